What follows belongs to an exercise in optimizing a design on an open flow for small area and a short achievable clock period; a production flow would make more cautious choices.
RTL that was checked went through simulation tests only; none was proved equivalent to the original.
Runs are listed by start time; runs that overlapped did not see each other's results, and the first one shown may already differ from the original design.
The series may have gaps, and a smaller design here may also do less where the tests do not look.
Only the layout flow was run in runs 4 and 7 to 11; the RTL was not checked for function there.
No driver is modelled on the clock port, so clocking that relies on it looks cheaper here than on a real chip.
No activity file was given, so power comes from the tool's default toggle rates.

==> flow/design.v <==
module alu
  (
   input [2:0]       ctrl,
   input [31:0]      src_a, src_b,
   output reg [31:0] result);
   always @(*) begin
      case (ctrl)
        0: result = src_a & src_b;
        1: result = src_a | src_b;
        2: result = src_a + src_b;
        3: result = src_a * src_b;
        4: result = (src_b == 0) ? 32'hFFFFFFFF : src_a / src_b;
        6: result = src_a - src_b;
        7: result = src_a < src_b;
        default: result = src_a + src_b;
      endcase  
   end  
endmodule  
module dsp_alu
  (
   input             clk,
   input [2:0]       ctrl,
   input [31:0]      src_a, src_b,
   output reg [31:0] result);
   reg [2:0]         ctrl_q;
   reg [31:0]        src_a_q, src_b_q;
   wire [31:0]       alu_result;
   alu u_alu(.ctrl(ctrl_q), .src_a(src_a_q), .src_b(src_b_q), .result(alu_result));
   always @(posedge clk) begin
      ctrl_q  <= ctrl;
      src_a_q <= src_a;
      src_b_q <= src_b;
      result  <= alu_result;
   end
endmodule
==> flow/run.sh <==
#!/bin/bash
# synth_recipe.tcl (not shown) runs the flow's synth.tcl, then flattens the netlist and writes it again
# the make line also repeats each setting of config.mk as NAME=value (left out here)
make -C /OpenROAD-flow-scripts/flow DESIGN_CONFIG=/design/flow/config.mk WORK_HOME=/design/flow/orfs CLKGATE_MAP_FILE= SYNTH_SCRIPT=/design/flow/synth_recipe.tcl finish
==> flow/config.mk <==
export PLATFORM = sky130hd
export DESIGN_NAME = dsp_alu
export DESIGN_NICKNAME = dsp_alu
export VERILOG_FILES = /design/flow/design.v
export SDC_FILE = /design/flow/constraint.sdc
export NUM_CORES = 4
export LEC_CHECK = 0
export CAP_MARGIN = 20
export CORE_MARGIN = 2
export CORE_UTILIZATION = 40
export CTS_CLUSTER_DIAMETER = 60
export CTS_CLUSTER_SIZE = 12
export SLEW_MARGIN = 20
==> flow/constraint.sdc <==
create_clock -name core_clock -period 70.0 [get_ports {clk}]
set_input_delay 14.0000 -clock core_clock [delete_from_list [all_inputs] [get_ports {clk}]]
set_output_delay 14.0000 -clock core_clock [all_outputs]
set_load 0.01 [all_outputs]
==> metrics.md, run 1 <==
| Metric | Value |
|---|---|
| Footprint of the multi-input gates | `47100 µm²` |
| Fin Hold WS | `1.03 ns` |
| Share of cells above drive strength 1 | `11.6%` |
| Synth cell types | `108` |
| Status | `complete, no violations` |
| # Max-Cap Violations | `0` |
| Register area | `1990 µm²` |
| Cell Area, Synth | `51400 µm²` |
| Final core area utilization | `45.6%` |
| Total number of H-tree levels | `3` |
| Syn Nets | `8244` |
| Starting Density | `40.3%` |
| Initial antenna violation count | `18` |
| WP data arrival | `67.65 ns` |
| Die width | `363 µm` |
| Hold WC Path Type | `reg2reg` |
| FP Rows | `131` |
| First-pass GRT wire length | `354000 µm` |
| Port bufs | `99` |
| Wirelength per Cell | `27.5 µm` |
| TritonCTS sink count | `99` |
| Chip height | `363 µm` |
| Number of synthesized flops with an enable pin | `0` |
| Slew Viols, Final | `0` |
| Vias after detailed routing | `56.0k` |
| Synth area leaders | `ha_1 18%, fa_1 16%, nand2_1 6.5%` |
| CTS buffer count | `9` |
| LEAKAGE | `0.0275 µW` |
| Post-synthesis average cell area | `7.33 µm²` |
| CP Capture Type | `flop` |
| Root buffer cell | `clkbuf_16` |
| TritonRoute pass-1 iters | `6` |
| Clk_skew | `0.0451 ns` |
| Top-count cell post-synth | `nand2_1` |
| Dpl hpwl | `193000 µm` |
| Layout area overhead | `13.1%` |
| Crit path kind | `reg2reg` |
| Tot GR Track Use | `36.2%` |
| Final wirelength | `246000 µm` |
| Endpoints failing hold | `0` |
| Setup-failing EPs final | `0` |
| Worst path required time | `70.38 ns` |
| DRC Markers | `0` |
| PD cells | `44.6 nW/µm²` |
| CTS tree | `built` |
| IO Pins | `100` |
| Routed Antenna Nets | `0` |
| Synthesized flop and latch total | `99` |
| GRT overflow | `0` |
| Vias in the first global route | `53.4k` |
| Reg clk slew, reported paths | `0.13 ns` |
| Post-synth top area share | `18.2%` |
| GPL Wtd Cong | `1.07` |
| Max-slew headroom | `26.8%` |
| Worst Tran Pin Value | `1.10 ns` |
| Net count, final | `8483` |
| CP max stage cell | `or4_1` |
| Clock latency on the worst-skew pair | `0.49 ns` |
| CP max stage delay | `0.53 ns` |
| Post-synth ARST share | `0%` |
| Critical Path Source Type | `flop` |
| Bufs on Longest Clock Path | `2` |
| Hold Buf Count CTS | `0` |
| Largest net degree at the start of global routing | `40` |
| Synth area leader | `ha_1` |
| Top FF cell, synth | `dfxtp_1` |
| Number of fill cells | `13.1k` |
| Tcrit/Tclk final | `96.1%` |
| CP most frequent cell | `ha_1` |
| Cells after synthesis | `7016` |
| Die area | `131000 µm²` |
| Core footprint | `128000 µm²` |
| Tmin final | `67.27 ns` |
| VDD IR max | `0.168 mV` |
| Vias per inst | `6.28` |
| Max Clock Freq | `14.9 MHz` |
| Yosys warns | `2` |
| Commonest cells in the netlist | `885 x nand2_1, 750 x ha_1, 704 x inv_1, 700 x nor2_1, 494 x a21oi_1` |
| Critical path fanouts, max | `19` |
| Seq/Total Area, Yosys | `3.85%` |
| Initial DRC count | `6764` |
==> power breakdown <==
group	internal [µW]	total [µW]	leakage, µW	switching (µW)
sequential	68.0	79.3	0.000835	11.2
combinational	987	2450	0.0265	1470
clock	25.7	63.5	0.000148	37.7
total	1080	2600	0.0275	1520
==> through the flow <==
stage | TNS [ns] | power, µW | setup slack [ns] | area, µm² | cells
2_1_floorplan | 0 | 1750 | 0.905 | 51400 | 7016
3_3_place_gp | -1.93 | 2430 | -1.75 | 56200 | 8851
3_5_place_dp | -3.40 | 2440 | -2.51 | 56200 | 8851
4_1_cts | 0 | 2530 | 0.0143 | 56700 | 8872
5_1_grt | -0.524 | 2820 | -0.524 | 58200 | 8923
6_report | 0 | 2600 | 2.73 | 58200 | 8925
==> placed cells by master, fill, tap and decap left out, types with 42 or more instances in the layout <==
master / Yosys / layout
o21a_1: 123 / 121
a31oi_1: 86 / 77
xor2_1: 161 / 161
inv_1: 704 / 694
nor2_1: 700 / 686
nand4_1: 51 / 51
dfxtp_1: 99 / 94
nand2b_1: 54 / 53
or3_1: 46 / 44
o21ai_0: 339 / 305
and2_1: 43 / 42
a21oi_1: 494 / 446
clkdlybuf4s50_1: 0 / 99
nand2_1: 885 / 878
or2_2: 46 / 46
o211ai_1: 64 / 64
o21bai_1: 54 / 53
nand3_1: 133 / 128
buf_4: 2 / 383
xnor2_1: 272 / 272
mux2_2: 74 / 74
nor2b_1: 61 / 59
nor3_1: 152 / 139
a21o_1: 186 / 185
ha_1: 750 / 746
a21oi_2: 2 / 45
fa_1: 410 / 410
==> worst max-delay path, delay by kind of cell, from the launching register on <==
kind            cells  cell delay (ns)
compound gates    159            34.64
simple gates       82            15.81
buf+inv            31             5.80
mux                 1             0.39
flops               1             0.43
fa+ha+maj          31             9.91
==> flip-flops by register name, indices dropped and copies added (netlist names) <==
name	count
ctrl_q	3
result	32
src_b_q	32
src_a_q	32
==> per-layer routing <==
metal	vias up	wire, µm	track usage [%]
li1	25022	-	-
met5	-	188	0
met1	27111	102000	49.3
met4	22	14200	17.5
met3	719	26500	7.39
met2	3168	102000	54.3
==> path summary, 6_finish.rpt <==
check                                 start        end  slack, ns  cells after the start
worst max register to register  src_b_q[31]  result[0]       2.73                    304
worst min-delay path              ctrl_q[2]  result[7]       1.03                      2
worst min register to register    ctrl_q[2]  result[7]       1.03                      2
worst max-delay path            src_b_q[31]  result[0]       2.73                    304
==> cell families (layout without fill, tap and decap cells) <==
| family | count (synthesis) | count (layout) | share of synthesized area, % |
|---|---|---|---|
| AOI/OAI and AO/OA | 1904 | 1907 | 24.7 |
| xor gates and xnor gates | 433 | 433 | 7.37 |
| adders and majority gates | 1160 | 1160 | 34.2 |
| buffers and inverters | 983 | 1224 | 7.25 |
| DFF | 99 | 99 | 3.85 |
| muxes | 99 | 99 | 2.12 |
| other | 0 | 3 | 0 |
| and+or+nand+nor | 2338 | 2338 | 20.5 |
==> final cells by class <==
class                           instances  share of cell area, %
Timing Repair Buffer                  495                   6.95
Multi-Input combinational cell       5937                   80.9
Tap cell                             1662                   3.58
Clock buffer                            9                  0.387
Clock inverter                          7                  0.151
Inverter                              713                   4.60
Sequential cell                        99                   3.42
Antenna cell                            3                 0.0129
==> what timing repair did <==
action                     in CTS  in global routing
setup buffers                   5                 46
resized for setup              42                254
pin swaps                       3                 48
setup endpoints to repair       2                  3
gates cloned                    0                  4
==> run 2, diff against run 1 <==
==> flow/design.v (replaced) <==
module mdrow #(parameter W = 32)
  (
   input [W-1:0]  r,
   input [W-1:0]  x,
   input          ci,
   input          m,
   input          dv,
   output [W-1:0] ro,
   output         q);
   reg [W-1:0] g, p, c;
   reg         co;
   integer     l, i;
   always @(*) begin
      g = r & x;
      p = r ^ x;
      g[0] = g[0] | (p[0] & ci);
      for (l = 0; (1 << l) < W; l = l + 1)
        for (i = (2 << l) - 1; i < W; i = i + (2 << l)) begin
           g[i] = g[i] | (p[i] & g[i - (1 << l)]);
           p[i] = p[i] & p[i - (1 << l)];
        end
      for (l = 8; l >= 0; l = l - 1)
        if ((2 << l) < W)
          for (i = 3 * (1 << l) - 1; i < W; i = i + (2 << l)) begin
             g[i] = g[i] | (p[i] & g[i - (1 << l)]);
             p[i] = p[i] & p[i - (1 << l)];
          end
      c[0] = ci;
      for (i = 1; i < W; i = i + 1)
        c[i] = g[i-1];
      co = g[W-1];
   end
   wire sel = m & (co | ~dv);
   assign q  = co & m;
   assign ro = sel ? (r ^ x ^ c) : r;
endmodule
module dsp_alu
  (
   input             clk,
   input [2:0]       ctrl,
   input [31:0]      src_a, src_b,
   output [31:0]     result);
   localparam K1 = 20, K2 = 7;
   wire [31:0] a = src_a, b = src_b;
   wire op_and = ctrl == 3'd0;
   wire op_or  = ctrl == 3'd1;
   wire op_mul = ctrl == 3'd3;
   wire op_div = ctrl == 3'd4;
   wire op_sub = ctrl == 3'd6;
   wire op_slt = ctrl == 3'd7;
   wire op_add = ctrl == 3'd2 || ctrl == 3'd5;
   wire [31:0] x0 = op_mul ? a : op_add ? b : op_slt ? ~a : ~b;
   wire [31:0] r0 = (op_div | op_add | op_sub) ? a :
                    op_slt ? b : op_and ? (a & b) : op_or ? (a | b) : 32'd0;
   reg [31:0] m0;
   integer    k;
   always @(*) begin
      m0[0] = op_div | op_mul & b[0] | op_add | op_sub | op_slt;
      for (k = 1; k < 32; k = k + 1)
        m0[k] = op_div ? ~|(b >> (32 - k)) : op_mul & b[k];
   end
   wire [31:0] rv [0:32];
   wire [31:0] xv [0:32];
   wire [31:0] mq [0:32];
   wire        dv [0:32];
   wire        sb [0:32];
   wire        qs [0:32];
   assign rv[32] = r0;
   assign xv[32] = x0;
   assign mq[32] = m0;
   assign dv[32] = op_div;
   assign sb[32] = op_sub;
   assign qs[32] = op_div | op_slt;
   genvar j;
   generate
      for (j = 31; j >= 0; j = j - 1) begin : row
         wire [31:0] ri, xi, mi;
         wire        di, si, qi;
         if (j == K1 - 1 || j == K2 - 1) begin : cut
            reg [31:0] r_q, x_q, m_q;
            reg        d_q, s_q, qs_q;
            always @(posedge clk) begin
               r_q <= rv[j+1]; x_q <= xv[j+1]; m_q <= mq[j+1];
               d_q <= dv[j+1]; s_q <= sb[j+1]; qs_q <= qs[j+1];
            end
            assign ri = r_q; assign xi = x_q; assign mi = m_q;
            assign di = d_q; assign si = s_q; assign qi = qs_q;
         end else begin : nocut
            assign ri = rv[j+1]; assign xi = xv[j+1]; assign mi = mq[j+1];
            assign di = dv[j+1]; assign si = sb[j+1]; assign qi = qs[j+1];
         end
         wire [31-j:0] ro;
         wire          q;
         mdrow #(.W(32 - j)) u_row
           (.r(ri[31:j]), .x(xi[31-j:0]), .ci(di | (j == 0 ? si : 1'b0)),
            .m(mi[j]), .dv(di), .ro(ro), .q(q));
         if (j == 0) begin : lsb
            assign rv[j] = ro;
         end else begin : rest
            assign rv[j] = {ro, ri[j-1:0]};
         end
         assign mq[j] = (mi & ~(32'd1 << j)) | ({31'd0, q} << j);
         assign xv[j] = xi;
         assign dv[j] = di;
         assign sb[j] = si;
         assign qs[j] = qi;
      end
   endgenerate
   generate
      if (K2 == 0) begin : outreg
         reg [31:0] res_q;
         always @(posedge clk) res_q <= qs[0] ? mq[0] : rv[0];
         assign result = res_q;
      end else begin : outcomb
         assign result = qs[0] ? mq[0] : rv[0];
      end
   endgenerate
endmodule
==> run 2 against run 1 <==
  * Still clean on timing, DRC and antenna
  * Utilization down 1.8 points
  * Power down 47%
  * Hold slack worse by 0.70 ns
  * Via count down 42%
  * Register-to-register slack better by 20 ns
  * Maximum frequency up 43%
  * Global-route usage down 9.8 points
  * Setup slack better by 20 ns
  * Combinational power down 54%
==> metrics.md, run 2 <==
| Metric | Value |
|---|---|
| TritonRoute pass-1 iters | `6 (unchanged)` |
| CP max stage cell | `o21ai_0` |
| WP data arrival | `47.21 ns (-20.44 ns)` |
| IO Pins | `100 (unchanged)` |
| Die area | `90500 µm² (-31%)` |
| PD cells | `36.1 nW/µm² (-19%)` |
| Synth cell types | `83 (-23%)` |
| Root buffer cell | `clkbuf_16` |
| Seq/Total Area, Yosys | `11.2% (+7.4 points)` |
| Most frequent cells in the layout | `483 x nand2_1, 450 x ha_1, 337 x a21oi_1` |
| Post-synth top area share | `17.2% (-1.0 points)` |
| Fin Hold WS | `0.328 ns (-0.702 ns)` |
| CP most frequent cell | `a21o_1` |
| Worst path required time | `70.30 ns (-0.08 ns)` |
| Synthesized flop and latch total | `198 (+100%)` |
| Top Registers | `row.cut.m_q (64), row.cut.r_q (64), row.cut.x_q (64)` |
| Vias after detailed routing | `32.4k (-42%)` |
| Largest net degree at the start of global routing | `97 (+140%)` |
| Wirelength per Cell | `21.7 µm (-21%)` |
| Antenna cell count | `0 (-3)` |
| Net count, final | `5134 (-39%)` |
| Initial antenna violation count | `5 (-13)` |
| Chip height | `301 µm (-17%)` |
| Sw Ratio | `52.2% (-6.2 points)` |
| DRC Markers | `0 (unchanged)` |
| Tcrit/Tclk final | `67.0% (-29 points)` |
| Commonest cells in the netlist | `483 x nand2_1, 450 x ha_1, 339 x a21oi_1, 303 x fa_1, 296 x o21ai_0` |
| Slew Viols, Final | `0 (unchanged)` |
| Crit path kind | `reg2reg` |
| Cell Area, Synth | `35300 µm² (-31%)` |
| Seq pwr share | `11.0% (+7.9 points)` |
| CP max stage delay | `0.84 ns (+0.31 ns)` |
| GRT overflow | `0 (unchanged)` |
| CTS buffer count | `17 (+8)` |
| Syn Nets | `5140 (-38%)` |
| # Max-Cap Violations | `0 (unchanged)` |
| CTS resizes | `0 (-100%)` |
| CTS tree | `built` |
| Max-slew headroom | `9.37% (-17 points)` |
| Synth area leaders | `fa_1 17%, ha_1 16%, dfxtp_1 11%` |
| Initial DRC count | `2859 (-58%)` |
| Clock latency on the worst-skew pair | `0.48 ns (about the same)` |
| Synth area leader | `fa_1` |
| GPL Wtd Cong | `0.940 (-12%)` |
| Worst Tran Pin Value | `1.34 ns (+0.246 ns)` |
| Routed Antenna Nets | `0 (unchanged)` |
| Int Power | `658 µW (-39%)` |
| Max Clock Freq | `21.3 MHz (+43%)` |
| First-pass GRT wire length | `186000 µm (-48%)` |
| Clk_skew | `0.0199 ns (-0.0251 ns)` |
| Hold Buf Count CTS | `0 (unchanged)` |
| Cell count of the worst hold path | `0 (-2)` |
| TritonCTS sink count | `198 (+100%)` |
| Vias per inst | `5.90 (-6.0%)` |
| Most common cell after layout, fill and taps aside | `nand2_1` |
| Number of synthesized flops with an enable pin | `0 (unchanged)` |
| R2r worst-path depth | `172 (-43%)` |
| Post-synthesis average cell area | `8.16 µm² (+11%)` |
| Share of cells above drive strength 1 | `5.64% (-5.9 points)` |
| Final core area utilization | `43.8% (-1.8 points)` |
| Port bufs | `99 (unchanged)` |
| RSZ-0062 raised after global routing | `false` |
| Top-count cell post-synth | `nand2_1` |
| Yosys warns | `33 (+31)` |
| Top FF cell, synth | `dfxtp_1` |
| Setup-failing EPs final | `0 (unchanged)` |
| Bufs on Longest Clock Path | `2 (unchanged)` |
| LEAKAGE | `0.0174 µW (-37%)` |
| Status | `complete, no violations` |
| Final wirelength | `119000 µm (-51%)` |
| Vias in the first global route | `31.1k (-42%)` |
| CP Capture Type | `flop` |
| Comb pwr share | `81.7% (-13 points)` |
| Post-CTS setup buffer count | `0 (-5)` |
| Psw | `718 µW (-53%)` |
| Cells after synthesis | `4319 (-38%)` |
| FP Rows | `108 (-18%)` |
| Layout area overhead | `8.15%` |
| Clock Power Share | `7.3% (+4.9 points)` |
| Tot GR Track Use | `26.4% (-9.8 points)` |
| Critical path fanouts, max | `39 (+20)` |
| Reg clk slew, reported paths | `0.08 ns (-0.05 ns)` |
| Critical Path Source Type | `flop` |
| Total number of H-tree levels | `4 (+1)` |
| Endpoints failing hold | `0 (unchanged)` |
| Cells after DPL | `5449 (-38%)` |
| Core footprint | `87000 µm² (-32%)` |
| Starting Density | `40.5% (+0.18 points)` |
| Finished Layout Cells | `5481 (-39%)` |
| Die width | `301 µm (-17%)` |
| VDD IR max | `0.0177 mV (-89%)` |
| Post-synth ARST share | `0% (unchanged)` |
| Dpl hpwl | `95400 µm (-50%)` |
| Tmin final | `46.91 ns (-20.37 ns)` |
| Hold WC Path Type | `reg2reg` |
| TNS Setup | `0 ns (unchanged)` |
run 2: cell types whose count changed in the layout (fill, tap and decap cells not counted), moves of 42 or more:
cell     previous run  this run
inv_1             694       244
nor2_1            686       266
a21oi_1           446       337
fa_1              410       303
ha_1              746       450
nand2_1           878       483
a21oi_2            45         1
dfxtp_1            94       197
xnor2_1           272       130
nand3_1           128        44
o21a_1            121        79
buf_4             383        81
mux2i_1            18        66
run 2: cells by family (layout without fill, tap and decap cells):
| group | count (synthesis) | after routing | share of synthesized area (%) |
|---|---|---|---|
| DFF | 198 | 198 | 11.2 |
| xor gates and xnor gates | 253 | 253 | 6.29 |
| and+or+nand+nor | 1161 | 1161 | 14.9 |
| buffers and inverters | 449 | 456 | 4.83 |
| muxes | 145 | 145 | 4.41 |
| AOI/OAI and AO/OA | 1360 | 1360 | 25.1 |
| adders and majority gates | 753 | 753 | 33.2 |
run 2: layout make-up:
class                      count  area, µm²
clock inverter                13        143
sequential                   198       3970
inverter                     245        920
fill                        8797      48900
multi-input combinational   3672      29600
tap                         1155       1450
timing repair buffer         179       1580
clock buffer                  19        453
run 2: path summary, 6_finish.rpt:
check | from | end | slack, ns
worst max-delay path | row[19].cut.x_q[0] | row[6].cut.r_q[29] | 23.09
worst min-delay path | row[19].cut.x_q[31] | row[6].cut.x_q[31] | 0.33
worst max register to register | row[19].cut.x_q[0] | row[6].cut.r_q[29] | 23.09
worst min register to register | row[19].cut.x_q[31] | row[6].cut.x_q[31] | 0.33
run 2: stage by stage:
| stage | cell area [µm²] | total power [µW] | worst slack [ns] |
|---|---|---|---|
| final | 38100 | 1380 | 23.09 |
| after global routing | 38100 | 1530 | 19.12 |
| after CTS | 38100 | 1370 | 23.52 |
| after detailed placement | 37500 | 1260 | 23.69 |
| after global placement | 37500 | 1250 | 24.76 |
| after floorplan | 35300 | 966 | 30.16 |
run 2: critical path, delay by kind of cell, from the launching register on:
| kind | cells | cell delay, ns |
|---|---|---|
| compound gates | 103 | 26.52 |
| fa+ha+maj | 21 | 6.99 |
| buf+inv | 5 | 0.96 |
| flops | 1 | 0.30 |
| mux | 7 | 2.99 |
| simple gates | 36 | 8.91 |
run 2: routing by layer:
metal | track usage, % | part of all wire [%] | vias up
li1 | - | - | 15465
met3 | 4.08 | 7.3 | 189
met1 | 37.7 | 46 | 15601
met5 | 0 | 0.031 | -
met4 | 6.89 | 2.6 | 6
met2 | 41.5 | 44 | 1104
run 2: power groups by stage:
stage	Clock (µW)	Sequential, µW	Combinational, µW
2_1_floorplan	0	148	818
3_3_place_gp	0	154	1100
3_5_place_dp	0	154	1110
4_1_cts	103	151	1120
5_1_grt	107	152	1270
6_report	100	151	1120
==> run 3, diff against run 2 <==
--- a/flow/design.v
+++ b/flow/design.v
@@ -1,2 +1,2 @@
-module mdrow #(parameter W = 32)
+module mdrow #(parameter W = 32, parameter ARCH = 1)
   (
@@ -9,3 +9,3 @@
    output         q);
-   reg [W-1:0] g, p, c;
+   reg [W-1:0] g, t, c;
    reg         co;
@@ -14,15 +14,34 @@
       g = r & x;
-      p = r ^ x;
-      g[0] = g[0] | (p[0] & ci);
-      for (l = 0; (1 << l) < W; l = l + 1)
-        for (i = (2 << l) - 1; i < W; i = i + (2 << l)) begin
-           g[i] = g[i] | (p[i] & g[i - (1 << l)]);
-           p[i] = p[i] & p[i - (1 << l)];
-        end
-      for (l = 8; l >= 0; l = l - 1)
-        if ((2 << l) < W)
-          for (i = 3 * (1 << l) - 1; i < W; i = i + (2 << l)) begin
-             g[i] = g[i] | (p[i] & g[i - (1 << l)]);
-             p[i] = p[i] & p[i - (1 << l)];
-          end
+      t = r | x;
+      g[0] = g[0] | (t[0] & ci);
+      if (ARCH == 0) begin
+         for (i = 1; i < W; i = i + 1) begin
+            g[i] = g[i] | (t[i] & g[i-1]);
+         end
+      end else if (ARCH == 1) begin
+         for (l = 0; (1 << l) < W; l = l + 1)
+           for (i = (2 << l) - 1; i < W; i = i + (2 << l)) begin
+              g[i] = g[i] | (t[i] & g[i - (1 << l)]);
+              t[i] = t[i] & t[i - (1 << l)];
+           end
+         for (l = 8; l >= 0; l = l - 1)
+           if ((2 << l) < W)
+             for (i = 3 * (1 << l) - 1; i < W; i = i + (2 << l)) begin
+                g[i] = g[i] | (t[i] & g[i - (1 << l)]);
+                t[i] = t[i] & t[i - (1 << l)];
+             end
+      end else if (ARCH == 2) begin
+         for (l = 0; (1 << l) < W; l = l + 1)
+           for (i = W - 1; i >= 0; i = i - 1)
+             if ((i >> l) & 1) begin
+                g[i] = g[i] | (t[i] & g[((i >> l) << l) - 1]);
+                t[i] = t[i] & t[((i >> l) << l) - 1];
+             end
+      end else begin
+         for (l = 0; (1 << l) < W; l = l + 1)
+           for (i = W - 1; i >= (1 << l); i = i - 1) begin
+              g[i] = g[i] | (t[i] & g[i - (1 << l)]);
+              t[i] = t[i] & t[i - (1 << l)];
+           end
+      end
       c[0] = ci;
@@ -34,3 +53,3 @@
    assign q  = co & m;
-   assign ro = sel ? (r ^ x ^ c) : r;
+   assign ro = r ^ ({W{sel}} & (x ^ c));
 endmodule
@@ -42,3 +61,3 @@
    output [31:0]     result);
-   localparam K1 = 20, K2 = 7;
+   localparam K1 = 23, K2 = 6;
    wire [31:0] a = src_a, b = src_b;
--- a/flow/config.mk
+++ b/flow/config.mk
@@ -7,2 +7,3 @@
 export LEC_CHECK = 0
+export ABC_AREA = 1
 export CAP_MARGIN = 20
@@ -13 +14,2 @@
 export SLEW_MARGIN = 20
+export SYNTH_HIERARCHICAL = 1
==> run 3 against run 2 <==
  * Synthesized cell count rose by 58%
  * Sequential power grew 5%
  * Global-route usage shrank 2.4 points
  * Sequential share of layout area decreased by 0.80 points
  * Count of clock-buffer cells in the layout decreased by 2
  * Synthesized area up 11%
  * Critical endpoint is now result[5]
  * Still clean on timing, DRC and antenna
  * Design area rose by 9.0%
  * Setup slack gained 18 ns
  * Sequential cell count unchanged
  * Clock power about the same
  * Maximum frequency is 61% higher
  * Largest power group unchanged
  * Via count rose by 26%
==> metrics.md, run 3 <==
| Metric | Value |
|---|---|
| Power Total | `2270 µW (+65%)` |
| CTS buffer count | `17 (unchanged)` |
| Synth area leaders | `nand2_1 23%, dfxtp_1 10%, xor2_1 9.3%` |
| GPL Wtd Cong | `0.925 (-1.5%)` |
| Critical Path Source Type | `flop` |
| DRC Markers | `0 (unchanged)` |
| Final wirelength | `121000 µm (+1.9%)` |
| Bufs on Longest Clock Path | `2 (unchanged)` |
| CP Capture Type | `primary output` |
| Crit path kind | `reg2out` |
| Critical path's top delay family | `simple AND/OR/NAND/NOR gates` |
| Cell Area, Synth | `39000 µm² (+11%)` |
| Max-slew headroom | `21.5% (+12 points)` |
| TNS Setup | `0 ns (unchanged)` |
| Largest net degree at the start of global routing | `63 (-35%)` |
| Core footprint | `96600 µm² (+11%)` |
| Post-CTS setup buffer count | `0 (unchanged)` |
| Post-synthesis adder-cell area fraction | `0.494% (-33 points)` |
| Endpoints failing hold | `0 (unchanged)` |
| Seq/Total Area, Yosys | `10.2% (-1.1 points)` |
| Most frequent cells in the layout | `2363 x nand2_1, 903 x inv_1, 527 x nor2_1` |
| Root buffer cell | `clkbuf_16` |
| Syn Nets | `6883 (+34%)` |
| Most common cell after layout, fill and taps aside | `nand2_1` |
| IO Pins | `100 (unchanged)` |
| Routed Antenna Nets | `0 (unchanged)` |
| WP data arrival | `15.09 ns (-32.12 ns)` |
| Wirelength per Cell | `14.9 µm (-32%)` |
| Post-synthesis average cell area | `5.72 µm² (-30%)` |
| First-pass GRT wire length | `193000 µm (+3.9%)` |
| Yosys warns | `39 (+18%)` |
| Seq pwr share | `7.0% (-4.0 points)` |
| VDD IR max | `0.0299 mV (+69%)` |
| Final core area utilization | `43.0% (-0.78 points)` |
| Number of synthesized flops with an enable pin | `0 (unchanged)` |
| Die width | `316 µm (+5.1%)` |
| Sw Ratio | `60.2% (+8.1 points)` |
| Worst Tran Pin Value | `1.18 ns (-0.166 ns)` |
| Reg clk slew, reported paths | `0.08 ns (about the same)` |
| Pre-CTS setup slack | `41.44 ns (+17.75 ns)` |
| Compound-cell area share of the yosys netlist | `10.7% (-14 points)` |
| FP Rows | `114 (+5.6%)` |
| Synth area leader | `nand2_1` |
| Post-synth ARST share | `0% (unchanged)` |
| Layout area overhead | `6.62%` |
| Synthesized flop and latch total | `198 (unchanged)` |
| Synth Area in Simple Gates | `50.0% (+35 points)` |
| Vias after detailed routing | `40.7k (+26%)` |
| Tcrit/Tclk final | `41.6% (-25 points)` |
| Port bufs | `99 (unchanged)` |
| Multiplexer share of the synthesized area | `0.925% (-3.5 points)` |
| Buffers and inverters on the worst path | `5 (unchanged)` |
| # Max-Cap Violations | `0 (unchanged)` |
| Number of fill cells | `10.4k (+18%)` |
| Initial DRC count | `3019 (+5.6%)` |
| Comb pwr share | `88.6% (+6.9 points)` |
| Top-count cell post-synth | `nand2_1` |
| Xor/xnor share of the synthesized area | `15.6% (+9.3 points)` |
| Int Power | `904 µW (+37%)` |
| TritonRoute pass-1 iters | `6 (unchanged)` |
| Top FF cell, synth | `dfxtp_1` |
| Clk_skew | `0.0240 ns (+0.00405 ns)` |
| Post-synth top area share | `22.8% (+5.6 points)` |
| Footprint of the multi-input gates | `30300 µm² (+2.3%)` |
| RSZ-0062 raised after global routing | `false` |
| LEAKAGE | `0.0216 µW (+24%)` |
| Dpl hpwl | `95600 µm (+0.15%)` |
| Slew Viols, Final | `0 (unchanged)` |
| Status | `complete, no violations` |
| Cells after synthesis | `6815 (+58%)` |
| Tmin final | `29.09 ns (-17.82 ns)` |
| Register area | `3990 µm² (+0.60%)` |
| Synth cell types | `72 (-13%)` |
| Chip height | `316 µm (+5.1%)` |
| Setup-failing EPs final | `0 (unchanged)` |
| Initial antenna violation count | `4 (-1)` |
| Clock Power Share | `4.5% (-2.8 points)` |
| Worst path required time | `56.00 ns (-14.30 ns)` |
| Vias in the first global route | `36.4k (+17%)` |
| Net count, final | `6953 (+35%)` |
| Cells after DPL | `8142 (+49%)` |
| Vias per inst | `4.98 (-16%)` |
| CTS resizes | `0 (unchanged)` |
| Final Worst Setup Slack | `40.91 ns (+17.82 ns)` |
| PD cells | `54.7 nW/µm² (+52%)` |
| Finished Layout Cells | `8175 (+49%)` |
| Tot GR Track Use | `24.0% (-2.4 points)` |
| Max Clock Freq | `34.4 MHz (+61%)` |
| Commonest cells in the netlist | `2363 x nand2_1, 903 x inv_1, 527 x nor2_1, 444 x nand3_1, 412 x xor2_1` |
| Largest family of logic cells by synthesized area | `simple AND/OR/NAND/NOR gates` |
| CP most frequent cell | `nand2_4` |
| CP max stage cell | `dfxtp_1` |
| CTS tree | `built` |
| Psw | `1370 µW (+91%)` |
| Hold WC Path Type | `reg2reg` |
| TritonCTS sink count | `198 (unchanged)` |
| Total number of H-tree levels | `4 (unchanged)` |
| Top Registers | `row.cut.m_q (64), row.cut.r_q (64), row.cut.x_q (64)` |
| GRT overflow | `0 (unchanged)` |
| Clock latency on the worst-skew pair | `0.50 ns (+0.02 ns)` |
| Share of cells above drive strength 1 | `13.3% (+7.7 points)` |
| Die area | `100000 µm² (+10%)` |
| Critical path fanouts, max | `62 (+59%)` |
| CP max stage delay | `1.10 ns (+0.26 ns)` |
| Hold Buf Count CTS | `0 (unchanged)` |
| Starting Density | `40.4% (-0.15 points)` |
[run 3: cell types whose count changed in the layout (fill, tap and decap cells not counted), moves of 289 or more]
cell     before   now
nand3_1      44   444
inv_1       244   903
ha_1        450     0
xor2_1      123   412
fa_1        303     0
nand2_1     483  2363
[run 3: worst reg2reg max path, delay by kind of cell (launching register included)]
kind	cells	cell delay, ns
flops	1	0.33
compound gates	26	4.04
buf+inv	9	1.48
xor+xnor	11	3.19
simple gates	173	18.92
[run 3: area by class of cell]
cell class | instances | share of cell area (%)
multi-input cells | 5536 | 72.9
diodes | 1 | 0.00602
well taps | 1276 | 3.84
inverters | 978 | 8.84
clock buffers | 17 | 1.02
flip-flops and latches | 198 | 9.60
clock inverters | 15 | 0.416
repair buffers | 154 | 3.38
[run 3: worst paths after layout]
check / end / slack (ns) / cells after the start / startpoint
max: result[5] / 40.91 / 93 / row[5].cut.x_q[13]
min: row[5].cut.x_q[30] / 0.32 / 0 / row[22].cut.x_q[30]
max reg2reg: row[5].cut.r_q[22] / 42.01 / 219 / row[22].cut.x_q[4]
min reg2reg: row[5].cut.x_q[30] / 0.32 / 0 / row[22].cut.x_q[30]
[run 3: logic make-up (layout without fill, tap and decap cells)]
kind of cell	Yosys count	count (layout)
buffers and inverters	1081	1164
and+or+nand+nor	4136	4136
adders and majority gates	17	17
AOI/OAI and AO/OA	695	695
DFF	198	198
muxes	32	32
other	0	1
xor gates and xnor gates	656	656
[run 3: routing by layer]
layer	vias to the layer above	global-route usage, %	share of wire [%]
li1	21308	-	-
met1	18376	33.1	48
met2	929	40.0	45
met3	126	2.50	5.0
met4	4	5.61	2.0
met5	-	0	0.017
[run 3: power groups by stage]
stage                     Sequential (µW)  Clock, µW  Combinational (µW)
after CTS                             158        104                2010
after global routing                  161        108                2270
final                                 159        102                2010
after detailed placement              161          0                2000
after global placement                160          0                1980
after floorplan                       166          0                1570
[run 3: metrics by stage]
stage | instance area (µm²) | hold slack (ns)
floorplan | 39000 | 0.310
global placement | 41000 | 0.311
detailed placement | 41000 | 0.312
CTS | 41500 | 0.330
global route | 41600 | 0.333
finish | 41600 | 0.323
==> run 4, diff against run 3 <==
==> flow/design.v (replaced) <==
module mdrow #(parameter W = 32)
  (
   input [W-1:0]  r,
   input [W-1:0]  x,
   input          ci,
   input          en,
   input          dv,
   input          mul,
   output [W-1:0] ro,
   output         q);
   reg [W-1:0] ra, g, t, c;
   reg         co;
   integer     l, i;
   always @(*) begin
      ra = r;
      ra[0] = r[0] & ~mul;
      g = ra & x;
      t = ra | x;
      g[0] = g[0] | (t[0] & ci);
      for (l = 0; (1 << l) < W; l = l + 1)
        for (i = (2 << l) - 1; i < W; i = i + (2 << l)) begin
           g[i] = g[i] | (t[i] & g[i - (1 << l)]);
           t[i] = t[i] & t[i - (1 << l)];
        end
      for (l = 8; l >= 0; l = l - 1)
        if ((2 << l) < W)
          for (i = 3 * (1 << l) - 1; i < W; i = i + (2 << l)) begin
             g[i] = g[i] | (t[i] & g[i - (1 << l)]);
             t[i] = t[i] & t[i - (1 << l)];
          end
      c[0] = ci;
      for (i = 1; i < W; i = i + 1)
        c[i] = g[i-1];
      co = g[W-1];
   end
   wire sel = mul ? r[0] : en & (co | ~dv);
   assign q  = co & en;
   assign ro = ra ^ ({W{sel}} & (x ^ c));
endmodule
module dsp_alu
  (
   input             clk,
   input [2:0]       ctrl,
   input [31:0]      src_a, src_b,
   output [31:0]     result);
   localparam K1 = 23, K2 = 6;
   function [31:0] top_and(input [31:0] x);
      integer l, i;
      reg [31:0] p;
      begin
         for (i = 0; i < 32; i = i + 1)
           p[i] = x[31 - i];
         for (l = 0; l < 5; l = l + 1)
           for (i = 31; i >= 0; i = i - 1)
             if ((i >> l) & 1)
               p[i] = p[i] & p[((i >> l) << l) - 1];
         top_and = p;
      end
   endfunction
   wire [31:0] a = src_a, b = src_b;
   wire op_slt = ctrl == 3'd7;
   wire [31:0] r0 = op_slt ? b : ctrl == 3'd0 ? (a & b) : ctrl == 3'd1 ? (a | b) : a;
   wire [31:0] x0 = (op_slt ? a : b) ^ {32{ctrl == 3'd4 || ctrl == 3'd6 || op_slt}};
   wire [31:0] rv [0:32];
   wire [31:0] xv [0:32];
   wire [31:0] qv [0:32];
   wire [2:0]  cv [0:32];
   wire        dvv [0:32];
   wire        mlv [0:32];
   assign rv[32] = r0;
   assign xv[32] = x0;
   assign qv[32] = 32'd0;
   assign cv[32] = ctrl;
   assign dvv[32] = ctrl == 3'd4;
   assign mlv[32] = ctrl == 3'd3;
   genvar j;
   generate
      for (j = 31; j >= 0; j = j - 1) begin : row
         wire [31:0] ri, xi, qi;
         wire [2:0]  ci;
         wire        dv, mul;
         if (j == K1 - 1 || j == K2 - 1) begin : cut
            reg [31:0]  r_q, x_q;
            reg [31:j+1] q_q;
            reg [2:0]   c_q;
            reg         dv_q, mul_q;
            always @(posedge clk) begin
               dv_q <= dvv[j+1];
               mul_q <= mlv[j+1];
               r_q <= rv[j+1];
               x_q <= xv[j+1];
               q_q <= qv[j+1][31:j+1];
               c_q <= cv[j+1];
            end
            assign ri = r_q; assign xi = x_q; assign ci = c_q;
            assign dv = dv_q; assign mul = mul_q;
            assign qi = {q_q, {(j+1){1'b0}}};
         end else begin : nocut
            assign ri = rv[j+1]; assign xi = xv[j+1]; assign qi = qv[j+1];
            assign ci = cv[j+1];
            assign dv = dvv[j+1]; assign mul = mlv[j+1];
         end
         wire [31:0] ta = top_and(xi);
         wire en;
         if (j == 0) begin : r0en
            assign en = dv | ci == 3'd2 | ci == 3'd5 | ci == 3'd6 | ci == 3'd7;
         end else begin : rnen
            assign en = dv & ta[j-1];
         end
         wire [31-j:0] ro;
         wire          q;
         mdrow #(.W(32 - j)) u_row
           (.r(ri[31:j]), .x(xi[31-j:0]),
            .ci(j == 0 ? (dv | ci == 3'd6) : dv),
            .en(en), .dv(dv), .mul(mul), .ro(ro), .q(q));
         if (j == 0) begin : lsb
            assign rv[j] = ro;
         end else begin : rest
            assign rv[j] = {ro, ri[j-1:0]};
         end
         assign qv[j] = qi | ({31'd0, q} << j);
         assign xv[j] = xi;
         assign cv[j] = ci;
         assign dvv[j] = dv;
         assign mlv[j] = mul;
      end
   endgenerate
   wire [31:0] res = (cv[0] == 3'd4 || cv[0] == 3'd7) ? qv[0] : rv[0];
   generate
      if (K2 == 0) begin : outreg
         reg [31:0] res_q;
         always @(posedge clk) res_q <= res;
         assign result = res_q;
      end else begin : outcomb
         assign result = res;
      end
   endgenerate
endmodule
==> run 4 against run 3 <==
  * Utilization hardly changed
  * Synthesized area is 0.93% lower
  * Sequential cell count is 25 lower
  * Design area is 1.4% lower
  * Critical path type is now reg2reg
  * Clock skew is 0.010 ns lower
  * Power is 39% lower
==> metrics.md, run 4 <==
| Metric | Value |
|---|---|
| Status | `complete, no violations` |
| Post-synth ARST share | `0% (unchanged)` |
| Routed Antenna Nets | `0 (unchanged)` |
| Cells after synthesis | `7045 (+3.4%)` |
| Crit path kind | `reg2reg` |
| Critical Path Source Type | `flop` |
| WP data arrival | `31.03 ns (+15.94 ns)` |
| Core footprint | `95300 µm² (-1.3%)` |
| IO Pins | `100 (unchanged)` |
| Cell Area, Synth | `38600 µm² (-0.93%)` |
| TritonCTS sink count | `173 (-13%)` |
| Share of cells above drive strength 1 | `11.6% (-1.7 points)` |
| Synth area leaders | `nand2_1 23%, inv_1 12%, xor2_1 10%` |
| PD cells | `33.6 nW/µm² (-39%)` |
| Power Total | `1380 µW (-39%)` |
| Critical path's top delay family | `simple AND/OR/NAND/NOR gates` |
| TNS Setup | `0 ns (unchanged)` |
| Die width | `315 µm (-0.46%)` |
| Chip height | `315 µm (-0.46%)` |
| Seq/Total Area, Yosys | `8.97% (-1.2 points)` |
| Psw | `824 µW (-40%)` |
| Tcrit/Tclk final | `43.8% (+2.2 points)` |
| Root buffer cell | `clkbuf_16` |
| CP max stage delay | `0.80 ns (-0.30 ns)` |
| Post-synth top area share | `22.6% (-0.20 points)` |
| Sw Ratio | `59.8% (-0.38 points)` |
| Commonest cells in the netlist | `2320 x nand2_1, 1212 x inv_1, 547 x nor2_1, 486 x nand3_1, 454 x xor2_1` |
| Die area | `99000 µm² (-0.92%)` |
| Slew Viols, Final | `0 (unchanged)` |
| CP Capture Type | `flop` |
| # Max-Cap Violations | `0 (unchanged)` |
| CTS buffer count | `17 (unchanged)` |
| Net count, final | `7175 (+3.2%)` |
| Clock latency on the worst-skew pair | `0.48 ns (-0.02 ns)` |
| Top FF cell, synth | `dfxtp_1` |
| Number of synthesized flops with an enable pin | `0 (unchanged)` |
| Total number of H-tree levels | `4 (unchanged)` |
| Synth cell types | `61 (-15%)` |
| Post-synthesis average cell area | `5.48 µm² (-4.2%)` |
| Endpoints failing hold | `0 (unchanged)` |
| Comb pwr share | `82.8% (-5.8 points)` |
| Largest net degree at the start of global routing | `63 (unchanged)` |
| Top Registers | `row.cut.r_q (64), row.cut.x_q (64), row.cut.q_q (35)` |
| DP Area | `40400 µm² (-1.3%)` |
| CTS tree | `built` |
| Initial DRC count | `2838 (-6.0%)` |
| Tmin final | `30.63 ns (+1.54 ns)` |
| GPL Wtd Cong | `0.904 (-2.3%)` |
| Bufs on Longest Clock Path | `2 (unchanged)` |
| Max Clock Freq | `32.6 MHz (-5.0%)` |
| Setup-failing EPs final | `0 (unchanged)` |
| Clock Power Share | `7.0% (+2.5 points)` |
| Number of fill cells | `10.4k (+0.14%)` |
| Layout area overhead | `6.17%` |
| Design area | `41000 µm² (-1.4%)` |
| Port bufs | `99 (unchanged)` |
| Most common cell after layout, fill and taps aside | `nand2_1` |
| Max-slew headroom | `19.1% (-2.4 points)` |
| Tot GR Track Use | `22.7% (-1.3 points)` |
| CP max stage cell | `dfxtp_2` |
| Clk_skew | `0.0139 ns (-0.0101 ns)` |
| Critical path fanouts, max | `46 (-26%)` |
| Worst Tran Pin Value | `1.20 ns (+0.0255 ns)` |
| Synth area leader | `nand2_1` |
| Final wirelength | `114000 µm (-6.4%)` |
| Yosys warns | `39 (unchanged)` |
| Starting Density | `40.5% (+0.16 points)` |
| Dpl hpwl | `90100 µm (-5.8%)` |
| Vias after detailed routing | `40.9k (+0.28%)` |
| Reg clk slew, reported paths | `0.08 ns (about the same)` |
| Vias per inst | `4.87 (-2.3%)` |
| VDD IR max | `0.0264 mV (-12%)` |
| Worst path required time | `70.39 ns (+14.39 ns)` |
| Synthesized flop and latch total | `173 (-13%)` |
| Vias in the first global route | `35.5k (-2.4%)` |
| GRT overflow | `0 (unchanged)` |
| Seq pwr share | `10.2% (+3.2 points)` |
| Initial antenna violation count | `15 (+11)` |
| First-pass GRT wire length | `183000 µm (-5.4%)` |
| Post-CTS setup buffer count | `0 (unchanged)` |
| CTS resizes | `0 (unchanged)` |
| RSZ-0062 raised after global routing | `false` |
| Buffers and inverters on the worst path | `3 (-2)` |
| FP Rows | `113 (-0.88%)` |
| Most frequent cells in the layout | `2320 x nand2_1, 1212 x inv_1, 547 x nor2_1` |
| CP most frequent cell | `nand2_2` |
| DRC Markers | `0 (unchanged)` |
| Int Power | `553 µW (-39%)` |
| Hold WC Path Type | `reg2reg` |
| LEAKAGE | `0.0217 µW (+0.32%)` |
| Syn Nets | `7113 (+3.3%)` |
| Top-count cell post-synth | `nand2_1` |
| Wirelength per Cell | `13.6 µm (-8.8%)` |
| TritonRoute pass-1 iters | `5 (-1)` |
| Hold Buf Count CTS | `0 (unchanged)` |
| Fin Hold WS | `0.321 ns (-0.00255 ns)` |
-- run 4: changes by cell type in the layout (fill, tap and decap cells not counted), sizes merged, moves of 43 or more --
cell	before	now
inv	979	1240
xnor2	211	134
o21ai	217	148
a21oi	331	396
nand3b	88	25
a31oi	64	124
or2	131	73
nor2	582	629
nor3	11	54
-- run 4: per-stage QoR --
stage	instances	worst slack, ns	util [%]
global placement	8353	40.23	42.4
detailed placement	8353	39.66	42.4
global route	8385	35.64	43.0
finish	8387	39.37	43.0
floorplan	7045	43.23	-
CTS	8385	39.55	43.0
-- run 4: kinds of logic (layout without fill, tap and decap cells) --
group,count (synthesis),count (layout),share of synthesized area [%]
AOI/OAI and AO/OA,727,727,10.4
DFF,173,173,8.97
and+or+nand+nor,4164,4164,50.5
buffers and inverters,1338,1413,15.1
muxes,32,32,0.933
other,0,2,0
xor gates and xnor gates,595,595,13.7
adders and majority gates,16,16,0.415
-- run 4: final timing paths --
path | startpoint | endpoint | slack (ns) | depth (start not counted)
setup / recovery | row[22].cut.x_q[6] | row[5].cut.r_q[9] | 39.37 | 246
hold / removal | row[22].cut.r_q[3] | row[5].cut.r_q[3] | 0.32 | 0
setup reg to reg | row[22].cut.x_q[6] | row[5].cut.r_q[9] | 39.37 | 246
hold reg to reg | row[22].cut.r_q[3] | row[5].cut.r_q[3] | 0.32 | 0
-- run 4: cell type report --
cell class	count	area [µm²]	share of cell area [%]
inverters	1234	4630	11.3
repair buffers	147	1350	3.30
diodes	2	5.00	0.0122
clock inverters	13	124	0.302
clock buffers	19	443	1.08
multi-input cells	5534	29400	71.6
well taps	1265	1580	3.86
flip-flops and latches	173	3480	8.50
-- run 4: power groups by stage --
stage	sequential [µW]	combinational (µW)	clock, µW
finish	141	1140	96.0
CTS	140	1130	98.1
global route	143	1290	102
detailed placement	142	1130	0
floorplan	144	877	0
global placement	142	1120	0
-- run 4: metal layers --
metal	up-vias	track usage (%)	part of all wire, %
met1	18083	31.1	48
met2	829	37.1	44
li1	21818	-	-
met5	-	0	0.011
met3	124	3.15	5.3
met4	2	6.02	2.4
==> run 5, diff against run 4 <==
==> flow/design.v: back to that of run 3 <==
--- a/flow/config.mk
+++ b/flow/config.mk
@@ -10,3 +10,3 @@
 export CORE_MARGIN = 2
-export CORE_UTILIZATION = 40
+export CORE_UTILIZATION = 60
 export CTS_CLUSTER_DIAMETER = 60
==> run 5 against run 4 <==
  * Synthesized cell count down 3.3%
  * Clock power up 5%
  * Register-to-register slack gained 2.0 ns
  * Largest cell class unchanged
  * Routed wire length up 1.6%
  * Sequential cell count rose by 25
  * Hold slack better by 0.0086 ns
  * Power up 65%
  * Critical path type is now reg2out
  * Critical endpoint is now result[17]
  * Design area is essentially flat
  * Non-clock buffer count is 2 higher
==> metrics.md, run 5 <==
| Metric | Value |
|---|---|
| Status | `complete, no violations` |
| Layout area overhead | `5.19%` |
| Top FF cell, synth | `dfxtp_1` |
| Syn Nets | `6883 (-3.2%)` |
| Port bufs | `99 (unchanged)` |
| Register area | `3990 µm² (+14%)` |
| Synthesized flop and latch total | `198 (+14%)` |
| Die area | `67000 µm² (-32%)` |
| Setup crit end | `result[17]` |
| Share of cells above drive strength 1 | `13.2% (+1.6 points)` |
| Chip height | `259 µm (-18%)` |
| Root buffer cell | `clkbuf_16` |
| Number of synthesized flops with an enable pin | `0 (unchanged)` |
| Synth area leader | `nand2_1` |
| FP Rows | `93 (-18%)` |
| Hold WC Path Type | `reg2reg` |
| WP data arrival | `15.21 ns (-15.82 ns)` |
| Net count, final | `6948 (-3.2%)` |
| Largest net degree at the start of global routing | `71 (+13%)` |
| Vias per inst | `5.35 (+9.8%)` |
| GPL Wtd Cong | `0.963 (+6.5%)` |
| PD cells | `55.6 nW/µm² (+65%)` |
| Worst path depth | `99 (-60%)` |
| Worst path required time | `56.00 ns (-14.39 ns)` |
| R2r startpoint | `row[22].cut.d_q` |
| Cells after synthesis | `6815 (-3.3%)` |
| CTS buffer count | `17 (unchanged)` |
| First-pass GRT wire length | `186000 µm (+1.7%)` |
| CTS tree | `built` |
| Tcrit/Tclk final | `41.7% (-2.0 points)` |
| CTS resizes | `0 (unchanged)` |
| R2r worst-path depth | `223 (-9.3%)` |
| Post-synthesis average cell area | `5.72 µm² (+4.3%)` |
| Wirelength per Cell | `14.9 µm (+9.9%)` |
| Post-CTS setup buffer count | `0 (unchanged)` |
| Crit path kind | `reg2out` |
| Max Clock Freq | `34.2 MHz (+4.9%)` |
| Worst Tran Pin Value | `1.16 ns (-0.0397 ns)` |
| Slew Viols, Final | `0 (unchanged)` |
| Reg clk slew, reported paths | `0.08 ns (about the same)` |
| RR Endpoint | `row[5].cut.r_q[23]` |
| Endpoints failing hold | `0 (unchanged)` |
| Most common cell after layout, fill and taps aside | `nand2_1` |
| Total number of H-tree levels | `4 (unchanged)` |
| Final wirelength | `115000 µm (+1.6%)` |
| Dpl hpwl | `90400 µm (+0.39%)` |
| Synth cell types | `72 (+18%)` |
| IO Pins | `100 (unchanged)` |
| Synth area leaders | `nand2_1 23%, dfxtp_1 10%, xor2_1 9.3%` |
| Setup-failing EPs final | `0 (unchanged)` |
| Yosys warns | `39 (unchanged)` |
| Initial DRC count | `3552 (+25%)` |
| Bufs on Longest Clock Path | `2 (unchanged)` |
| Buffers and inverters on the worst path | `4 (+1)` |
| Worst reg-to-reg setup slack | `41.40 ns (+2.03 ns)` |
| Post-synth ARST share | `0% (unchanged)` |
| CP most frequent cell | `nand2_4` |
| Seq/Total Area, Yosys | `10.2% (+1.2 points)` |
| Commonest cells in the netlist | `2363 x nand2_1, 903 x inv_1, 527 x nor2_1, 444 x nand3_1, 412 x xor2_1` |
| Critical Path Start | `row[5].cut.x_q[14]` |
| Vias after detailed routing | `41.4k (+1.4%)` |
| Top Registers | `row.cut.m_q (64), row.cut.r_q (64), row.cut.x_q (64)` |
| Routed Antenna Nets | `0 (unchanged)` |
| Cells after DPL | `7716 (-7.6%)` |
| CP max stage cell | `dfxtp_1` |
| VDD IR max | `0.0281 mV (+6.4%)` |
| Most frequent cells in the layout | `2363 x nand2_1, 903 x inv_1, 527 x nor2_1` |
| Cell Area, Synth | `39000 µm² (+0.94%)` |
| Number of fill cells | `6465 (-38%)` |
| CP max stage delay | `1.09 ns (+0.29 ns)` |
| RSZ-0062 raised after global routing | `false` |
| Post-synth top area share | `22.8% (+0.20 points)` |
| Fin Hold WS | `0.329 ns (+0.00857 ns)` |
| TNS Setup | `0 ns (unchanged)` |
| DRC Markers | `0 (unchanged)` |
| Finished Layout Cells | `7749 (-7.6%)` |
| Clock latency on the worst-skew pair | `0.48 ns (about the same)` |
| Tmin final | `29.21 ns (-1.42 ns)` |
| CP Capture Type | `primary output` |
| Starting Density | `60.6% (+20 points)` |
| Hold Buf Count CTS | `0 (unchanged)` |
| Critical path fanouts, max | `62 (+35%)` |
| TritonRoute pass-1 iters | `6 (+1)` |
| Top-count cell post-synth | `nand2_1` |
| # Max-Cap Violations | `0 (unchanged)` |
| TritonCTS sink count | `198 (+14%)` |
| Max-slew headroom | `22.5% (+3.4 points)` |
| LEAKAGE | `0.0216 µW (-0.44%)` |
| Critical path's top delay family | `simple AND/OR/NAND/NOR gates` |
| Critical Path Source Type | `flop` |
| Footprint of the multi-input gates | `30300 µm² (+3.1%)` |
| Clk_skew | `0.0173 ns (+0.00344 ns)` |
| Tot GR Track Use | `34.0% (+11 points)` |
| Die width | `259 µm (-18%)` |
| GRT overflow | `0 (unchanged)` |
| Vias in the first global route | `36.6k (+3.1%)` |
| Core footprint | `64300 µm² (-32%)` |
| Initial antenna violation count | `8 (-7)` |
==> run 5: worst min-delay path by stage <==
stage | cells after the start | start | to | slack [ns]
detailed placement | 0 | row[22].cut.qs_q | row[5].cut.qs_q | 0.31
CTS | 0 | row[22].cut.qs_q | row[5].cut.qs_q | 0.33
finish | 0 | row[22].cut.x_q[29] | row[5].cut.x_q[29] | 0.33
floorplan | 0 | row[22].cut.m_q[0] | row[5].cut.m_q[0] | 0.31
global placement | 0 | row[22].cut.r_q[0] | row[5].cut.r_q[0] | 0.31
global route | 0 | row[22].cut.m_q[1] | row[5].cut.m_q[1] | 0.34
==> run 5: per-layer routing <==
metal | global-route usage [%] | up-vias | share of wire [%]
met5 | 0 | - | 0.034
met4 | 10.9 | 6 | 3.0
met1 | 46.0 | 18589 | 45
li1 | - | 21342 | -
met3 | 3.95 | 185 | 7.0
met2 | 56.1 | 1309 | 45
==> run 5: cells by family (layout without fill, tap and decap cells) <==
kind of cell,after synthesis,after routing,share of synthesized area (%)
AOI/OAI and AO/OA,695,695,10.7
muxes,32,32,0.925
buffers and inverters,1081,1159,12.1
other,0,1,0
xor gates and xnor gates,656,656,15.6
adders and majority gates,17,17,0.494
and+or+nand+nor,4136,4136,50.0
DFF,198,198,10.2
==> run 5: area by class of cell <==
type / instances / area share [%]
Multi-Input combinational cell: 5536 / 73.9
Sequential cell: 198 / 9.72
Inverter: 978 / 8.96
Timing Repair Buffer: 149 / 3.33
Tap cell: 855 / 2.61
Clock buffer: 18 / 1.05
Clock inverter: 14 / 0.433
Antenna cell: 1 / 0.00610
==> run 5: where the power goes <==
| group | switching (µW) | internal, µW | total [µW] |
|---|---|---|---|
| Combinational | 1300 | 721 | 2020 |
| Sequential | 26.1 | 132 | 159 |
| Clock | 52.8 | 48.6 | 101 |
==> run 5: stage by stage <==
step                power [µW]  worst slack [ns]  instance area [µm²]  util (%)
floorplan                 1740             45.08                39000         -
global placement          2130             41.75                40400      62.8
detailed placement        2150             41.57                40400      62.8
CTS                       2260             41.01                41000      63.7
global route              2530             38.39                41000      63.7
finish                    2280             40.79                41000      63.7
==> run 5: worst reg2reg max path, delay by kind of cell (launching register included) <==
kind            cells  cell delay (ns)
xor+xnor           11             3.50
buf+inv             7             1.31
flops               1             0.36
compound gates     20             2.99
simple gates      185            20.33
==> run 6, diff against run 5 <==
--- a/flow/design.v
+++ b/flow/design.v
@@ -61,3 +61,3 @@
    output [31:0]     result);
-   localparam K1 = 23, K2 = 6;
+   localparam K1 = 21, K2 = 5;
    wire [31:0] a = src_a, b = src_b;
--- a/flow/config.mk
+++ b/flow/config.mk
@@ -10,3 +10,3 @@
 export CORE_MARGIN = 2
-export CORE_UTILIZATION = 60
+export CORE_UTILIZATION = 40
 export CTS_CLUSTER_DIAMETER = 60
==> run 6 against run 5 <==
  * Still clean
  * Maximum frequency is 3.9% higher
  * Count of clock-buffer cells in the layout is 1 lower
  * Global-route usage is 10 points lower
  * Routed wire length is 3.1% higher
  * Sequential share of layout area is 0.12 points lower
  * Critical path depth is 13 lower
  * Highest routed layer unchanged
==> metrics.md, run 6 <==
| Metric | Value |
|---|---|
| Clk_skew | `0.0173 ns (-0.0000414 ns)` |
| Most common cell after layout, fill and taps aside | `nand2_1` |
| R2r worst-path depth | `216 (-3.1%)` |
| Initial DRC count | `3251 (-8.5%)` |
| Layout area overhead | `6.49%` |
| # Max-Cap Violations | `0 (unchanged)` |
| Core footprint | `96600 µm² (+50%)` |
| Die area | `100000 µm² (+49%)` |
| TNS Setup | `0 ns (unchanged)` |
| Crit path kind | `reg2out` |
| Critical path fanouts, max | `62 (unchanged)` |
| Initial antenna violation count | `6 (-2)` |
| Worst path required time | `56.00 ns (about the same)` |
| WP data arrival | `14.12 ns (-1.09 ns)` |
| Share of cells above drive strength 1 | `13.2% (about the same)` |
| Finished Layout Cells | `8170 (+5.4%)` |
| Vias per inst | `4.96 (-7.2%)` |
| Total number of H-tree levels | `4 (unchanged)` |
| Number of fill cells | `10.4k (+61%)` |
| LEAKAGE | `0.0216 µW (about the same)` |
| Cell Area, Synth | `39000 µm² (unchanged)` |
| Bufs on Longest Clock Path | `2 (unchanged)` |
| R2r startpoint | `row[20].cut.d_q` |
| CTS buffer count | `17 (unchanged)` |
| Net count, final | `6945 (-0.043%)` |
| GRT overflow | `0 (unchanged)` |
| Critical Path Source Type | `flop` |
| CTS tree | `built` |
| Die width | `316 µm (+22%)` |
| Syn Nets | `6883 (unchanged)` |
| Post-synth top area share | `22.8% (unchanged)` |
| Number of synthesized flops with an enable pin | `0 (unchanged)` |
| Setup-failing EPs final | `0 (unchanged)` |
| Reg clk slew, reported paths | `0.08 ns (about the same)` |
| Hold WC Path Type | `reg2reg` |
| Synth area leaders | `nand2_1 23%, dfxtp_1 10%, xor2_1 9.3%` |
| Top Registers | `row.cut.m_q (64), row.cut.r_q (64), row.cut.x_q (64)` |
| Synth area leader | `nand2_1` |
| Most frequent cells in the layout | `2363 x nand2_1, 902 x inv_1, 527 x nor2_1` |
| Seq/Total Area, Yosys | `10.2% (unchanged)` |
| Setup crit end | `result[13]` |
| Tot GR Track Use | `23.6% (-10 points)` |
| TritonRoute pass-1 iters | `6 (unchanged)` |
| GPL Wtd Cong | `0.926 (-3.8%)` |
| CP max stage delay | `0.73 ns (-0.36 ns)` |
| Synth cell types | `72 (unchanged)` |
| Dpl hpwl | `93500 µm (+3.4%)` |
| Final wirelength | `119000 µm (+3.1%)` |
| Chip height | `316 µm (+22%)` |
| Tmin final | `28.12 ns (-1.09 ns)` |
| Top-count cell post-synth | `nand2_1` |
| Top FF cell, synth | `dfxtp_1` |
| First-pass GRT wire length | `190000 µm (+2.4%)` |
| Post-synthesis average cell area | `5.72 µm² (unchanged)` |
| Footprint of the multi-input gates | `30300 µm² (unchanged)` |
| Root buffer cell | `clkbuf_16` |
| RR Endpoint | `row[4].cut.r_q[7]` |
| Max Clock Freq | `35.6 MHz (+3.9%)` |
| IO Pins | `100 (unchanged)` |
| Endpoints failing hold | `0 (unchanged)` |
| Wirelength per Cell | `14.6 µm (-2.2%)` |
| DP Area | `40900 µm² (+1.3%)` |
| Vias after detailed routing | `40.5k (-2.1%)` |
| Tcrit/Tclk final | `40.2% (-1.6 points)` |
| RSZ-0062 raised after global routing | `false` |
| Largest net degree at the start of global routing | `63 (-11%)` |
| Register area | `3990 µm² (unchanged)` |
| VDD IR max | `0.0293 mV (+4.4%)` |
| TritonCTS sink count | `198 (unchanged)` |
| Routed Antenna Nets | `0 (unchanged)` |
| Max-slew headroom | `26.5% (+4.0 points)` |
| Cells after synthesis | `6815 (unchanged)` |
| Worst Tran Pin Value | `1.10 ns (-0.0590 ns)` |
| Starting Density | `40.4% (-20 points)` |
| Clock latency on the worst-skew pair | `0.49 ns (about the same)` |
| Status | `complete, no violations` |
| Critical Path Start | `row[4].cut.x_q[2]` |
| DRC Markers | `0 (unchanged)` |
| CP max stage cell | `dfxtp_1` |
| Synthesized flop and latch total | `198 (unchanged)` |
| Slew Viols, Final | `0 (unchanged)` |
| PD cells | `56.2 nW/µm² (+1.1%)` |
| Port bufs | `99 (unchanged)` |
| Cells after DPL | `8134 (+5.4%)` |
| CP Capture Type | `primary output` |
| Post-CTS setup buffer count | `0 (unchanged)` |
| Vias in the first global route | `36.2k (-1.1%)` |
| FP Rows | `114 (+23%)` |
| Commonest cells in the netlist | `2363 x nand2_1, 903 x inv_1, 527 x nor2_1, 444 x nand3_1, 412 x xor2_1` |
| Worst reg-to-reg setup slack | `42.20 ns (+0.80 ns)` |
| CTS resizes | `0 (unchanged)` |
| Hold Buf Count CTS | `0 (unchanged)` |
| Design area | `41500 µm² (+1.2%)` |
| CP most frequent cell | `nand2_4` |
| Post-synth ARST share | `0% (unchanged)` |
| Yosys warns | `39 (unchanged)` |
| Fin Hold WS | `0.329 ns (-0.0000320 ns)` |
-- run 6: logic make-up (layout without fill, tap and decap cells) --
group / count (synthesis) / in the layout / synth area share [%]
AOI/OAI and AO/OA: 695 / 695 / 10.7
buffers and inverters: 1081 / 1156 / 12.1
xor gates and xnor gates: 656 / 656 / 15.6
muxes: 32 / 32 / 0.925
and+or+nand+nor: 4136 / 4136 / 50.0
DFF: 198 / 198 / 10.2
adders and majority gates: 17 / 17 / 0.494
other: 0 / 4 / 0
-- run 6: routing by layer --
layer  wire length (µm)  part of all wire [%]  vias up  global-route usage (%)
met5                 11                0.0092        -                       0
li1                   -                     -    21338                       -
met4               2800                   2.4        2                    6.01
met3               6190                   5.2      127                    2.20
met1              57100                    48    18126                    32.5
met2              52900                    44      956                    39.5
-- run 6: cell type report --
| type | instances | area share (%) |
|---|---|---|
| Antenna cell | 4 | 0.0241 |
| Clock buffer | 17 | 1.02 |
| Clock inverter | 15 | 0.428 |
| Inverter | 978 | 8.85 |
| Multi-Input combinational cell | 5536 | 73.0 |
| Sequential cell | 198 | 9.60 |
| Tap cell | 1276 | 3.85 |
| Timing Repair Buffer | 146 | 3.24 |
-- run 6: critical path: cells and delay by family (launching register included) --
family | cells | cell delay (ns)
simple gates | 71 | 8.32
xor+xnor | 3 | 1.52
buf+inv | 4 | 1.48
compound gates | 7 | 1.03
flops | 1 | 0.73
mux | 1 | 0.40
-- run 6: where the power goes --
group	leakage [µW]	internal, µW	total (µW)	switching (µW)
Sequential	0.00165	134	166	32.3
Clock	0.000293	51.1	103	52.4
Combinational	0.0196	729	2060	1330
Total	0.0216	914	2330	1420
-- run 6: how the worst min path moves through the flow --
stage	start	end	slack, ns	depth (start not counted)
after floorplan	row[20].cut.m_q[0]	row[4].cut.m_q[0]	0.31	0
after global placement	row[20].cut.m_q[0]	row[4].cut.m_q[0]	0.31	0
after detailed placement	row[20].cut.m_q[26]	row[4].cut.m_q[26]	0.31	0
after CTS	row[20].cut.x_q[27]	row[4].cut.x_q[27]	0.33	0
after global routing	row[20].cut.x_q[27]	row[4].cut.x_q[27]	0.33	0
final	row[20].cut.m_q[29]	row[4].cut.m_q[29]	0.33	0
-- run 6: through the flow --
stage	util (%)	setup WS [ns]	power, µW
4_1_cts	43.0	42.05	2330
5_1_grt	43.0	38.71	2600
3_3_place_gp	42.3	42.73	2190
3_5_place_dp	42.3	42.47	2220
2_1_floorplan	-	45.11	1780
6_report	43.0	41.88	2330
==> run 7, diff against run 6 <==
--- a/flow/design.v
+++ b/flow/design.v
@@ -61,3 +61,3 @@
    output [31:0]     result);
-   localparam K1 = 21, K2 = 5;
+   localparam K1 = 20, K2 = 5;
    wire [31:0] a = src_a, b = src_b;
==> run 7 against run 6 <==
  * Synthesized cell count unchanged
  * Routed wire length decreased by 6.0%
  * Sequential share of layout area about the same
  * First-iteration DRC count decreased by 23%
  * Clock skew increased by 0.0031 ns
  * Largest power group unchanged
==> metrics.md, run 7 <==
| Metric | Value |
|---|---|
| Power Total | `2250 µW (-3.5%)` |
| FP Rows | `114 (unchanged)` |
| GR Util met2 | `37.0% (-2.5 points)` |
| Top-count cell post-synth | `nand2_1` |
| Clock latency on the worst-skew pair | `0.50 ns (about the same)` |
| Cells after synthesis | `6815 (unchanged)` |
| IO Pins | `100 (unchanged)` |
| Critical Path Source Type | `input port` |
| VDD IR max | `0.0272 mV (-7.2%)` |
| Critical path's top delay family | `simple AND/OR/NAND/NOR gates` |
| Root buffer cell | `clkbuf_16` |
| Endpoints failing hold | `0 (unchanged)` |
| Core footprint | `96600 µm² (unchanged)` |
| CP max stage delay | `0.72 ns (about the same)` |
| Max Clock Freq | `36.0 MHz (+1.2%)` |
| Largest net degree at the start of global routing | `63 (unchanged)` |
| Synth area leaders | `nand2_1 23%, dfxtp_1 10%, xor2_1 9.3%` |
| Cell count of the worst hold path | `0 (unchanged)` |
| PD cells | `54.3 nW/µm² (-3.4%)` |
| Crit path kind | `in2reg` |
| R2r startpoint | `row[19].cut.x_q[5]` |
| TritonRoute pass-1 iters | `6 (unchanged)` |
| CP most frequent cell | `nand2_1` |
| Synthesized flop and latch total | `198 (unchanged)` |
| Max-slew headroom | `27.2% (+0.73 points)` |
| Initial DRC count | `2493 (-23%)` |
| Critical Path Start | `ctrl[1]` |
| Layout area overhead | `6.35%` |
| WP data arrival | `28.18 ns (+14.06 ns)` |
| Die width | `316 µm (unchanged)` |
| Bufs on Longest Clock Path | `2 (unchanged)` |
| Number of synthesized flops with an enable pin | `0 (unchanged)` |
| Tmin final | `27.79 ns (-0.329 ns)` |
| Starting Density | `40.4% (unchanged)` |
| Critical path fanouts, max | `37 (-40%)` |
| Initial antenna violation count | `2 (-4)` |
| Min-Delay Endpoint | `row[4].cut.qs_q` |
| Synth area leader | `nand2_1` |
| Post-synth ARST share | `0% (unchanged)` |
| # Max-Cap Violations | `0 (unchanged)` |
| Setup-failing EPs final | `0 (unchanged)` |
| Total number of H-tree levels | `4 (unchanged)` |
| Tcrit/Tclk final | `39.7% (-0.47 points)` |
| Die area | `100000 µm² (unchanged)` |
| Clk_skew | `0.0204 ns (+0.00306 ns)` |
| LEAKAGE | `0.0215 µW (-0.21%)` |
| Most frequent cells in the layout | `2363 x nand2_1, 902 x inv_1, 527 x nor2_1` |
| Hold Buf Count CTS | `0 (unchanged)` |
| Commonest cells in the netlist | `2363 x nand2_1, 903 x inv_1, 527 x nor2_1, 444 x nand3_1, 412 x xor2_1` |
| M1 GR Usage | `30.1% (-2.4 points)` |
| Post-synthesis average cell area | `5.72 µm² (unchanged)` |
| Chip height | `316 µm (unchanged)` |
| R2r worst-path depth | `201 (-6.9%)` |
| Most common cell after layout, fill and taps aside | `nand2_1` |
| CTS resizes | `0 (unchanged)` |
| Wirelength per Cell | `13.7 µm (-5.8%)` |
| TritonCTS sink count | `198 (unchanged)` |
| Cells after DPL | `8123 (-0.14%)` |
| Worst reg-to-reg setup slack | `42.54 ns (+0.34 ns)` |
| Tot GR Track Use | `22.2% (-1.4 points)` |
| Top Registers | `row.cut.m_q (64), row.cut.r_q (64), row.cut.x_q (64)` |
| Syn Nets | `6883 (unchanged)` |
| Dpl hpwl | `90100 µm (-3.7%)` |
| Worst path required time | `70.39 ns (+14.39 ns)` |
| First-pass GRT wire length | `181000 µm (-4.9%)` |
| Vias after detailed routing | `40.0k (-1.4%)` |
| Worst Tran Pin Value | `1.09 ns (-0.0110 ns)` |
| Buffers and inverters on the worst path | `5 (+1)` |
| RSZ-0062 raised after global routing | `false` |
| DRC Markers | `0 (unchanged)` |
| Top FF cell, synth | `dfxtp_1` |
| Routed Antenna Nets | `0 (unchanged)` |
| Net count, final | `6934 (-0.16%)` |
| Share of cells above drive strength 1 | `13.1% (-0.12 points)` |
| Reg clk slew, reported paths | `0.08 ns (about the same)` |
| Seq/Total Area, Yosys | `10.2% (unchanged)` |
| CTS tree | `built` |
| GPL Wtd Cong | `0.932 (+0.64%)` |
| Synth cell types | `72 (unchanged)` |
| Post-synth top area share | `22.8% (unchanged)` |
| Most Crowded Layer GR | `met2` |
| Cell Area, Synth | `39000 µm² (unchanged)` |
| GRT overflow | `0 (unchanged)` |
| Yosys warns | `39 (unchanged)` |
| CP max stage cell | `clkdlybuf4s50_1` |
| RR Endpoint | `row[4].cut.r_q[9]` |
| CTS buffer count | `17 (unchanged)` |
| Finished Layout Cells | `8158 (-0.15%)` |
| Final wirelength | `112000 µm (-6.0%)` |
| Hold WC Path Type | `reg2reg` |
| Vias per inst | `4.90 (-1.3%)` |
| Vias in the first global route | `35.4k (-2.1%)` |
| Status | `complete, no violations` |
| GRT met3 Usage | `3.02% (+0.82 points)` |
| HP Start | `row[19].cut.qs_q` |
| Slew Viols, Final | `0 (unchanged)` |
| Port bufs | `99 (unchanged)` |
| CP Capture Type | `flop` |
| TNS Setup | `0 ns (unchanged)` |
| Post-CTS setup buffer count | `0 (unchanged)` |
run 7: changes by cell type in the layout (fill, tap and decap cells not counted), moves of 2 or more:
| cell | before | now |
|---|---|---|
| clkinv_8 | 3 | 5 |
| inv_6 | 4 | 2 |
| dfxtp_2 | 18 | 16 |
| buf_4 | 47 | 36 |
| dfxtp_4 | 0 | 2 |
run 7: layer usage:
metal / routed length [µm] / vias to the layer above / part of all wire, %
met3: 5830 / 134 / 5.2
li1: - / 21297 / -
met2: 50200 / 761 / 45
met1: 53400 / 17775 / 48
met4: 2470 / 2 / 2.2
met5: 15 / - / 0.013
run 7: cell type report:
type,instances,area (µm²)
clock inverter,15,203
fill,10454,55100
clock buffer,17,425
antenna,3,7.51
timing repair buffer,135,1260
sequential,198,3990
inverter,978,3670
tap,1276,1600
multi-input combinational,5536,30300
run 7: kinds of logic (layout without fill, tap and decap cells):
group / after synthesis / after routing / share of synthesized area [%]
AND/OR/NAND/NOR: 4136 / 4136 / 50.0
buffers and inverters: 1081 / 1145 / 12.1
AO/OA/AOI/OAI: 695 / 695 / 10.7
XOR/XNOR: 656 / 656 / 15.6
flip-flops: 198 / 198 / 10.2
multiplexers: 32 / 32 / 0.925
adder cells (fa/ha/maj): 17 / 17 / 0.494
other: 0 / 3 / 0
run 7: worst max path at each step:
stage	endpoint	slack (ns)	cells after the start
floorplan	row[19].cut.r_q[31]	43.82	125
global placement	row[19].cut.r_q[23]	42.25	123
detailed placement	row[19].cut.r_q[25]	41.84	120
CTS	result[17]	42.26	84
global route	row[4].cut.r_q[9]	39.48	198
finish	row[19].cut.r_q[25]	42.21	120
run 7: report_power, final:
part	switching (µW)	leakage, µW	internal [µW]
logic	1260	0.0196	717
registers	34.2	0.00165	134
clock network	53.9	0.000297	51.9
run 7: metrics by stage:
step	util (%)	setup slack, ns	cell area (µm²)	hold WS (ns)
detailed placement	42.3	41.84	40800	0.312
global placement	42.3	42.25	40800	0.311
global route	42.9	39.48	41400	0.335
floorplan	-	43.82	39000	0.310
CTS	42.9	42.26	41400	0.328
finish	42.9	42.21	41400	0.328
run 7: worst reg2reg max path, delay by kind of cell (launching register included):
kind	cells	cell delay, ns
simple gates	158	18.18
compound gates	27	4.11
xor+xnor	11	3.42
buf+inv	5	1.07
flops	1	0.57
==> run 8, diff against run 7 <==
--- a/flow/design.v
+++ b/flow/design.v
@@ -1,2 +1,2 @@
-module mdrow #(parameter W = 32, parameter ARCH = 1)
+module mdrow #(parameter W = 32, parameter LAST = 0)
   (
@@ -16,32 +16,13 @@
       g[0] = g[0] | (t[0] & ci);
-      if (ARCH == 0) begin
-         for (i = 1; i < W; i = i + 1) begin
-            g[i] = g[i] | (t[i] & g[i-1]);
-         end
-      end else if (ARCH == 1) begin
-         for (l = 0; (1 << l) < W; l = l + 1)
-           for (i = (2 << l) - 1; i < W; i = i + (2 << l)) begin
-              g[i] = g[i] | (t[i] & g[i - (1 << l)]);
-              t[i] = t[i] & t[i - (1 << l)];
-           end
-         for (l = 8; l >= 0; l = l - 1)
-           if ((2 << l) < W)
-             for (i = 3 * (1 << l) - 1; i < W; i = i + (2 << l)) begin
-                g[i] = g[i] | (t[i] & g[i - (1 << l)]);
-                t[i] = t[i] & t[i - (1 << l)];
-             end
-      end else if (ARCH == 2) begin
-         for (l = 0; (1 << l) < W; l = l + 1)
-           for (i = W - 1; i >= 0; i = i - 1)
-             if ((i >> l) & 1) begin
-                g[i] = g[i] | (t[i] & g[((i >> l) << l) - 1]);
-                t[i] = t[i] & t[((i >> l) << l) - 1];
-             end
-      end else begin
-         for (l = 0; (1 << l) < W; l = l + 1)
-           for (i = W - 1; i >= (1 << l); i = i - 1) begin
-              g[i] = g[i] | (t[i] & g[i - (1 << l)]);
-              t[i] = t[i] & t[i - (1 << l)];
-           end
-      end
+      for (l = 0; (1 << l) < W; l = l + 1)
+        for (i = (2 << l) - 1; i < W; i = i + (2 << l)) begin
+           g[i] = g[i] | (t[i] & g[i - (1 << l)]);
+           t[i] = t[i] & t[i - (1 << l)];
+        end
+      for (l = 8; l >= 0; l = l - 1)
+        if ((2 << l) < W)
+          for (i = 3 * (1 << l) - 1; i < W; i = i + (2 << l)) begin
+             g[i] = g[i] | (t[i] & g[i - (1 << l)]);
+             t[i] = t[i] & t[i - (1 << l)];
+          end
       c[0] = ci;
@@ -51,3 +32,3 @@
    end
-   wire sel = m & (co | ~dv);
+   wire sel = LAST ? m : m & (co | ~dv);
    assign q  = co & m;
@@ -61,3 +42,3 @@
    output [31:0]     result);
-   localparam K1 = 20, K2 = 5;
+   localparam K1 = 21, K2 = 5;
    wire [31:0] a = src_a, b = src_b;
@@ -112,3 +93,3 @@
          wire          q;
-         mdrow #(.W(32 - j)) u_row
+         mdrow #(.W(32 - j), .LAST(j == 0)) u_row
            (.r(ri[31:j]), .x(xi[31-j:0]), .ci(di | (j == 0 ? si : 1'b0)),
==> flow/flow/run.sh (new file) <==
#!/bin/bash
# Standard layout, with the timing repair steps asked to leave a setup
# margin so that they also work on paths that already meet the clock.
set -euo pipefail
bash standard.sh finish SETUP_SLACK_MARGIN=44 > standard.log 2>&1
==> flow/standard.sh (new file) <==
#!/bin/bash
# synth_recipe.tcl (not shown) runs the flow's synth.tcl, then flattens the netlist and writes it again
# the make line also repeats each setting of config.mk as NAME=value (left out here)
make -C /OpenROAD-flow-scripts/flow DESIGN_CONFIG=/design/flow/config.mk WORK_HOME=/design/flow/orfs CLKGATE_MAP_FILE= SYNTH_SCRIPT=/design/flow/synth_recipe.tcl "${@:-finish}"
removed: flow/run.sh
==> run 8 against run 7 <==
  * First-iteration DRC count rose by 34%
  * Critical path depth fell by 37
  * Setup slack better by 2.5 ns
  * Sequential share of layout area down 0.74 points
  * Utilization grew 4.7 points
  * Hold slack lost 0.0092 ns
  * Die area is 0.33% lower
  * Routed wire length grew 14%
  * Clock skew rose by 0.011 ns
  * Largest cell class unchanged
  * Count of clock-buffer cells in the layout is the same
==> metrics.md, run 8 <==
| Metric | Value |
|---|---|
| Slew Viols, Final | `0 (unchanged)` |
| # Max-Cap Violations | `0 (unchanged)` |
| Xor/xnor share of the synthesized area | `15.4% (-0.19 points)` |
| Crit path kind | `reg2out` |
| Vias per inst | `5.07 (+3.5%)` |
| Synth area leader | `nand2_1` |
| Multiplexer share of the synthesized area | `0.928% (+0.0031 points)` |
| Largest family of logic cells by synthesized area | `simple AND/OR/NAND/NOR gates` |
| Worst Tran Pin Value | `1.09 ns (-0.00500 ns)` |
| Initial antenna violation count | `9 (+7)` |
| Top-count cell post-synth | `nand2_1` |
| CTS buffer count | `17 (unchanged)` |
| Top FF cell, synth | `dfxtp_1` |
| Worst path required time | `56.00 ns (-14.39 ns)` |
| Footprint of the multi-input gates | `33100 µm² (+9.1%)` |
| PD cells | `53.5 nW/µm² (-1.5%)` |
| Clk_skew | `0.0309 ns (+0.0105 ns)` |
| TritonCTS sink count | `198 (unchanged)` |
| Synth cell types | `69 (-4.2%)` |
| Endpoints failing hold | `0 (unchanged)` |
| Starting Density | `40.3% (-0.077 points)` |
| Critical Path Source Type | `flop` |
| CP max stage delay | `0.56 ns (-0.16 ns)` |
| Setup-failing EPs final | `0 (unchanged)` |
| Pre-CTS setup slack | `41.96 ns (+0.122 ns)` |
| Synthesized flop and latch total | `198 (unchanged)` |
| Post-synth top area share | `22.6% (-0.17 points)` |
| Final wirelength | `128000 µm (+14%)` |
| Cells after synthesis | `6778 (-0.54%)` |
| Synth area leaders | `nand2_1 23%, dfxtp_1 10%, xor2_1 9.3%` |
| Reg clk slew, reported paths | `0.08 ns (about the same)` |
| CTS tree | `built` |
| Syn Nets | `6846 (-0.54%)` |
| Post-synthesis adder-cell area fraction | `0.470% (-0.024 points)` |
| GRT overflow | `0 (unchanged)` |
| CP most frequent cell | `nand2_4` |
| VDD IR max | `0.0305 mV (+12%)` |
| Tot GR Track Use | `23.2% (+1.0 points)` |
| Core footprint | `96400 µm² (-0.15%)` |
| Status | `complete, no violations` |
| Net count, final | `7068 (+1.9%)` |
| First-pass GRT wire length | `188000 µm (+3.6%)` |
| Final core area utilization | `47.6% (+4.7 points)` |
| Routed Antenna Nets | `0 (unchanged)` |
| RSZ-0062 raised after global routing | `false` |
| CP Capture Type | `primary output` |
| Commonest cells in the netlist | `2337 x nand2_1, 882 x inv_1, 521 x nor2_1, 442 x nand3_1, 411 x xor2_1` |
| Tmin final | `25.25 ns (-2.54 ns)` |
| Port bufs | `99 (unchanged)` |
| R2r startpoint | `row[20].cut.x_q[11]` |
| Post-synthesis average cell area | `5.73 µm² (+0.21%)` |
| Layout area overhead | `18.1%` |
| Number of fill cells | `10.1k (-3.1%)` |
| IO Pins | `100 (unchanged)` |
| LEAKAGE | `0.0235 µW (+9.1%)` |
| Most frequent cells in the layout | `2275 x nand2_1, 878 x inv_1, 479 x nor2_1` |
| Synth Area in Simple Gates | `49.9% (-0.13 points)` |
| Register area | `4080 µm² (+2.2%)` |
| Cell Area, Synth | `38800 µm² (-0.34%)` |
| DP Area | `40800 µm² (about the same)` |
| Design area | `45900 µm² (+11%)` |
| Total number of H-tree levels | `4 (unchanged)` |
| Critical path fanouts, max | `31 (-16%)` |
| Critical Path Start | `row[4].cut.x_q[5]` |
| Final Worst Setup Slack | `44.75 ns (+2.54 ns)` |
| Number of synthesized flops with an enable pin | `0 (unchanged)` |
| TNS Setup | `0 ns (unchanged)` |
| Wirelength per Cell | `15.4 µm (+13%)` |
| Clock latency on the worst-skew pair | `0.51 ns (about the same)` |
| Chip height | `316 µm (-0.17%)` |
| CP max stage cell | `clkdlybuf4s50_1` |
| Yosys warns | `39 (unchanged)` |
| GPL Wtd Cong | `0.901 (-3.4%)` |
| TritonRoute pass-1 iters | `6 (unchanged)` |
| Share of cells above drive strength 1 | `20.0% (+6.9 points)` |
| Largest net degree at the start of global routing | `63 (unchanged)` |
| WP data arrival | `11.25 ns (-16.93 ns)` |
| Post-synth ARST share | `0% (unchanged)` |
| Seq/Total Area, Yosys | `10.2% (+0.034 points)` |
| FP Rows | `114 (unchanged)` |
| Max Clock Freq | `39.6 MHz (+10%)` |
| Die width | `316 µm (-0.17%)` |
| Most common cell after layout, fill and taps aside | `nand2_1` |
| Hold WC Path Type | `reg2reg` |
| Top Registers | `row.cut.m_q (64), row.cut.r_q (64), row.cut.x_q (64)` |
| Dpl hpwl | `92400 µm (+2.5%)` |
| Vias after detailed routing | `42.0k (+5.2%)` |
| Compound-cell area share of the yosys netlist | `11.2% (+0.52 points)` |
| Vias in the first global route | `35.8k (+0.95%)` |
| Initial DRC count | `3331 (+34%)` |
| Hold Buf Count CTS | `0 (unchanged)` |
| Tcrit/Tclk final | `36.1% (-3.6 points)` |
| Max-slew headroom | `27.4% (+0.16 points)` |
| Die area | `99600 µm² (-0.33%)` |
| Root buffer cell | `clkbuf_16` |
| DRC Markers | `0 (unchanged)` |
| HP Start | `row[20].cut.r_q[4]` |
| Bufs on Longest Clock Path | `2 (unchanged)` |
## run 8: power by group
part / total [µW] / switching, µW / leakage (µW) / internal, µW
Combinational: 2180 / 1390 / 0.0215 / 796
Sequential: 165 / 30.7 / 0.00165 / 134
Clock: 105 / 53.3 / 0.000295 / 51.2
## run 8: metal layers
metal	up-vias	share of wire [%]	GRT usage [%]
met4	2	2.2	4.85
met3	137	5.7	2.14
met5	-	0.010	0
met2	1115	46	39.3
li1	21593	-	-
met1	19187	46	32.0
## run 8: logic make-up (layout without fill, tap and decap cells)
| kind of cell | count (synthesis) | in the layout |
|---|---|---|
| DFF | 198 | 198 |
| and+or+nand+nor | 4094 | 4130 |
| muxes | 32 | 32 |
| AOI/OAI and AO/OA | 725 | 728 |
| other | 0 | 3 |
| xor gates and xnor gates | 648 | 648 |
| adders and majority gates | 16 | 16 |
| buffers and inverters | 1065 | 1261 |
## run 8: what timing repair did
item | in CTS | in global routing
gates cloned | 2 | 59
pin swaps | 2 | 77
buffers inserted | 4 | 98
endpoints found under the setup margin | 68 | 70
resized for setup | 67 | 508
## run 8: stage by stage
step | hold WS [ns] | instances | total power (µW)
3_5_place_dp | 0.312 | 8094 | 2150
3_3_place_gp | 0.311 | 8094 | 2130
2_1_floorplan | 0.310 | 6778 | 1740
4_1_cts | 0.322 | 8132 | 2270
5_1_grt | 0.325 | 8289 | 2710
6_report | 0.318 | 8292 | 2450
## run 8: critical path, delay by kind of cell (launching register included)
kind	cells	cell delay, ns
AO/OA/AOI/OAI	4	0.61
XOR/XNOR	2	0.58
buffers and inverters	3	0.82
flip-flops	1	0.52
multiplexers	1	0.26
AND/OR/NAND/NOR	73	7.93
## run 8: worst paths after layout
check | end | slack, ns | cells after the start
worst max-delay path | result[15] | 44.75 | 83
worst min-delay path | row[4].cut.r_q[4] | 0.32 | 0
worst max register to register | row[4].cut.r_q[15] | 45.52 | 214
worst min register to register | row[4].cut.r_q[4] | 0.32 | 0
## run 8: cell type report
type,instances,area share (%)
inverter,962,7.91
sequential,198,8.89
timing repair buffer,265,6.31
clock inverter,15,0.398
tap,1276,3.48
multi-input combinational,5554,72.0
antenna,3,0.0164
clock buffer,17,0.927
timing repair inverter,2,0.0382
==> run 9, diff against run 8 <==
==> flow/run.sh (new file) <==
#!/bin/bash
# synth_recipe.tcl (not shown) runs the flow's synth.tcl, then flattens the netlist and writes it again
# the make line also repeats each setting of config.mk as NAME=value (left out here)
make -C /OpenROAD-flow-scripts/flow DESIGN_CONFIG=/design/flow/config.mk WORK_HOME=/design/flow/orfs CLKGATE_MAP_FILE= SYNTH_SCRIPT=/design/flow/synth_recipe.tcl finish
removed: flow/flow/run.sh
removed: flow/standard.sh
==> run 9 against run 8 <==
  * Still clean
  * Clock skew increased by 0.0062 ns
  * Non-clock buffer count fell by 122
  * Register-to-register slack lost 3.8 ns
  * Die area unchanged
  * Critical endpoint is now row[4].cut.r_q[28]
  * Largest power group unchanged
  * Highest routed layer unchanged
==> metrics.md, run 9 <==
| Metric | Value |
|---|---|
| Root buffer cell | `clkbuf_16` |
| Hold WC Path Type | `reg2reg` |
| DP Area | `40800 µm² (unchanged)` |
| Cell Area, Synth | `38800 µm² (unchanged)` |
| Tmin final | `28.25 ns (+2.99 ns)` |
| Number of synthesized flops with an enable pin | `0 (unchanged)` |
| Vias in the first global route | `35.6k (-0.60%)` |
| Syn Nets | `6846 (unchanged)` |
| Endpoints failing hold | `0 (unchanged)` |
| Post-synthesis average cell area | `5.73 µm² (unchanged)` |
| Most common cell after layout, fill and taps aside | `nand2_1` |
| DRC Markers | `0 (unchanged)` |
| Layout area overhead | `6.55%` |
| Hold Buf Count CTS | `0 (unchanged)` |
| Commonest cells in the netlist | `2337 x nand2_1, 882 x inv_1, 521 x nor2_1, 442 x nand3_1, 411 x xor2_1` |
| Most frequent cells in the layout | `2337 x nand2_1, 881 x inv_1, 521 x nor2_1` |
| CP most frequent cell | `nand2_2` |
| Max Clock Freq | `35.4 MHz (-11%)` |
| Port bufs | `99 (unchanged)` |
| Pre-CTS setup slack | `41.96 ns (unchanged)` |
| LEAKAGE | `0.0214 µW (-8.9%)` |
| Vias per inst | `4.94 (-2.6%)` |
| CP max stage delay | `0.94 ns (+0.38 ns)` |
| # Max-Cap Violations | `0 (unchanged)` |
| Cells after synthesis | `6778 (unchanged)` |
| Chip height | `316 µm (unchanged)` |
| R2r startpoint | `row[20].cut.x_q[7]` |
| CTS resizes | `0 (-100%)` |
| Post-synth top area share | `22.6% (unchanged)` |
| Synthesized flop and latch total | `198 (unchanged)` |
| Dpl hpwl | `92400 µm (unchanged)` |
| Setup-failing EPs final | `0 (unchanged)` |
| Starting Density | `40.3% (unchanged)` |
| Core footprint | `96400 µm² (unchanged)` |
| CP Capture Type | `flop` |
| Tot GR Track Use | `23.0% (-0.22 points)` |
| Die area | `99600 µm² (unchanged)` |
| Die width | `316 µm (unchanged)` |
| Wirelength per Cell | `14.3 µm (-7.6%)` |
| Clk_skew | `0.0371 ns (+0.00620 ns)` |
| CTS buffer count | `17 (unchanged)` |
| CP max stage cell | `dfxtp_2` |
| TNS Setup | `0 ns (unchanged)` |
| Vias after detailed routing | `40.1k (-4.5%)` |
| Critical path fanouts, max | `46 (+48%)` |
| Total number of H-tree levels | `4 (unchanged)` |
| Net count, final | `6905 (-2.3%)` |
| Yosys warns | `39 (unchanged)` |
| PD cells | `54.7 nW/µm² (+2.3%)` |
| Slew Viols, Final | `0 (unchanged)` |
| Post-synth ARST share | `0% (unchanged)` |
| CTS tree | `built` |
| Max-slew headroom | `36.5% (+9.1 points)` |
| Worst reg-to-reg setup slack | `41.75 ns (-3.77 ns)` |
| Worst Tran Pin Value | `0.951 ns (-0.136 ns)` |
| Crit path kind | `reg2reg` |
| Synth cell types | `69 (unchanged)` |
| Reg clk slew, reported paths | `0.11 ns (+0.03 ns)` |
| RSZ-0062 raised after global routing | `false` |
| Largest net degree at the start of global routing | `63 (unchanged)` |
| VDD IR max | `0.0330 mV (+7.9%)` |
| Power Total | `2260 µW (-7.7%)` |
| FP Rows | `114 (unchanged)` |
| Critical Path Source Type | `flop` |
| R2r worst-path depth | `210 (-1.9%)` |
| Number of fill cells | `10.6k (+4.2%)` |
| Seq/Total Area, Yosys | `10.2% (unchanged)` |
| GPL Wtd Cong | `0.901 (unchanged)` |
| WP data arrival | `28.62 ns (+17.37 ns)` |
| Worst path required time | `70.38 ns (+14.38 ns)` |
| Routed Antenna Nets | `0 (unchanged)` |
| Design area | `41400 µm² (-9.8%)` |
| IO Pins | `100 (unchanged)` |
| Final Worst Setup Slack | `41.75 ns (-2.99 ns)` |
| Clock latency on the worst-skew pair | `0.51 ns (about the same)` |
| Top-count cell post-synth | `nand2_1` |
| Setup crit end | `row[4].cut.r_q[28]` |
| TritonRoute pass-1 iters | `9 (+3)` |
| Top FF cell, synth | `dfxtp_1` |
| Top Registers | `row.cut.m_q (64), row.cut.r_q (64), row.cut.x_q (64)` |
| Critical Path Start | `row[20].cut.x_q[7]` |
| GRT overflow | `0 (unchanged)` |
| First-pass GRT wire length | `186000 µm (-0.72%)` |
| Final wirelength | `116000 µm (-9.5%)` |
| Initial antenna violation count | `9 (unchanged)` |
| Share of cells above drive strength 1 | `13.4% (-6.6 points)` |
| Synth area leader | `nand2_1` |
| Bufs on Longest Clock Path | `2 (unchanged)` |
| Synth area leaders | `nand2_1 23%, dfxtp_1 10%, xor2_1 9.3%` |
| Status | `complete, no violations` |
| TritonCTS sink count | `198 (unchanged)` |
| Initial DRC count | `2833 (-15%)` |
| Tcrit/Tclk final | `40.4% (+4.3 points)` |
| Post-CTS setup buffer count | `0 (-4)` |
| RR Endpoint | `row[4].cut.r_q[28]` |
[run 9: cell families after synthesis]
logic type / count (synthesis) / share of synthesized area (%)
and+or+nand+nor: 4094 / 49.9
xor gates and xnor gates: 648 / 15.4
adders and majority gates: 16 / 0.470
DFF: 198 / 10.2
buffers and inverters: 1065 / 11.9
AOI/OAI and AO/OA: 725 / 11.2
muxes: 32 / 0.928
[run 9: metal layers]
layer	vias to the layer above	global-route usage, %	part of all wire [%]
met2	825	38.9	46
met4	2	4.72	1.6
met3	99	2.00	4.8
met1	17974	31.8	48
met5	-	0	0.011
li1	21223	-	-
[run 9: area by class of cell]
cell class / count / area, µm² / area share, %
repair buffers: 143 / 1320 / 3.19
flip-flops and latches: 198 / 3990 / 9.63
clock inverters: 15 / 183 / 0.441
multi-input cells: 5515 / 30300 / 73.1
diodes: 1 / 2.50 / 0.00605
well taps: 1276 / 1600 / 3.86
inverters: 962 / 3610 / 8.73
clock buffers: 17 / 425 / 1.03
[run 9: worst min path at each step]
| stage | start | to | slack, ns | cells past startpoint |
|---|---|---|---|---|
| floorplan | row[20].cut.m_q[0] | row[4].cut.m_q[0] | 0.31 | 0 |
| global placement | row[20].cut.qs_q | row[4].cut.qs_q | 0.31 | 0 |
| detailed placement | row[20].cut.qs_q | row[4].cut.qs_q | 0.31 | 0 |
| CTS | row[20].cut.r_q[4] | row[4].cut.r_q[4] | 0.32 | 0 |
| global route | row[20].cut.r_q[4] | row[4].cut.r_q[4] | 0.33 | 0 |
| finish | row[20].cut.r_q[4] | row[4].cut.r_q[4] | 0.32 | 0 |
[run 9: report_power, final]
part	switching, µW	leakage (µW)	total [µW]	internal (µW)
Combinational	1290	0.0194	2000	706
Clock	52.7	0.000295	104	51.3
Sequential	31.2	0.00165	165	134
[run 9: worst max-delay path, delay by kind of cell, from the launching register on]
family | cells | cell delay, ns
DFF | 1 | 0.94
xor gates and xnor gates | 11 | 3.72
AOI/OAI and AO/OA | 23 | 3.97
and+or+nand+nor | 171 | 18.38
buffers and inverters | 5 | 0.97
[run 9: per-stage QoR]
stage / util, % / cells / hold slack [ns]
final: 42.9 / 8127 / 0.322
after global routing: 42.9 / 8127 / 0.326
after CTS: 42.9 / 8126 / 0.322
after detailed placement: 42.3 / 8094 / 0.312
after global placement: 42.3 / 8094 / 0.311
after floorplan: - / 6778 / 0.310
==> run 10, diff against run 9 <==
--- a/flow/config.mk
+++ b/flow/config.mk
@@ -13,2 +13,3 @@
 export CTS_CLUSTER_SIZE = 12
+export PLACE_DENSITY = 0.85
 export SLEW_MARGIN = 20
==> run 10 against run 9 <==
  * Combinational power is essentially flat
  * Via count grew 4.4%
  * Die area is the same
  * Routed wire length shrank 1.5%
  * Clock skew shrank 0.018 ns
  * Still clean
  * Final cell count is essentially flat
  * First-iteration DRC count grew 27%
  * Critical endpoint is now row[4].cut.r_q[9]
  * Design area shrank 0.11%
  * Critical path depth grew 4
  * Maximum frequency grew 1.5%
  * Synthesized area is the same
  * Synthesized cell count is the same
==> metrics.md, run 10 <==
| Metric | Value |
|---|---|
| Number of synthesized flops with an enable pin | `0 (unchanged)` |
| Buffers and inverters on the worst path | `4 (-1)` |
| Worst reg-to-reg setup slack | `42.17 ns (+0.42 ns)` |
| Crit path kind | `reg2reg` |
| Routed Antenna Nets | `0 (unchanged)` |
| Worst Tran Pin Value | `1.11 ns (+0.161 ns)` |
| Reg clk slew, reported paths | `0.07 ns (-0.04 ns)` |
| Port bufs | `99 (unchanged)` |
| Initial DRC count | `3586 (+27%)` |
| R2r startpoint | `row[20].cut.x_q[2]` |
| Bufs on Longest Clock Path | `2 (unchanged)` |
| Critical Path Start | `row[20].cut.x_q[2]` |
| First-pass GRT wire length | `184000 µm (-1.3%)` |
| Tcrit/Tclk final | `39.8% (-0.60 points)` |
| TritonRoute pass-1 iters | `9 (unchanged)` |
| PD cells | `55.2 nW/µm² (+0.95%)` |
| Post-synth ARST share | `0% (unchanged)` |
| Yosys warns | `39 (unchanged)` |
| Max-slew headroom | `25.9% (-11 points)` |
| Register area | `3990 µm² (unchanged)` |
| VDD IR max | `0.0308 mV (-6.6%)` |
| Tot GR Track Use | `22.3% (-0.69 points)` |
| Starting Density | `40.3% (unchanged)` |
| Total number of H-tree levels | `4 (unchanged)` |
| Clock latency on the worst-skew pair | `0.49 ns (-0.02 ns)` |
| Die width | `316 µm (unchanged)` |
| Core footprint | `96400 µm² (unchanged)` |
| Critical Path Source Type | `flop` |
| Top FF cell, synth | `dfxtp_1` |
| Status | `complete, no violations` |
| Vias per inst | `5.16 (+4.4%)` |
| GPL Wtd Cong | `0.967 (+7.3%)` |
| Power Total | `2280 µW (+0.84%)` |
| Hold Buf Count CTS | `0 (unchanged)` |
| TNS Setup | `0 ns (unchanged)` |
| Syn Nets | `6846 (unchanged)` |
| Slew Viols, Final | `0 (unchanged)` |
| Most frequent cells in the layout | `2337 x nand2_1, 881 x inv_1, 521 x nor2_1` |
| Chip height | `316 µm (unchanged)` |
| Final Worst Setup Slack | `42.17 ns (+0.420 ns)` |
| TritonCTS sink count | `198 (unchanged)` |
| Top-count cell post-synth | `nand2_1` |
| CP most frequent cell | `nand2_2` |
| Tmin final | `27.83 ns (-0.420 ns)` |
| Worst path required time | `70.37 ns (about the same)` |
| Layout area overhead | `6.43%` |
| Vias after detailed routing | `41.9k (+4.4%)` |
| Initial antenna violation count | `7 (-2)` |
| Synth cell types | `69 (unchanged)` |
| Hold WC Path Type | `reg2reg` |
| RR Endpoint | `row[4].cut.r_q[9]` |
| RSZ-0062 raised after global routing | `false` |
| CTS resizes | `0 (unchanged)` |
| Synthesized flop and latch total | `198 (unchanged)` |
| Critical path's top delay family | `simple AND/OR/NAND/NOR gates` |
| Synth area leader | `nand2_1` |
| FP Rows | `114 (unchanged)` |
| Commonest cells in the netlist | `2337 x nand2_1, 882 x inv_1, 521 x nor2_1, 442 x nand3_1, 411 x xor2_1` |
| Cells after synthesis | `6778 (unchanged)` |
| GRT overflow | `0 (unchanged)` |
| # Max-Cap Violations | `0 (unchanged)` |
| Max Clock Freq | `35.9 MHz (+1.5%)` |
| Top Registers | `row.cut.m_q (64), row.cut.r_q (64), row.cut.x_q (64)` |
| Footprint of the multi-input gates | `30300 µm² (unchanged)` |
| Synth area leaders | `nand2_1 23%, dfxtp_1 10%, xor2_1 9.3%` |
| WP data arrival | `28.20 ns (-0.42 ns)` |
| Post-synthesis average cell area | `5.73 µm² (unchanged)` |
| CP max stage delay | `0.52 ns (-0.42 ns)` |
| R2r worst-path depth | `214 (+1.9%)` |
| Setup crit end | `row[4].cut.r_q[9]` |
| Net count, final | `6902 (-0.043%)` |
| Endpoints failing hold | `0 (unchanged)` |
| CTS tree | `built` |
| IO Pins | `100 (unchanged)` |
| Seq/Total Area, Yosys | `10.2% (unchanged)` |
| Critical path fanouts, max | `49 (+6.5%)` |
| Final wirelength | `114000 µm (-1.5%)` |
| Die area | `99600 µm² (unchanged)` |
| CP Capture Type | `flop` |
| Worst path depth | `214 (+1.9%)` |
| Root buffer cell | `clkbuf_16` |
| Cell Area, Synth | `38800 µm² (unchanged)` |
| Vias in the first global route | `37.8k (+6.3%)` |
| Pre-CTS setup slack | `42.66 ns (+0.700 ns)` |
| Most common cell after layout, fill and taps aside | `nand2_1` |
| Post-synth top area share | `22.6% (unchanged)` |
| CP max stage cell | `nand2_2` |
| Largest net degree at the start of global routing | `63 (unchanged)` |
| Setup-failing EPs final | `0 (unchanged)` |
| DRC Markers | `0 (unchanged)` |
| Clk_skew | `0.0190 ns (-0.0180 ns)` |
| CTS buffer count | `17 (unchanged)` |
| Number of fill cells | `10.0k (-5.0%)` |
| Share of cells above drive strength 1 | `13.3% (-0.082 points)` |
| LEAKAGE | `0.0214 µW (-0.15%)` |
| Wirelength per Cell | `14.0 µm (-1.5%)` |
| Post-CTS setup buffer count | `0 (unchanged)` |
| Dpl hpwl | `88700 µm (-4.0%)` |
[run 10: kinds of logic (layout without fill, tap and decap cells)]
family                     after synthesis  in the layout  share of synthesized area, %
xor gates and xnor gates               648            648                          15.4
buffers and inverters                 1065           1134                          11.9
adders and majority gates               16             16                         0.470
AOI/OAI and AO/OA                      725            725                          11.2
muxes                                   32             32                         0.928
other                                    0              2                             0
DFF                                    198            198                          10.2
and+or+nand+nor                       4094           4094                          49.9
[run 10: final cells by class]
cell class	instances	share of cell area, %
repair buffers	140	3.14
clock inverters	8	0.215
clock buffers	24	1.19
well taps	1276	3.86
multi-input cells	5515	73.2
inverters	962	8.74
diodes	2	0.0121
flip-flops and latches	198	9.64
[run 10: routing by layer]
metal	routed length (µm)	up-vias	global-route usage, %
li1	-	21216	-
met1	49600	18952	28.1
met2	52700	1457	38.4
met3	7740	257	3.11
met4	3940	6	8.41
met5	42	-	0
[run 10: worst min-delay path by stage]
stage | cells past startpoint | endpoint | startpoint | slack [ns]
2_1_floorplan | 0 | row[4].cut.m_q[0] | row[20].cut.m_q[0] | 0.31
6_report | 0 | row[4].cut.r_q[4] | row[20].cut.r_q[4] | 0.32
3_5_place_dp | 0 | row[4].cut.r_q[0] | row[20].cut.r_q[0] | 0.31
3_3_place_gp | 0 | row[4].cut.qs_q | row[20].cut.qs_q | 0.31
5_1_grt | 0 | row[4].cut.x_q[30] | row[20].cut.x_q[30] | 0.33
4_1_cts | 0 | row[4].cut.m_q[27] | row[20].cut.m_q[27] | 0.33
[run 10: stage by stage]
step | instance area (µm²) | std cells | util (%) | hold slack, ns
2_1_floorplan | 38800 | 6778 | - | 0.310
3_3_place_gp | 40800 | 8091 | 42.3 | 0.310
3_5_place_dp | 40800 | 8091 | 42.3 | 0.312
4_1_cts | 41300 | 8123 | 42.9 | 0.328
5_1_grt | 41300 | 8124 | 42.9 | 0.333
6_report | 41300 | 8125 | 42.9 | 0.322
[run 10: worst reg2reg max path, delay by kind of cell, from the launching register on]
kind / cells / cell delay (ns)
XOR/XNOR: 12 / 3.74
AO/OA/AOI/OAI: 28 / 4.34
flip-flops: 1 / 0.32
buffers and inverters: 4 / 0.99
AND/OR/NAND/NOR: 170 / 18.32
[run 10: power breakdown]
group	switching, µW	internal, µW	total, µW	leakage (µW)
Combinational	1310	706	2020	0.0194
Clock	47.7	53.2	101	0.000278
Sequential	28.8	134	163	0.00165
Total	1390	893	2280	0.0214
==> run 11, diff against run 10 <==
--- a/flow/config.mk
+++ b/flow/config.mk
@@ -10,3 +10,3 @@
 export CORE_MARGIN = 2
-export CORE_UTILIZATION = 40
+export CORE_UTILIZATION = 65
 export CTS_CLUSTER_DIAMETER = 60
==> run 11 against run 10 <==
  * Routed wire length down 5.0%
  * Combinational power about the same
  * Non-clock buffer count down 5
  * Clock power up 4%
  * Via count down 1.1%
  * Die area down 38%
  * Global-route usage up 12 points
==> metrics.md, run 11 <==
| Metric | Value |
|---|---|
| Cell Area, Synth | `38800 µm² (unchanged)` |
| Die area | `61700 µm² (-38%)` |
| Psw | `1380 µW (-0.54%)` |
| CP most frequent cell | `nand2_4` |
| Power Total | `2270 µW (-0.41%)` |
| Top FF cell, synth | `dfxtp_1` |
| Cells after synthesis | `6778 (unchanged)` |
| CP Capture Type | `flop` |
| TNS Setup | `0 ns (unchanged)` |
| Post-synthesis average cell area | `5.73 µm² (unchanged)` |
| Clk_skew | `0.0216 ns (+0.00257 ns)` |
| Clock latency on the worst-skew pair | `0.47 ns (-0.02 ns)` |
| DRC Markers | `0 (unchanged)` |
| Register area | `3990 µm² (unchanged)` |
| Critical Path Source Type | `flop` |
| R2r worst-path depth | `216 (+0.93%)` |
| Net count, final | `6897 (-0.072%)` |
| Top-count cell post-synth | `nand2_1` |
| Most common cell after layout, fill and taps aside | `nand2_1` |
| Die width | `248 µm (-21%)` |
| Endpoints failing hold | `0 (unchanged)` |
| Top Registers | `row.cut.m_q (64), row.cut.r_q (64), row.cut.x_q (64)` |
| Tmin final | `28.03 ns (+0.205 ns)` |
| Initial DRC count | `3520 (-1.8%)` |
| Total number of H-tree levels | `4 (unchanged)` |
| IO Pins | `100 (unchanged)` |
| Crit path kind | `reg2reg` |
| LEAKAGE | `0.0213 µW (about the same)` |
| CTS buffer count | `17 (unchanged)` |
| GRT overflow | `0 (unchanged)` |
| Final Worst Setup Slack | `41.97 ns (-0.205 ns)` |
| WP data arrival | `28.37 ns (+0.17 ns)` |
| Number of fill cells | `5337 (-47%)` |
| Multiplexer share of the synthesized area | `0.928% (unchanged)` |
| Largest family of logic cells by synthesized area | `simple AND/OR/NAND/NOR gates` |
| CP max stage delay | `0.88 ns (+0.36 ns)` |
| Pre-CTS setup slack | `42.48 ns (-0.180 ns)` |
| Wirelength per Cell | `14.2 µm (+1.3%)` |
| Tot GR Track Use | `33.9% (+12 points)` |
| Xor/xnor share of the synthesized area | `15.4% (unchanged)` |
| Cells after DPL | `7583 (-6.3%)` |
| First-pass GRT wire length | `176000 µm (-4.2%)` |
| Core footprint | `59000 µm² (-39%)` |
| PD cells | `55.8 nW/µm² (+1.1%)` |
| Worst path required time | `70.34 ns (-0.03 ns)` |
| CTS tree | `built` |
| Initial antenna violation count | `5 (-2)` |
| Largest net degree at the start of global routing | `69 (+9.5%)` |
| FP Rows | `89 (-22%)` |
| TritonRoute pass-1 iters | `6 (-3)` |
| Most frequent cells in the layout | `2337 x nand2_1, 881 x inv_1, 521 x nor2_1` |
| Final wirelength | `108000 µm (-5.0%)` |
| # Max-Cap Violations | `0 (unchanged)` |
| Post-synthesis adder-cell area fraction | `0.470% (unchanged)` |
| Post-CTS setup buffer count | `0 (unchanged)` |
| VDD IR max | `0.0647 mV (+110%)` |
| Critical Path Start | `row[20].cut.x_q[7]` |
| Status | `complete, no violations` |
| Post-synth ARST share | `0% (unchanged)` |
| R2r startpoint | `row[20].cut.x_q[7]` |
| Seq/Total Area, Yosys | `10.2% (unchanged)` |
| Share of cells above drive strength 1 | `13.3% (-0.020 points)` |
| CTS resizes | `0 (unchanged)` |
| RR Endpoint | `row[4].cut.r_q[6]` |
| Hold Buf Count CTS | `0 (unchanged)` |
| Hold WC Path Type | `reg2reg` |
| Synth area leaders | `nand2_1 23%, dfxtp_1 10%, xor2_1 9.3%` |
| Comb pwr share | `88.1% (-0.4 points)` |
| Syn Nets | `6846 (unchanged)` |
| Synth Area in Simple Gates | `49.9% (unchanged)` |
| Vias in the first global route | `36.1k (-4.5%)` |
| Sw Ratio | `60.8% (-0.078 points)` |
| Finished Layout Cells | `7618 (-6.2%)` |
| GPL Wtd Cong | `1.02 (+5.0%)` |
| Yosys warns | `39 (unchanged)` |
| Dpl hpwl | `84100 µm (-5.2%)` |
| Compound-cell area share of the yosys netlist | `11.2% (unchanged)` |
| Chip height | `248 µm (-21%)` |
| TritonCTS sink count | `198 (unchanged)` |
| Setup crit end | `row[4].cut.r_q[6]` |
| Vias after detailed routing | `41.4k (-1.1%)` |
| Tcrit/Tclk final | `40.0% (+0.29 points)` |
| Fin Hold WS | `0.330 ns (+0.00859 ns)` |
| Slew Viols, Final | `0 (unchanged)` |
| Worst Tran Pin Value | `1.08 ns (-0.0297 ns)` |
| Clock Power Share | `4.6% (+0.2 points)` |
| RSZ-0062 raised after global routing | `false` |
| Root buffer cell | `clkbuf_16` |
| Footprint of the multi-input gates | `30300 µm² (unchanged)` |
| Starting Density | `65.8% (+26 points)` |
| CP max stage cell | `dfxtp_2` |
| Synth area leader | `nand2_1` |
| Bufs on Longest Clock Path | `2 (unchanged)` |
| Synth cell types | `69 (unchanged)` |
| Worst reg-to-reg setup slack | `41.97 ns (-0.20 ns)` |
| Seq pwr share | `7.3% (+0.2 points)` |
| Vias per inst | `5.44 (+5.5%)` |
| Layout area overhead | `4.85%` |
| Port bufs | `99 (unchanged)` |
| Routed Antenna Nets | `0 (unchanged)` |
| Commonest cells in the netlist | `2337 x nand2_1, 882 x inv_1, 521 x nor2_1, 442 x nand3_1, 411 x xor2_1` |
| Synthesized flop and latch total | `198 (unchanged)` |
| Post-synth top area share | `22.6% (unchanged)` |
| Setup-failing EPs final | `0 (unchanged)` |
| Max-slew headroom | `27.9% (+2.0 points)` |
| Max Clock Freq | `35.7 MHz (-0.73%)` |
| Critical path fanouts, max | `46 (-6.1%)` |
| Reg clk slew, reported paths | `0.09 ns (+0.02 ns)` |
| Number of synthesized flops with an enable pin | `0 (unchanged)` |
| Int Power | `891 µW (-0.21%)` |
## run 11: cell counts after synthesis
Identical to the previous run, type by type.
## run 11: area by class of cell
type,instances,area share (%)
Tap cell,773,2.37
Clock inverter,15,0.507
Clock buffer,17,1.04
Antenna cell,3,0.0184
Sequential cell,198,9.78
Inverter,962,8.87
Multi-Input combinational cell,5515,74.3
Timing Repair Buffer,135,3.10
## run 11: kinds of logic (layout without fill, tap and decap cells)
family | after synthesis | after routing
other | 0 | 3
flip-flops | 198 | 198
AND/OR/NAND/NOR | 4094 | 4094
buffers and inverters | 1065 | 1129
AO/OA/AOI/OAI | 725 | 725
adder cells (fa/ha/maj) | 16 | 16
XOR/XNOR | 648 | 648
multiplexers | 32 | 32
## run 11: worst min-delay path by stage
stage	startpoint	to	slack, ns	cells past startpoint
after floorplan	row[20].cut.m_q[0]	row[4].cut.m_q[0]	0.31	0
final	row[20].cut.m_q[29]	row[4].cut.m_q[29]	0.33	0
after CTS	row[20].cut.r_q[3]	row[4].cut.r_q[3]	0.33	0
after global routing	row[20].cut.r_q[3]	row[4].cut.r_q[3]	0.33	0
after detailed placement	row[20].cut.m_q[30]	row[4].cut.m_q[30]	0.31	0
after global placement	row[20].cut.r_q[2]	row[4].cut.r_q[2]	0.31	0
## run 11: critical path: cells and delay by family, from the launching register on
family / cells / cell delay (ns)
flops: 1 / 0.88
xor+xnor: 12 / 3.88
buf+inv: 5 / 1.08
compound gates: 25 / 3.87
simple gates: 174 / 18.02
## run 11: power groups by stage
| stage | logic, µW | registers [µW] | clock network, µW |
|---|---|---|---|
| floorplan | 1580 | 168 | 0 |
| global placement | 1910 | 167 | 0 |
| detailed placement | 1960 | 167 | 0 |
| CTS | 1970 | 165 | 106 |
| global route | 2230 | 168 | 111 |
| finish | 2000 | 166 | 105 |
## run 11: routing by layer
metal  global-route usage, %  vias up  wire (µm)
met5                       0        -          7
met4                    13.7        2       4260
met3                    4.15      255       8160
met2                    55.5     1490      47700
met1                    45.1    18463      48200
li1                        -    21208          -
## run 11: through the flow
stage               instance area [µm²]  util, %
detailed placement                40100     67.9
global route                      40700     69.0
CTS                               40700     69.0
global placement                  40100     67.9
floorplan                         38800        -
finish                            40700     69.0
==> run 12, diff against run 11 <==
==> flow/design.v (replaced) <==
module mdgrp #(parameter HI = 31, parameter N = 1)
  (
   input [31:HI-N+1]   r,
   input [32-HI+N-2:0] x,
   input [HI:HI-N+1]   m,
   input               dv,
   input               ci0,
   output [31:HI-N+1]  ro,
   output [HI:HI-N+1]  q);
   localparam LO = HI - N + 1;
   wire [31:LO] rs [0:N];
   assign rs[0] = r;
   genvar n;
   generate
      for (n = 0; n < N; n = n + 1) begin : row
         localparam K = HI - n;
         localparam W = 32 - K;
         wire [W-1:0] rr = rs[n][31:K];
         wire [W-1:0] xx = x[W-1:0];
         wire         ci = (K == 0) ? ci0 : dv;
         reg [W-1:0]  g, t, c;
         reg          co;
         integer      l, i;
         always @(*) begin
            g = rr & xx;
            t = rr | xx;
            g[0] = g[0] | (t[0] & ci);
            for (l = 0; (1 << l) < W; l = l + 1)
              for (i = (2 << l) - 1; i < W; i = i + (2 << l)) begin
                 g[i] = g[i] | (t[i] & g[i - (1 << l)]);
                 t[i] = t[i] & t[i - (1 << l)];
              end
            for (l = 8; l >= 0; l = l - 1)
              if ((2 << l) < W)
                for (i = 3 * (1 << l) - 1; i < W; i = i + (2 << l)) begin
                   g[i] = g[i] | (t[i] & g[i - (1 << l)]);
                   t[i] = t[i] & t[i - (1 << l)];
                end
            c[0] = ci;
            for (i = 1; i < W; i = i + 1)
              c[i] = g[i-1];
            co = g[W-1];
         end
         wire          mk  = m[K];
         wire          sel = (K == 0) ? mk : mk & (co | ~dv);
         assign q[K] = co & mk;
         wire [W-1:0]  sum = rr ^ ({W{sel}} & (xx ^ c));
         if (K == LO) begin : lsb
            assign rs[n+1] = sum;
         end else begin : rest
            assign rs[n+1] = {sum, rs[n][K-1:LO]};
         end
      end
   endgenerate
   assign ro = rs[N];
endmodule
module dsp_alu
  (
   input             clk,
   input [2:0]       ctrl,
   input [31:0]      src_a, src_b,
   output [31:0]     result);
   localparam K1 = 21, K2 = 4, G = 6;
   wire [31:0] a = src_a, b = src_b;
   wire op_and = ctrl == 3'd0;
   wire op_or  = ctrl == 3'd1;
   wire op_mul = ctrl == 3'd3;
   wire op_div = ctrl == 3'd4;
   wire op_sub = ctrl == 3'd6;
   wire op_slt = ctrl == 3'd7;
   wire op_add = ctrl == 3'd2 || ctrl == 3'd5;
   wire [31:0] x0 = op_mul ? a : op_add ? b : op_slt ? ~a : ~b;
   wire [31:0] r0 = (op_div | op_add | op_sub) ? a :
                    op_slt ? b : op_and ? (a & b) : op_or ? (a | b) : 32'd0;
   reg [31:0] m0;
   integer    k;
   always @(*) begin
      m0[0] = op_div | op_mul & b[0] | op_add | op_sub | op_slt;
      for (k = 1; k < 32; k = k + 1)
        m0[k] = op_div ? ~|(b >> (32 - k)) : op_mul & b[k];
   end
   wire [31:0] rv [0:32];
   wire [31:0] xv [0:32];
   wire [31:0] mq [0:32];
   wire        dv [0:32];
   wire        sb [0:32];
   wire        qs [0:32];
   assign rv[32] = r0;
   assign xv[32] = x0;
   assign mq[32] = m0;
   assign dv[32] = op_div;
   assign sb[32] = op_sub;
   assign qs[32] = op_div | op_slt;
   function integer seg_top(input integer j);
      seg_top = j >= K1 ? 31 : j >= K2 ? K1 - 1 : K2 - 1;
   endfunction
   function integer seg_bot(input integer j);
      seg_bot = j >= K1 ? K1 : j >= K2 ? K2 : 0;
   endfunction
   genvar j;
   generate
      for (j = 31; j >= 0; j = j - 1) begin : grp
         if ((seg_top(j) - j) % G == 0) begin : g
            localparam N = (j - seg_bot(j) + 1) < G ? (j - seg_bot(j) + 1) : G;
            wire [31:0] ri, xi, mi;
            wire        di, si, qi;
            if (j == K1 - 1 || j == K2 - 1) begin : cut
               reg [31:0] r_q, x_q, m_q;
               reg        d_q, s_q, qs_q;
               always @(posedge clk) begin
                  r_q <= rv[j+1]; x_q <= xv[j+1]; m_q <= mq[j+1];
                  d_q <= dv[j+1]; s_q <= sb[j+1]; qs_q <= qs[j+1];
               end
               assign ri = r_q; assign xi = x_q; assign mi = m_q;
               assign di = d_q; assign si = s_q; assign qi = qs_q;
            end else begin : nocut
               assign ri = rv[j+1]; assign xi = xv[j+1]; assign mi = mq[j+1];
               assign di = dv[j+1]; assign si = sb[j+1]; assign qi = qs[j+1];
            end
            wire [31:j-N+1] ro;
            wire [j:j-N+1]  q;
            mdgrp #(.HI(j), .N(N)) u_grp
              (.r(ri[31:j-N+1]), .x(xi[32-j+N-2:0]), .m(mi[j:j-N+1]),
               .dv(di), .ci0(di | si), .ro(ro), .q(q));
            if (j - N + 1 == 0) begin : lsb
               assign rv[j-N+1] = ro;
            end else begin : rest
               assign rv[j-N+1] = {ro, ri[j-N:0]};
            end
            if (j == 31) begin : top
               assign mq[j-N+1] = {q, mi[j-N:0]};
            end else if (j - N + 1 == 0) begin : bot
               assign mq[j-N+1] = {mi[31:j+1], q};
            end else begin : mid
               assign mq[j-N+1] = {mi[31:j+1], q, mi[j-N:0]};
            end
            assign xv[j-N+1] = xi;
            assign dv[j-N+1] = di;
            assign sb[j-N+1] = si;
            assign qs[j-N+1] = qi;
         end
      end
   endgenerate
   assign result = qs[0] ? mq[0] : rv[0];
endmodule
--- a/flow/config.mk
+++ b/flow/config.mk
@@ -10,6 +10,5 @@
 export CORE_MARGIN = 2
-export CORE_UTILIZATION = 65
+export CORE_UTILIZATION = 40
 export CTS_CLUSTER_DIAMETER = 60
 export CTS_CLUSTER_SIZE = 12
-export PLACE_DENSITY = 0.85
 export SLEW_MARGIN = 20
==> run 12 against run 11 <==
  * Still clean on timing, DRC and antenna
  * Maximum frequency decreased by 1.2%
  * Sequential share of layout area down 0.48 points
  * Global-route usage decreased by 7.5 points
  * Synthesized cell count up 14%
  * Clock skew is 0.0016 ns lower
  * Final cell count increased by 19%
  * Setup slack got worse by 0.33 ns
  * Non-clock buffer count increased by 19
  * Sequential power fell by 6%
  * First-iteration DRC count rose by 7.9%
  * Largest cell class unchanged
==> metrics.md, run 12 <==
| Metric | Value |
|---|---|
| Status | `complete, no violations` |
| Number of fill cells | `11.3k (+110%)` |
| Clk_skew | `0.0201 ns (-0.00156 ns)` |
| Worst reg-to-reg setup slack | `41.64 ns (-0.33 ns)` |
| Comb pwr share | `84.7% (-3.4 points)` |
| Dpl hpwl | `113000 µm (+34%)` |
| Routed Antenna Nets | `0 (unchanged)` |
| Cell count of the worst hold path | `0 (unchanged)` |
| CP Capture Type | `flop` |
| Port bufs | `99 (unchanged)` |
| HP Start | `grp[20].g.cut.r_q[2]` |
| R2r worst-path depth | `208 (-3.7%)` |
| Initial DRC count | `3799 (+7.9%)` |
| Worst Tran Pin Value | `1.22 ns (+0.135 ns)` |
| Slew Viols, Final | `0 (unchanged)` |
| R2r startpoint | `grp[20].g.cut.x_q[5]` |
| Critical path's top delay family | `simple AND/OR/NAND/NOR gates` |
| Power Total | `1750 µW (-23%)` |
| WP data arrival | `28.77 ns (+0.40 ns)` |
| Starting Density | `40.5% (-25 points)` |
| IO Pins | `100 (unchanged)` |
| Hold WC Path Type | `reg2reg` |
| Top Registers | `grp.g.cut.m_q (64), grp.g.cut.r_q (64), grp.g.cut.x_q (64)` |
| Worst path required time | `70.41 ns (+0.07 ns)` |
| Wirelength per Cell | `15.4 µm (+8.4%)` |
| Most frequent cells in the layout | `2942 x nand2_1, 1077 x nand3_1, 983 x inv_1` |
| Bufs on Longest Clock Path | `2 (unchanged)` |
| Post-synthesis average cell area | `5.24 µm² (-8.5%)` |
| Die area | `104000 µm² (+69%)` |
| VDD IR max | `0.0286 mV (-56%)` |
| Int Power | `669 µW (-25%)` |
| Critical Path Start | `grp[20].g.cut.x_q[5]` |
| Die width | `323 µm (+30%)` |
| GRT overflow | `0 (unchanged)` |
| Seq pwr share | `8.9% (+1.6 points)` |
| Psw | `1080 µW (-22%)` |
| Net count, final | `7739 (+12%)` |
| Setup-failing EPs final | `0 (unchanged)` |
| Vias in the first global route | `41.9k (+16%)` |
| TritonCTS sink count | `198 (unchanged)` |
| Final wirelength | `139000 µm (+29%)` |
| Critical Path Source Type | `flop` |
| RSZ-0062 raised after global routing | `false` |
| # Max-Cap Violations | `0 (unchanged)` |
| Vias after detailed routing | `46.8k (+13%)` |
| Core footprint | `100000 µm² (+70%)` |
| Layout area overhead | `4.88% (about the same)` |
| FP Rows | `116 (+30%)` |
| Tcrit/Tclk final | `40.5% (+0.47 points)` |
| Critical path fanouts, max | `53 (+15%)` |
| DRC Markers | `0 (unchanged)` |
| Footprint of the multi-input gates | `30700 µm² (+1.3%)` |
| TritonRoute pass-1 iters | `8 (+2)` |
| Pre-CTS setup slack | `42.17 ns (-0.303 ns)` |
| Cells after synthesis | `7758 (+14%)` |
| Chip height | `323 µm (+30%)` |
| Max Clock Freq | `35.3 MHz (-1.2%)` |
| Sw Ratio | `61.8% (+1.0 points)` |
| Vias per inst | `5.17 (-4.8%)` |
| Register area | `3970 µm² (-0.41%)` |
| CTS buffer count | `17 (unchanged)` |
| TNS Setup | `0 ns (unchanged)` |
| Reg clk slew, reported paths | `0.09 ns (about the same)` |
| Final Worst Setup Slack | `41.64 ns (-0.331 ns)` |
| Max-slew headroom | `18.2% (-9.7 points)` |
| CP max stage delay | `0.52 ns (-0.36 ns)` |
| Buffers and inverters on the worst path | `19 (+14)` |
| Largest net degree at the start of global routing | `54 (-22%)` |
| Syn Nets | `7826 (+14%)` |
| Tot GR Track Use | `26.4% (-7.5 points)` |
| First-pass GRT wire length | `222000 µm (+26%)` |
| Endpoints failing hold | `0 (unchanged)` |
| RR Endpoint | `grp[3].g.cut.r_q[18]` |
| PD cells | `41.1 nW/µm² (-26%)` |
| CP max stage cell | `nand2_2` |
| Yosys warns | `13 (-67%)` |
| CP most frequent cell | `nand2_1` |
| Root buffer cell | `clkbuf_16` |
| GPL Wtd Cong | `0.962 (-5.2%)` |
| Total number of H-tree levels | `4 (unchanged)` |
| Hold Buf Count CTS | `0 (unchanged)` |
| LEAKAGE | `0.0239 µW (+12%)` |
| Share of cells above drive strength 1 | `9.16% (-4.1 points)` |
| Cell Area, Synth | `40700 µm² (+4.7%)` |
| Clock latency on the worst-skew pair | `0.50 ns (+0.03 ns)` |
| Most common cell after layout, fill and taps aside | `nand2_1` |
| Tmin final | `28.36 ns (+0.331 ns)` |
| CTS resizes | `0 (unchanged)` |
| Post-CTS setup buffer count | `0 (unchanged)` |
| Worst path depth | `208 (-3.7%)` |
| Clock Power Share | `6.3% (+1.7 points)` |
| Crit path kind | `reg2reg` |
| Setup crit end | `grp[3].g.cut.r_q[18]` |
| Initial antenna violation count | `3 (-2)` |
| CTS tree | `built` |
[run 12: cell types whose count changed in the layout (fill, tap and decap cells not counted), moves of 86 or more]
cell     delta
a21oi_1    -86
inv_1     +102
nand3_1   +635
nand2_4   -105
nand2_1   +605
nand4_1   +169
nor2_1     -87
xnor2_1   -168
[run 12: worst min-delay path by stage]
stage	to	slack, ns
final	grp[3].g.cut.r_q[2]	0.33
after global routing	grp[3].g.cut.qs_q	0.33
after CTS	grp[3].g.cut.qs_q	0.33
after detailed placement	grp[3].g.cut.r_q[0]	0.31
after global placement	grp[3].g.cut.qs_q	0.31
after floorplan	grp[3].g.cut.m_q[0]	0.31
[run 12: through the flow]
stage	instances	util [%]	instance area (µm²)	hold slack, ns
5_1_grt	9041	42.5	42700	0.333
3_5_place_dp	9009	41.8	42000	0.312
2_1_floorplan	7758	-	40700	0.310
6_report	9042	42.5	42700	0.329
4_1_cts	9041	42.5	42700	0.331
3_3_place_gp	9009	41.8	42000	0.312
[run 12: layout make-up]
| cell class | count | area share [%] |
|---|---|---|
| well taps | 1357 | 3.98 |
| flip-flops and latches | 198 | 9.30 |
| clock buffers | 17 | 0.997 |
| multi-input cells | 6165 | 71.9 |
| diodes | 1 | 0.00587 |
| inverters | 1135 | 10.0 |
| repair buffers | 154 | 3.29 |
| clock inverters | 15 | 0.557 |
[run 12: power by group through the flow]
stage	registers (µW)	clock network, µW	logic, µW
global placement	159	0	1450
floorplan	147	0	1150
detailed placement	159	0	1460
global route	159	118	1680
CTS	156	114	1470
finish	156	111	1490
[run 12: routing by layer]
metal	GRT usage [%]	part of all wire, %	routed length [µm]
met5	0	0	0
met4	9.47	3.7	5110
met3	2.15	5.7	8020
met2	44.7	45	63000
met1	34.9	45	63300
==> run 13, diff against run 12 <==
--- a/flow/design.v
+++ b/flow/design.v
@@ -62,3 +62,3 @@
    output [31:0]     result);
-   localparam K1 = 21, K2 = 4, G = 6;
+   localparam K1 = 21, K2 = 4, G = 4;
    wire [31:0] a = src_a, b = src_b;
==> run 13 against run 12 <==
  * Still clean on timing, DRC and antenna
  * Combinational power is essentially flat
  * Power is essentially flat
  * Critical path depth up 11
  * First-iteration DRC count fell by 16%
  * Clock power fell by 5%
  * Synthesized cell count is 0.43% lower
  * Setup slack improved by 0.17 ns
  * Design area rose by 0.14%
  * Highest routed layer is now met5
==> metrics.md, run 13 <==
| Metric | Value |
|---|---|
| Status | `complete, no violations` |
| Die area | `104000 µm² (about the same)` |
| Setup-failing EPs final | `0 (unchanged)` |
| CP most frequent cell | `nand2_1` |
| Dpl hpwl | `112000 µm (-0.91%)` |
| FP Rows | `116 (unchanged)` |
| Initial antenna violation count | `9 (+6)` |
| TritonCTS sink count | `198 (unchanged)` |
| CTS tree | `built` |
| Net count, final | `7730 (-0.12%)` |
| Cells after synthesis | `7725 (-0.43%)` |
| Routed Antenna Nets | `0 (unchanged)` |
| Post-synthesis average cell area | `5.27 µm² (+0.45%)` |
| Critical path fanouts, max | `51 (-3.8%)` |
| Root buffer cell | `clkbuf_16` |
| CP max stage cell | `dfxtp_1` |
| R2r startpoint | `grp[20].g.cut.x_q[10]` |
| R2r worst-path depth | `219 (+5.3%)` |
| Clock latency on the worst-skew pair | `0.50 ns (about the same)` |
| Pre-CTS setup slack | `42.16 ns (-0.0120 ns)` |
| Top Registers | `grp.g.cut.m_q (64), grp.g.cut.r_q (64), grp.g.cut.x_q (64)` |
| Tot GR Track Use | `25.8% (-0.55 points)` |
| LEAKAGE | `0.0239 µW (about the same)` |
| M1 GR Usage | `34.9% (about the same)` |
| DRC Markers | `0 (unchanged)` |
| Seq pwr share | `9.2% (+0.3 points)` |
| Buffers and inverters on the worst path | `13 (-6)` |
| Slew Viols, Final | `0 (unchanged)` |
| GR Util met2 | `43.0% (-1.6 points)` |
| Bufs on Longest Clock Path | `2 (unchanged)` |
| Clock Power Share | `6.0% (-0.3 points)` |
| RR Endpoint | `grp[3].g.cut.r_q[10]` |
| Share of cells above drive strength 1 | `9.43% (+0.27 points)` |
| Sw Ratio | `61.3% (-0.48 points)` |
| Most common cell after layout, fill and taps aside | `nand2_1` |
| Vias per inst | `5.16 (-0.24%)` |
| CTS buffer count | `17 (unchanged)` |
| CP Capture Type | `flop` |
| Worst Tran Pin Value | `1.14 ns (-0.0778 ns)` |
| Critical path's top delay family | `simple AND/OR/NAND/NOR gates` |
| VDD IR max | `0.0227 mV (-21%)` |
| Cells after DPL | `9000 (-0.10%)` |
| Psw | `1080 µW (-0.73%)` |
| Comb pwr share | `84.7% (about the same)` |
| Layout area overhead | `5.00%` |
| Port bufs | `99 (unchanged)` |
| Endpoints failing hold | `0 (unchanged)` |
| Worst path required time | `70.36 ns (-0.05 ns)` |
| GRT met3 Usage | `3.09% (+0.93 points)` |
| Fin Hold WS | `0.322 ns (-0.00700 ns)` |
| Core footprint | `100000 µm² (unchanged)` |
| Cell count of the worst hold path | `0 (unchanged)` |
| GPL Wtd Cong | `0.937 (-2.6%)` |
| Min-Delay Endpoint | `grp[3].g.cut.qs_q` |
| Critical Path Source Type | `flop` |
| Largest net degree at the start of global routing | `54 (unchanged)` |
| Hold Buf Count CTS | `0 (unchanged)` |
| Clk_skew | `0.0238 ns (+0.00372 ns)` |
| Cell Area, Synth | `40700 µm² (about the same)` |
| Worst reg-to-reg setup slack | `41.81 ns (+0.17 ns)` |
| Final wirelength | `137000 µm (-2.0%)` |
| HP Start | `grp[20].g.cut.qs_q` |
| Initial DRC count | `3180 (-16%)` |
| Final Worst Setup Slack | `41.81 ns (+0.175 ns)` |
| Most frequent cells in the layout | `2944 x nand2_1, 1000 x inv_1, 975 x nand3_1` |
| Vias after detailed routing | `46.6k (-0.29%)` |
| CP max stage delay | `0.82 ns (+0.30 ns)` |
| # Max-Cap Violations | `0 (unchanged)` |
| Total number of H-tree levels | `4 (unchanged)` |
| Starting Density | `40.5% (about the same)` |
| TNS Setup | `0 ns (unchanged)` |
| Tcrit/Tclk final | `40.3% (-0.25 points)` |
| RSZ-0062 raised after global routing | `false` |
| TritonRoute pass-1 iters | `6 (-2)` |
| Final core area utilization | `42.5% (+0.060 points)` |
| Post-CTS setup buffer count | `0 (unchanged)` |
| Tmin final | `28.19 ns (-0.175 ns)` |
| IO Pins | `100 (unchanged)` |
| Reg clk slew, reported paths | `0.09 ns (about the same)` |
| Syn Nets | `7793 (-0.42%)` |
| Yosys warns | `16 (+3)` |
| Die width | `323 µm (about the same)` |
| Chip height | `323 µm (about the same)` |
| Most Crowded Layer GR | `met2` |
| Crit path kind | `reg2reg` |
| Wirelength per Cell | `15.1 µm (-2.0%)` |
| Int Power | `678 µW (+1.3%)` |
| First-pass GRT wire length | `217000 µm (-2.0%)` |
| Hold WC Path Type | `reg2reg` |
| Max-slew headroom | `23.4% (+5.2 points)` |
| Vias in the first global route | `41.5k (-0.87%)` |
| Max Clock Freq | `35.5 MHz (+0.62%)` |
| Finished Layout Cells | `9037 (-0.055%)` |
| PD cells | `41.0 nW/µm² (about the same)` |
| GRT overflow | `0 (unchanged)` |
| CTS resizes | `0 (unchanged)` |
| WP data arrival | `28.55 ns (-0.22 ns)` |
[run 13: metrics by stage]
step | power [µW] | area, µm²
after global placement | 1620 | 42100
after floorplan | 1320 | 40700
after detailed placement | 1640 | 42100
final | 1750 | 42700
after global routing | 1970 | 42700
after CTS | 1750 | 42700
[run 13: area by class of cell]
class | instances | area, µm²
timing repair buffer | 150 | 1370
sequential | 198 | 3980
tap | 1357 | 1700
clock inverter | 14 | 179
inverter | 1135 | 4270
fill | 11284 | 57700
multi-input combinational | 6160 | 30800
clock buffer | 18 | 439
antenna | 5 | 12.5
[run 13: worst max path at each step]
stage | depth (start not counted) | slack, ns | to | start
floorplan | 94 | 47.14 | grp[20].g.cut.r_q[28] | ctrl[1]
global placement | 219 | 42.72 | grp[3].g.cut.r_q[10] | grp[20].g.cut.x_q[10]
detailed placement | 223 | 42.16 | grp[3].g.cut.r_q[10] | grp[20].g.cut.d_q
CTS | 223 | 42.07 | grp[3].g.cut.r_q[10] | grp[20].g.cut.d_q
global route | 223 | 38.21 | grp[3].g.cut.r_q[10] | grp[20].g.cut.d_q
finish | 219 | 41.81 | grp[3].g.cut.r_q[10] | grp[20].g.cut.x_q[10]
[run 13: power groups by stage]
stage                     Combinational [µW]  Clock, µW  Sequential, µW
final                                   1490        106             162
after global routing                    1690        112             164
after CTS                               1480        108             161
after detailed placement                1470          0             164
after global placement                  1460          0             163
after floorplan                         1170          0             150
[run 13: per-layer routing]
layer / vias up / routed length (µm)
li1: 24163 / -
met1: 21066 / 64100
met2: 1247 / 61000
met3: 169 / 8190
met4: 2 / 3320
met5: - / 12
==> run 14, diff against run 13 <==
--- a/flow/design.v
+++ b/flow/design.v
@@ -62,3 +62,3 @@
    output [31:0]     result);
-   localparam K1 = 21, K2 = 4, G = 4;
+   localparam K1 = 21, K2 = 5, G = 4;
    wire [31:0] a = src_a, b = src_b;
==> run 14 against run 13 <==
  * Sequential cell count unchanged
  * Sequential power barely moved
  * Global-route usage is 0.20 points higher
  * Clock skew is 0.0034 ns lower
  * Highest routed layer unchanged
  * Setup slack better by 0.48 ns
  * Critical path depth down 22
  * Still clean
  * First-iteration DRC count increased by 25%
==> metrics.md, run 14 <==
| Metric | Value |
|---|---|
| Routed Antenna Nets | `0 (unchanged)` |
| Critical path's top delay family | `simple AND/OR/NAND/NOR gates` |
| Slew Viols, Final | `0 (unchanged)` |
| Bufs on Longest Clock Path | `2 (unchanged)` |
| Power Total | `1690 µW (-3.5%)` |
| Die area | `105000 µm² (+0.77%)` |
| Worst path depth | `197 (-10%)` |
| VDD IR max | `0.0224 mV (-1.4%)` |
| Worst path required time | `70.33 ns (-0.03 ns)` |
| TritonRoute pass-1 iters | `6 (unchanged)` |
| R2r worst-path depth | `197 (-10%)` |
| Die width | `324 µm (+0.39%)` |
| Port bufs | `99 (unchanged)` |
| GPL Wtd Cong | `0.960 (+2.4%)` |
| Number of fill cells | `11.2k (-0.35%)` |
| Crit path kind | `reg2reg` |
| Wirelength per Cell | `15.1 µm (-0.15%)` |
| Max-slew headroom | `24.9% (+1.5 points)` |
| Finished Layout Cells | `9153 (+1.3%)` |
| Status | `complete, no violations` |
| CP Capture Type | `flop` |
| # Max-Cap Violations | `0 (unchanged)` |
| Final wirelength | `138000 µm (+1.1%)` |
| CP max stage delay | `0.55 ns (-0.27 ns)` |
| CTS tree | `built` |
| Initial DRC count | `3960 (+25%)` |
| Share of cells above drive strength 1 | `9.19% (-0.24 points)` |
| Clk_skew | `0.0204 ns (-0.00342 ns)` |
| Core footprint | `102000 µm² (+1.3%)` |
| First-pass GRT wire length | `221000 µm (+1.8%)` |
| DRC Markers | `0 (unchanged)` |
| Vias after detailed routing | `47.2k (+1.1%)` |
| IO Pins | `100 (unchanged)` |
| Vias per inst | `5.15 (-0.19%)` |
| Most common cell after layout, fill and taps aside | `nand2_1` |
| Fin Hold WS | `0.334 ns (+0.0119 ns)` |
| R2r startpoint | `grp[20].g.cut.x_q[9]` |
| Post-synthesis average cell area | `5.23 µm² (-0.78%)` |
| Setup crit end | `grp[4].g.cut.r_q[20]` |
| Tcrit/Tclk final | `39.6% (-0.69 points)` |
| Most frequent cells in the layout | `2997 x nand2_1, 1038 x inv_1, 984 x nand3_1` |
| LEAKAGE | `0.0241 µW (+1.0%)` |
| Starting Density | `40.3% (-0.21 points)` |
| Total number of H-tree levels | `4 (unchanged)` |
| Critical path fanouts, max | `51 (unchanged)` |
| CP most frequent cell | `nand2_1` |
| WP data arrival | `28.04 ns (-0.51 ns)` |
| Net count, final | `7834 (+1.3%)` |
| Cells after synthesis | `7847 (+1.6%)` |
| PD cells | `39.3 nW/µm² (-4.1%)` |
| GRT overflow | `0 (unchanged)` |
| Max Clock Freq | `36.1 MHz (+1.7%)` |
| Chip height | `324 µm (+0.39%)` |
| Setup-failing EPs final | `0 (unchanged)` |
| Yosys warns | `16 (unchanged)` |
| Hold Buf Count CTS | `0 (unchanged)` |
| Cell count of the worst hold path | `0 (unchanged)` |
| TritonCTS sink count | `198 (unchanged)` |
| Root buffer cell | `clkbuf_16` |
| Vias in the first global route | `41.7k (+0.45%)` |
| FP Rows | `117 (+0.86%)` |
| TNS Setup | `0 ns (unchanged)` |
| RSZ-0062 raised after global routing | `false` |
| Cells after DPL | `9115 (+1.3%)` |
| Endpoints failing hold | `0 (unchanged)` |
| CTS resizes | `0 (unchanged)` |
| Buffers and inverters on the worst path | `8 (-5)` |
| Critical Path Source Type | `flop` |
| Layout area overhead | `4.85%` |
| Top Registers | `grp.g.cut.m_q (64), grp.g.cut.r_q (64), grp.g.cut.x_q (64)` |
| CP max stage cell | `nand2_2` |
| Critical Path Start | `grp[20].g.cut.x_q[9]` |
| Pre-CTS setup slack | `42.43 ns (+0.263 ns)` |
| Worst Tran Pin Value | `1.12 ns (-0.0139 ns)` |
| Dpl hpwl | `112000 µm (-0.33%)` |
| RR Endpoint | `grp[4].g.cut.r_q[20]` |
| Tot GR Track Use | `26.0% (+0.20 points)` |
| Final Worst Setup Slack | `42.29 ns (+0.480 ns)` |
| Tmin final | `27.71 ns (-0.480 ns)` |
| Syn Nets | `7915 (+1.6%)` |
| Largest net degree at the start of global routing | `63 (+17%)` |
| Cell Area, Synth | `41000 µm² (+0.78%)` |
| Post-CTS setup buffer count | `0 (unchanged)` |
| Reg clk slew, reported paths | `0.09 ns (about the same)` |
| Initial antenna violation count | `16 (+7)` |
| Clock latency on the worst-skew pair | `0.50 ns (about the same)` |
| Hold WC Path Type | `reg2reg` |
| CTS buffer count | `17 (unchanged)` |
| Worst reg-to-reg setup slack | `42.29 ns (+0.48 ns)` |
[run 14: changes by cell type in the layout (fill, tap and decap cells not counted), sizes merged, moves of 9 or more]
cell,delta
inv,+46
nand4,+45
nand2,+30
xor2,-24
a21boi,+18
a21oi,-12
nand3,+11
o21ai,+9
[run 14: how the worst min path moves through the flow]
stage | startpoint | endpoint | slack [ns]
after floorplan | grp[20].g.cut.m_q[0] | grp[4].g.cut.m_q[0] | 0.31
after global placement | grp[20].g.cut.m_q[25] | grp[4].g.cut.m_q[25] | 0.31
after detailed placement | grp[20].g.cut.x_q[27] | grp[4].g.cut.x_q[27] | 0.31
after CTS | grp[20].g.cut.x_q[27] | grp[4].g.cut.x_q[27] | 0.33
after global routing | grp[20].g.cut.x_q[27] | grp[4].g.cut.x_q[27] | 0.34
final | grp[20].g.cut.x_q[27] | grp[4].g.cut.x_q[27] | 0.33
[run 14: power breakdown]
part / total [µW] / switching, µW / internal [µW]
Clock: 110 / 56.9 / 53.4
Combinational: 1420 / 952 / 468
Sequential: 161 / 30.4 / 131
Total: 1690 / 1040 / 653
[run 14: worst register-to-register path, delay by kind of cell (launching register included)]
family | cells | cell delay, ns
buffers and inverters | 8 | 1.41
DFF | 1 | 0.31
xor gates and xnor gates | 1 | 0.26
AOI/OAI and AO/OA | 16 | 3.02
and+or+nand+nor | 172 | 22.55
[run 14: through the flow]
stage	area, µm²	utilization (%)
2_1_floorplan	41000	-
3_3_place_gp	42300	41.6
3_5_place_dp	42300	41.6
4_1_cts	43000	42.2
5_1_grt	43000	42.3
6_report	43000	42.3
[run 14: area by class of cell]
type                            count  area [µm²]  share of cell area [%]
Timing Repair Buffer              148        1360                    3.16
Sequential cell                   198        3970                    9.24
Multi-Input combinational cell   6223       30800                    71.7
Clock buffer                       17         425                   0.989
Antenna cell                        6        15.0                  0.0349
Inverter                         1178        4430                    10.3
Clock inverter                     15         239                   0.556
Tap cell                         1368        1710                    3.98
[run 14: metal layers]
metal / wire (µm) / track usage (%) / vias up
met4: 3920 / 8.22 / 6
met1: 64000 / 35.2 / 21215
met2: 61700 / 42.9 / 1212
met3: 8430 / 3.17 / 177
li1: - / - / 24544
met5: 39 / 0 / -
==> run 15, diff against run 14 <==
==> flow/design.v (replaced) <==
module mdrow #(parameter W = 32, parameter LAST = 0)
  (
   input [W-1:0]  r,
   input [W-1:0]  x,
   input          ci,
   input          m,
   input          dv,
   output [W-1:0] ro,
   output         q);
   reg [W-1:0] g, t, c;
   reg         co;
   integer     l, i;
   always @(*) begin
      g = r & x;
      t = r | x;
      g[0] = g[0] | (t[0] & ci);
      for (l = 0; (1 << l) < W; l = l + 1)
        for (i = (2 << l) - 1; i < W; i = i + (2 << l)) begin
           g[i] = g[i] | (t[i] & g[i - (1 << l)]);
           t[i] = t[i] & t[i - (1 << l)];
        end
      for (l = 8; l >= 0; l = l - 1)
        if ((2 << l) < W)
          for (i = 3 * (1 << l) - 1; i < W; i = i + (2 << l)) begin
             g[i] = g[i] | (t[i] & g[i - (1 << l)]);
             t[i] = t[i] & t[i - (1 << l)];
          end
      c[0] = ci;
      for (i = 1; i < W; i = i + 1)
        c[i] = g[i-1];
      co = g[W-1];
   end
   wire sel = LAST ? m : m & (co | ~dv);
   assign q  = co & m;
   assign ro = r ^ ({W{sel}} & (x ^ c));
endmodule
module dsp_alu
  (
   input             clk,
   input [2:0]       ctrl,
   input [31:0]      src_a, src_b,
   output [31:0]     result);
   localparam K1 = 20, K2 = 5;
   wire [31:0] a = src_a, b = src_b;
   wire op_and = ctrl == 3'd0;
   wire op_or  = ctrl == 3'd1;
   wire op_mul = ctrl == 3'd3;
   wire op_div = ctrl == 3'd4;
   wire op_sub = ctrl == 3'd6;
   wire op_slt = ctrl == 3'd7;
   wire op_add = ctrl == 3'd2 || ctrl == 3'd5;
   wire [31:0] x0 = op_mul ? a : op_add ? b : op_slt ? ~a : ~b;
   wire [31:0] r0 = (op_div | op_add | op_sub) ? a :
                    op_slt ? b : op_and ? (a & b) : op_or ? (a | b) : 32'd0;
   reg [31:0] m0;
   integer    k;
   always @(*) begin
      m0[0] = op_div | op_mul & b[0] | op_add | op_sub | op_slt;
      for (k = 1; k < 32; k = k + 1)
        m0[k] = op_div ? ~|(b >> (32 - k)) : op_mul & b[k];
   end
   wire [31:0] rv [0:32];
   wire [31:0] xv [0:32];
   wire [31:0] mq [0:32];
   wire        dv [0:32];
   wire        sb [0:32];
   wire        qs [0:32];
   assign rv[32] = r0;
   assign xv[32] = x0;
   assign mq[32] = m0;
   assign dv[32] = op_div;
   assign sb[32] = op_sub;
   assign qs[32] = op_div | op_slt;
   genvar j;
   generate
      for (j = 31; j >= 0; j = j - 1) begin : row
         wire [31:0] ri, xi, mi;
         wire        di, si, qi;
         if (j == K1 - 1 || j == K2 - 1) begin : cut
            reg [31:0] r_q, x_q, m_q;
            reg        d_q, s_q, qs_q;
            always @(posedge clk) begin
               r_q <= rv[j+1]; x_q <= xv[j+1]; m_q <= mq[j+1];
               d_q <= dv[j+1]; s_q <= sb[j+1]; qs_q <= qs[j+1];
            end
            assign ri = r_q; assign xi = x_q; assign mi = m_q;
            assign di = d_q; assign si = s_q; assign qi = qs_q;
         end else begin : nocut
            assign ri = rv[j+1]; assign xi = xv[j+1]; assign mi = mq[j+1];
            assign di = dv[j+1]; assign si = sb[j+1]; assign qi = qs[j+1];
         end
         wire [31-j:0] ro;
         wire          q;
         mdrow #(.W(32 - j), .LAST(j == 0)) u_row
           (.r(ri[31:j]), .x(xi[31-j:0]), .ci(di | (j == 0 ? si : 1'b0)),
            .m(mi[j]), .dv(di), .ro(ro), .q(q));
         if (j == 0) begin : lsb
            assign rv[j] = ro;
         end else begin : rest
            assign rv[j] = {ro, ri[j-1:0]};
         end
         assign mq[j] = (mi & ~(32'd1 << j)) | ({31'd0, q} << j);
         assign xv[j] = xi;
         assign dv[j] = di;
         assign sb[j] = si;
         assign qs[j] = qi;
      end
   endgenerate
   generate
      if (K2 == 0) begin : outreg
         reg [31:0] res_q;
         always @(posedge clk) res_q <= qs[0] ? mq[0] : rv[0];
         assign result = res_q;
      end else begin : outcomb
         assign result = qs[0] ? mq[0] : rv[0];
      end
   endgenerate
endmodule
==> run 15 against run 14 <==
  * Still clean on timing, DRC and antenna
  * Count of clock-buffer cells in the layout up 1
  * Die area down 5.2%
  * Non-clock buffer count down 9
  * Critical path depth down 80
  * Largest cell class unchanged
==> metrics.md, run 15 <==
| Metric | Value |
|---|---|
| Max Clock Freq | `36.4 MHz (+0.88%)` |
| VDD IR max | `0.0215 mV (-3.8%)` |
| CP Capture Type | `flop` |
| Starting Density | `40.3% (about the same)` |
| Reg clk slew, reported paths | `0.09 ns (about the same)` |
| Largest net degree at the start of global routing | `63 (unchanged)` |
| HP Start | `row[19].cut.m_q[0]` |
| CTS buffer count | `17 (unchanged)` |
| Die width | `316 µm (-2.6%)` |
| # Max-Cap Violations | `0 (unchanged)` |
| Dpl hpwl | `89500 µm (-20%)` |
| Syn Nets | `6846 (-14%)` |
| Seq pwr share | `7.6% (-1.9 points)` |
| Worst path required time | `70.37 ns (+0.04 ns)` |
| Top-count cell post-synth | `nand2_1` |
| Clk_skew | `0.0157 ns (-0.00466 ns)` |
| Post-synth top area share | `22.6%` |
| Core footprint | `96400 µm² (-5.2%)` |
| Clock latency on the worst-skew pair | `0.47 ns (-0.03 ns)` |
| CP max stage delay | `0.75 ns (+0.20 ns)` |
| WP data arrival | `27.83 ns (-0.21 ns)` |
| GPL Wtd Cong | `0.938 (-2.2%)` |
| Critical Path Start | `ctrl[1]` |
| Synthesized flop and latch total | `198` |
| PD cells | `53.1 nW/µm² (+35%)` |
| Bufs on Longest Clock Path | `2 (unchanged)` |
| Share of cells above drive strength 1 | `13.4% (+4.2 points)` |
| Psw | `1320 µW (+27%)` |
| Status | `complete, no violations` |
| FP Rows | `114 (-2.6%)` |
| R2r startpoint | `row[19].cut.x_q[6]` |
| Top FF cell, synth | `dfxtp_1` |
| Final wirelength | `111000 µm (-20%)` |
| Port bufs | `99 (unchanged)` |
| Slew Viols, Final | `0 (unchanged)` |
| Root buffer cell | `clkbuf_16` |
| Max-slew headroom | `27.8% (+2.9 points)` |
| Vias per inst | `4.90 (-4.8%)` |
| Most common cell after layout, fill and taps aside | `nand2_1` |
| Setup-failing EPs final | `0 (unchanged)` |
| Hold WC Path Type | `reg2reg` |
| LEAKAGE | `0.0214 µW (-11%)` |
| DRC Markers | `0 (unchanged)` |
| Total number of H-tree levels | `4 (unchanged)` |
| Final core area utilization | `42.9% (+0.64 points)` |
| Hold Buf Count CTS | `0 (unchanged)` |
| Critical Path Source Type | `input port` |
| Buffers and inverters on the worst path | `2 (-6)` |
| Crit path kind | `in2reg` |
| Initial antenna violation count | `6 (-10)` |
| Vias after detailed routing | `39.8k (-16%)` |
| Yosys warns | `39 (+23)` |
| Routed Antenna Nets | `0 (unchanged)` |
| Tot GR Track Use | `22.0% (-4.1 points)` |
| Post-CTS setup buffer count | `0 (unchanged)` |
| CP most frequent cell | `nand2_1` |
| RSZ-0062 raised after global routing | `false` |
| Critical path's top delay family | `simple AND/OR/NAND/NOR gates` |
| Number of synthesized flops with an enable pin | `0` |
| Synth area leaders | `nand2_1 23%, dfxtp_1 10%, xor2_1 9.3%` |
| CTS tree | `built` |
| CP max stage cell | `nand2_2` |
| Synth cell types | `69` |
| Vias in the first global route | `35.2k (-16%)` |
| Clock Power Share | `4.7% (-1.8 points)` |
| Tcrit/Tclk final | `39.2% (-0.35 points)` |
| Cell Area, Synth | `38800 µm² (-5.3%)` |
| Endpoints failing hold | `0 (unchanged)` |
| Critical path fanouts, max | `36 (-29%)` |
| TritonCTS sink count | `198 (unchanged)` |
| Cells after synthesis | `6778 (-14%)` |
| Net count, final | `6901 (-12%)` |
| Wirelength per Cell | `13.6 µm (-9.8%)` |
| First-pass GRT wire length | `180000 µm (-19%)` |
| Initial DRC count | `2511 (-37%)` |
| Post-synthesis average cell area | `5.73 µm² (+9.7%)` |
| Worst Tran Pin Value | `1.08 ns (-0.0415 ns)` |
| Comb pwr share | `87.7% (+3.8 points)` |
| Synth area leader | `nand2_1` |
| GRT overflow | `0 (unchanged)` |
| Die area | `99600 µm² (-5.2%)` |
| IO Pins | `100 (unchanged)` |
| Tmin final | `27.46 ns (-0.242 ns)` |
| TritonRoute pass-1 iters | `5 (-1)` |
| CTS resizes | `0 (unchanged)` |
| Top Registers | `row.cut.m_q (64), row.cut.r_q (64), row.cut.x_q (64)` |
| Seq/Total Area, Yosys | `10.2%` |
| Most frequent cells in the layout | `2337 x nand2_1, 881 x inv_1, 521 x nor2_1` |
| Chip height | `316 µm (-2.6%)` |
| Commonest cells in the netlist | `2337 x nand2_1, 882 x inv_1, 521 x nor2_1, 442 x nand3_1, 411 x xor2_1` |
| Layout area overhead | `6.50%` |
| Sw Ratio | `60.1% (-1.4 points)` |
| TNS Setup | `0 ns (unchanged)` |
| Post-synth ARST share | `0%` |
| Int Power | `878 µW (+35%)` |
## run 15: cells by family after synthesis
| group | synth area share, % |
|---|---|
| AND/OR/NAND/NOR | 49.9 |
| buffers and inverters | 11.9 |
| AO/OA/AOI/OAI | 11.2 |
| XOR/XNOR | 15.4 |
| flip-flops | 10.2 |
| multiplexers | 0.928 |
| adder cells (fa/ha/maj) | 0.470 |
## run 15: path summary, 6_finish.rpt
kind | to | slack [ns] | cells past startpoint
worst max-delay path | row[19].cut.r_q[23] | 42.54 | 117
worst min-delay path | row[4].cut.m_q[0] | 0.33 | 0
worst max register to register | row[4].cut.r_q[28] | 42.94 | 195
worst min register to register | row[4].cut.m_q[0] | 0.33 | 0
## run 15: area by class of cell
| type | count | area [µm²] |
|---|---|---|
| repair buffers | 139 | 1290 |
| multi-input cells | 5515 | 30300 |
| fillers | 10494 | 55100 |
| inverters | 962 | 3610 |
| diodes | 2 | 5.00 |
| clock inverters | 14 | 173 |
| clock buffers | 18 | 439 |
| well taps | 1276 | 1600 |
| flip-flops and latches | 198 | 3990 |
## run 15: metal layers
layer  vias up  GRT usage, %  wire length (µm)
met1     17841          30.2             53300
met5         -             0                 0
li1      21232             -                 -
met2       679          37.4             50400
met4         0          4.33              1910
met3        93          2.08              4960
## run 15: power groups by stage
stage / combinational, µW / clock (µW) / sequential, µW
floorplan: 1550 / 0 / 168
detailed placement: 1920 / 0 / 170
CTS: 1930 / 105 / 167
finish: 1930 / 102 / 167
global placement: 1900 / 0 / 170
global route: 2190 / 109 / 171
## run 15: stage by stage
step                      cell area [µm²]  hold WS, ns  power, µW  cells  setup WS [ns]
after floorplan                     38800        0.310       1720   6778          43.82
after global placement              40700        0.311       2070   8090          42.49
after detailed placement            40700        0.312       2090   8090          42.15
after CTS                           41400        0.326       2200   8122          42.61
after global routing                41400        0.329       2470   8122          39.78
final                               41400        0.326       2200   8124          42.54
==> run 16, diff against run 15 <==
==> flow/flow/run.sh (new file) <==
#!/bin/bash
# The standard layout, with the port buffers made from buf_2 cells.
set -euo pipefail
bash standard.sh finish "BUFFER_PORTS_ARGS=-buffer_cell sky130_fd_sc_hd__buf_2" > standard.log 2>&1
==> flow/standard.sh (new file) <==
#!/bin/bash
# synth_recipe.tcl (not shown) runs the flow's synth.tcl, then flattens the netlist and writes it again
# the make line also repeats each setting of config.mk as NAME=value (left out here)
make -C /OpenROAD-flow-scripts/flow DESIGN_CONFIG=/design/flow/config.mk WORK_HOME=/design/flow/orfs CLKGATE_MAP_FILE= SYNTH_SCRIPT=/design/flow/synth_recipe.tcl "${@:-finish}"
removed: flow/run.sh
==> run 16 against run 15 <==
  * Still clean on timing, DRC and antenna
  * Register-to-register slack better by 0.58 ns
  * Routed wire length hardly changed
  * Die area stayed put
  * Sequential share of layout area is 0.11 points higher
  * Count of clock-buffer cells in the layout is 1 higher
  * Design area is 1.1% lower
  * Setup slack better by 0.72 ns
  * Global-route usage is 0.096 points higher
  * Hold slack better by 0.0010 ns
  * Maximum frequency is 2.7% higher
  * First-iteration DRC count is 5.9% higher
  * Critical endpoint is now row[19].cut.r_q[25]
  * Largest cell class unchanged
==> metrics.md, run 16 <==
| Metric | Value |
|---|---|
| Yosys warns | `39 (unchanged)` |
| Routed Antenna Nets | `0 (unchanged)` |
| Share of cells above drive strength 1 | `14.8% (+1.4 points)` |
| Largest net degree at the start of global routing | `63 (unchanged)` |
| Top FF cell, synth | `dfxtp_1` |
| CP max stage delay | `0.74 ns (about the same)` |
| Clk_skew | `0.0213 ns (+0.00560 ns)` |
| Max-slew headroom | `32.5% (+4.7 points)` |
| CP Capture Type | `flop` |
| Commonest cells in the netlist | `2337 x nand2_1, 882 x inv_1, 521 x nor2_1, 442 x nand3_1, 411 x xor2_1` |
| Critical Path Start | `ctrl[1]` |
| Endpoints failing hold | `0 (unchanged)` |
| Reg clk slew, reported paths | `0.09 ns (about the same)` |
| Post-synth ARST share | `0% (unchanged)` |
| Worst path required time | `70.39 ns (+0.02 ns)` |
| Synth Area in Simple Gates | `49.9% (unchanged)` |
| Starting Density | `40.3% (unchanged)` |
| PD cells | `53.2 nW/µm² (+0.11%)` |
| Initial DRC count | `2660 (+5.9%)` |
| Net count, final | `6902 (+0.014%)` |
| Worst reg-to-reg setup slack | `43.52 ns (+0.58 ns)` |
| Clock latency on the worst-skew pair | `0.49 ns (+0.02 ns)` |
| Worst path depth | `117 (unchanged)` |
| GPL Wtd Cong | `0.911 (-2.9%)` |
| Max Clock Freq | `37.4 MHz (+2.7%)` |
| VDD IR max | `0.0216 mV (+0.39%)` |
| Synth area leader | `nand2_1` |
| Largest family of logic cells by synthesized area | `simple AND/OR/NAND/NOR gates` |
| RSZ-0062 raised after global routing | `false` |
| First-pass GRT wire length | `180000 µm (about the same)` |
| Power Total | `2170 µW (-1.0%)` |
| Layout area overhead | `5.29%` |
| Hold WC Path Type | `reg2reg` |
| Syn Nets | `6846 (unchanged)` |
| Setup crit end | `row[19].cut.r_q[25]` |
| Post-CTS setup buffer count | `0 (unchanged)` |
| Cells after synthesis | `6778 (unchanged)` |
| Bufs on Longest Clock Path | `2 (unchanged)` |
| Setup-failing EPs final | `0 (unchanged)` |
| FP Rows | `114 (unchanged)` |
| Cell Area, Synth | `38800 µm² (unchanged)` |
| Total number of H-tree levels | `4 (unchanged)` |
| DRC Markers | `0 (unchanged)` |
| TritonRoute pass-1 iters | `6 (+1)` |
| Synthesized flop and latch total | `198 (unchanged)` |
| Critical path fanouts, max | `36 (unchanged)` |
| Crit path kind | `in2reg` |
| Status | `complete, no violations` |
| Most common cell after layout, fill and taps aside | `nand2_1` |
| # Max-Cap Violations | `0 (unchanged)` |
| TNS Setup | `0 ns (unchanged)` |
| Top Registers | `row.cut.m_q (64), row.cut.r_q (64), row.cut.x_q (64)` |
| R2r worst-path depth | `202 (+3.6%)` |
| Initial antenna violation count | `9 (+3)` |
| Compound-cell area share of the yosys netlist | `11.2% (unchanged)` |
| Vias in the first global route | `35.3k (+0.079%)` |
| Synth area leaders | `nand2_1 23%, dfxtp_1 10%, xor2_1 9.3%` |
| LEAKAGE | `0.0214 µW (+0.18%)` |
| Buffers and inverters on the worst path | `3 (+1)` |
| Chip height | `316 µm (unchanged)` |
| Worst Tran Pin Value | `1.01 ns (-0.0705 ns)` |
| Critical path's top delay family | `simple AND/OR/NAND/NOR gates` |
| Final wirelength | `111000 µm (about the same)` |
| Cells after DPL | `8091 (+0.012%)` |
| Finished Layout Cells | `8128 (+0.049%)` |
| CTS resizes | `0 (unchanged)` |
| Slew Viols, Final | `0 (unchanged)` |
| RR Endpoint | `row[4].cut.r_q[28]` |
| Top-count cell post-synth | `nand2_1` |
| Vias per inst | `4.91 (+0.18%)` |
| Die width | `316 µm (unchanged)` |
| Wirelength per Cell | `13.6 µm (about the same)` |
| Core footprint | `96400 µm² (unchanged)` |
| Number of synthesized flops with an enable pin | `0 (unchanged)` |
| Hold Buf Count CTS | `0 (unchanged)` |
| Post-synthesis adder-cell area fraction | `0.470% (unchanged)` |
| R2r startpoint | `row[19].cut.x_q[5]` |
| Port bufs | `99 (unchanged)` |
| Post-synth top area share | `22.6% (unchanged)` |
| Multiplexer share of the synthesized area | `0.928% (unchanged)` |
| Die area | `99600 µm² (unchanged)` |
| CP most frequent cell | `nand2_1` |
| Tmin final | `26.74 ns (-0.722 ns)` |
| IO Pins | `100 (unchanged)` |
| CP max stage cell | `nand2_2` |
| Most frequent cells in the layout | `2337 x nand2_1, 881 x inv_1, 521 x nor2_1` |
| Final core area utilization | `42.4% (-0.49 points)` |
| Critical Path Source Type | `input port` |
| CTS buffer count | `17 (unchanged)` |
| Tcrit/Tclk final | `38.2% (-1.0 points)` |
| Post-synthesis average cell area | `5.73 µm² (unchanged)` |
| Tot GR Track Use | `22.1% (+0.096 points)` |
| Dpl hpwl | `89300 µm (-0.21%)` |
| CTS tree | `built` |
| Seq/Total Area, Yosys | `10.2% (unchanged)` |
| GRT overflow | `0 (unchanged)` |
| Synth cell types | `69 (unchanged)` |
| Final Worst Setup Slack | `43.26 ns (+0.722 ns)` |
| Pre-CTS setup slack | `42.85 ns (+0.709 ns)` |
| Xor/xnor share of the synthesized area | `15.4% (unchanged)` |
| TritonCTS sink count | `198 (unchanged)` |
| Vias after detailed routing | `39.9k (+0.23%)` |
| Root buffer cell | `clkbuf_16` |
| WP data arrival | `27.13 ns (-0.70 ns)` |
## run 16: where the power goes
group          switching [µW]  internal, µW  total [µW]
Sequential               31.2           134         165
Clock                    51.2          52.5         104
Combinational            1240           669        1910
Total                    1320           856        2170
## run 16: logic make-up after synthesis
family	count (synthesis)
buf+inv	1065
simple gates	4094
xor+xnor	648
flops	198
fa+ha+maj	16
mux	32
compound gates	725
## run 16: stage by stage
stage	instance area (µm²)	hold slack, ns
after floorplan	38800	0.310
after global placement	40300	0.310
after detailed placement	40300	0.312
after CTS	40900	0.329
after global routing	40900	0.332
final	40900	0.327
## run 16: area by class of cell
cell class / instances / area (µm²)
fill: 10550 / 55500
multi-input combinational: 5515 / 30300
clock inverter: 13 / 179
inverter: 962 / 3610
tap: 1276 / 1600
timing repair buffer: 140 / 803
clock buffer: 19 / 443
antenna: 5 / 12.5
sequential: 198 / 3990
## run 16: how the worst min path moves through the flow
stage | startpoint | endpoint | slack (ns) | cells after the start
after CTS | row[19].cut.r_q[4] | row[4].cut.r_q[4] | 0.33 | 0
after global placement | row[19].cut.qs_q | row[4].cut.qs_q | 0.31 | 0
after detailed placement | row[19].cut.qs_q | row[4].cut.qs_q | 0.31 | 0
after global routing | row[19].cut.m_q[1] | row[4].cut.m_q[1] | 0.33 | 0
final | row[19].cut.m_q[1] | row[4].cut.m_q[1] | 0.33 | 0
after floorplan | row[19].cut.m_q[0] | row[4].cut.m_q[0] | 0.31 | 0
## run 16: metal layers
| layer | vias up | GRT usage (%) | share of wire [%] |
|---|---|---|---|
| li1 | 21247 | - | - |
| met1 | 17851 | 30.7 | 49 |
| met2 | 721 | 36.3 | 45 |
| met3 | 117 | 2.38 | 4.2 |
| met4 | 0 | 5.39 | 2.0 |
| met5 | - | 0 | 0 |
==> run 17, diff against run 16 <==
==> flow/flow/run.sh (replaced) <==
#!/bin/bash
# The standard layout, with the port buffers made from buf_2 cells, and an
# extra gate-sizing pass after clock tree synthesis (flow/post_cts.tcl).
set -euo pipefail
export POST_CTS_TCL="$PWD/flow/post_cts.tcl"
bash standard.sh finish "BUFFER_PORTS_ARGS=-buffer_cell sky130_fd_sc_hd__buf_2" > standard.log 2>&1
==> flow/flow/post_cts.tcl (new file) <==
# Upsize gates on the slowest register-to-register and port paths (no
# buffering or cloning), aiming for 44.5 ns of setup slack at the 70 ns
# clock, then legalize the placement again.
repair_timing -setup -setup_margin 44.5 -sequence "sizeup,swap" -skip_last_gasp -verbose
detailed_placement
check_placement -verbose
==> run 17 against run 16 <==
  * Setup slack improved by 1.0 ns
  * Combinational power barely moved
  * Routed wire length rose by 0.28%
  * Global-route usage rose by 0.12 points
  * Sequential cell count did not move
  * Final cell count did not move
  * Maximum frequency rose by 4.0%
  * Clock power barely moved
  * Non-clock buffer count did not move
  * Critical path depth fell by 1
  * Via count rose by 0.32%
  * Power rose by 0.37%
  * Critical path type unchanged
==> metrics.md, run 17 <==
| Metric | Value |
|---|---|
| R2r worst-path depth | `208 (+3.0%)` |
| # Max-Cap Violations | `0 (unchanged)` |
| Footprint of the multi-input gates | `30600 µm² (+1.1%)` |
| Vias per inst | `4.93 (+0.32%)` |
| Status | `complete, no violations` |
| Initial antenna violation count | `9 (unchanged)` |
| Seq/Total Area, Yosys | `10.2% (unchanged)` |
| DRC Markers | `0 (unchanged)` |
| Final wirelength | `111000 µm (+0.28%)` |
| Worst Tran Pin Value | `1.02 ns (+0.00498 ns)` |
| Layout area overhead | `6.41%` |
| Compound-cell area share of the yosys netlist | `11.2% (unchanged)` |
| Worst path required time | `70.39 ns (about the same)` |
| Cells after synthesis | `6778 (unchanged)` |
| Crit path kind | `in2reg` |
| GPL Wtd Cong | `0.911 (unchanged)` |
| Synth area leader | `nand2_1` |
| RSZ-0062 raised after global routing | `false` |
| Psw | `1320 µW (+0.34%)` |
| TritonCTS sink count | `198 (unchanged)` |
| Starting Density | `40.3% (unchanged)` |
| Int Power | `860 µW (+0.42%)` |
| Top FF cell, synth | `dfxtp_1` |
| WP data arrival | `26.11 ns (-1.02 ns)` |
| Reg clk slew, reported paths | `0.09 ns (about the same)` |
| Die area | `99600 µm² (unchanged)` |
| Syn Nets | `6846 (unchanged)` |
| Port bufs | `99 (unchanged)` |
| Synthesized flop and latch total | `198 (unchanged)` |
| PD cells | `52.8 nW/µm² (-0.69%)` |
| Cells after DPL | `8091 (unchanged)` |
| Clock latency on the worst-skew pair | `0.49 ns (about the same)` |
| Largest net degree at the start of global routing | `63 (unchanged)` |
| Seq pwr share | `7.6% (about the same)` |
| Clock Power Share | `4.8% (about the same)` |
| FP Rows | `114 (unchanged)` |
| Net count, final | `6902 (unchanged)` |
| CP Capture Type | `flop` |
| Post-synthesis average cell area | `5.73 µm² (unchanged)` |
| Tot GR Track Use | `22.2% (+0.12 points)` |
| Worst reg-to-reg setup slack | `44.65 ns (+1.13 ns)` |
| LEAKAGE | `0.0215 µW (+0.55%)` |
| Register area | `3990 µm² (+0.13%)` |
| Commonest cells in the netlist | `2337 x nand2_1, 882 x inv_1, 521 x nor2_1, 442 x nand3_1, 411 x xor2_1` |
| Die width | `316 µm (unchanged)` |
| Post-synth top area share | `22.6% (unchanged)` |
| Most common cell after layout, fill and taps aside | `nand2_1` |
| Finished Layout Cells | `8128 (unchanged)` |
| Setup-failing EPs final | `0 (unchanged)` |
| Max-slew headroom | `32.2% (-0.33 points)` |
| Critical Path Source Type | `input port` |
| Sw Ratio | `60.6% (about the same)` |
| Slew Viols, Final | `0 (unchanged)` |
| Endpoints failing hold | `0 (unchanged)` |
| CP most frequent cell | `nand2_2` |
| Hold WC Path Type | `reg2reg` |
| Wirelength per Cell | `13.6 µm (+0.28%)` |
| Vias after detailed routing | `40.1k (+0.32%)` |
| Multiplexer share of the synthesized area | `0.928% (unchanged)` |
| Initial DRC count | `2663 (+0.11%)` |
| First-pass GRT wire length | `181000 µm (+0.58%)` |
| Post-synth ARST share | `0% (unchanged)` |
| Tmin final | `25.71 ns (-1.03 ns)` |
| Synth cell types | `69 (unchanged)` |
| Max Clock Freq | `38.9 MHz (+4.0%)` |
| Synth Area in Simple Gates | `49.9% (unchanged)` |
| Post-synthesis adder-cell area fraction | `0.470% (unchanged)` |
| Number of fill cells | `10.5k (-0.16%)` |
| Yosys warns | `39 (unchanged)` |
| Setup crit end | `row[19].cut.r_q[25]` |
| Synth area leaders | `nand2_1 23%, dfxtp_1 10%, xor2_1 9.3%` |
| RR Endpoint | `row[4].cut.r_q[29]` |
| Share of cells above drive strength 1 | `15.7% (+0.85 points)` |
| CP max stage cell | `nand3_4` |
| CTS tree | `built` |
| Chip height | `316 µm (unchanged)` |
| Comb pwr share | `87.7% (about the same)` |
| VDD IR max | `0.0218 mV (+0.74%)` |
| Critical Path Start | `ctrl[2]` |
| Dpl hpwl | `89300 µm (unchanged)` |
| Xor/xnor share of the synthesized area | `15.4% (unchanged)` |
| GRT overflow | `0 (unchanged)` |
| TNS Setup | `0 ns (unchanged)` |
| IO Pins | `100 (unchanged)` |
| Routed Antenna Nets | `0 (unchanged)` |
| Tcrit/Tclk final | `36.7% (-1.5 points)` |
| Number of synthesized flops with an enable pin | `0 (unchanged)` |
| Largest family of logic cells by synthesized area | `simple AND/OR/NAND/NOR gates` |
| Most frequent cells in the layout | `2313 x nand2_1, 878 x inv_1, 519 x nor2_1` |
| Cell Area, Synth | `38800 µm² (unchanged)` |
| Clk_skew | `0.0227 ns (+0.00139 ns)` |
| Cell count of the worst hold path | `0 (unchanged)` |
| Top Registers | `row.cut.m_q (64), row.cut.r_q (64), row.cut.x_q (64)` |
| Critical path fanouts, max | `36 (unchanged)` |
| TritonRoute pass-1 iters | `6 (unchanged)` |
| R2r startpoint | `row[19].cut.d_q` |
| CP max stage delay | `0.41 ns (-0.33 ns)` |
| Core footprint | `96400 µm² (unchanged)` |
| Vias in the first global route | `35.5k (+0.65%)` |
| Top-count cell post-synth | `nand2_1` |
run 17: cell count changes in the layout (fill, tap and decap cells not counted), sizes merged:
cell / before / now
clkinv: 9 / 10
buf: 140 / 139
inv: 965 / 964
clkbuf: 19 / 20
run 17: area by class of cell:
type | instances | share of cell area, %
antenna | 5 | 0.0303
clock buffer | 19 | 1.07
clock inverter | 13 | 0.433
inverter | 962 | 8.75
multi-input combinational | 5515 | 74.1
sequential | 198 | 9.66
tap | 1276 | 3.86
timing repair buffer | 140 | 2.14
run 17: worst min path at each step:
stage                                   from                end
after floorplan           row[19].cut.m_q[0]  row[4].cut.m_q[0]
after global placement      row[19].cut.qs_q    row[4].cut.qs_q
final                     row[19].cut.m_q[1]  row[4].cut.m_q[1]
after global routing      row[19].cut.m_q[1]  row[4].cut.m_q[1]
after detailed placement    row[19].cut.qs_q    row[4].cut.qs_q
run 17: metrics by stage:
step / utilization [%] / instance area [µm²] / hold slack, ns / total power (µW) / setup WS, ns
2_1_floorplan: - / 38800 / 0.310 / 1720 / 43.82
5_1_grt: 42.9 / 41300 / 0.331 / 2450 / 41.52
6_report: 42.9 / 41300 / 0.327 / 2180 / 44.29
3_3_place_gp: 41.8 / 40300 / 0.310 / 2040 / 43.11
3_5_place_dp: 41.8 / 40300 / 0.312 / 2070 / 42.85
run 17: power groups by stage:
stage	registers, µW	clock network (µW)	logic, µW
floorplan	168	0	1550
finish	165	104	1910
global route	169	110	2170
detailed placement	168	0	1900
global placement	167	0	1870
run 17: critical path: cells and delay by family:
family	cells	cell delay (ns)
buf+inv	4	0.36
xor+xnor	4	0.78
simple gates	94	9.00
compound gates	14	1.86
run 17: logic make-up after synthesis:
logic type      count (synthesis)
compound gates                725
fa+ha+maj                      16
xor+xnor                      648
buf+inv                      1065
simple gates                 4094
flops                         198
mux                            32
run 17: metal layers:
metal	track usage, %	part of all wire [%]
met1	30.8	49
met2	36.7	44
met3	2.47	4.6
met4	5.18	2.1
met5	0	0
==> run 18, diff against run 17 <==
==> flow/flow/run.sh (replaced) <==
#!/bin/bash
# The standard layout, with the port buffers made from buf_2 cells, and the
# timing repair after clock tree synthesis and after global routing asked
# to upsize gates (no buffering or cloning) until 44.5 ns of setup slack
# at the 70 ns clock.
set -euo pipefail
bash standard.sh finish "BUFFER_PORTS_ARGS=-buffer_cell sky130_fd_sc_hd__buf_2" \
  SETUP_SLACK_MARGIN=44.5 SETUP_MOVE_SEQUENCE=sizeup,swap SKIP_LAST_GASP=1 > standard.log 2>&1
removed: flow/flow/post_cts.tcl
==> run 18 against run 17 <==
  * Via count grew 1.3%
  * Critical path depth rose by 3
  * Maximum frequency is 1.5% lower
  * Setup slack worse by 0.39 ns
  * Sequential power barely moved
  * Synthesized cell count is the same
  * Critical path type unchanged
  * Clock skew fell by 0.0022 ns
  * Combinational power is 9% higher
  * Clock power hardly changed
  * Power rose by 8.3%
  * Hold slack gained 0.0021 ns
  * Routed wire length grew 2.8%
==> metrics.md, run 18 <==
| Metric | Value |
|---|---|
| First-pass GRT wire length | `183000 µm (+1.0%)` |
| Initial antenna violation count | `9 (unchanged)` |
| Root buffer cell | `clkbuf_16` |
| Initial DRC count | `2275 (-15%)` |
| Synth area leaders | `nand2_1 23%, dfxtp_1 10%, xor2_1 9.3%` |
| TNS Setup | `0 ns (unchanged)` |
| GRT overflow | `0 (unchanged)` |
| CP Capture Type | `flop` |
| Top FF cell, synth | `dfxtp_1` |
| VDD IR max | `0.0236 mV (+8.5%)` |
| Critical Path Source Type | `input port` |
| Synth cell types | `69 (unchanged)` |
| TritonCTS sink count | `198 (unchanged)` |
| Net count, final | `6899 (-0.043%)` |
| Commonest cells in the netlist | `2337 x nand2_1, 882 x inv_1, 521 x nor2_1, 442 x nand3_1, 411 x xor2_1` |
| Largest net degree at the start of global routing | `63 (unchanged)` |
| DP Area | `40300 µm² (about the same)` |
| Post-synth top area share | `22.6% (unchanged)` |
| Critical path fanouts, max | `37 (+2.8%)` |
| Vias after detailed routing | `40.6k (+1.3%)` |
| Number of synthesized flops with an enable pin | `0 (unchanged)` |
| Final wirelength | `114000 µm (+2.8%)` |
| Max-slew headroom | `28.4% (-3.7 points)` |
| TritonRoute pass-1 iters | `6 (unchanged)` |
| FP Rows | `114 (unchanged)` |
| Routed Antenna Nets | `0 (unchanged)` |
| Seq/Total Area, Yosys | `10.2% (unchanged)` |
| Most common cell after layout, fill and taps aside | `nand2_1` |
| Dpl hpwl | `88800 µm (-0.52%)` |
| Post-synth ARST share | `0% (unchanged)` |
| GPL Wtd Cong | `0.925 (+1.5%)` |
| Vias per inst | `4.99 (+1.3%)` |
| Syn Nets | `6846 (unchanged)` |
| DRC Markers | `0 (unchanged)` |
| Chip height | `316 µm (unchanged)` |
| Status | `complete, no violations` |
| Yosys warns | `39 (unchanged)` |
| Top-count cell post-synth | `nand2_1` |
| Clock latency on the worst-skew pair | `0.49 ns (about the same)` |
| IO Pins | `100 (unchanged)` |
| Post-CTS setup buffer count | `0` |
| Fin Hold WS | `0.329 ns (+0.00208 ns)` |
| CP most frequent cell | `nand2_2` |
| Synth area leader | `nand2_1` |
| Hold WC Path Type | `reg2reg` |
| Total number of H-tree levels | `4` |
| Wirelength per Cell | `14.0 µm (+2.8%)` |
| WP data arrival | `26.49 ns (+0.38 ns)` |
| RSZ-0062 raised after global routing | `true` |
| Hold Buf Count CTS | `0` |
| PD cells | `52.3 nW/µm² (-0.93%)` |
| Port bufs | `99 (unchanged)` |
| Die area | `99600 µm² (unchanged)` |
| CP max stage delay | `0.44 ns (+0.03 ns)` |
| Final core area utilization | `46.9% (+4.0 points)` |
| Slew Viols, Final | `0 (unchanged)` |
| Top Registers | `row.cut.m_q (64), row.cut.r_q (64), row.cut.x_q (64)` |
| Bufs on Longest Clock Path | `2` |
| Most frequent cells in the layout | `2106 x nand2_1, 869 x inv_1, 442 x nor2_1` |
| Vias in the first global route | `36.1k (+1.9%)` |
| Worst Tran Pin Value | `1.07 ns (+0.0560 ns)` |
| CP max stage cell | `nand3_4` |
| Tcrit/Tclk final | `37.3% (+0.55 points)` |
| # Max-Cap Violations | `0 (unchanged)` |
| Clk_skew | `0.0205 ns (-0.00215 ns)` |
| Pre-CTS setup slack | `42.40 ns (-0.453 ns)` |
| Final Worst Setup Slack | `43.90 ns (-0.388 ns)` |
| Die width | `316 µm (unchanged)` |
| Tot GR Track Use | `22.3% (+0.075 points)` |
| Synthesized flop and latch total | `198 (unchanged)` |
| CTS buffer count | `17` |
| Core footprint | `96400 µm² (unchanged)` |
| Worst path required time | `70.39 ns (about the same)` |
| Starting Density | `40.3% (unchanged)` |
| CTS tree | `built` |
| Cell Area, Synth | `38800 µm² (unchanged)` |
| Post-synthesis average cell area | `5.73 µm² (unchanged)` |
| Crit path kind | `in2reg` |
| Layout area overhead | `16.3%` |
| Reg clk slew, reported paths | `0.09 ns (about the same)` |
| Tmin final | `26.10 ns (+0.388 ns)` |
| Cells after synthesis | `6778 (unchanged)` |
| Max Clock Freq | `38.3 MHz (-1.5%)` |
| Design area | `45200 µm² (+9.3%)` |
| Setup-failing EPs final | `0 (unchanged)` |
| LEAKAGE | `0.0228 µW (+5.8%)` |
| Share of cells above drive strength 1 | `23.7% (+8.1 points)` |
| Endpoints failing hold | `0 (unchanged)` |
[run 18: cells by family (layout without fill, tap and decap cells)]
family / Yosys count / in the layout / share of synthesized area, %
muxes: 32 / 32 / 0.928
buffers and inverters: 1065 / 1131 / 11.9
DFF: 198 / 198 / 10.2
adders and majority gates: 16 / 16 / 0.470
other: 0 / 5 / 0
AOI/OAI and AO/OA: 725 / 725 / 11.2
and+or+nand+nor: 4094 / 4094 / 49.9
xor gates and xnor gates: 648 / 648 / 15.4
[run 18: worst max-delay path: cells and delay by family]
kind	cells	cell delay (ns)
AND/OR/NAND/NOR	100	9.65
AO/OA/AOI/OAI	12	1.52
XOR/XNOR	3	0.54
buffers and inverters	4	0.65
[run 18: what timing repair did]
action,CTS,global route
pin swaps,77,321
setup endpoints to repair,70,74
gates resized for setup,185,744
endpoints found under the hold margin,0,0
[run 18: stage by stage]
step | total power (µW) | std cells
finish | 2360 | 8125
floorplan | 1720 | 6778
CTS | 2200 | 8120
detailed placement | 2060 | 8088
global route | 2640 | 8124
global placement | 2040 | 8088
[run 18: final timing paths]
kind	start	to	slack (ns)	cells past startpoint
hold / removal	row[19].cut.qs_q	row[4].cut.qs_q	0.33	0
setup reg to reg	row[19].cut.d_q	row[4].cut.r_q[28]	45.44	209
setup / recovery	ctrl[2]	row[19].cut.r_q[25]	43.90	119
hold reg to reg	row[19].cut.qs_q	row[4].cut.qs_q	0.33	0
[run 18: area by class of cell]
| type | instances | area, µm² |
|---|---|---|
| timing repair buffer | 137 | 853 |
| antenna | 5 | 12.5 |
| fill | 10217 | 51200 |
| inverter | 962 | 3650 |
| clock buffer | 17 | 425 |
| multi-input combinational | 5515 | 34400 |
| tap | 1276 | 1600 |
| sequential | 198 | 4060 |
| clock inverter | 15 | 204 |
[run 18: metal layers]
layer	wire length, µm	up-vias	track usage [%]
met4	2030	0	5.17
met5	0	-	0
met3	4720	116	1.86
li1	-	21218	-
met2	53000	735	37.5
met1	54300	18511	30.7
[run 18: power by group]
group,total (µW),leakage (µW),switching [µW],internal (µW)
clock network,105,0.000303,55.4,49.7
logic,2090,0.0208,1340,748
registers,167,0.00165,32.0,135
total,2360,0.0228,1430,932

separate check: timing with driven ports:
The flow's constraints put no driver on any port. The routed layouts listed below were extracted and timed again, unchanged, in two steps. Step 1 (the two cells are an assumption about what drives the block):
set clk [get_ports {clk}]
set_driving_cell -lib_cell sky130_fd_sc_hd__clkbuf_16 $clk
set_driving_cell -lib_cell sky130_fd_sc_hd__buf_2 [delete_from_list [all_inputs] $clk]
Step 2 also shifts input and output timing later by t, the mid clock arrival at the registers, as if the neighbouring blocks saw the same clock. a / b / c = no drivers / after step 1 / after step 2; a / b = the first two.
| run | t, ns | setup slack, ns | worst register clock-pin slew, ns | worst slew at a driven data input, ns |
|---|---|---|---|---|
| run 1 | 0.530 | 2.729 / 2.729 / 2.729 | 0.13 / 0.13 | 0.12 |
| run 2 | 0.540 | 23.095 / 23.095 / 23.095 | 0.08 / 0.08 | 0.07 |
| run 3 | 0.556 | 40.913 / 40.847 / 41.403 | 0.09 / 0.09 | 0.07 |
| run 4 | 0.543 | 39.368 / 39.368 / 39.368 | 0.08 / 0.08 | 0.06 |
| run 5 | 0.534 | 40.786 / 40.726 / 41.260 | 0.09 / 0.09 | 0.09 |
| run 6 | 0.548 | 41.877 / 41.811 / 42.197 | 0.09 / 0.09 | 0.10 |
| run 7 | 0.550 | 42.206 / 42.223 / 41.673 | 0.09 / 0.09 | 0.05 |
| run 8 | 0.562 | 44.746 / 44.679 / 44.605 | 0.10 / 0.10 | 0.08 |
| run 9 | 0.554 | 41.755 / 41.755 / 41.755 | 0.11 / 0.11 | 0.08 |
| run 10 | 0.546 | 42.174 / 42.174 / 42.174 | 0.08 / 0.08 | 0.14 |
| run 11 | 0.522 | 41.969 / 41.969 / 41.969 | 0.09 / 0.09 | 0.07 |
| run 12 | 0.554 | 41.638 / 41.638 / 41.638 | 0.10 / 0.10 | 0.06 |
| run 13 | 0.557 | 41.813 / 41.813 / 41.813 | 0.09 / 0.09 | 0.17 |
| run 14 | 0.556 | 42.293 / 42.293 / 42.293 | 0.09 / 0.09 | 0.14 |
| run 15 | 0.526 | 42.535 / 42.548 / 42.022 | 0.09 / 0.09 | 0.05 |
| run 16 | 0.542 | 43.257 / 43.268 / 42.725 | 0.09 / 0.09 | 0.09 |
| run 17 | 0.552 | 44.287 / 44.288 / 43.736 | 0.09 / 0.09 | 0.09 |
| run 18 | 0.552 | 43.899 / 43.877 / 43.326 | 0.09 / 0.09 | 0.12 |
After both steps every run listed still meets setup and hold. The setup slack of run 18, which loses most, moves by -0.022 ns with the drivers and by -0.573 ns with both steps.
